This is an optimization exercise on Yosys and OpenROAD, whose aim is small area, a short achievable clock period and few clock cycles, not a production implementation. Only simulation tests tie the RTL to the original design; equivalence was not proved. Runs are listed by start time; runs that overlapped did not see each other's results, and the first one shown may already differ from the original design. The series may have gaps, and a smaller design here may also do less where the tests do not look.

$ cat flow/constraint.sdc
create_clock -name core_clock -period 5.0 [get_ports {clk_i}]
set_input_delay 1.0000 -clock core_clock [delete_from_list [all_inputs] [get_ports {clk_i}]]
set_output_delay 1.0000 -clock core_clock [all_outputs]
set_load 0.01 [all_outputs]
$ cat flow/design.v
module fibonacci (
    input  logic        clk_i,
    input  logic        rst_ni,
    input  logic        start_i,
    input  logic [31:0] n_i,
    output logic [31:0] result_o,
    output logic        busy_o
);
    logic [31:0] counter, counter_next;
    logic [31:0] a, a_next;
    logic [31:0] result_next;
    typedef enum logic {
        IDLE,
        CALC
    } state_t;
    state_t state, next_state;
    always_ff @(posedge clk_i or negedge rst_ni) begin
        if (!rst_ni) begin
            state     <= IDLE;
            counter   <= 32'd0;
            a         <= 32'd0;
            result_o  <= 32'd0;
        end else begin
            state     <= next_state;
            counter   <= counter_next;
            a         <= a_next;
            result_o  <= result_next;
        end
    end
    always_comb begin
        next_state   = state;
        counter_next = counter;
        a_next       = a;
        result_next  = result_o;
        case (state)
            IDLE: begin
                if (start_i) begin
                    counter_next = 32'd2;
                    a_next       = 32'd0;
                    result_next  = 32'd1;
                    next_state   = CALC;
                    if (n_i < 32'd2) begin
                        result_next = n_i;
                    end
                end
            end
            CALC: begin
                result_next  = a + result_o;
                a_next       = result_o;
                counter_next = counter + 1;
                if (counter >= n_i) begin
                    next_state = IDLE;
                end
            end
            default: begin
                next_state = IDLE;
            end
        endcase
    end
    assign busy_o = (state == CALC);
endmodule
$ cat flow/run.sh
#!/bin/bash
# synth_recipe.tcl (not shown) runs the flow's synth.tcl, then flattens the netlist and writes it again
# the make line also repeats each setting of config.mk as NAME=value (left out here)
make -C /OpenROAD-flow-scripts/flow DESIGN_CONFIG=/design/flow/config.mk WORK_HOME=/design/flow/orfs CLKGATE_MAP_FILE= SYNTH_SCRIPT=/design/flow/synth_recipe.tcl finish
$ cat flow/config.mk
export PLATFORM = sky130hd
export DESIGN_NAME = fibonacci
export DESIGN_NICKNAME = fibonacci
export VERILOG_FILES = /design/flow/design.v
export SDC_FILE = /design/flow/constraint.sdc
export NUM_CORES = 4
export LEC_CHECK = 0
export CAP_MARGIN = 20
export CORE_MARGIN = 2
export CORE_UTILIZATION = 40
export SLEW_MARGIN = 20
==> impl_metrics.yaml, run 1 <==
synthesis:
  synth_top_family_by_area: "compound AO/OA/AOI/OAI gates"
  synthMuxAreaShare_pct: 1.409
  ys_seq_area_share_pct: 37.44
  syn_area_per_cell_um2: 9.105
  synthTopCellsByArea: "dfrtp_1 37%, ha_1 12%, a22o_1 4.6%, nand2_1 4.6%, o21ai_0 3.2%"
  synthArstFlopShare_pct: 100.0
  ys.warnings.count: 1
  syn_nets: 812
  yosysMostFrequentCell: "dfrtp_1"
  synth-seq-cells: 97
  synth_cells: 712
  synth-compound-area-share_pct: 22.89
  synth_fa_ha_area_share_pct: 12.66
  yosys-top-cells-count: "97 x dfrtp_1, 79 x nand2_1, 64 x ha_1"
  synth_flop_cell: "dfrtp_1"
  yosysTopAreaCell: "dfrtp_1"
  synth_xor_area_share_pct: 3.648
  synthSimpleGateAreaFrac_pct: 17.26
  synth-edff-count: 0
  yosysTopAreaCellShare_pct: 37.44
  synth.distinct_cells: 62
  syn_area_um2: 6482
cts:
  cts_max_level: 3
  cts-buffers-inserted: 9
  clk_pin_slew_ns: 0.06
  clockBufferDepth: 2
  clk_latency_ns: 0.36
  clockRootBuffer: "clkbuf_16"
  cts_tree: "done"
  cts_hold_buf: 0
  cts_setup_buffers: 0
  cts_sinks: 97
  cts_resized: 0
setup_path:
  critical_path_arrival_ns: 3.35
  cp-end-kind: "flip-flop"
  start_kind: "flip-flop"
  reg2reg_depth: 10
  timing.rr.start: "result_o[0]"
  crit_slowest_cell: "dfrtp_1"
  worst-path-buf-inv: 0
  critPathMaxStageDelay_ns: 0.43
  cp.required_ns: 5.23
  rrSetupSlack_ns: 1.87
  cp_max_fo: 4
  criticalPathCategory: "reg2reg"
  crit_chain: "ha_1 > fa_1 > a21oi_1 > o211ai_1 > a211oi_2 > o2111ai_1 > a311oi_2 > o21a_1 > nor4_1 > nand3b_1"
  timing.rr.end: "result_o[30]"
  critical-path-top-delay-family: "compound AO/OA/AOI/OAI gates"
floorplanning:
  io_pins: 68
  die-area_um2: 17240
  core_area_um2: 15890
  rows: 46
  fp.dieW_um: 131.3
  initial_core_util_pct: 40.81
  fp.dieH_um: 131.3
grt:
  grt_pass1_wl_mm: 27.25
  grt_pass1_vias: 5449
  grt_max_degree: 67
  grt_antenna_before_repair: 0
  overflow: 0
  grt_usage_pct: 19.02
route:
  drc_errors: 0
  drt-total-wl_mm: 16.14
  antenna_left: 0
  vias_per_cell: 5.620
  first_pass_iters: 5
  routedWlPerCell_um: 16.42
  drt-initial-drc-count: 375
  num_vias: 5524
final_layout:
  diodes: 0
  finalInstanceArea_um2: 7602
  syn_to_final_growth_pct: 17.27
  finish.net_count: 862
  utilization_pct: 47.86
  layout-drive-gt1-share_pct: 5.476
  fillers: 1527
sta:
  fmax_ghz: 0.3197
  grt_setup_unrepaired: "false"
  maxSlewViolCount: 0
  setup_tns_ns: 0
  hold_viol: 0
  finClkSkew_ns: 0.01008
  worst_pin_slew_ns: 0.8040
  period_needed_ns: 3.128
  slew_headroom_pct: 46.40
  timing.hold.ws_ns: 0.5031
  period_share_pct: 62.55
  setup_viol_count_final: 0
job:
  drv_cap: 0
hold_path:
  worstHoldEndpoint: "a[27]"
  min_from: "a[27]"
  min_path_cells: 1
  hold_path.class: "reg2reg"
placement:
  hpwl_mm: 11.48
  place.gp.congestion: 0.8523
  placed_area_um2: 7327
  numPortBuffers: 67
outcome:
  status: "no timing/DRC/antenna violations"
## state kept, by name (all words and copies together), names as in the netlist
name	count
counter	32
a	32
result_o	32
state	1
## worst max path at each step
| stage | cells after the start | startpoint | endpoint |
|---|---|---|---|
| 2_1_floorplan | 10 | n_i[9] | state |
| 3_3_place_gp | 11 | n_i[9] | state |
| 3_5_place_dp | 11 | n_i[9] | state |
| 4_1_cts | 10 | result_o[0] | result_o[30] |
| 5_1_grt | 10 | result_o[0] | result_o[30] |
| 6_report | 10 | result_o[0] | result_o[30] |
## per-layer routing
metal | global-route usage, % | vias to the layer above | share of wire (%)
li1 | - | 2740 | -
met1 | 25.48 | 2645 | 47
met2 | 32.05 | 122 | 47
met3 | 2.546 | 17 | 3.9
met4 | 5.918 | 0 | 1.4
met5 | 0 | - | 0
## final cells by class
cell class	instances	area [um2]	area share, %
multi-input combinational	538	3754	49.37
sequential	97	2429	31.95
timing repair buffer	73	713.2	9.381
tap	216	270.3	3.555
clock buffer	13	260.3	3.423
inverter	43	161.4	2.123
clock inverter	3	15.01	0.1975
## cells by family after synthesis
family / count (synthesis)
muxes: 9
and+or+nand+nor: 224
DFF: 97
adders and majority gates: 65
buffers and inverters: 77
xor gates and xnor gates: 27
AOI/OAI and AO/OA: 213
## through the flow
| stage | std cells | setup slack [ns] |
|---|---|---|
| 6_report | 983 | 1.872 |
| 5_1_grt | 983 | 1.677 |
| 4_1_cts | 983 | 1.868 |
| 3_5_place_dp | 967 | 1.554 |
| 3_3_place_gp | 967 | 1.551 |
| 2_1_floorplan | 712 | 2.258 |
## cells in the final DEF, fill, tap and decap left out, types with 6 or more instances in the layout
| master | Yosys | routed |
|---|---|---|
| nor4_1 | 9 | 9 |
| a21oi_1 | 32 | 32 |
| o22ai_1 | 16 | 16 |
| nor3_1 | 6 | 6 |
| o21ai_0 | 41 | 41 |
| o31ai_1 | 6 | 6 |
| nand2_1 | 79 | 79 |
| o211ai_1 | 10 | 10 |
| nand4_1 | 20 | 20 |
| a21o_1 | 22 | 22 |
| ha_1 | 64 | 64 |
| xnor2_1 | 13 | 13 |
| clkdlybuf4s50_1 | 0 | 66 |
| xor2_1 | 14 | 14 |
| and3_1 | 12 | 12 |
| inv_1 | 43 | 42 |
| nand3_1 | 33 | 33 |
| dfrtp_1 | 97 | 96 |
| a31oi_1 | 9 | 9 |
| buf_4 | 0 | 7 |
| and2_1 | 7 | 7 |
| mux2i_1 | 8 | 8 |
| nor2b_1 | 9 | 9 |
| nor2_1 | 28 | 27 |
| a22o_1 | 34 | 34 |
| clkbuf_16 | 0 | 9 |
Testbench counts, summed over its fixed seeds: cycles 261,695.
Power of run 1 is not shown: the default activity estimate is doubtful for this run.
==> inputs of run 2 (changes only) <==
==> flow/design.v (replaced) <==
module fibonacci (
    input  logic        clk_i,
    input  logic        rst_ni,
    input  logic        start_i,
    input  logic [31:0] n_i,
    output logic [31:0] result_o,
    output logic        busy_o
);
    localparam int T = 5;
    localparam int W = T + 1;
    logic        busy_q;
    logic [1:0]  ph_q;
    logic [4:0]  cnt_q;
    logic [31:0] x_q, r1_q, r2_q, c0_q, c1_q;
    logic [31:0] above, lead;
    always_comb begin
        above[31] = 1'b0;
        for (int i = 30; i >= 0; i--) above[i] = above[i+1] | n_i[i+1];
    end
    assign lead = n_i & ~above;
    logic         big;
    logic [T-1:0] wnd;
    logic [4:0]   cnt0;
    assign big = above[T];
    always_comb begin
        wnd  = '0;
        cnt0 = '0;
        for (int i = T + 1; i < 32; i++) begin
            wnd  = wnd  | ({T{lead[i]}} & n_i[i-1 -: T]);
            cnt0 = cnt0 | ({5{lead[i]}} & 5'(i - T - 1));
        end
    end
    logic [31:0] tab_small;
    always_comb begin
        case (n_i[W-1:0])
            6'd0: tab_small = 32'd0;
            6'd1: tab_small = 32'd1;
            6'd2: tab_small = 32'd1;
            6'd3: tab_small = 32'd2;
            6'd4: tab_small = 32'd3;
            6'd5: tab_small = 32'd5;
            6'd6: tab_small = 32'd8;
            6'd7: tab_small = 32'd13;
            6'd8: tab_small = 32'd21;
            6'd9: tab_small = 32'd34;
            6'd10: tab_small = 32'd55;
            6'd11: tab_small = 32'd89;
            6'd12: tab_small = 32'd144;
            6'd13: tab_small = 32'd233;
            6'd14: tab_small = 32'd377;
            6'd15: tab_small = 32'd610;
            6'd16: tab_small = 32'd987;
            6'd17: tab_small = 32'd1597;
            6'd18: tab_small = 32'd2584;
            6'd19: tab_small = 32'd4181;
            6'd20: tab_small = 32'd6765;
            6'd21: tab_small = 32'd10946;
            6'd22: tab_small = 32'd17711;
            6'd23: tab_small = 32'd28657;
            6'd24: tab_small = 32'd46368;
            6'd25: tab_small = 32'd75025;
            6'd26: tab_small = 32'd121393;
            6'd27: tab_small = 32'd196418;
            6'd28: tab_small = 32'd317811;
            6'd29: tab_small = 32'd514229;
            6'd30: tab_small = 32'd832040;
            6'd31: tab_small = 32'd1346269;
            6'd32: tab_small = 32'd2178309;
            6'd33: tab_small = 32'd3524578;
            6'd34: tab_small = 32'd5702887;
            6'd35: tab_small = 32'd9227465;
            6'd36: tab_small = 32'd14930352;
            6'd37: tab_small = 32'd24157817;
            6'd38: tab_small = 32'd39088169;
            6'd39: tab_small = 32'd63245986;
            6'd40: tab_small = 32'd102334155;
            6'd41: tab_small = 32'd165580141;
            6'd42: tab_small = 32'd267914296;
            6'd43: tab_small = 32'd433494437;
            6'd44: tab_small = 32'd701408733;
            6'd45: tab_small = 32'd1134903170;
            6'd46: tab_small = 32'd1836311903;
            6'd47: tab_small = 32'd2971215073;
            6'd48: tab_small = 32'd512559680;
            6'd49: tab_small = 32'd3483774753;
            6'd50: tab_small = 32'd3996334433;
            6'd51: tab_small = 32'd3185141890;
            6'd52: tab_small = 32'd2886509027;
            6'd53: tab_small = 32'd1776683621;
            6'd54: tab_small = 32'd368225352;
            6'd55: tab_small = 32'd2144908973;
            6'd56: tab_small = 32'd2513134325;
            6'd57: tab_small = 32'd363076002;
            6'd58: tab_small = 32'd2876210327;
            6'd59: tab_small = 32'd3239286329;
            6'd60: tab_small = 32'd1820529360;
            6'd61: tab_small = 32'd764848393;
            6'd62: tab_small = 32'd2585377753;
            6'd63: tab_small = 32'd3350226146;
            default: tab_small = 32'd0;
        endcase
    end
    logic [95:0] tab_big;
    always_comb begin
        case (wnd)
            5'd0: tab_big = {32'd1604658052, 32'd3386204697, 32'd4258988745};
            5'd1: tab_big = {32'd1427769457, 32'd1604658052, 32'd3386204697};
            5'd2: tab_big = {32'd2678650321, 32'd1427769457, 32'd1604658052};
            5'd3: tab_big = {32'd2313214208, 32'd2678650321, 32'd1427769457};
            5'd4: tab_big = {32'd4260992305, 32'd2313214208, 32'd2678650321};
            5'd5: tab_big = {32'd1879828113, 32'd4260992305, 32'd2313214208};
            5'd6: tab_big = {32'd1378492036, 32'd1879828113, 32'd4260992305};
            5'd7: tab_big = {32'd2255647993, 32'd1378492036, 32'd1879828113};
            5'd8: tab_big = {32'd1093484649, 32'd2255647993, 32'd1378492036};
            5'd9: tab_big = {32'd1024805952, 32'd1093484649, 32'd2255647993};
            5'd10: tab_big = {32'd1980933209, 32'd1024805952, 32'd1093484649};
            5'd11: tab_big = {32'd623026377, 32'd1980933209, 32'd1024805952};
            5'd12: tab_big = {32'd4183113220, 32'd623026377, 32'd1980933209};
            5'd13: tab_big = {32'd3336378689, 32'd4183113220, 32'd623026377};
            5'd14: tab_big = {32'd1531055553, 32'd3336378689, 32'd4183113220};
            5'd15: tab_big = {32'd1256787968, 32'd1531055553, 32'd3336378689};
            5'd16: tab_big = {32'd2239308353, 32'd1256787968, 32'd1531055553};
            5'd17: tab_big = {32'd1166169793, 32'd2239308353, 32'd1256787968};
            5'd18: tab_big = {32'd1259201028, 32'd1166169793, 32'd2239308353};
            5'd19: tab_big = {32'd2611433289, 32'd1259201028, 32'd1166169793};
            5'd20: tab_big = {32'd2280131545, 32'd2611433289, 32'd1259201028};
            5'd21: tab_big = {32'd4228961344, 32'd2280131545, 32'd2611433289};
            5'd22: tab_big = {32'd1816817897, 32'd4228961344, 32'd2280131545};
            5'd23: tab_big = {32'd1221492345, 32'd1816817897, 32'd4228961344};
            5'd24: tab_big = {32'd1847659140, 32'd1221492345, 32'd1816817897};
            5'd25: tab_big = {32'd26517777, 32'd1847659140, 32'd1221492345};
            5'd26: tab_big = {32'd2526861489, 32'd26517777, 32'd1847659140};
            5'd27: tab_big = {32'd3259099392, 32'd2526861489, 32'd26517777};
            5'd28: tab_big = {32'd2955469393, 32'd3259099392, 32'd2526861489};
            5'd29: tab_big = {32'd1312341489, 32'd2955469393, 32'd3259099392};
            5'd30: tab_big = {32'd981555076, 32'd1312341489, 32'd2955469393};
            5'd31: tab_big = {32'd1632323737, 32'd981555076, 32'd1312341489};
            default: tab_big = 96'd0;
        endcase
    end
    logic [31:0] sq0, sq1;
    logic ts1;
    logic tc2;
    logic ts3;
    logic tc4;
    logic ts5;
    logic tc6;
    logic ts7;
    logic tc8;
    logic ts9;
    logic tc10;
    logic ts11;
    logic tc12;
    logic ts13;
    logic tc14;
    logic ts15;
    logic tc16;
    logic ts17;
    logic tc18;
    logic ts19;
    logic tc20;
    logic ts21;
    logic tc22;
    logic ts23;
    logic tc24;
    logic ts25;
    logic tc26;
    logic ts27;
    logic tc28;
    logic ts29;
    logic tc30;
    logic ts31;
    logic tc32;
    logic ts33;
    logic tc34;
    logic ts35;
    logic tc36;
    logic ts37;
    logic tc38;
    logic ts39;
    logic tc40;
    logic ts41;
    logic tc42;
    logic ts43;
    logic tc44;
    logic ts45;
    logic tc46;
    logic ts47;
    logic tc48;
    logic ts49;
    logic tc50;
    logic ts51;
    logic tc52;
    logic ts53;
    logic tc54;
    logic ts55;
    logic tc56;
    logic ts57;
    logic tc58;
    logic ts59;
    logic tc60;
    logic ts61;
    logic tc62;
    logic ts63;
    logic tc64;
    logic ts65;
    logic tc66;
    logic ts67;
    logic tc68;
    logic ts69;
    logic tc70;
    logic ts71;
    logic tc72;
    logic ts73;
    logic tc74;
    logic ts75;
    logic tc76;
    logic ts77;
    logic tc78;
    logic ts79;
    logic tc80;
    logic ts81;
    logic tc82;
    logic ts83;
    logic tc84;
    logic ts85;
    logic tc86;
    logic ts87;
    logic tc88;
    logic ts89;
    logic tc90;
    logic ts91;
    logic tc92;
    logic ts93;
    logic tc94;
    logic ts95;
    logic tc96;
    logic ts97;
    logic tc98;
    logic ts99;
    logic tc100;
    logic ts101;
    logic tc102;
    logic ts103;
    logic tc104;
    logic ts105;
    logic tc106;
    logic ts107;
    logic tc108;
    logic ts109;
    logic tc110;
    logic ts111;
    logic tc112;
    logic ts113;
    logic tc114;
    logic ts115;
    logic tc116;
    logic ts117;
    logic tc118;
    logic ts119;
    logic tc120;
    logic ts121;
    logic tc122;
    logic ts123;
    logic tc124;
    logic ts125;
    logic tc126;
    logic ts127;
    logic tc128;
    logic ts129;
    logic tc130;
    logic ts131;
    logic tc132;
    logic ts133;
    logic tc134;
    logic ts135;
    logic tc136;
    logic ts137;
    logic tc138;
    logic ts139;
    logic tc140;
    logic ts141;
    logic tc142;
    logic ts143;
    logic tc144;
    logic ts145;
    logic tc146;
    logic ts147;
    logic tc148;
    logic ts149;
    logic tc150;
    logic ts151;
    logic tc152;
    logic ts153;
    logic tc154;
    logic ts155;
    logic tc156;
    logic ts157;
    logic tc158;
    logic ts159;
    logic tc160;
    logic ts161;
    logic tc162;
    logic ts163;
    logic tc164;
    logic ts165;
    logic tc166;
    logic ts167;
    logic tc168;
    logic ts169;
    logic tc170;
    logic ts171;
    logic tc172;
    logic ts173;
    logic tc174;
    logic ts175;
    logic tc176;
    logic ts177;
    logic tc178;
    logic ts179;
    logic tc180;
    logic ts181;
    logic tc182;
    logic ts183;
    logic tc184;
    logic ts185;
    logic tc186;
    logic ts187;
    logic tc188;
    logic ts189;
    logic tc190;
    logic ts191;
    logic tc192;
    logic ts193;
    logic tc194;
    logic ts195;
    logic tc196;
    logic ts197;
    logic tc198;
    logic ts199;
    logic tc200;
    logic ts201;
    logic tc202;
    logic ts203;
    logic tc204;
    logic ts205;
    logic tc206;
    logic ts207;
    logic tc208;
    logic ts209;
    logic tc210;
    logic ts211;
    logic tc212;
    logic ts213;
    logic tc214;
    logic ts215;
    logic tc216;
    logic ts217;
    logic tc218;
    logic ts219;
    logic tc220;
    logic ts221;
    logic tc222;
    logic ts223;
    logic tc224;
    logic ts225;
    logic tc226;
    logic ts227;
    logic tc228;
    logic ts229;
    logic tc230;
    logic ts231;
    logic tc232;
    logic ts233;
    logic tc234;
    logic ts235;
    logic tc236;
    logic ts237;
    logic tc238;
    logic ts239;
    logic tc240;
    logic ts241;
    logic tc242;
    logic ts243;
    logic tc244;
    logic ts245;
    logic tc246;
    logic ts247;
    logic tc248;
    logic ts249;
    logic tc250;
    logic ts251;
    logic tc252;
    logic ts253;
    logic tc254;
    logic ts255;
    logic tc256;
    logic ts257;
    logic tc258;
    logic ts259;
    logic tc260;
    logic ts261;
    logic tc262;
    logic ts263;
    logic tc264;
    logic ts265;
    logic tc266;
    logic ts267;
    logic tc268;
    logic ts269;
    logic tc270;
    logic ts271;
    logic tc272;
    logic ts273;
    logic tc274;
    logic ts275;
    logic tc276;
    logic ts277;
    logic tc278;
    logic ts279;
    logic tc280;
    logic ts281;
    logic tc282;
    logic ts283;
    logic tc284;
    logic ts285;
    logic tc286;
    logic ts287;
    logic tc288;
    logic ts289;
    logic tc290;
    logic ts291;
    logic tc292;
    logic ts293;
    logic tc294;
    logic ts295;
    logic tc296;
    logic ts297;
    logic tc298;
    logic ts299;
    logic tc300;
    logic ts301;
    logic tc302;
    logic ts303;
    logic tc304;
    logic ts305;
    logic tc306;
    logic ts307;
    logic tc308;
    logic ts309;
    logic tc310;
    logic ts311;
    logic tc312;
    logic ts313;
    logic tc314;
    logic ts315;
    logic tc316;
    logic ts317;
    logic tc318;
    logic ts319;
    logic tc320;
    logic ts321;
    logic tc322;
    logic ts323;
    logic tc324;
    logic ts325;
    logic tc326;
    logic ts327;
    logic tc328;
    logic ts329;
    logic tc330;
    logic ts331;
    logic tc332;
    logic ts333;
    logic tc334;
    logic ts335;
    logic tc336;
    logic ts337;
    logic tc338;
    logic ts339;
    logic tc340;
    logic ts341;
    logic tc342;
    logic ts343;
    logic tc344;
    logic ts345;
    logic tc346;
    logic ts347;
    logic tc348;
    logic ts349;
    logic tc350;
    logic ts351;
    logic tc352;
    logic ts353;
    logic tc354;
    logic ts355;
    logic tc356;
    logic ts357;
    logic tc358;
    logic ts359;
    logic tc360;
    logic ts361;
    logic tc362;
    logic ts363;
    logic tc364;
    logic ts365;
    logic tc366;
    logic ts367;
    logic tc368;
    logic ts369;
    logic tc370;
    logic ts371;
    logic tc372;
    logic ts373;
    logic tc374;
    logic ts375;
    logic tc376;
    logic ts377;
    logic tc378;
    logic ts379;
    logic tc380;
    logic ts381;
    logic tc382;
    logic ts383;
    logic tc384;
    logic ts385;
    logic tc386;
    logic ts387;
    logic tc388;
    logic ts389;
    logic tc390;
    logic ts391;
    logic tc392;
    logic ts393;
    logic tc394;
    logic ts395;
    logic tc396;
    logic ts397;
    logic tc398;
    logic ts399;
    logic tc400;
    logic ts401;
    logic tc402;
    logic ts403;
    logic tc404;
    logic ts405;
    logic tc406;
    logic ts407;
    logic tc408;
    logic ts409;
    logic tc410;
    logic ts411;
    logic tc412;
    logic ts413;
    logic tc414;
    logic ts415;
    logic tc416;
    logic ts417;
    logic tc418;
    logic ts419;
    logic tc420;
    assign ts1 = result_o[13] ^ (result_o[0] & result_o[25]);
    assign tc2 = result_o[13] & (result_o[0] & result_o[25]);
    assign ts3 = (result_o[0] & result_o[26]) ^ (result_o[1] & result_o[25]);
    assign tc4 = (result_o[0] & result_o[26]) & (result_o[1] & result_o[25]);
    assign ts5 = result_o[14] ^ (result_o[0] & result_o[27]) ^ (result_o[1] & result_o[26]);
    assign tc6 = (result_o[14] & (result_o[0] & result_o[27])) | (result_o[14] & (result_o[1] & result_o[26])) | ((result_o[0] & result_o[27]) & (result_o[1] & result_o[26]));
    assign ts7 = (result_o[2] & result_o[25]) ^ (result_o[3] & result_o[24]);
    assign tc8 = (result_o[2] & result_o[25]) & (result_o[3] & result_o[24]);
    assign ts9 = (result_o[0] & result_o[28]) ^ (result_o[1] & result_o[27]) ^ (result_o[2] & result_o[26]);
    assign tc10 = ((result_o[0] & result_o[28]) & (result_o[1] & result_o[27])) | ((result_o[0] & result_o[28]) & (result_o[2] & result_o[26])) | ((result_o[1] & result_o[27]) & (result_o[2] & result_o[26]));
    assign ts11 = (result_o[3] & result_o[25]) ^ (result_o[4] & result_o[24]);
    assign tc12 = (result_o[3] & result_o[25]) & (result_o[4] & result_o[24]);
    assign ts13 = result_o[15] ^ (result_o[0] & result_o[29]) ^ (result_o[1] & result_o[28]);
    assign tc14 = (result_o[15] & (result_o[0] & result_o[29])) | (result_o[15] & (result_o[1] & result_o[28])) | ((result_o[0] & result_o[29]) & (result_o[1] & result_o[28]));
    assign ts15 = (result_o[2] & result_o[27]) ^ (result_o[3] & result_o[26]) ^ (result_o[4] & result_o[25]);
    assign tc16 = ((result_o[2] & result_o[27]) & (result_o[3] & result_o[26])) | ((result_o[2] & result_o[27]) & (result_o[4] & result_o[25])) | ((result_o[3] & result_o[26]) & (result_o[4] & result_o[25]));
    assign ts17 = (result_o[5] & result_o[24]) ^ (result_o[6] & result_o[23]);
    assign tc18 = (result_o[5] & result_o[24]) & (result_o[6] & result_o[23]);
    assign ts19 = (result_o[0] & result_o[30]) ^ (result_o[1] & result_o[29]) ^ (result_o[2] & result_o[28]);
    assign tc20 = ((result_o[0] & result_o[30]) & (result_o[1] & result_o[29])) | ((result_o[0] & result_o[30]) & (result_o[2] & result_o[28])) | ((result_o[1] & result_o[29]) & (result_o[2] & result_o[28]));
    assign ts21 = (result_o[3] & result_o[27]) ^ (result_o[4] & result_o[26]) ^ (result_o[5] & result_o[25]);
    assign tc22 = ((result_o[3] & result_o[27]) & (result_o[4] & result_o[26])) | ((result_o[3] & result_o[27]) & (result_o[5] & result_o[25])) | ((result_o[4] & result_o[26]) & (result_o[5] & result_o[25]));
    assign ts23 = (result_o[6] & result_o[24]) ^ (result_o[7] & result_o[23]);
    assign tc24 = (result_o[6] & result_o[24]) & (result_o[7] & result_o[23]);
    assign ts25 = result_o[9] ^ (result_o[0] & result_o[17]);
    assign tc26 = result_o[9] & (result_o[0] & result_o[17]);
    assign ts27 = (result_o[0] & result_o[18]) ^ (result_o[1] & result_o[17]);
    assign tc28 = (result_o[0] & result_o[18]) & (result_o[1] & result_o[17]);
    assign ts29 = result_o[10] ^ (result_o[0] & result_o[19]) ^ (result_o[1] & result_o[18]);
    assign tc30 = (result_o[10] & (result_o[0] & result_o[19])) | (result_o[10] & (result_o[1] & result_o[18])) | ((result_o[0] & result_o[19]) & (result_o[1] & result_o[18]));
    assign ts31 = (result_o[2] & result_o[17]) ^ (result_o[3] & result_o[16]);
    assign tc32 = (result_o[2] & result_o[17]) & (result_o[3] & result_o[16]);
    assign ts33 = (result_o[0] & result_o[20]) ^ (result_o[1] & result_o[19]) ^ (result_o[2] & result_o[18]);
    assign tc34 = ((result_o[0] & result_o[20]) & (result_o[1] & result_o[19])) | ((result_o[0] & result_o[20]) & (result_o[2] & result_o[18])) | ((result_o[1] & result_o[19]) & (result_o[2] & result_o[18]));
    assign ts35 = (result_o[3] & result_o[17]) ^ (result_o[4] & result_o[16]);
    assign tc36 = (result_o[3] & result_o[17]) & (result_o[4] & result_o[16]);
    assign ts37 = result_o[11] ^ (result_o[0] & result_o[21]) ^ (result_o[1] & result_o[20]);
    assign tc38 = (result_o[11] & (result_o[0] & result_o[21])) | (result_o[11] & (result_o[1] & result_o[20])) | ((result_o[0] & result_o[21]) & (result_o[1] & result_o[20]));
    assign ts39 = (result_o[2] & result_o[19]) ^ (result_o[3] & result_o[18]) ^ (result_o[4] & result_o[17]);
    assign tc40 = ((result_o[2] & result_o[19]) & (result_o[3] & result_o[18])) | ((result_o[2] & result_o[19]) & (result_o[4] & result_o[17])) | ((result_o[3] & result_o[18]) & (result_o[4] & result_o[17]));
    assign ts41 = (result_o[5] & result_o[16]) ^ (result_o[6] & result_o[15]);
    assign tc42 = (result_o[5] & result_o[16]) & (result_o[6] & result_o[15]);
    assign ts43 = (result_o[0] & result_o[22]) ^ (result_o[1] & result_o[21]) ^ (result_o[2] & result_o[20]);
    assign tc44 = ((result_o[0] & result_o[22]) & (result_o[1] & result_o[21])) | ((result_o[0] & result_o[22]) & (result_o[2] & result_o[20])) | ((result_o[1] & result_o[21]) & (result_o[2] & result_o[20]));
    assign ts45 = (result_o[3] & result_o[19]) ^ (result_o[4] & result_o[18]) ^ (result_o[5] & result_o[17]);
    assign tc46 = ((result_o[3] & result_o[19]) & (result_o[4] & result_o[18])) | ((result_o[3] & result_o[19]) & (result_o[5] & result_o[17])) | ((result_o[4] & result_o[18]) & (result_o[5] & result_o[17]));
    assign ts47 = (result_o[6] & result_o[16]) ^ (result_o[7] & result_o[15]);
    assign tc48 = (result_o[6] & result_o[16]) & (result_o[7] & result_o[15]);
    assign ts49 = result_o[12] ^ (result_o[0] & result_o[23]) ^ (result_o[1] & result_o[22]);
    assign tc50 = (result_o[12] & (result_o[0] & result_o[23])) | (result_o[12] & (result_o[1] & result_o[22])) | ((result_o[0] & result_o[23]) & (result_o[1] & result_o[22]));
    assign ts51 = (result_o[2] & result_o[21]) ^ (result_o[3] & result_o[20]) ^ (result_o[4] & result_o[19]);
    assign tc52 = ((result_o[2] & result_o[21]) & (result_o[3] & result_o[20])) | ((result_o[2] & result_o[21]) & (result_o[4] & result_o[19])) | ((result_o[3] & result_o[20]) & (result_o[4] & result_o[19]));
    assign ts53 = (result_o[5] & result_o[18]) ^ (result_o[6] & result_o[17]) ^ (result_o[7] & result_o[16]);
    assign tc54 = ((result_o[5] & result_o[18]) & (result_o[6] & result_o[17])) | ((result_o[5] & result_o[18]) & (result_o[7] & result_o[16])) | ((result_o[6] & result_o[17]) & (result_o[7] & result_o[16]));
    assign ts55 = (result_o[8] & result_o[15]) ^ (result_o[9] & result_o[14]);
    assign tc56 = (result_o[8] & result_o[15]) & (result_o[9] & result_o[14]);
    assign ts57 = (result_o[0] & result_o[24]) ^ (result_o[1] & result_o[23]) ^ (result_o[2] & result_o[22]);
    assign tc58 = ((result_o[0] & result_o[24]) & (result_o[1] & result_o[23])) | ((result_o[0] & result_o[24]) & (result_o[2] & result_o[22])) | ((result_o[1] & result_o[23]) & (result_o[2] & result_o[22]));
    assign ts59 = (result_o[3] & result_o[21]) ^ (result_o[4] & result_o[20]) ^ (result_o[5] & result_o[19]);
    assign tc60 = ((result_o[3] & result_o[21]) & (result_o[4] & result_o[20])) | ((result_o[3] & result_o[21]) & (result_o[5] & result_o[19])) | ((result_o[4] & result_o[20]) & (result_o[5] & result_o[19]));
    assign ts61 = (result_o[6] & result_o[18]) ^ (result_o[7] & result_o[17]) ^ (result_o[8] & result_o[16]);
    assign tc62 = ((result_o[6] & result_o[18]) & (result_o[7] & result_o[17])) | ((result_o[6] & result_o[18]) & (result_o[8] & result_o[16])) | ((result_o[7] & result_o[17]) & (result_o[8] & result_o[16]));
    assign ts63 = (result_o[9] & result_o[15]) ^ (result_o[10] & result_o[14]);
    assign tc64 = (result_o[9] & result_o[15]) & (result_o[10] & result_o[14]);
    assign ts65 = ts1 ^ (result_o[1] & result_o[24]) ^ (result_o[2] & result_o[23]);
    assign tc66 = (ts1 & (result_o[1] & result_o[24])) | (ts1 & (result_o[2] & result_o[23])) | ((result_o[1] & result_o[24]) & (result_o[2] & result_o[23]));
    assign ts67 = (result_o[3] & result_o[22]) ^ (result_o[4] & result_o[21]) ^ (result_o[5] & result_o[20]);
    assign tc68 = ((result_o[3] & result_o[22]) & (result_o[4] & result_o[21])) | ((result_o[3] & result_o[22]) & (result_o[5] & result_o[20])) | ((result_o[4] & result_o[21]) & (result_o[5] & result_o[20]));
    assign ts69 = (result_o[6] & result_o[19]) ^ (result_o[7] & result_o[18]) ^ (result_o[8] & result_o[17]);
    assign tc70 = ((result_o[6] & result_o[19]) & (result_o[7] & result_o[18])) | ((result_o[6] & result_o[19]) & (result_o[8] & result_o[17])) | ((result_o[7] & result_o[18]) & (result_o[8] & result_o[17]));
    assign ts71 = (result_o[9] & result_o[16]) ^ (result_o[10] & result_o[15]) ^ (result_o[11] & result_o[14]);
    assign tc72 = ((result_o[9] & result_o[16]) & (result_o[10] & result_o[15])) | ((result_o[9] & result_o[16]) & (result_o[11] & result_o[14])) | ((result_o[10] & result_o[15]) & (result_o[11] & result_o[14]));
    assign ts73 = tc2 ^ ts3 ^ (result_o[2] & result_o[24]);
    assign tc74 = (tc2 & ts3) | (tc2 & (result_o[2] & result_o[24])) | (ts3 & (result_o[2] & result_o[24]));
    assign ts75 = (result_o[3] & result_o[23]) ^ (result_o[4] & result_o[22]) ^ (result_o[5] & result_o[21]);
    assign tc76 = ((result_o[3] & result_o[23]) & (result_o[4] & result_o[22])) | ((result_o[3] & result_o[23]) & (result_o[5] & result_o[21])) | ((result_o[4] & result_o[22]) & (result_o[5] & result_o[21]));
    assign ts77 = (result_o[6] & result_o[20]) ^ (result_o[7] & result_o[19]) ^ (result_o[8] & result_o[18]);
    assign tc78 = ((result_o[6] & result_o[20]) & (result_o[7] & result_o[19])) | ((result_o[6] & result_o[20]) & (result_o[8] & result_o[18])) | ((result_o[7] & result_o[19]) & (result_o[8] & result_o[18]));
    assign ts79 = (result_o[9] & result_o[17]) ^ (result_o[10] & result_o[16]) ^ (result_o[11] & result_o[15]);
    assign tc80 = ((result_o[9] & result_o[17]) & (result_o[10] & result_o[16])) | ((result_o[9] & result_o[17]) & (result_o[11] & result_o[15])) | ((result_o[10] & result_o[16]) & (result_o[11] & result_o[15]));
    assign ts81 = tc4 ^ ts5 ^ ts7;
    assign tc82 = (tc4 & ts5) | (tc4 & ts7) | (ts5 & ts7);
    assign ts83 = (result_o[4] & result_o[23]) ^ (result_o[5] & result_o[22]) ^ (result_o[6] & result_o[21]);
    assign tc84 = ((result_o[4] & result_o[23]) & (result_o[5] & result_o[22])) | ((result_o[4] & result_o[23]) & (result_o[6] & result_o[21])) | ((result_o[5] & result_o[22]) & (result_o[6] & result_o[21]));
    assign ts85 = (result_o[7] & result_o[20]) ^ (result_o[8] & result_o[19]) ^ (result_o[9] & result_o[18]);
    assign tc86 = ((result_o[7] & result_o[20]) & (result_o[8] & result_o[19])) | ((result_o[7] & result_o[20]) & (result_o[9] & result_o[18])) | ((result_o[8] & result_o[19]) & (result_o[9] & result_o[18]));
    assign ts87 = (result_o[10] & result_o[17]) ^ (result_o[11] & result_o[16]) ^ (result_o[12] & result_o[15]);
    assign tc88 = ((result_o[10] & result_o[17]) & (result_o[11] & result_o[16])) | ((result_o[10] & result_o[17]) & (result_o[12] & result_o[15])) | ((result_o[11] & result_o[16]) & (result_o[12] & result_o[15]));
    assign ts89 = tc6 ^ tc8 ^ ts9;
    assign tc90 = (tc6 & tc8) | (tc6 & ts9) | (tc8 & ts9);
    assign ts91 = ts11 ^ (result_o[5] & result_o[23]) ^ (result_o[6] & result_o[22]);
    assign tc92 = (ts11 & (result_o[5] & result_o[23])) | (ts11 & (result_o[6] & result_o[22])) | ((result_o[5] & result_o[23]) & (result_o[6] & result_o[22]));
    assign ts93 = (result_o[7] & result_o[21]) ^ (result_o[8] & result_o[20]) ^ (result_o[9] & result_o[19]);
    assign tc94 = ((result_o[7] & result_o[21]) & (result_o[8] & result_o[20])) | ((result_o[7] & result_o[21]) & (result_o[9] & result_o[19])) | ((result_o[8] & result_o[20]) & (result_o[9] & result_o[19]));
    assign ts95 = (result_o[10] & result_o[18]) ^ (result_o[11] & result_o[17]) ^ (result_o[12] & result_o[16]);
    assign tc96 = ((result_o[10] & result_o[18]) & (result_o[11] & result_o[17])) | ((result_o[10] & result_o[18]) & (result_o[12] & result_o[16])) | ((result_o[11] & result_o[17]) & (result_o[12] & result_o[16]));
    assign ts97 = tc10 ^ tc12 ^ ts13;
    assign tc98 = (tc10 & tc12) | (tc10 & ts13) | (tc12 & ts13);
    assign ts99 = ts15 ^ ts17 ^ (result_o[7] & result_o[22]);
    assign tc100 = (ts15 & ts17) | (ts15 & (result_o[7] & result_o[22])) | (ts17 & (result_o[7] & result_o[22]));
    assign ts101 = (result_o[8] & result_o[21]) ^ (result_o[9] & result_o[20]) ^ (result_o[10] & result_o[19]);
    assign tc102 = ((result_o[8] & result_o[21]) & (result_o[9] & result_o[20])) | ((result_o[8] & result_o[21]) & (result_o[10] & result_o[19])) | ((result_o[9] & result_o[20]) & (result_o[10] & result_o[19]));
    assign ts103 = (result_o[11] & result_o[18]) ^ (result_o[12] & result_o[17]) ^ (result_o[13] & result_o[16]);
    assign tc104 = ((result_o[11] & result_o[18]) & (result_o[12] & result_o[17])) | ((result_o[11] & result_o[18]) & (result_o[13] & result_o[16])) | ((result_o[12] & result_o[17]) & (result_o[13] & result_o[16]));
    assign ts105 = tc14 ^ tc16 ^ tc18;
    assign tc106 = (tc14 & tc16) | (tc14 & tc18) | (tc16 & tc18);
    assign ts107 = ts19 ^ ts21 ^ ts23;
    assign tc108 = (ts19 & ts21) | (ts19 & ts23) | (ts21 & ts23);
    assign ts109 = (result_o[8] & result_o[22]) ^ (result_o[9] & result_o[21]) ^ (result_o[10] & result_o[20]);
    assign tc110 = ((result_o[8] & result_o[22]) & (result_o[9] & result_o[21])) | ((result_o[8] & result_o[22]) & (result_o[10] & result_o[20])) | ((result_o[9] & result_o[21]) & (result_o[10] & result_o[20]));
    assign ts111 = (result_o[11] & result_o[19]) ^ (result_o[12] & result_o[18]) ^ (result_o[13] & result_o[17]);
    assign tc112 = ((result_o[11] & result_o[19]) & (result_o[12] & result_o[18])) | ((result_o[11] & result_o[19]) & (result_o[13] & result_o[17])) | ((result_o[12] & result_o[18]) & (result_o[13] & result_o[17]));
    assign ts113 = result_o[6] ^ (result_o[0] & result_o[11]);
    assign tc114 = result_o[6] & (result_o[0] & result_o[11]);
    assign ts115 = (result_o[0] & result_o[12]) ^ (result_o[1] & result_o[11]);
    assign tc116 = (result_o[0] & result_o[12]) & (result_o[1] & result_o[11]);
    assign ts117 = result_o[7] ^ (result_o[0] & result_o[13]) ^ (result_o[1] & result_o[12]);
    assign tc118 = (result_o[7] & (result_o[0] & result_o[13])) | (result_o[7] & (result_o[1] & result_o[12])) | ((result_o[0] & result_o[13]) & (result_o[1] & result_o[12]));
    assign ts119 = (result_o[2] & result_o[11]) ^ (result_o[3] & result_o[10]);
    assign tc120 = (result_o[2] & result_o[11]) & (result_o[3] & result_o[10]);
    assign ts121 = (result_o[0] & result_o[14]) ^ (result_o[1] & result_o[13]) ^ (result_o[2] & result_o[12]);
    assign tc122 = ((result_o[0] & result_o[14]) & (result_o[1] & result_o[13])) | ((result_o[0] & result_o[14]) & (result_o[2] & result_o[12])) | ((result_o[1] & result_o[13]) & (result_o[2] & result_o[12]));
    assign ts123 = (result_o[3] & result_o[11]) ^ (result_o[4] & result_o[10]);
    assign tc124 = (result_o[3] & result_o[11]) & (result_o[4] & result_o[10]);
    assign ts125 = result_o[8] ^ (result_o[0] & result_o[15]) ^ (result_o[1] & result_o[14]);
    assign tc126 = (result_o[8] & (result_o[0] & result_o[15])) | (result_o[8] & (result_o[1] & result_o[14])) | ((result_o[0] & result_o[15]) & (result_o[1] & result_o[14]));
    assign ts127 = (result_o[2] & result_o[13]) ^ (result_o[3] & result_o[12]) ^ (result_o[4] & result_o[11]);
    assign tc128 = ((result_o[2] & result_o[13]) & (result_o[3] & result_o[12])) | ((result_o[2] & result_o[13]) & (result_o[4] & result_o[11])) | ((result_o[3] & result_o[12]) & (result_o[4] & result_o[11]));
    assign ts129 = (result_o[5] & result_o[10]) ^ (result_o[6] & result_o[9]);
    assign tc130 = (result_o[5] & result_o[10]) & (result_o[6] & result_o[9]);
    assign ts131 = (result_o[0] & result_o[16]) ^ (result_o[1] & result_o[15]) ^ (result_o[2] & result_o[14]);
    assign tc132 = ((result_o[0] & result_o[16]) & (result_o[1] & result_o[15])) | ((result_o[0] & result_o[16]) & (result_o[2] & result_o[14])) | ((result_o[1] & result_o[15]) & (result_o[2] & result_o[14]));
    assign ts133 = (result_o[3] & result_o[13]) ^ (result_o[4] & result_o[12]) ^ (result_o[5] & result_o[11]);
    assign tc134 = ((result_o[3] & result_o[13]) & (result_o[4] & result_o[12])) | ((result_o[3] & result_o[13]) & (result_o[5] & result_o[11])) | ((result_o[4] & result_o[12]) & (result_o[5] & result_o[11]));
    assign ts135 = (result_o[6] & result_o[10]) ^ (result_o[7] & result_o[9]);
    assign tc136 = (result_o[6] & result_o[10]) & (result_o[7] & result_o[9]);
    assign ts137 = ts25 ^ (result_o[1] & result_o[16]) ^ (result_o[2] & result_o[15]);
    assign tc138 = (ts25 & (result_o[1] & result_o[16])) | (ts25 & (result_o[2] & result_o[15])) | ((result_o[1] & result_o[16]) & (result_o[2] & result_o[15]));
    assign ts139 = (result_o[3] & result_o[14]) ^ (result_o[4] & result_o[13]) ^ (result_o[5] & result_o[12]);
    assign tc140 = ((result_o[3] & result_o[14]) & (result_o[4] & result_o[13])) | ((result_o[3] & result_o[14]) & (result_o[5] & result_o[12])) | ((result_o[4] & result_o[13]) & (result_o[5] & result_o[12]));
    assign ts141 = (result_o[6] & result_o[11]) ^ (result_o[7] & result_o[10]) ^ (result_o[8] & result_o[9]);
    assign tc142 = ((result_o[6] & result_o[11]) & (result_o[7] & result_o[10])) | ((result_o[6] & result_o[11]) & (result_o[8] & result_o[9])) | ((result_o[7] & result_o[10]) & (result_o[8] & result_o[9]));
    assign ts143 = tc26 ^ ts27 ^ (result_o[2] & result_o[16]);
    assign tc144 = (tc26 & ts27) | (tc26 & (result_o[2] & result_o[16])) | (ts27 & (result_o[2] & result_o[16]));
    assign ts145 = (result_o[3] & result_o[15]) ^ (result_o[4] & result_o[14]) ^ (result_o[5] & result_o[13]);
    assign tc146 = ((result_o[3] & result_o[15]) & (result_o[4] & result_o[14])) | ((result_o[3] & result_o[15]) & (result_o[5] & result_o[13])) | ((result_o[4] & result_o[14]) & (result_o[5] & result_o[13]));
    assign ts147 = (result_o[6] & result_o[12]) ^ (result_o[7] & result_o[11]) ^ (result_o[8] & result_o[10]);
    assign tc148 = ((result_o[6] & result_o[12]) & (result_o[7] & result_o[11])) | ((result_o[6] & result_o[12]) & (result_o[8] & result_o[10])) | ((result_o[7] & result_o[11]) & (result_o[8] & result_o[10]));
    assign ts149 = tc28 ^ ts29 ^ ts31;
    assign tc150 = (tc28 & ts29) | (tc28 & ts31) | (ts29 & ts31);
    assign ts151 = (result_o[4] & result_o[15]) ^ (result_o[5] & result_o[14]) ^ (result_o[6] & result_o[13]);
    assign tc152 = ((result_o[4] & result_o[15]) & (result_o[5] & result_o[14])) | ((result_o[4] & result_o[15]) & (result_o[6] & result_o[13])) | ((result_o[5] & result_o[14]) & (result_o[6] & result_o[13]));
    assign ts153 = (result_o[7] & result_o[12]) ^ (result_o[8] & result_o[11]) ^ (result_o[9] & result_o[10]);
    assign tc154 = ((result_o[7] & result_o[12]) & (result_o[8] & result_o[11])) | ((result_o[7] & result_o[12]) & (result_o[9] & result_o[10])) | ((result_o[8] & result_o[11]) & (result_o[9] & result_o[10]));
    assign ts155 = tc30 ^ tc32 ^ ts33;
    assign tc156 = (tc30 & tc32) | (tc30 & ts33) | (tc32 & ts33);
    assign ts157 = ts35 ^ (result_o[5] & result_o[15]) ^ (result_o[6] & result_o[14]);
    assign tc158 = (ts35 & (result_o[5] & result_o[15])) | (ts35 & (result_o[6] & result_o[14])) | ((result_o[5] & result_o[15]) & (result_o[6] & result_o[14]));
    assign ts159 = (result_o[7] & result_o[13]) ^ (result_o[8] & result_o[12]) ^ (result_o[9] & result_o[11]);
    assign tc160 = ((result_o[7] & result_o[13]) & (result_o[8] & result_o[12])) | ((result_o[7] & result_o[13]) & (result_o[9] & result_o[11])) | ((result_o[8] & result_o[12]) & (result_o[9] & result_o[11]));
    assign ts161 = tc34 ^ tc36 ^ ts37;
    assign tc162 = (tc34 & tc36) | (tc34 & ts37) | (tc36 & ts37);
    assign ts163 = ts39 ^ ts41 ^ (result_o[7] & result_o[14]);
    assign tc164 = (ts39 & ts41) | (ts39 & (result_o[7] & result_o[14])) | (ts41 & (result_o[7] & result_o[14]));
    assign ts165 = (result_o[8] & result_o[13]) ^ (result_o[9] & result_o[12]) ^ (result_o[10] & result_o[11]);
    assign tc166 = ((result_o[8] & result_o[13]) & (result_o[9] & result_o[12])) | ((result_o[8] & result_o[13]) & (result_o[10] & result_o[11])) | ((result_o[9] & result_o[12]) & (result_o[10] & result_o[11]));
    assign ts167 = tc38 ^ tc40 ^ tc42;
    assign tc168 = (tc38 & tc40) | (tc38 & tc42) | (tc40 & tc42);
    assign ts169 = ts43 ^ ts45 ^ ts47;
    assign tc170 = (ts43 & ts45) | (ts43 & ts47) | (ts45 & ts47);
    assign ts171 = (result_o[8] & result_o[14]) ^ (result_o[9] & result_o[13]) ^ (result_o[10] & result_o[12]);
    assign tc172 = ((result_o[8] & result_o[14]) & (result_o[9] & result_o[13])) | ((result_o[8] & result_o[14]) & (result_o[10] & result_o[12])) | ((result_o[9] & result_o[13]) & (result_o[10] & result_o[12]));
    assign ts173 = tc44 ^ tc46 ^ tc48;
    assign tc174 = (tc44 & tc46) | (tc44 & tc48) | (tc46 & tc48);
    assign ts175 = ts49 ^ ts51 ^ ts53;
    assign tc176 = (ts49 & ts51) | (ts49 & ts53) | (ts51 & ts53);
    assign ts177 = ts55 ^ (result_o[10] & result_o[13]) ^ (result_o[11] & result_o[12]);
    assign tc178 = (ts55 & (result_o[10] & result_o[13])) | (ts55 & (result_o[11] & result_o[12])) | ((result_o[10] & result_o[13]) & (result_o[11] & result_o[12]));
    assign ts179 = tc50 ^ tc52 ^ tc54;
    assign tc180 = (tc50 & tc52) | (tc50 & tc54) | (tc52 & tc54);
    assign ts181 = tc56 ^ ts57 ^ ts59;
    assign tc182 = (tc56 & ts57) | (tc56 & ts59) | (ts57 & ts59);
    assign ts183 = ts61 ^ ts63 ^ (result_o[11] & result_o[13]);
    assign tc184 = (ts61 & ts63) | (ts61 & (result_o[11] & result_o[13])) | (ts63 & (result_o[11] & result_o[13]));
    assign ts185 = tc58 ^ tc60 ^ tc62;
    assign tc186 = (tc58 & tc60) | (tc58 & tc62) | (tc60 & tc62);
    assign ts187 = tc64 ^ ts65 ^ ts67;
    assign tc188 = (tc64 & ts65) | (tc64 & ts67) | (ts65 & ts67);
    assign ts189 = ts69 ^ ts71 ^ (result_o[12] & result_o[13]);
    assign tc190 = (ts69 & ts71) | (ts69 & (result_o[12] & result_o[13])) | (ts71 & (result_o[12] & result_o[13]));
    assign ts191 = tc66 ^ tc68 ^ tc70;
    assign tc192 = (tc66 & tc68) | (tc66 & tc70) | (tc68 & tc70);
    assign ts193 = tc72 ^ ts73 ^ ts75;
    assign tc194 = (tc72 & ts73) | (tc72 & ts75) | (ts73 & ts75);
    assign ts195 = ts77 ^ ts79 ^ (result_o[12] & result_o[14]);
    assign tc196 = (ts77 & ts79) | (ts77 & (result_o[12] & result_o[14])) | (ts79 & (result_o[12] & result_o[14]));
    assign ts197 = tc74 ^ tc76 ^ tc78;
    assign tc198 = (tc74 & tc76) | (tc74 & tc78) | (tc76 & tc78);
    assign ts199 = tc80 ^ ts81 ^ ts83;
    assign tc200 = (tc80 & ts81) | (tc80 & ts83) | (ts81 & ts83);
    assign ts201 = ts85 ^ ts87 ^ (result_o[13] & result_o[14]);
    assign tc202 = (ts85 & ts87) | (ts85 & (result_o[13] & result_o[14])) | (ts87 & (result_o[13] & result_o[14]));
    assign ts203 = tc82 ^ tc84 ^ tc86;
    assign tc204 = (tc82 & tc84) | (tc82 & tc86) | (tc84 & tc86);
    assign ts205 = tc88 ^ ts89 ^ ts91;
    assign tc206 = (tc88 & ts89) | (tc88 & ts91) | (ts89 & ts91);
    assign ts207 = ts93 ^ ts95 ^ (result_o[13] & result_o[15]);
    assign tc208 = (ts93 & ts95) | (ts93 & (result_o[13] & result_o[15])) | (ts95 & (result_o[13] & result_o[15]));
    assign ts209 = tc90 ^ tc92 ^ tc94;
    assign tc210 = (tc90 & tc92) | (tc90 & tc94) | (tc92 & tc94);
    assign ts211 = tc96 ^ ts97 ^ ts99;
    assign tc212 = (tc96 & ts97) | (tc96 & ts99) | (ts97 & ts99);
    assign ts213 = ts101 ^ ts103 ^ (result_o[14] & result_o[15]);
    assign tc214 = (ts101 & ts103) | (ts101 & (result_o[14] & result_o[15])) | (ts103 & (result_o[14] & result_o[15]));
    assign ts215 = tc98 ^ tc100 ^ tc102;
    assign tc216 = (tc98 & tc100) | (tc98 & tc102) | (tc100 & tc102);
    assign ts217 = tc104 ^ ts105 ^ ts107;
    assign tc218 = (tc104 & ts105) | (tc104 & ts107) | (ts105 & ts107);
    assign ts219 = ts109 ^ ts111 ^ (result_o[14] & result_o[16]);
    assign tc220 = (ts109 & ts111) | (ts109 & (result_o[14] & result_o[16])) | (ts111 & (result_o[14] & result_o[16]));
    assign ts221 = result_o[4] ^ (result_o[0] & result_o[7]);
    assign tc222 = result_o[4] & (result_o[0] & result_o[7]);
    assign ts223 = (result_o[0] & result_o[8]) ^ (result_o[1] & result_o[7]);
    assign tc224 = (result_o[0] & result_o[8]) & (result_o[1] & result_o[7]);
    assign ts225 = result_o[5] ^ (result_o[0] & result_o[9]) ^ (result_o[1] & result_o[8]);
    assign tc226 = (result_o[5] & (result_o[0] & result_o[9])) | (result_o[5] & (result_o[1] & result_o[8])) | ((result_o[0] & result_o[9]) & (result_o[1] & result_o[8]));
    assign ts227 = (result_o[2] & result_o[7]) ^ (result_o[3] & result_o[6]);
    assign tc228 = (result_o[2] & result_o[7]) & (result_o[3] & result_o[6]);
    assign ts229 = (result_o[0] & result_o[10]) ^ (result_o[1] & result_o[9]) ^ (result_o[2] & result_o[8]);
    assign tc230 = ((result_o[0] & result_o[10]) & (result_o[1] & result_o[9])) | ((result_o[0] & result_o[10]) & (result_o[2] & result_o[8])) | ((result_o[1] & result_o[9]) & (result_o[2] & result_o[8]));
    assign ts231 = (result_o[3] & result_o[7]) ^ (result_o[4] & result_o[6]);
    assign tc232 = (result_o[3] & result_o[7]) & (result_o[4] & result_o[6]);
    assign ts233 = ts113 ^ (result_o[1] & result_o[10]) ^ (result_o[2] & result_o[9]);
    assign tc234 = (ts113 & (result_o[1] & result_o[10])) | (ts113 & (result_o[2] & result_o[9])) | ((result_o[1] & result_o[10]) & (result_o[2] & result_o[9]));
    assign ts235 = (result_o[3] & result_o[8]) ^ (result_o[4] & result_o[7]) ^ (result_o[5] & result_o[6]);
    assign tc236 = ((result_o[3] & result_o[8]) & (result_o[4] & result_o[7])) | ((result_o[3] & result_o[8]) & (result_o[5] & result_o[6])) | ((result_o[4] & result_o[7]) & (result_o[5] & result_o[6]));
    assign ts237 = tc114 ^ ts115 ^ (result_o[2] & result_o[10]);
    assign tc238 = (tc114 & ts115) | (tc114 & (result_o[2] & result_o[10])) | (ts115 & (result_o[2] & result_o[10]));
    assign ts239 = (result_o[3] & result_o[9]) ^ (result_o[4] & result_o[8]) ^ (result_o[5] & result_o[7]);
    assign tc240 = ((result_o[3] & result_o[9]) & (result_o[4] & result_o[8])) | ((result_o[3] & result_o[9]) & (result_o[5] & result_o[7])) | ((result_o[4] & result_o[8]) & (result_o[5] & result_o[7]));
    assign ts241 = tc116 ^ ts117 ^ ts119;
    assign tc242 = (tc116 & ts117) | (tc116 & ts119) | (ts117 & ts119);
    assign ts243 = (result_o[4] & result_o[9]) ^ (result_o[5] & result_o[8]) ^ (result_o[6] & result_o[7]);
    assign tc244 = ((result_o[4] & result_o[9]) & (result_o[5] & result_o[8])) | ((result_o[4] & result_o[9]) & (result_o[6] & result_o[7])) | ((result_o[5] & result_o[8]) & (result_o[6] & result_o[7]));
    assign ts245 = tc118 ^ tc120 ^ ts121;
    assign tc246 = (tc118 & tc120) | (tc118 & ts121) | (tc120 & ts121);
    assign ts247 = ts123 ^ (result_o[5] & result_o[9]) ^ (result_o[6] & result_o[8]);
    assign tc248 = (ts123 & (result_o[5] & result_o[9])) | (ts123 & (result_o[6] & result_o[8])) | ((result_o[5] & result_o[9]) & (result_o[6] & result_o[8]));
    assign ts249 = tc122 ^ tc124 ^ ts125;
    assign tc250 = (tc122 & tc124) | (tc122 & ts125) | (tc124 & ts125);
    assign ts251 = ts127 ^ ts129 ^ (result_o[7] & result_o[8]);
    assign tc252 = (ts127 & ts129) | (ts127 & (result_o[7] & result_o[8])) | (ts129 & (result_o[7] & result_o[8]));
    assign ts253 = tc126 ^ tc128 ^ tc130;
    assign tc254 = (tc126 & tc128) | (tc126 & tc130) | (tc128 & tc130);
    assign ts255 = ts131 ^ ts133 ^ ts135;
    assign tc256 = (ts131 & ts133) | (ts131 & ts135) | (ts133 & ts135);
    assign ts257 = tc132 ^ tc134 ^ tc136;
    assign tc258 = (tc132 & tc134) | (tc132 & tc136) | (tc134 & tc136);
    assign ts259 = ts137 ^ ts139 ^ ts141;
    assign tc260 = (ts137 & ts139) | (ts137 & ts141) | (ts139 & ts141);
    assign ts261 = tc138 ^ tc140 ^ tc142;
    assign tc262 = (tc138 & tc140) | (tc138 & tc142) | (tc140 & tc142);
    assign ts263 = ts143 ^ ts145 ^ ts147;
    assign tc264 = (ts143 & ts145) | (ts143 & ts147) | (ts145 & ts147);
    assign ts265 = tc144 ^ tc146 ^ tc148;
    assign tc266 = (tc144 & tc146) | (tc144 & tc148) | (tc146 & tc148);
    assign ts267 = ts149 ^ ts151 ^ ts153;
    assign tc268 = (ts149 & ts151) | (ts149 & ts153) | (ts151 & ts153);
    assign ts269 = tc150 ^ tc152 ^ tc154;
    assign tc270 = (tc150 & tc152) | (tc150 & tc154) | (tc152 & tc154);
    assign ts271 = ts155 ^ ts157 ^ ts159;
    assign tc272 = (ts155 & ts157) | (ts155 & ts159) | (ts157 & ts159);
    assign ts273 = tc156 ^ tc158 ^ tc160;
    assign tc274 = (tc156 & tc158) | (tc156 & tc160) | (tc158 & tc160);
    assign ts275 = ts161 ^ ts163 ^ ts165;
    assign tc276 = (ts161 & ts163) | (ts161 & ts165) | (ts163 & ts165);
    assign ts277 = tc162 ^ tc164 ^ tc166;
    assign tc278 = (tc162 & tc164) | (tc162 & tc166) | (tc164 & tc166);
    assign ts279 = ts167 ^ ts169 ^ ts171;
    assign tc280 = (ts167 & ts169) | (ts167 & ts171) | (ts169 & ts171);
    assign ts281 = tc168 ^ tc170 ^ tc172;
    assign tc282 = (tc168 & tc170) | (tc168 & tc172) | (tc170 & tc172);
    assign ts283 = ts173 ^ ts175 ^ ts177;
    assign tc284 = (ts173 & ts175) | (ts173 & ts177) | (ts175 & ts177);
    assign ts285 = tc174 ^ tc176 ^ tc178;
    assign tc286 = (tc174 & tc176) | (tc174 & tc178) | (tc176 & tc178);
    assign ts287 = ts179 ^ ts181 ^ ts183;
    assign tc288 = (ts179 & ts181) | (ts179 & ts183) | (ts181 & ts183);
    assign ts289 = tc180 ^ tc182 ^ tc184;
    assign tc290 = (tc180 & tc182) | (tc180 & tc184) | (tc182 & tc184);
    assign ts291 = ts185 ^ ts187 ^ ts189;
    assign tc292 = (ts185 & ts187) | (ts185 & ts189) | (ts187 & ts189);
    assign ts293 = tc186 ^ tc188 ^ tc190;
    assign tc294 = (tc186 & tc188) | (tc186 & tc190) | (tc188 & tc190);
    assign ts295 = ts191 ^ ts193 ^ ts195;
    assign tc296 = (ts191 & ts193) | (ts191 & ts195) | (ts193 & ts195);
    assign ts297 = tc192 ^ tc194 ^ tc196;
    assign tc298 = (tc192 & tc194) | (tc192 & tc196) | (tc194 & tc196);
    assign ts299 = ts197 ^ ts199 ^ ts201;
    assign tc300 = (ts197 & ts199) | (ts197 & ts201) | (ts199 & ts201);
    assign ts301 = tc198 ^ tc200 ^ tc202;
    assign tc302 = (tc198 & tc200) | (tc198 & tc202) | (tc200 & tc202);
    assign ts303 = ts203 ^ ts205 ^ ts207;
    assign tc304 = (ts203 & ts205) | (ts203 & ts207) | (ts205 & ts207);
    assign ts305 = tc204 ^ tc206 ^ tc208;
    assign tc306 = (tc204 & tc206) | (tc204 & tc208) | (tc206 & tc208);
    assign ts307 = ts209 ^ ts211 ^ ts213;
    assign tc308 = (ts209 & ts211) | (ts209 & ts213) | (ts211 & ts213);
    assign ts309 = tc210 ^ tc212 ^ tc214;
    assign tc310 = (tc210 & tc212) | (tc210 & tc214) | (tc212 & tc214);
    assign ts311 = ts215 ^ ts217 ^ ts219;
    assign tc312 = (ts215 & ts217) | (ts215 & ts219) | (ts217 & ts219);
    assign ts313 = result_o[3] ^ (result_o[0] & result_o[5]);
    assign tc314 = result_o[3] & (result_o[0] & result_o[5]);
    assign ts315 = (result_o[0] & result_o[6]) ^ (result_o[1] & result_o[5]);
    assign tc316 = (result_o[0] & result_o[6]) & (result_o[1] & result_o[5]);
    assign ts317 = ts221 ^ (result_o[1] & result_o[6]) ^ (result_o[2] & result_o[5]);
    assign tc318 = (ts221 & (result_o[1] & result_o[6])) | (ts221 & (result_o[2] & result_o[5])) | ((result_o[1] & result_o[6]) & (result_o[2] & result_o[5]));
    assign ts319 = tc222 ^ ts223 ^ (result_o[2] & result_o[6]);
    assign tc320 = (tc222 & ts223) | (tc222 & (result_o[2] & result_o[6])) | (ts223 & (result_o[2] & result_o[6]));
    assign ts321 = tc224 ^ ts225 ^ ts227;
    assign tc322 = (tc224 & ts225) | (tc224 & ts227) | (ts225 & ts227);
    assign ts323 = tc226 ^ tc228 ^ ts229;
    assign tc324 = (tc226 & tc228) | (tc226 & ts229) | (tc228 & ts229);
    assign ts325 = tc230 ^ tc232 ^ ts233;
    assign tc326 = (tc230 & tc232) | (tc230 & ts233) | (tc232 & ts233);
    assign ts327 = tc234 ^ tc236 ^ ts237;
    assign tc328 = (tc234 & tc236) | (tc234 & ts237) | (tc236 & ts237);
    assign ts329 = tc238 ^ tc240 ^ ts241;
    assign tc330 = (tc238 & tc240) | (tc238 & ts241) | (tc240 & ts241);
    assign ts331 = tc242 ^ tc244 ^ ts245;
    assign tc332 = (tc242 & tc244) | (tc242 & ts245) | (tc244 & ts245);
    assign ts333 = tc246 ^ tc248 ^ ts249;
    assign tc334 = (tc246 & tc248) | (tc246 & ts249) | (tc248 & ts249);
    assign ts335 = tc250 ^ tc252 ^ ts253;
    assign tc336 = (tc250 & tc252) | (tc250 & ts253) | (tc252 & ts253);
    assign ts337 = tc254 ^ tc256 ^ ts257;
    assign tc338 = (tc254 & tc256) | (tc254 & ts257) | (tc256 & ts257);
    assign ts339 = tc258 ^ tc260 ^ ts261;
    assign tc340 = (tc258 & tc260) | (tc258 & ts261) | (tc260 & ts261);
    assign ts341 = tc262 ^ tc264 ^ ts265;
    assign tc342 = (tc262 & tc264) | (tc262 & ts265) | (tc264 & ts265);
    assign ts343 = tc266 ^ tc268 ^ ts269;
    assign tc344 = (tc266 & tc268) | (tc266 & ts269) | (tc268 & ts269);
    assign ts345 = tc270 ^ tc272 ^ ts273;
    assign tc346 = (tc270 & tc272) | (tc270 & ts273) | (tc272 & ts273);
    assign ts347 = tc274 ^ tc276 ^ ts277;
    assign tc348 = (tc274 & tc276) | (tc274 & ts277) | (tc276 & ts277);
    assign ts349 = tc278 ^ tc280 ^ ts281;
    assign tc350 = (tc278 & tc280) | (tc278 & ts281) | (tc280 & ts281);
    assign ts351 = tc282 ^ tc284 ^ ts285;
    assign tc352 = (tc282 & tc284) | (tc282 & ts285) | (tc284 & ts285);
    assign ts353 = tc286 ^ tc288 ^ ts289;
    assign tc354 = (tc286 & tc288) | (tc286 & ts289) | (tc288 & ts289);
    assign ts355 = tc290 ^ tc292 ^ ts293;
    assign tc356 = (tc290 & tc292) | (tc290 & ts293) | (tc292 & ts293);
    assign ts357 = tc294 ^ tc296 ^ ts297;
    assign tc358 = (tc294 & tc296) | (tc294 & ts297) | (tc296 & ts297);
    assign ts359 = tc298 ^ tc300 ^ ts301;
    assign tc360 = (tc298 & tc300) | (tc298 & ts301) | (tc300 & ts301);
    assign ts361 = tc302 ^ tc304 ^ ts305;
    assign tc362 = (tc302 & tc304) | (tc302 & ts305) | (tc304 & ts305);
    assign ts363 = tc306 ^ tc308 ^ ts309;
    assign tc364 = (tc306 & tc308) | (tc306 & ts309) | (tc308 & ts309);
    assign ts365 = result_o[2] ^ (result_o[0] & result_o[3]);
    assign tc366 = result_o[2] & (result_o[0] & result_o[3]);
    assign ts367 = (result_o[0] & result_o[4]) ^ (result_o[1] & result_o[3]);
    assign tc368 = (result_o[0] & result_o[4]) & (result_o[1] & result_o[3]);
    assign ts369 = ts313 ^ (result_o[1] & result_o[4]) ^ (result_o[2] & result_o[3]);
    assign tc370 = (ts313 & (result_o[1] & result_o[4])) | (ts313 & (result_o[2] & result_o[3])) | ((result_o[1] & result_o[4]) & (result_o[2] & result_o[3]));
    assign ts371 = tc314 ^ ts315 ^ (result_o[2] & result_o[4]);
    assign tc372 = (tc314 & ts315) | (tc314 & (result_o[2] & result_o[4])) | (ts315 & (result_o[2] & result_o[4]));
    assign ts373 = tc316 ^ ts317 ^ (result_o[3] & result_o[4]);
    assign tc374 = (tc316 & ts317) | (tc316 & (result_o[3] & result_o[4])) | (ts317 & (result_o[3] & result_o[4]));
    assign ts375 = tc318 ^ ts319 ^ (result_o[3] & result_o[5]);
    assign tc376 = (tc318 & ts319) | (tc318 & (result_o[3] & result_o[5])) | (ts319 & (result_o[3] & result_o[5]));
    assign ts377 = tc320 ^ ts321 ^ (result_o[4] & result_o[5]);
    assign tc378 = (tc320 & ts321) | (tc320 & (result_o[4] & result_o[5])) | (ts321 & (result_o[4] & result_o[5]));
    assign ts379 = tc322 ^ ts323 ^ ts231;
    assign tc380 = (tc322 & ts323) | (tc322 & ts231) | (ts323 & ts231);
    assign ts381 = tc324 ^ ts325 ^ ts235;
    assign tc382 = (tc324 & ts325) | (tc324 & ts235) | (ts325 & ts235);
    assign ts383 = tc326 ^ ts327 ^ ts239;
    assign tc384 = (tc326 & ts327) | (tc326 & ts239) | (ts327 & ts239);
    assign ts385 = tc328 ^ ts329 ^ ts243;
    assign tc386 = (tc328 & ts329) | (tc328 & ts243) | (ts329 & ts243);
    assign ts387 = tc330 ^ ts331 ^ ts247;
    assign tc388 = (tc330 & ts331) | (tc330 & ts247) | (ts331 & ts247);
    assign ts389 = tc332 ^ ts333 ^ ts251;
    assign tc390 = (tc332 & ts333) | (tc332 & ts251) | (ts333 & ts251);
    assign ts391 = tc334 ^ ts335 ^ ts255;
    assign tc392 = (tc334 & ts335) | (tc334 & ts255) | (ts335 & ts255);
    assign ts393 = tc336 ^ ts337 ^ ts259;
    assign tc394 = (tc336 & ts337) | (tc336 & ts259) | (ts337 & ts259);
    assign ts395 = tc338 ^ ts339 ^ ts263;
    assign tc396 = (tc338 & ts339) | (tc338 & ts263) | (ts339 & ts263);
    assign ts397 = tc340 ^ ts341 ^ ts267;
    assign tc398 = (tc340 & ts341) | (tc340 & ts267) | (ts341 & ts267);
    assign ts399 = tc342 ^ ts343 ^ ts271;
    assign tc400 = (tc342 & ts343) | (tc342 & ts271) | (ts343 & ts271);
    assign ts401 = tc344 ^ ts345 ^ ts275;
    assign tc402 = (tc344 & ts345) | (tc344 & ts275) | (ts345 & ts275);
    assign ts403 = tc346 ^ ts347 ^ ts279;
    assign tc404 = (tc346 & ts347) | (tc346 & ts279) | (ts347 & ts279);
    assign ts405 = tc348 ^ ts349 ^ ts283;
    assign tc406 = (tc348 & ts349) | (tc348 & ts283) | (ts349 & ts283);
    assign ts407 = tc350 ^ ts351 ^ ts287;
    assign tc408 = (tc350 & ts351) | (tc350 & ts287) | (ts351 & ts287);
    assign ts409 = tc352 ^ ts353 ^ ts291;
    assign tc410 = (tc352 & ts353) | (tc352 & ts291) | (ts353 & ts291);
    assign ts411 = tc354 ^ ts355 ^ ts295;
    assign tc412 = (tc354 & ts355) | (tc354 & ts295) | (ts355 & ts295);
    assign ts413 = tc356 ^ ts357 ^ ts299;
    assign tc414 = (tc356 & ts357) | (tc356 & ts299) | (ts357 & ts299);
    assign ts415 = tc358 ^ ts359 ^ ts303;
    assign tc416 = (tc358 & ts359) | (tc358 & ts303) | (ts359 & ts303);
    assign ts417 = tc360 ^ ts361 ^ ts307;
    assign tc418 = (tc360 & ts361) | (tc360 & ts307) | (ts361 & ts307);
    assign ts419 = tc362 ^ ts363 ^ ts311;
    assign tc420 = (tc362 & ts363) | (tc362 & ts311) | (ts363 & ts311);
    assign sq0 = {tc418, tc416, tc414, tc412, tc410, tc408, tc406, tc404, tc402, tc400, tc398, tc396, tc394, tc392, tc390, tc388, tc386, tc384, tc382, tc380, tc378, tc376, tc374, tc372, tc370, tc368, tc366, ts365, (result_o[0] & result_o[2]), result_o[1], 1'b0, result_o[0]};
    assign sq1 = {ts419, ts417, ts415, ts413, ts411, ts409, ts407, ts405, ts403, ts401, ts399, ts397, ts395, ts393, ts391, ts389, ts387, ts385, ts383, ts381, ts379, ts377, ts375, ts373, ts371, ts369, ts367, (result_o[1] & result_o[2]), 1'b0, (result_o[0] & result_o[1]), 1'b0, 1'b0};
    logic        b;
    logic [31:0] ga, gs, gc, es, ec, g, e, h, sum_xy;
    assign b  = n_i[cnt_q];
    assign ga = (ph_q == 2'd3) ? r1_q : 32'd0;
    assign gs = c0_q ^ c1_q ^ ga;
    assign gc = (c0_q & c1_q) | (c0_q & ga) | (c1_q & ga);
    assign es = c0_q ^ c1_q ^ ~r2_q;
    assign ec = (c0_q & c1_q) | (c0_q & ~r2_q) | (c1_q & ~r2_q);
    assign g  = gs + {gc[30:0], 1'b0};           
    assign e  = es + {ec[30:0], 1'b1};           
    assign h  = r1_q + r2_q;                     
    assign sum_xy = result_o + x_q;
    logic accept;
    assign accept = start_i && !busy_q;
    always_ff @(posedge clk_i or negedge rst_ni) begin
        if (!rst_ni) begin
            busy_q   <= 1'b0;
            result_o <= 32'd0;
        end else if (accept) begin
            busy_q   <= big;
            if (!big) result_o <= tab_small;
        end else if (busy_q) begin
            case (ph_q)
                2'd0:    result_o <= x_q;
                2'd1:    result_o <= sum_xy;
                2'd2:    ;
                default: begin
                    result_o <= b ? g : e;
                    busy_q   <= (cnt_q != 5'd0);
                end
            endcase
        end
    end
    always_ff @(posedge clk_i) begin
        if (accept) begin
            c0_q <= tab_big[95:64];
            c1_q <= 32'd0;
        end else begin
            c0_q <= sq0;
            c1_q <= sq1;
        end
    end
    always_ff @(posedge clk_i) begin
        if (accept) begin
            ph_q  <= 2'd3;
            cnt_q <= cnt0;
            r1_q  <= tab_big[63:32];
            r2_q  <= tab_big[31:0];
        end else if (busy_q) begin
            ph_q <= ph_q + 2'd1;
            case (ph_q)
                2'd0: x_q  <= result_o;
                2'd1: r1_q <= g;
                2'd2: r2_q <= g;
                default: begin
                    cnt_q <= cnt_q - 5'd1;
                    x_q   <= b ? e : h;
                end
            endcase
        end
    end
    assign busy_o = busy_q;
endmodule
==> impl_metrics.yaml, run 2 <==
hold_path:
  min_path_cells: 1
  min_from: "ph_q[0]"
  hold_path.class: "reg2reg"
  worstHoldEndpoint: "ph_q[0]"
synthesis:
  synthTopCellsByArea: "fa_1 15%, edfxtp_1 10%, ha_1 8.5%, and2_1 5.2%, nand2_1 4.8%"
  synth_cells: 3730
  synth-seq-cells: 196
  syn_area_um2: 29600
  synth_flop_cell: "edfxtp_1"
  yosysTopAreaCellShare_pct: 15.42
  ys.warnings.count: 1
  synth.distinct_cells: 99
  ys_seq_area_share_pct: 17.23
  yosys-top-cells-count: "376 x nand2_1, 359 x inv_1, 276 x a21oi_1"
  syn_area_per_cell_um2: 7.935
  syn_nets: 4194
  synth-edff-count: 101
  synthArstFlopShare_pct: 16.84
  yosysMostFrequentCell: "nand2_1"
  yosysTopAreaCell: "fa_1"
floorplanning:
  core_area_um2: 73080
  die-area_um2: 76180
  rows: 99
  fp.dieH_um: 276.0
  initial_core_util_pct: 40.50
  fp.dieW_um: 276.0
  io_pins: 68
sta:
  period_share_pct: 96.52
  worst_pin_slew_ns: 1.059
  setup_tns_ns: 0
  layout_setup_ws_ns: 0.1738
  hold_viol: 0
  period_needed_ns: 4.826
  fmax_ghz: 0.2072
  finClkSkew_ns: 0.02190
  grt_setup_unrepaired: "false"
  maxSlewViolCount: 0
  slew_headroom_pct: 29.14
  timing.hold.ws_ns: 0.5716
  setup_viol_count_final: 0
route:
  drc_errors: 0
  drt-total-wl_mm: 130.6
  antenna_left: 0
  vias_per_cell: 6.131
  routedWlPerCell_um: 26.29
  num_vias: 30460
  first_pass_iters: 19
  drt-initial-drc-count: 3693
grt:
  grt_max_degree: 95
  grt_pass1_vias: 29150
  grt_antenna_before_repair: 2
  grt_pass1_wl_mm: 192.2
  overflow: 0
  grt_usage_pct: 33.50
job:
  drv_cap: 0
setup_path:
  cp-end-kind: "flip-flop"
  critPathMaxStageDelay_ns: 0.58
  critical-path-top-delay-family: "simple AND/OR/NAND/NOR gates"
  timing.rr.end: "r2_q[31]"
  crit_chain: "clkdlybuf4s50_1 > buf_4 > nor4_2 > nand4_2 > or4_4 > nor3_2 > nand2_1 > and2_1 > buf_4 > ha_1 > buf_12 > nand2_1 > buf_4 > nor2_1 > a2111oi_0 > buf_4 > nor3_1"
  cp_max_fo: 8
  start_kind: "input port"
  worst-path-buf-inv: 6
  rrSetupSlack_ns: 0.20
  criticalPathCategory: "in2reg"
  timing.rr.start: "ph_q[0]"
  reg2reg_depth: 15
  critical_path_arrival_ns: 5.09
  crit_slowest_cell: "a2111oi_0"
  cp_common_cell: "buf_4"
  cp.required_ns: 5.26
final_layout:
  mostFrequentLayoutCell: "buf_4"
  layout-drive-gt1-share_pct: 13.52
  finish.net_count: 4460
  syn_to_final_growth_pct: 16.66
  layout_common_cells: "412 x buf_4, 375 x nand2_1, 359 x inv_1"
placement:
  pre_cts_slack_ns: -0.3113
  numPortBuffers: 67
  place.gp.congestion: 1.025
  hpwl_mm: 104.6
cts:
  cts-buffers-inserted: 17
  clk_latency_ns: 0.52
  clockRootBuffer: "clkbuf_16"
  clk_pin_slew_ns: 0.08
  cts_tree: "done"
  clockBufferDepth: 2
  cts_sinks: 196
  cts_max_level: 4
  cts_setup_buffers: 0
outcome:
  status: "no timing/DRC/antenna violations"
run 2: changes by cell type after synthesis, moves of 78 or more:
cell / previous run / this run
inv_1: 43 / 359
clkbuf_1: 25 / 180
edfxtp_1: 0 / 101
nand2_1: 79 / 376
a21oi_1: 32 / 276
ha_1: 64 / 201
and2_1: 7 / 246
xnor2_1: 13 / 91
o21ai_0: 41 / 213
nor2_1: 28 / 239
fa_1: 1 / 228
run 2: per-stage QoR:
| step | cell area, um2 | utilization [%] | instances |
|---|---|---|---|
| 2_1_floorplan | 29600 | - | 3730 |
| 3_3_place_gp | 33950 | 46.46 | 4936 |
| 3_5_place_dp | 33950 | 46.46 | 4936 |
| 4_1_cts | 34520 | 47.24 | 4968 |
| 5_1_grt | 34520 | 47.24 | 4968 |
| 6_report | 34530 | 47.24 | 4969 |
run 2: final cells by class:
type / instances / area (um2)
Tap cell: 959 / 1200
Inverter: 365 / 1370
Multi-Input combinational cell: 2919 / 22190
Sequential cell: 196 / 5100
Fill cell: 7365 / 38560
Clock buffer: 19 / 432.9
Antenna cell: 1 / 2.502
Timing Repair Buffer: 497 / 4099
Clock inverter: 13 / 136.4
run 2: what timing repair did:
item,in CTS,in global routing
hold buffers,0,0
setup endpoints to repair,0,1
resized for setup,0,1
run 2: how the worst max path moves through the flow:
stage                 start       end  slack (ns)  cells past startpoint
floorplan           n_i[25]  r1_q[30]        0.05                     19
global placement    n_i[31]   r2_q[7]       -0.26                     17
detailed placement  n_i[31]   r2_q[7]       -0.31                     17
CTS                 n_i[31]   r2_q[7]        0.23                     17
global route        ph_q[0]  r1_q[30]        0.04                     16
finish              n_i[31]   r2_q[7]        0.17                     17
run 2: routing by layer:
metal | wire [um] | global-route usage [%]
met1 | 53480 | 44.11
met2 | 59010 | 53.08
met3 | 12210 | 7.445
met4 | 5929 | 13.94
met5 | 13 | 0
run 2: cell families after synthesis:
| kind of cell | count (synthesis) | share of synthesized area (%) |
|---|---|---|
| buffers and inverters | 615 | 8.054 |
| AOI/OAI and AO/OA | 1106 | 24.27 |
| xor gates and xnor gates | 139 | 4.113 |
| adders and majority gates | 430 | 23.95 |
| and+or+nand+nor | 1185 | 19.87 |
| muxes | 59 | 2.507 |
| DFF | 196 | 17.23 |
run 2: worst reg2reg max path, stage by stage, from the launching register on:
cell and delay (ns):
dfxtp_1 0.37, ha_1 0.25, buf_12 0.16, and2_1 0.20
fa_1 0.38, ha_1 0.36, a211oi_1 0.42, o211ai_1 0.26
a2111oi_0 0.49, nor2_1 0.28, a21oi_1 0.38, o21ai_0 0.19
nor2_1 0.14, xnor2_1 0.25, or2_2 0.25, o31ai_1 0.12
Testbench counts for the RTL of run 2, summed over its fixed seeds: cycles 5,312.
Power of run 2 is left out: the tool's default activity adds up to more than one toggle a clock period on the data nets, which glitch-free logic cannot reach.
==> inputs of run 3 (changes only) <==
--- a/flow/design.v
+++ b/flow/design.v
@@ -8,3 +8,3 @@
 );
-    localparam int T = 5;
+    localparam int T = 6;
     localparam int W = T + 1;
@@ -35,66 +35,130 @@
         case (n_i[W-1:0])
-            6'd0: tab_small = 32'd0;
-            6'd1: tab_small = 32'd1;
-            6'd2: tab_small = 32'd1;
-            6'd3: tab_small = 32'd2;
-            6'd4: tab_small = 32'd3;
-            6'd5: tab_small = 32'd5;
-            6'd6: tab_small = 32'd8;
-            6'd7: tab_small = 32'd13;
-            6'd8: tab_small = 32'd21;
-            6'd9: tab_small = 32'd34;
-            6'd10: tab_small = 32'd55;
-            6'd11: tab_small = 32'd89;
-            6'd12: tab_small = 32'd144;
-            6'd13: tab_small = 32'd233;
-            6'd14: tab_small = 32'd377;
-            6'd15: tab_small = 32'd610;
-            6'd16: tab_small = 32'd987;
-            6'd17: tab_small = 32'd1597;
-            6'd18: tab_small = 32'd2584;
-            6'd19: tab_small = 32'd4181;
-            6'd20: tab_small = 32'd6765;
-            6'd21: tab_small = 32'd10946;
-            6'd22: tab_small = 32'd17711;
-            6'd23: tab_small = 32'd28657;
-            6'd24: tab_small = 32'd46368;
-            6'd25: tab_small = 32'd75025;
-            6'd26: tab_small = 32'd121393;
-            6'd27: tab_small = 32'd196418;
-            6'd28: tab_small = 32'd317811;
-            6'd29: tab_small = 32'd514229;
-            6'd30: tab_small = 32'd832040;
-            6'd31: tab_small = 32'd1346269;
-            6'd32: tab_small = 32'd2178309;
-            6'd33: tab_small = 32'd3524578;
-            6'd34: tab_small = 32'd5702887;
-            6'd35: tab_small = 32'd9227465;
-            6'd36: tab_small = 32'd14930352;
-            6'd37: tab_small = 32'd24157817;
-            6'd38: tab_small = 32'd39088169;
-            6'd39: tab_small = 32'd63245986;
-            6'd40: tab_small = 32'd102334155;
-            6'd41: tab_small = 32'd165580141;
-            6'd42: tab_small = 32'd267914296;
-            6'd43: tab_small = 32'd433494437;
-            6'd44: tab_small = 32'd701408733;
-            6'd45: tab_small = 32'd1134903170;
-            6'd46: tab_small = 32'd1836311903;
-            6'd47: tab_small = 32'd2971215073;
-            6'd48: tab_small = 32'd512559680;
-            6'd49: tab_small = 32'd3483774753;
-            6'd50: tab_small = 32'd3996334433;
-            6'd51: tab_small = 32'd3185141890;
-            6'd52: tab_small = 32'd2886509027;
-            6'd53: tab_small = 32'd1776683621;
-            6'd54: tab_small = 32'd368225352;
-            6'd55: tab_small = 32'd2144908973;
-            6'd56: tab_small = 32'd2513134325;
-            6'd57: tab_small = 32'd363076002;
-            6'd58: tab_small = 32'd2876210327;
-            6'd59: tab_small = 32'd3239286329;
-            6'd60: tab_small = 32'd1820529360;
-            6'd61: tab_small = 32'd764848393;
-            6'd62: tab_small = 32'd2585377753;
-            6'd63: tab_small = 32'd3350226146;
+            7'd0: tab_small = 32'd0;
+            7'd1: tab_small = 32'd1;
+            7'd2: tab_small = 32'd1;
+            7'd3: tab_small = 32'd2;
+            7'd4: tab_small = 32'd3;
+            7'd5: tab_small = 32'd5;
+            7'd6: tab_small = 32'd8;
+            7'd7: tab_small = 32'd13;
+            7'd8: tab_small = 32'd21;
+            7'd9: tab_small = 32'd34;
+            7'd10: tab_small = 32'd55;
+            7'd11: tab_small = 32'd89;
+            7'd12: tab_small = 32'd144;
+            7'd13: tab_small = 32'd233;
+            7'd14: tab_small = 32'd377;
+            7'd15: tab_small = 32'd610;
+            7'd16: tab_small = 32'd987;
+            7'd17: tab_small = 32'd1597;
+            7'd18: tab_small = 32'd2584;
+            7'd19: tab_small = 32'd4181;
+            7'd20: tab_small = 32'd6765;
+            7'd21: tab_small = 32'd10946;
+            7'd22: tab_small = 32'd17711;
+            7'd23: tab_small = 32'd28657;
+            7'd24: tab_small = 32'd46368;
+            7'd25: tab_small = 32'd75025;
+            7'd26: tab_small = 32'd121393;
+            7'd27: tab_small = 32'd196418;
+            7'd28: tab_small = 32'd317811;
+            7'd29: tab_small = 32'd514229;
+            7'd30: tab_small = 32'd832040;
+            7'd31: tab_small = 32'd1346269;
+            7'd32: tab_small = 32'd2178309;
+            7'd33: tab_small = 32'd3524578;
+            7'd34: tab_small = 32'd5702887;
+            7'd35: tab_small = 32'd9227465;
+            7'd36: tab_small = 32'd14930352;
+            7'd37: tab_small = 32'd24157817;
+            7'd38: tab_small = 32'd39088169;
+            7'd39: tab_small = 32'd63245986;
+            7'd40: tab_small = 32'd102334155;
+            7'd41: tab_small = 32'd165580141;
+            7'd42: tab_small = 32'd267914296;
+            7'd43: tab_small = 32'd433494437;
+            7'd44: tab_small = 32'd701408733;
+            7'd45: tab_small = 32'd1134903170;
+            7'd46: tab_small = 32'd1836311903;
+            7'd47: tab_small = 32'd2971215073;
+            7'd48: tab_small = 32'd512559680;
+            7'd49: tab_small = 32'd3483774753;
+            7'd50: tab_small = 32'd3996334433;
+            7'd51: tab_small = 32'd3185141890;
+            7'd52: tab_small = 32'd2886509027;
+            7'd53: tab_small = 32'd1776683621;
+            7'd54: tab_small = 32'd368225352;
+            7'd55: tab_small = 32'd2144908973;
+            7'd56: tab_small = 32'd2513134325;
+            7'd57: tab_small = 32'd363076002;
+            7'd58: tab_small = 32'd2876210327;
+            7'd59: tab_small = 32'd3239286329;
+            7'd60: tab_small = 32'd1820529360;
+            7'd61: tab_small = 32'd764848393;
+            7'd62: tab_small = 32'd2585377753;
+            7'd63: tab_small = 32'd3350226146;
+            7'd64: tab_small = 32'd1640636603;
+            7'd65: tab_small = 32'd695895453;
+            7'd66: tab_small = 32'd2336532056;
+            7'd67: tab_small = 32'd3032427509;
+            7'd68: tab_small = 32'd1073992269;
+            7'd69: tab_small = 32'd4106419778;
+            7'd70: tab_small = 32'd885444751;
+            7'd71: tab_small = 32'd696897233;
+            7'd72: tab_small = 32'd1582341984;
+            7'd73: tab_small = 32'd2279239217;
+            7'd74: tab_small = 32'd3861581201;
+            7'd75: tab_small = 32'd1845853122;
+            7'd76: tab_small = 32'd1412467027;
+            7'd77: tab_small = 32'd3258320149;
+            7'd78: tab_small = 32'd375819880;
+            7'd79: tab_small = 32'd3634140029;
+            7'd80: tab_small = 32'd4009959909;
+            7'd81: tab_small = 32'd3349132642;
+            7'd82: tab_small = 32'd3064125255;
+            7'd83: tab_small = 32'd2118290601;
+            7'd84: tab_small = 32'd887448560;
+            7'd85: tab_small = 32'd3005739161;
+            7'd86: tab_small = 32'd3893187721;
+            7'd87: tab_small = 32'd2603959586;
+            7'd88: tab_small = 32'd2202180011;
+            7'd89: tab_small = 32'd511172301;
+            7'd90: tab_small = 32'd2713352312;
+            7'd91: tab_small = 32'd3224524613;
+            7'd92: tab_small = 32'd1642909629;
+            7'd93: tab_small = 32'd572466946;
+            7'd94: tab_small = 32'd2215376575;
+            7'd95: tab_small = 32'd2787843521;
+            7'd96: tab_small = 32'd708252800;
+            7'd97: tab_small = 32'd3496096321;
+            7'd98: tab_small = 32'd4204349121;
+            7'd99: tab_small = 32'd3405478146;
+            7'd100: tab_small = 32'd3314859971;
+            7'd101: tab_small = 32'd2425370821;
+            7'd102: tab_small = 32'd1445263496;
+            7'd103: tab_small = 32'd3870634317;
+            7'd104: tab_small = 32'd1020930517;
+            7'd105: tab_small = 32'd596597538;
+            7'd106: tab_small = 32'd1617528055;
+            7'd107: tab_small = 32'd2214125593;
+            7'd108: tab_small = 32'd3831653648;
+            7'd109: tab_small = 32'd1750811945;
+            7'd110: tab_small = 32'd1287498297;
+            7'd111: tab_small = 32'd3038310242;
+            7'd112: tab_small = 32'd30841243;
+            7'd113: tab_small = 32'd3069151485;
+            7'd114: tab_small = 32'd3099992728;
+            7'd115: tab_small = 32'd1874176917;
+            7'd116: tab_small = 32'd679202349;
+            7'd117: tab_small = 32'd2553379266;
+            7'd118: tab_small = 32'd3232581615;
+            7'd119: tab_small = 32'd1490993585;
+            7'd120: tab_small = 32'd428607904;
+            7'd121: tab_small = 32'd1919601489;
+            7'd122: tab_small = 32'd2348209393;
+            7'd123: tab_small = 32'd4267810882;
+            7'd124: tab_small = 32'd2321052979;
+            7'd125: tab_small = 32'd2293896565;
+            7'd126: tab_small = 32'd319982248;
+            7'd127: tab_small = 32'd2613878813;
             default: tab_small = 32'd0;
@@ -105,34 +169,66 @@
         case (wnd)
-            5'd0: tab_big = {32'd1604658052, 32'd3386204697, 32'd4258988745};
-            5'd1: tab_big = {32'd1427769457, 32'd1604658052, 32'd3386204697};
-            5'd2: tab_big = {32'd2678650321, 32'd1427769457, 32'd1604658052};
-            5'd3: tab_big = {32'd2313214208, 32'd2678650321, 32'd1427769457};
-            5'd4: tab_big = {32'd4260992305, 32'd2313214208, 32'd2678650321};
-            5'd5: tab_big = {32'd1879828113, 32'd4260992305, 32'd2313214208};
-            5'd6: tab_big = {32'd1378492036, 32'd1879828113, 32'd4260992305};
-            5'd7: tab_big = {32'd2255647993, 32'd1378492036, 32'd1879828113};
-            5'd8: tab_big = {32'd1093484649, 32'd2255647993, 32'd1378492036};
-            5'd9: tab_big = {32'd1024805952, 32'd1093484649, 32'd2255647993};
-            5'd10: tab_big = {32'd1980933209, 32'd1024805952, 32'd1093484649};
-            5'd11: tab_big = {32'd623026377, 32'd1980933209, 32'd1024805952};
-            5'd12: tab_big = {32'd4183113220, 32'd623026377, 32'd1980933209};
-            5'd13: tab_big = {32'd3336378689, 32'd4183113220, 32'd623026377};
-            5'd14: tab_big = {32'd1531055553, 32'd3336378689, 32'd4183113220};
-            5'd15: tab_big = {32'd1256787968, 32'd1531055553, 32'd3336378689};
-            5'd16: tab_big = {32'd2239308353, 32'd1256787968, 32'd1531055553};
-            5'd17: tab_big = {32'd1166169793, 32'd2239308353, 32'd1256787968};
-            5'd18: tab_big = {32'd1259201028, 32'd1166169793, 32'd2239308353};
-            5'd19: tab_big = {32'd2611433289, 32'd1259201028, 32'd1166169793};
-            5'd20: tab_big = {32'd2280131545, 32'd2611433289, 32'd1259201028};
-            5'd21: tab_big = {32'd4228961344, 32'd2280131545, 32'd2611433289};
-            5'd22: tab_big = {32'd1816817897, 32'd4228961344, 32'd2280131545};
-            5'd23: tab_big = {32'd1221492345, 32'd1816817897, 32'd4228961344};
-            5'd24: tab_big = {32'd1847659140, 32'd1221492345, 32'd1816817897};
-            5'd25: tab_big = {32'd26517777, 32'd1847659140, 32'd1221492345};
-            5'd26: tab_big = {32'd2526861489, 32'd26517777, 32'd1847659140};
-            5'd27: tab_big = {32'd3259099392, 32'd2526861489, 32'd26517777};
-            5'd28: tab_big = {32'd2955469393, 32'd3259099392, 32'd2526861489};
-            5'd29: tab_big = {32'd1312341489, 32'd2955469393, 32'd3259099392};
-            5'd30: tab_big = {32'd981555076, 32'd1312341489, 32'd2955469393};
-            5'd31: tab_big = {32'd1632323737, 32'd981555076, 32'd1312341489};
+            6'd0: tab_big = {32'd3915416137, 32'd1632323737, 32'd981555076};
+            6'd1: tab_big = {32'd1523990080, 32'd3915416137, 32'd1632323737};
+            6'd2: tab_big = {32'd656554105, 32'd1523990080, 32'd3915416137};
+            6'd3: tab_big = {32'd445672233, 32'd656554105, 32'd1523990080};
+            6'd4: tab_big = {32'd680462596, 32'd445672233, 32'd656554105};
+            6'd5: tab_big = {32'd1595715553, 32'd680462596, 32'd445672233};
+            6'd6: tab_big = {32'd4106684065, 32'd1595715553, 32'd680462596};
+            6'd7: tab_big = {32'd2134402048, 32'd4106684065, 32'd1595715553};
+            6'd8: tab_big = {32'd2296522081, 32'd2134402048, 32'd4106684065};
+            6'd9: tab_big = {32'd460196897, 32'd2296522081, 32'd2134402048};
+            6'd10: tab_big = {32'd3379035908, 32'd460196897, 32'd2296522081};
+            6'd11: tab_big = {32'd1086976233, 32'd3379035908, 32'd460196897};
+            6'd12: tab_big = {32'd4176860089, 32'd1086976233, 32'd3379035908};
+            6'd13: tab_big = {32'd2853669440, 32'd4176860089, 32'd1086976233};
+            6'd14: tab_big = {32'd89180937, 32'd2853669440, 32'd4176860089};
+            6'd15: tab_big = {32'd1708840665, 32'd89180937, 32'd2853669440};
+            6'd16: tab_big = {32'd742373764, 32'd1708840665, 32'd89180937};
+            6'd17: tab_big = {32'd518280625, 32'd742373764, 32'd1708840665};
+            6'd18: tab_big = {32'd812468113, 32'd518280625, 32'd742373764};
+            6'd19: tab_big = {32'd1919123712, 32'd812468113, 32'd518280625};
+            6'd20: tab_big = {32'd649935729, 32'd1919123712, 32'd812468113};
+            6'd21: tab_big = {32'd30683473, 32'd649935729, 32'd1919123712};
+            6'd22: tab_big = {32'd3737081988, 32'd30683473, 32'd649935729};
+            6'd23: tab_big = {32'd2590627897, 32'd3737081988, 32'd30683473};
+            6'd24: tab_big = {32'd4034801705, 32'd2590627897, 32'd3737081988};
+            6'd25: tab_big = {32'd923842624, 32'd4034801705, 32'd2590627897};
+            6'd26: tab_big = {32'd3031693465, 32'd923842624, 32'd4034801705};
+            6'd27: tab_big = {32'd3876270473, 32'd3031693465, 32'd923842624};
+            6'd28: tab_big = {32'd7183364, 32'd3876270473, 32'd3031693465};
+            6'd29: tab_big = {32'd440246913, 32'd7183364, 32'd3876270473};
+            6'd30: tab_big = {32'd1313557377, 32'd440246913, 32'd7183364};
+            6'd31: tab_big = {32'd3500425216, 32'd1313557377, 32'd440246913};
+            6'd32: tab_big = {32'd597783681, 32'd3500425216, 32'd1313557377};
+            6'd33: tab_big = {32'd2587893121, 32'd597783681, 32'd3500425216};
+            6'd34: tab_big = {32'd2870928388, 32'd2587893121, 32'd597783681};
+            6'd35: tab_big = {32'd1729924745, 32'd2870928388, 32'd2587893121};
+            6'd36: tab_big = {32'd2318845849, 32'd1729924745, 32'd2870928388};
+            6'd37: tab_big = {32'd931645504, 32'd2318845849, 32'd1729924745};
+            6'd38: tab_big = {32'd476090665, 32'd931645504, 32'd2318845849};
+            6'd39: tab_big = {32'd496626489, 32'd476090665, 32'd931645504};
+            6'd40: tab_big = {32'd1013788804, 32'd496626489, 32'd476090665};
+            6'd41: tab_big = {32'd2544739921, 32'd1013788804, 32'd496626489};
+            6'd42: tab_big = {32'd2325463665, 32'd2544739921, 32'd1013788804};
+            6'd43: tab_big = {32'd136683776, 32'd2325463665, 32'd2544739921};
+            6'd44: tab_big = {32'd2379554961, 32'd136683776, 32'd2325463665};
+            6'd45: tab_big = {32'd2707013809, 32'd2379554961, 32'd136683776};
+            6'd46: tab_big = {32'd1446519172, 32'd2707013809, 32'd2379554961};
+            6'd47: tab_big = {32'd1632543705, 32'd1446519172, 32'd2707013809};
+            6'd48: tab_big = {32'd3451111945, 32'd1632543705, 32'd1446519172};
+            6'd49: tab_big = {32'd130857536, 32'd3451111945, 32'd1632543705};
+            6'd50: tab_big = {32'd1236427961, 32'd130857536, 32'd3451111945};
+            6'd51: tab_big = {32'd3578426345, 32'd1236427961, 32'd130857536};
+            6'd52: tab_big = {32'd908916484, 32'd3578426345, 32'd1236427961};
+            6'd53: tab_big = {32'd3443290401, 32'd908916484, 32'd3578426345};
+            6'd54: tab_big = {32'd831020129, 32'd3443290401, 32'd908916484};
+            6'd55: tab_big = {32'd3344737280, 32'd831020129, 32'd3443290401};
+            6'd56: tab_big = {32'd613257121, 32'd3344737280, 32'd831020129};
+            6'd57: tab_big = {32'd2790001377, 32'd613257121, 32'd3344737280};
+            6'd58: tab_big = {32'd3461779716, 32'd2790001377, 32'd613257121};
+            6'd59: tab_big = {32'd3300370473, 32'd3461779716, 32'd2790001377};
+            6'd60: tab_big = {32'd2144364409, 32'd3300370473, 32'd3461779716};
+            6'd61: tab_big = {32'd3132722752, 32'd2144364409, 32'd3300370473};
+            6'd62: tab_big = {32'd2958836553, 32'd3132722752, 32'd2144364409};
+            6'd63: tab_big = {32'd1448819609, 32'd2958836553, 32'd3132722752};
             default: tab_big = 96'd0;
--- a/flow/config.mk
+++ b/flow/config.mk
@@ -11 +11,2 @@
 export SLEW_MARGIN = 20
+export SYNTH_MEMORY_MAX_BITS = 65536
==> impl_metrics.yaml, run 3 <==
outcome:
  status: "finished with violations"
  so_faults: "negative setup slack"
synthesis:
  ys_seq_area_share_pct: 14.35
  yosysTopAreaCell: "fa_1"
  synthArstFlopShare_pct: 16.84
  synth-seq-cells: 196
  syn_nets: 5205
  synth-edff-count: 101
  synth.distinct_cells: 98
  synth_cells: 4753
  syn_area_um2: 35530
  ys.warnings.count: 1
  yosysMostFrequentCell: "nand2_1"
  yosys-top-cells-count: "470 x nand2_1, 380 x o21ai_0, 363 x inv_1"
  synthTopCellsByArea: "fa_1 13%, edfxtp_1 8.5%, ha_1 6.7%, o21ai_0 5.4%, nand2_1 5.0%"
  synth_flop_cell: "edfxtp_1"
  syn_area_per_cell_um2: 7.475
  yosysTopAreaCellShare_pct: 12.85
floorplanning:
  fp.dieH_um: 302.0
  die-area_um2: 91230
  io_pins: 68
  initial_core_util_pct: 40.27
  core_area_um2: 88240
  fp.dieW_um: 302.0
  rows: 109
hold_path:
  worstHoldEndpoint: "ph_q[0]"
  hold_path.class: "reg2reg"
  min_path_cells: 1
  min_from: "ph_q[0]"
setup_path:
  timing.rr.end: "r2_q[18]"
  start_kind: "input port"
  reg2reg_depth: 18
  cp.required_ns: 5.41
  crit_chain: "clkdlybuf4s50_1 > or4_1 > buf_4 > nor4_2 > buf_4 > a32oi_1 > o211ai_1 > buf_4 > or3_4 > buf_12 > inv_4 > buf_12 > nand2_2 > nor2_1 > nor2_1 > o311ai_1 > buf_4 > o31ai_1"
  cp-end-kind: "flip-flop"
  criticalPathCategory: "in2reg"
  timing.rr.start: "ph_q[0]"
  rrSetupSlack_ns: 0.23
  cp_max_fo: 22
  crit_slowest_cell: "o311ai_1"
  critical_path_arrival_ns: 5.46
  cp_common_cell: "buf_4"
  critPathMaxStageDelay_ns: 0.54
sta:
  hold_viol: 0
  layout_setup_ws_ns: -0.04160
  maxSlewViolCount: 0
  worst_pin_slew_ns: 1.105
  grt_setup_unrepaired: "false"
  period_share_pct: 100.8
  fmax_ghz: 0.1984
  period_needed_ns: 5.042
  setup_viol_count_final: 1
  finClkSkew_ns: 0.03180
  slew_headroom_pct: 26.19
placement:
  dp.cells: 6657
  numPortBuffers: 67
  place.gp.congestion: 1.143
  hpwl_mm: 188.4
final_layout:
  regArea_um2: 5100
  layout-drive-gt1-share_pct: 22.17
  layout_common_cells: "996 x buf_4, 468 x nand2_1, 378 x o21ai_0"
  mostFrequentLayoutCell: "buf_4"
  finish.net_count: 5964
  multi_input_area_um2: 27510
  fillers: 8318
  stdcell_count: 6699
  syn_to_final_growth_pct: 28.68
grt:
  grt_pass1_wl_mm: 327.0
  grt_max_degree: 175
  overflow: 0
  grt_pass1_vias: 44040
  grt_usage_pct: 50.47
  grt_antenna_before_repair: 17
cts:
  cts_sinks: 196
  cts_tree: "done"
  clockRootBuffer: "clkbuf_16"
  clk_pin_slew_ns: 0.09
  clk_latency_ns: 0.55
  cts-buffers-inserted: 17
  cts_max_level: 4
  clockBufferDepth: 2
route:
  antenna_left: 0
  first_pass_iters: 9
  routedWlPerCell_um: 35.13
  vias_per_cell: 6.873
  drt-initial-drc-count: 8282
  drt-total-wl_mm: 235.3
  drc_errors: 0
  num_vias: 46040
job:
  drv_cap: 0
-- run 3: repair_timing --
| action | 4_1_cts | 5_1_grt |
|---|---|---|
| setup endpoints to repair | 3 | 69 |
| hold buffers | 0 | 0 |
| cloned | 0 | 0 |
| setup buffers | 0 | 1 |
| pin swaps | 0 | 2 |
| resized for setup | 3 | 15 |
-- run 3: kinds of logic after synthesis --
| family | share of synthesized area [%] |
|---|---|
| mux | 2.715 |
| buf+inv | 8.645 |
| xor+xnor | 3.550 |
| compound gates | 29.68 |
| fa+ha+maj | 19.50 |
| flops | 14.35 |
| simple gates | 21.55 |
-- run 3: worst max-delay path by stage --
stage          endpoint     from  depth (start not counted)
3_3_place_gp   r1_q[15]  n_i[22]                         17
3_5_place_dp   r1_q[15]  n_i[22]                         17
6_report       c0_q[30]  n_i[21]                         18
2_1_floorplan   r1_q[3]  n_i[23]                         20
5_1_grt         c0_q[0]  n_i[14]                         17
4_1_cts        r1_q[15]  n_i[22]                         17
-- run 3: per-stage QoR --
stage	setup slack, ns	TNS (ns)	hold WS [ns]	util, %	area [um2]
5_1_grt	0.01013	0	0.6015	51.79	45700
3_5_place_dp	-0.8011	-35.67	0.5552	50.96	44960
6_report	-0.04160	-0.04160	0.5923	51.81	45720
3_3_place_gp	-0.8370	-36.87	0.5199	50.95	44960
4_1_cts	0.001671	0	0.5755	51.71	45630
2_1_floorplan	-0.001354	-0.001354	0.4985	-	35540
-- run 3: metal layers --
| metal | part of all wire, % | track usage, % | vias to the layer above |
|---|---|---|---|
| li1 | - | - | 18760 |
| met1 | 38 | 64.51 | 22130 |
| met2 | 39 | 70.03 | 4127 |
| met3 | 16 | 21.37 | 1010 |
| met4 | 7.9 | 30.67 | 16 |
| met5 | 0.043 | 0 | - |
-- run 3: area by class of cell --
type	count	area share, %
multi-input combinational	3790	60.18
timing repair buffer	1135	20.94
sequential	196	11.15
tap	1165	3.188
inverter	372	3.071
clock buffer	17	0.9305
clock inverter	15	0.4953
antenna	9	0.04926
-- run 3: worst max-delay path: cells and delay by family --
| family | cells | cell delay [ns] |
|---|---|---|
| AND/OR/NAND/NOR | 6 | 1.29 |
| AO/OA/AOI/OAI | 4 | 1.21 |
| buffers and inverters | 8 | 1.89 |
Testbench counts for the RTL of run 3, summed over its fixed seeds: cycles 3,473.
Power of run 3 is not shown: the default activity estimate is doubtful for this run.
==> inputs of run 4 (changes only) <==
--- a/flow/design.v
+++ b/flow/design.v
@@ -8,4 +8,3 @@
 );
-    localparam int T = 6;
-    localparam int W = T + 1;
+    localparam int K = 8;
     logic        busy_q;
@@ -20,6 +19,7 @@
     assign lead = n_i & ~above;
-    logic         big;
-    logic [T-1:0] wnd;
+    logic         win, more;
+    logic [K-2:0] wnd;
     logic [4:0]   cnt0;
-    assign big = above[T];
+    assign win  = above[K-2];
+    assign more = above[K-1];
     always_comb begin
@@ -27,209 +27,404 @@
         cnt0 = '0;
-        for (int i = T + 1; i < 32; i++) begin
-            wnd  = wnd  | ({T{lead[i]}} & n_i[i-1 -: T]);
-            cnt0 = cnt0 | ({5{lead[i]}} & 5'(i - T - 1));
+        for (int i = K - 1; i < 32; i++) begin
+            wnd  = wnd  | ({(K-1){lead[i]}} & n_i[i-1 -: K-1]);
+        end
+        for (int i = K; i < 32; i++) begin
+            cnt0 = cnt0 | ({5{lead[i]}} & 5'(i - K));
         end
     end
-    logic [31:0] tab_small;
+    logic [K-1:0] idx;
+    assign idx = win ? {1'b1, wnd} : n_i[K-1:0];
+    logic [31:0] tab_y, tab_x;
     always_comb begin
-        case (n_i[W-1:0])
-            7'd0: tab_small = 32'd0;
-            7'd1: tab_small = 32'd1;
-            7'd2: tab_small = 32'd1;
-            7'd3: tab_small = 32'd2;
-            7'd4: tab_small = 32'd3;
-            7'd5: tab_small = 32'd5;
-            7'd6: tab_small = 32'd8;
-            7'd7: tab_small = 32'd13;
-            7'd8: tab_small = 32'd21;
-            7'd9: tab_small = 32'd34;
-            7'd10: tab_small = 32'd55;
-            7'd11: tab_small = 32'd89;
-            7'd12: tab_small = 32'd144;
-            7'd13: tab_small = 32'd233;
-            7'd14: tab_small = 32'd377;
-            7'd15: tab_small = 32'd610;
-            7'd16: tab_small = 32'd987;
-            7'd17: tab_small = 32'd1597;
-            7'd18: tab_small = 32'd2584;
-            7'd19: tab_small = 32'd4181;
-            7'd20: tab_small = 32'd6765;
-            7'd21: tab_small = 32'd10946;
-            7'd22: tab_small = 32'd17711;
-            7'd23: tab_small = 32'd28657;
-            7'd24: tab_small = 32'd46368;
-            7'd25: tab_small = 32'd75025;
-            7'd26: tab_small = 32'd121393;
-            7'd27: tab_small = 32'd196418;
-            7'd28: tab_small = 32'd317811;
-            7'd29: tab_small = 32'd514229;
-            7'd30: tab_small = 32'd832040;
-            7'd31: tab_small = 32'd1346269;
-            7'd32: tab_small = 32'd2178309;
-            7'd33: tab_small = 32'd3524578;
-            7'd34: tab_small = 32'd5702887;
-            7'd35: tab_small = 32'd9227465;
-            7'd36: tab_small = 32'd14930352;
-            7'd37: tab_small = 32'd24157817;
-            7'd38: tab_small = 32'd39088169;
-            7'd39: tab_small = 32'd63245986;
-            7'd40: tab_small = 32'd102334155;
-            7'd41: tab_small = 32'd165580141;
-            7'd42: tab_small = 32'd267914296;
-            7'd43: tab_small = 32'd433494437;
-            7'd44: tab_small = 32'd701408733;
-            7'd45: tab_small = 32'd1134903170;
-            7'd46: tab_small = 32'd1836311903;
-            7'd47: tab_small = 32'd2971215073;
-            7'd48: tab_small = 32'd512559680;
-            7'd49: tab_small = 32'd3483774753;
-            7'd50: tab_small = 32'd3996334433;
-            7'd51: tab_small = 32'd3185141890;
-            7'd52: tab_small = 32'd2886509027;
-            7'd53: tab_small = 32'd1776683621;
-            7'd54: tab_small = 32'd368225352;
-            7'd55: tab_small = 32'd2144908973;
-            7'd56: tab_small = 32'd2513134325;
-            7'd57: tab_small = 32'd363076002;
-            7'd58: tab_small = 32'd2876210327;
-            7'd59: tab_small = 32'd3239286329;
-            7'd60: tab_small = 32'd1820529360;
-            7'd61: tab_small = 32'd764848393;
-            7'd62: tab_small = 32'd2585377753;
-            7'd63: tab_small = 32'd3350226146;
-            7'd64: tab_small = 32'd1640636603;
-            7'd65: tab_small = 32'd695895453;
-            7'd66: tab_small = 32'd2336532056;
-            7'd67: tab_small = 32'd3032427509;
-            7'd68: tab_small = 32'd1073992269;
-            7'd69: tab_small = 32'd4106419778;
-            7'd70: tab_small = 32'd885444751;
-            7'd71: tab_small = 32'd696897233;
-            7'd72: tab_small = 32'd1582341984;
-            7'd73: tab_small = 32'd2279239217;
-            7'd74: tab_small = 32'd3861581201;
-            7'd75: tab_small = 32'd1845853122;
-            7'd76: tab_small = 32'd1412467027;
-            7'd77: tab_small = 32'd3258320149;
-            7'd78: tab_small = 32'd375819880;
-            7'd79: tab_small = 32'd3634140029;
-            7'd80: tab_small = 32'd4009959909;
-            7'd81: tab_small = 32'd3349132642;
-            7'd82: tab_small = 32'd3064125255;
-            7'd83: tab_small = 32'd2118290601;
-            7'd84: tab_small = 32'd887448560;
-            7'd85: tab_small = 32'd3005739161;
-            7'd86: tab_small = 32'd3893187721;
-            7'd87: tab_small = 32'd2603959586;
-            7'd88: tab_small = 32'd2202180011;
-            7'd89: tab_small = 32'd511172301;
-            7'd90: tab_small = 32'd2713352312;
-            7'd91: tab_small = 32'd3224524613;
-            7'd92: tab_small = 32'd1642909629;
-            7'd93: tab_small = 32'd572466946;
-            7'd94: tab_small = 32'd2215376575;
-            7'd95: tab_small = 32'd2787843521;
-            7'd96: tab_small = 32'd708252800;
-            7'd97: tab_small = 32'd3496096321;
-            7'd98: tab_small = 32'd4204349121;
-            7'd99: tab_small = 32'd3405478146;
-            7'd100: tab_small = 32'd3314859971;
-            7'd101: tab_small = 32'd2425370821;
-            7'd102: tab_small = 32'd1445263496;
-            7'd103: tab_small = 32'd3870634317;
-            7'd104: tab_small = 32'd1020930517;
-            7'd105: tab_small = 32'd596597538;
-            7'd106: tab_small = 32'd1617528055;
-            7'd107: tab_small = 32'd2214125593;
-            7'd108: tab_small = 32'd3831653648;
-            7'd109: tab_small = 32'd1750811945;
-            7'd110: tab_small = 32'd1287498297;
-            7'd111: tab_small = 32'd3038310242;
-            7'd112: tab_small = 32'd30841243;
-            7'd113: tab_small = 32'd3069151485;
-            7'd114: tab_small = 32'd3099992728;
-            7'd115: tab_small = 32'd1874176917;
-            7'd116: tab_small = 32'd679202349;
-            7'd117: tab_small = 32'd2553379266;
-            7'd118: tab_small = 32'd3232581615;
-            7'd119: tab_small = 32'd1490993585;
-            7'd120: tab_small = 32'd428607904;
-            7'd121: tab_small = 32'd1919601489;
-            7'd122: tab_small = 32'd2348209393;
-            7'd123: tab_small = 32'd4267810882;
-            7'd124: tab_small = 32'd2321052979;
-            7'd125: tab_small = 32'd2293896565;
-            7'd126: tab_small = 32'd319982248;
-            7'd127: tab_small = 32'd2613878813;
-            default: tab_small = 32'd0;
+        case (idx)
+            8'd0: tab_y = 32'd0;
+            8'd1: tab_y = 32'd1;
+            8'd2: tab_y = 32'd1;
+            8'd3: tab_y = 32'd2;
+            8'd4: tab_y = 32'd3;
+            8'd5: tab_y = 32'd5;
+            8'd6: tab_y = 32'd8;
+            8'd7: tab_y = 32'd13;
+            8'd8: tab_y = 32'd21;
+            8'd9: tab_y = 32'd34;
+            8'd10: tab_y = 32'd55;
+            8'd11: tab_y = 32'd89;
+            8'd12: tab_y = 32'd144;
+            8'd13: tab_y = 32'd233;
+            8'd14: tab_y = 32'd377;
+            8'd15: tab_y = 32'd610;
+            8'd16: tab_y = 32'd987;
+            8'd17: tab_y = 32'd1597;
+            8'd18: tab_y = 32'd2584;
+            8'd19: tab_y = 32'd4181;
+            8'd20: tab_y = 32'd6765;
+            8'd21: tab_y = 32'd10946;
+            8'd22: tab_y = 32'd17711;
+            8'd23: tab_y = 32'd28657;
+            8'd24: tab_y = 32'd46368;
+            8'd25: tab_y = 32'd75025;
+            8'd26: tab_y = 32'd121393;
+            8'd27: tab_y = 32'd196418;
+            8'd28: tab_y = 32'd317811;
+            8'd29: tab_y = 32'd514229;
+            8'd30: tab_y = 32'd832040;
+            8'd31: tab_y = 32'd1346269;
+            8'd32: tab_y = 32'd2178309;
+            8'd33: tab_y = 32'd3524578;
+            8'd34: tab_y = 32'd5702887;
+            8'd35: tab_y = 32'd9227465;
+            8'd36: tab_y = 32'd14930352;
+            8'd37: tab_y = 32'd24157817;
+            8'd38: tab_y = 32'd39088169;
+            8'd39: tab_y = 32'd63245986;
+            8'd40: tab_y = 32'd102334155;
+            8'd41: tab_y = 32'd165580141;
+            8'd42: tab_y = 32'd267914296;
+            8'd43: tab_y = 32'd433494437;
+            8'd44: tab_y = 32'd701408733;
+            8'd45: tab_y = 32'd1134903170;
+            8'd46: tab_y = 32'd1836311903;
+            8'd47: tab_y = 32'd2971215073;
+            8'd48: tab_y = 32'd512559680;
+            8'd49: tab_y = 32'd3483774753;
+            8'd50: tab_y = 32'd3996334433;
+            8'd51: tab_y = 32'd3185141890;
+            8'd52: tab_y = 32'd2886509027;
+            8'd53: tab_y = 32'd1776683621;
+            8'd54: tab_y = 32'd368225352;
+            8'd55: tab_y = 32'd2144908973;
+            8'd56: tab_y = 32'd2513134325;
+            8'd57: tab_y = 32'd363076002;
+            8'd58: tab_y = 32'd2876210327;
+            8'd59: tab_y = 32'd3239286329;
+            8'd60: tab_y = 32'd1820529360;
+            8'd61: tab_y = 32'd764848393;
+            8'd62: tab_y = 32'd2585377753;
+            8'd63: tab_y = 32'd3350226146;
+            8'd64: tab_y = 32'd1640636603;
+            8'd65: tab_y = 32'd695895453;
+            8'd66: tab_y = 32'd2336532056;
+            8'd67: tab_y = 32'd3032427509;
+            8'd68: tab_y = 32'd1073992269;
+            8'd69: tab_y = 32'd4106419778;
+            8'd70: tab_y = 32'd885444751;
+            8'd71: tab_y = 32'd696897233;
+            8'd72: tab_y = 32'd1582341984;
+            8'd73: tab_y = 32'd2279239217;
+            8'd74: tab_y = 32'd3861581201;
+            8'd75: tab_y = 32'd1845853122;
+            8'd76: tab_y = 32'd1412467027;
+            8'd77: tab_y = 32'd3258320149;
+            8'd78: tab_y = 32'd375819880;
+            8'd79: tab_y = 32'd3634140029;
+            8'd80: tab_y = 32'd4009959909;
+            8'd81: tab_y = 32'd3349132642;
+            8'd82: tab_y = 32'd3064125255;
+            8'd83: tab_y = 32'd2118290601;
+            8'd84: tab_y = 32'd887448560;
+            8'd85: tab_y = 32'd3005739161;
+            8'd86: tab_y = 32'd3893187721;
+            8'd87: tab_y = 32'd2603959586;
+            8'd88: tab_y = 32'd2202180011;
+            8'd89: tab_y = 32'd511172301;
+            8'd90: tab_y = 32'd2713352312;
+            8'd91: tab_y = 32'd3224524613;
+            8'd92: tab_y = 32'd1642909629;
+            8'd93: tab_y = 32'd572466946;
+            8'd94: tab_y = 32'd2215376575;
+            8'd95: tab_y = 32'd2787843521;
+            8'd96: tab_y = 32'd708252800;
+            8'd97: tab_y = 32'd3496096321;
+            8'd98: tab_y = 32'd4204349121;
+            8'd99: tab_y = 32'd3405478146;
+            8'd100: tab_y = 32'd3314859971;
+            8'd101: tab_y = 32'd2425370821;
+            8'd102: tab_y = 32'd1445263496;
+            8'd103: tab_y = 32'd3870634317;
+            8'd104: tab_y = 32'd1020930517;
+            8'd105: tab_y = 32'd596597538;
+            8'd106: tab_y = 32'd1617528055;
+            8'd107: tab_y = 32'd2214125593;
+            8'd108: tab_y = 32'd3831653648;
+            8'd109: tab_y = 32'd1750811945;
+            8'd110: tab_y = 32'd1287498297;
+            8'd111: tab_y = 32'd3038310242;
+            8'd112: tab_y = 32'd30841243;
+            8'd113: tab_y = 32'd3069151485;
+            8'd114: tab_y = 32'd3099992728;
+            8'd115: tab_y = 32'd1874176917;
+            8'd116: tab_y = 32'd679202349;
+            8'd117: tab_y = 32'd2553379266;
+            8'd118: tab_y = 32'd3232581615;
+            8'd119: tab_y = 32'd1490993585;
+            8'd120: tab_y = 32'd428607904;
+            8'd121: tab_y = 32'd1919601489;
+            8'd122: tab_y = 32'd2348209393;
+            8'd123: tab_y = 32'd4267810882;
+            8'd124: tab_y = 32'd2321052979;
+            8'd125: tab_y = 32'd2293896565;
+            8'd126: tab_y = 32'd319982248;
+            8'd127: tab_y = 32'd2613878813;
+            8'd128: tab_y = 32'd2933861061;
+            8'd129: tab_y = 32'd1252772578;
+            8'd130: tab_y = 32'd4186633639;
+            8'd131: tab_y = 32'd1144438921;
+            8'd132: tab_y = 32'd1036105264;
+            8'd133: tab_y = 32'd2180544185;
+            8'd134: tab_y = 32'd3216649449;
+            8'd135: tab_y = 32'd1102226338;
+            8'd136: tab_y = 32'd23908491;
+            8'd137: tab_y = 32'd1126134829;
+            8'd138: tab_y = 32'd1150043320;
+            8'd139: tab_y = 32'd2276178149;
+            8'd140: tab_y = 32'd3426221469;
+            8'd141: tab_y = 32'd1407432322;
+            8'd142: tab_y = 32'd538686495;
+            8'd143: tab_y = 32'd1946118817;
+            8'd144: tab_y = 32'd2484805312;
+            8'd145: tab_y = 32'd135956833;
+            8'd146: tab_y = 32'd2620762145;
+            8'd147: tab_y = 32'd2756718978;
+            8'd148: tab_y = 32'd1082513827;
+            8'd149: tab_y = 32'd3839232805;
+            8'd150: tab_y = 32'd626779336;
+            8'd151: tab_y = 32'd171044845;
+            8'd152: tab_y = 32'd797824181;
+            8'd153: tab_y = 32'd968869026;
+            8'd154: tab_y = 32'd1766693207;
+            8'd155: tab_y = 32'd2735562233;
+            8'd156: tab_y = 32'd207288144;
+            8'd157: tab_y = 32'd2942850377;
+            8'd158: tab_y = 32'd3150138521;
+            8'd159: tab_y = 32'd1798021602;
+            8'd160: tab_y = 32'd653192827;
+            8'd161: tab_y = 32'd2451214429;
+            8'd162: tab_y = 32'd3104407256;
+            8'd163: tab_y = 32'd1260654389;
+            8'd164: tab_y = 32'd70094349;
+            8'd165: tab_y = 32'd1330748738;
+            8'd166: tab_y = 32'd1400843087;
+            8'd167: tab_y = 32'd2731591825;
+            8'd168: tab_y = 32'd4132434912;
+            8'd169: tab_y = 32'd2569059441;
+            8'd170: tab_y = 32'd2406527057;
+            8'd171: tab_y = 32'd680619202;
+            8'd172: tab_y = 32'd3087146259;
+            8'd173: tab_y = 32'd3767765461;
+            8'd174: tab_y = 32'd2559944424;
+            8'd175: tab_y = 32'd2032742589;
+            8'd176: tab_y = 32'd297719717;
+            8'd177: tab_y = 32'd2330462306;
+            8'd178: tab_y = 32'd2628182023;
+            8'd179: tab_y = 32'd663677033;
+            8'd180: tab_y = 32'd3291859056;
+            8'd181: tab_y = 32'd3955536089;
+            8'd182: tab_y = 32'd2952427849;
+            8'd183: tab_y = 32'd2612996642;
+            8'd184: tab_y = 32'd1270457195;
+            8'd185: tab_y = 32'd3883453837;
+            8'd186: tab_y = 32'd858943736;
+            8'd187: tab_y = 32'd447430277;
+            8'd188: tab_y = 32'd1306374013;
+            8'd189: tab_y = 32'd1753804290;
+            8'd190: tab_y = 32'd3060178303;
+            8'd191: tab_y = 32'd519015297;
+            8'd192: tab_y = 32'd3579193600;
+            8'd193: tab_y = 32'd4098208897;
+            8'd194: tab_y = 32'd3382435201;
+            8'd195: tab_y = 32'd3185676802;
+            8'd196: tab_y = 32'd2273144707;
+            8'd197: tab_y = 32'd1163854213;
+            8'd198: tab_y = 32'd3436998920;
+            8'd199: tab_y = 32'd305885837;
+            8'd200: tab_y = 32'd3742884757;
+            8'd201: tab_y = 32'd4048770594;
+            8'd202: tab_y = 32'd3496688055;
+            8'd203: tab_y = 32'd3250491353;
+            8'd204: tab_y = 32'd2452212112;
+            8'd205: tab_y = 32'd1407736169;
+            8'd206: tab_y = 32'd3859948281;
+            8'd207: tab_y = 32'd972717154;
+            8'd208: tab_y = 32'd537698139;
+            8'd209: tab_y = 32'd1510415293;
+            8'd210: tab_y = 32'd2048113432;
+            8'd211: tab_y = 32'd3558528725;
+            8'd212: tab_y = 32'd1311674861;
+            8'd213: tab_y = 32'd575236290;
+            8'd214: tab_y = 32'd1886911151;
+            8'd215: tab_y = 32'd2462147441;
+            8'd216: tab_y = 32'd54091296;
+            8'd217: tab_y = 32'd2516238737;
+            8'd218: tab_y = 32'd2570330033;
+            8'd219: tab_y = 32'd791601474;
+            8'd220: tab_y = 32'd3361931507;
+            8'd221: tab_y = 32'd4153532981;
+            8'd222: tab_y = 32'd3220497192;
+            8'd223: tab_y = 32'd3079062877;
+            8'd224: tab_y = 32'd2004592773;
+            8'd225: tab_y = 32'd788688354;
+            8'd226: tab_y = 32'd2793281127;
+            8'd227: tab_y = 32'd3581969481;
+            8'd228: tab_y = 32'd2080283312;
+            8'd229: tab_y = 32'd1367285497;
+            8'd230: tab_y = 32'd3447568809;
+            8'd231: tab_y = 32'd519887010;
+            8'd232: tab_y = 32'd3967455819;
+            8'd233: tab_y = 32'd192375533;
+            8'd234: tab_y = 32'd4159831352;
+            8'd235: tab_y = 32'd57239589;
+            8'd236: tab_y = 32'd4217070941;
+            8'd237: tab_y = 32'd4274310530;
+            8'd238: tab_y = 32'd4196414175;
+            8'd239: tab_y = 32'd4175757409;
+            8'd240: tab_y = 32'd4077204288;
+            8'd241: tab_y = 32'd3957994401;
+            8'd242: tab_y = 32'd3740231393;
+            8'd243: tab_y = 32'd3403258498;
+            8'd244: tab_y = 32'd2848522595;
+            8'd245: tab_y = 32'd1956813797;
+            8'd246: tab_y = 32'd510369096;
+            8'd247: tab_y = 32'd2467182893;
+            8'd248: tab_y = 32'd2977551989;
+            8'd249: tab_y = 32'd1149767586;
+            8'd250: tab_y = 32'd4127319575;
+            8'd251: tab_y = 32'd982119865;
+            8'd252: tab_y = 32'd814472144;
+            8'd253: tab_y = 32'd1796592009;
+            8'd254: tab_y = 32'd2611064153;
+            8'd255: tab_y = 32'd112688866;
+            default: tab_y = 32'd0;
         endcase
     end
-    logic [95:0] tab_big;
     always_comb begin
         case (wnd)
-            6'd0: tab_big = {32'd3915416137, 32'd1632323737, 32'd981555076};
-            6'd1: tab_big = {32'd1523990080, 32'd3915416137, 32'd1632323737};
-            6'd2: tab_big = {32'd656554105, 32'd1523990080, 32'd3915416137};
-            6'd3: tab_big = {32'd445672233, 32'd656554105, 32'd1523990080};
-            6'd4: tab_big = {32'd680462596, 32'd445672233, 32'd656554105};
-            6'd5: tab_big = {32'd1595715553, 32'd680462596, 32'd445672233};
-            6'd6: tab_big = {32'd4106684065, 32'd1595715553, 32'd680462596};
-            6'd7: tab_big = {32'd2134402048, 32'd4106684065, 32'd1595715553};
-            6'd8: tab_big = {32'd2296522081, 32'd2134402048, 32'd4106684065};
-            6'd9: tab_big = {32'd460196897, 32'd2296522081, 32'd2134402048};
-            6'd10: tab_big = {32'd3379035908, 32'd460196897, 32'd2296522081};
-            6'd11: tab_big = {32'd1086976233, 32'd3379035908, 32'd460196897};
-            6'd12: tab_big = {32'd4176860089, 32'd1086976233, 32'd3379035908};
-            6'd13: tab_big = {32'd2853669440, 32'd4176860089, 32'd1086976233};
-            6'd14: tab_big = {32'd89180937, 32'd2853669440, 32'd4176860089};
-            6'd15: tab_big = {32'd1708840665, 32'd89180937, 32'd2853669440};
-            6'd16: tab_big = {32'd742373764, 32'd1708840665, 32'd89180937};
-            6'd17: tab_big = {32'd518280625, 32'd742373764, 32'd1708840665};
-            6'd18: tab_big = {32'd812468113, 32'd518280625, 32'd742373764};
-            6'd19: tab_big = {32'd1919123712, 32'd812468113, 32'd518280625};
-            6'd20: tab_big = {32'd649935729, 32'd1919123712, 32'd812468113};
-            6'd21: tab_big = {32'd30683473, 32'd649935729, 32'd1919123712};
-            6'd22: tab_big = {32'd3737081988, 32'd30683473, 32'd649935729};
-            6'd23: tab_big = {32'd2590627897, 32'd3737081988, 32'd30683473};
-            6'd24: tab_big = {32'd4034801705, 32'd2590627897, 32'd3737081988};
-            6'd25: tab_big = {32'd923842624, 32'd4034801705, 32'd2590627897};
-            6'd26: tab_big = {32'd3031693465, 32'd923842624, 32'd4034801705};
-            6'd27: tab_big = {32'd3876270473, 32'd3031693465, 32'd923842624};
-            6'd28: tab_big = {32'd7183364, 32'd3876270473, 32'd3031693465};
-            6'd29: tab_big = {32'd440246913, 32'd7183364, 32'd3876270473};
-            6'd30: tab_big = {32'd1313557377, 32'd440246913, 32'd7183364};
-            6'd31: tab_big = {32'd3500425216, 32'd1313557377, 32'd440246913};
-            6'd32: tab_big = {32'd597783681, 32'd3500425216, 32'd1313557377};
-            6'd33: tab_big = {32'd2587893121, 32'd597783681, 32'd3500425216};
-            6'd34: tab_big = {32'd2870928388, 32'd2587893121, 32'd597783681};
-            6'd35: tab_big = {32'd1729924745, 32'd2870928388, 32'd2587893121};
-            6'd36: tab_big = {32'd2318845849, 32'd1729924745, 32'd2870928388};
-            6'd37: tab_big = {32'd931645504, 32'd2318845849, 32'd1729924745};
-            6'd38: tab_big = {32'd476090665, 32'd931645504, 32'd2318845849};
-            6'd39: tab_big = {32'd496626489, 32'd476090665, 32'd931645504};
-            6'd40: tab_big = {32'd1013788804, 32'd496626489, 32'd476090665};
-            6'd41: tab_big = {32'd2544739921, 32'd1013788804, 32'd496626489};
-            6'd42: tab_big = {32'd2325463665, 32'd2544739921, 32'd1013788804};
-            6'd43: tab_big = {32'd136683776, 32'd2325463665, 32'd2544739921};
-            6'd44: tab_big = {32'd2379554961, 32'd136683776, 32'd2325463665};
-            6'd45: tab_big = {32'd2707013809, 32'd2379554961, 32'd136683776};
-            6'd46: tab_big = {32'd1446519172, 32'd2707013809, 32'd2379554961};
-            6'd47: tab_big = {32'd1632543705, 32'd1446519172, 32'd2707013809};
-            6'd48: tab_big = {32'd3451111945, 32'd1632543705, 32'd1446519172};
-            6'd49: tab_big = {32'd130857536, 32'd3451111945, 32'd1632543705};
-            6'd50: tab_big = {32'd1236427961, 32'd130857536, 32'd3451111945};
-            6'd51: tab_big = {32'd3578426345, 32'd1236427961, 32'd130857536};
-            6'd52: tab_big = {32'd908916484, 32'd3578426345, 32'd1236427961};
-            6'd53: tab_big = {32'd3443290401, 32'd908916484, 32'd3578426345};
-            6'd54: tab_big = {32'd831020129, 32'd3443290401, 32'd908916484};
-            6'd55: tab_big = {32'd3344737280, 32'd831020129, 32'd3443290401};
-            6'd56: tab_big = {32'd613257121, 32'd3344737280, 32'd831020129};
-            6'd57: tab_big = {32'd2790001377, 32'd613257121, 32'd3344737280};
-            6'd58: tab_big = {32'd3461779716, 32'd2790001377, 32'd613257121};
-            6'd59: tab_big = {32'd3300370473, 32'd3461779716, 32'd2790001377};
-            6'd60: tab_big = {32'd2144364409, 32'd3300370473, 32'd3461779716};
-            6'd61: tab_big = {32'd3132722752, 32'd2144364409, 32'd3300370473};
-            6'd62: tab_big = {32'd2958836553, 32'd3132722752, 32'd2144364409};
-            6'd63: tab_big = {32'd1448819609, 32'd2958836553, 32'd3132722752};
-            default: tab_big = 96'd0;
+            7'd0: tab_x = 32'd2613878813;
+            7'd1: tab_x = 32'd2933861061;
+            7'd2: tab_x = 32'd1252772578;
+            7'd3: tab_x = 32'd4186633639;
+            7'd4: tab_x = 32'd1144438921;
+            7'd5: tab_x = 32'd1036105264;
+            7'd6: tab_x = 32'd2180544185;
+            7'd7: tab_x = 32'd3216649449;
+            7'd8: tab_x = 32'd1102226338;
+            7'd9: tab_x = 32'd23908491;
+            7'd10: tab_x = 32'd1126134829;
+            7'd11: tab_x = 32'd1150043320;
+            7'd12: tab_x = 32'd2276178149;
+            7'd13: tab_x = 32'd3426221469;
+            7'd14: tab_x = 32'd1407432322;
+            7'd15: tab_x = 32'd538686495;
+            7'd16: tab_x = 32'd1946118817;
+            7'd17: tab_x = 32'd2484805312;
+            7'd18: tab_x = 32'd135956833;
+            7'd19: tab_x = 32'd2620762145;
+            7'd20: tab_x = 32'd2756718978;
+            7'd21: tab_x = 32'd1082513827;
+            7'd22: tab_x = 32'd3839232805;
+            7'd23: tab_x = 32'd626779336;
+            7'd24: tab_x = 32'd171044845;
+            7'd25: tab_x = 32'd797824181;
+            7'd26: tab_x = 32'd968869026;
+            7'd27: tab_x = 32'd1766693207;
+            7'd28: tab_x = 32'd2735562233;
+            7'd29: tab_x = 32'd207288144;
+            7'd30: tab_x = 32'd2942850377;
+            7'd31: tab_x = 32'd3150138521;
+            7'd32: tab_x = 32'd1798021602;
+            7'd33: tab_x = 32'd653192827;
+            7'd34: tab_x = 32'd2451214429;
+            7'd35: tab_x = 32'd3104407256;
+            7'd36: tab_x = 32'd1260654389;
+            7'd37: tab_x = 32'd70094349;
+            7'd38: tab_x = 32'd1330748738;
+            7'd39: tab_x = 32'd1400843087;
+            7'd40: tab_x = 32'd2731591825;
+            7'd41: tab_x = 32'd4132434912;
+            7'd42: tab_x = 32'd2569059441;
+            7'd43: tab_x = 32'd2406527057;
+            7'd44: tab_x = 32'd680619202;
+            7'd45: tab_x = 32'd3087146259;
+            7'd46: tab_x = 32'd3767765461;
+            7'd47: tab_x = 32'd2559944424;
+            7'd48: tab_x = 32'd2032742589;
+            7'd49: tab_x = 32'd297719717;
+            7'd50: tab_x = 32'd2330462306;
+            7'd51: tab_x = 32'd2628182023;
+            7'd52: tab_x = 32'd663677033;
+            7'd53: tab_x = 32'd3291859056;
+            7'd54: tab_x = 32'd3955536089;
+            7'd55: tab_x = 32'd2952427849;
+            7'd56: tab_x = 32'd2612996642;
+            7'd57: tab_x = 32'd1270457195;
+            7'd58: tab_x = 32'd3883453837;
+            7'd59: tab_x = 32'd858943736;
+            7'd60: tab_x = 32'd447430277;
+            7'd61: tab_x = 32'd1306374013;
+            7'd62: tab_x = 32'd1753804290;
+            7'd63: tab_x = 32'd3060178303;
+            7'd64: tab_x = 32'd519015297;
+            7'd65: tab_x = 32'd3579193600;
+            7'd66: tab_x = 32'd4098208897;
+            7'd67: tab_x = 32'd3382435201;
+            7'd68: tab_x = 32'd3185676802;
+            7'd69: tab_x = 32'd2273144707;
+            7'd70: tab_x = 32'd1163854213;
+            7'd71: tab_x = 32'd3436998920;
+            7'd72: tab_x = 32'd305885837;
+            7'd73: tab_x = 32'd3742884757;
+            7'd74: tab_x = 32'd4048770594;
+            7'd75: tab_x = 32'd3496688055;
+            7'd76: tab_x = 32'd3250491353;
+            7'd77: tab_x = 32'd2452212112;
+            7'd78: tab_x = 32'd1407736169;
+            7'd79: tab_x = 32'd3859948281;
+            7'd80: tab_x = 32'd972717154;
+            7'd81: tab_x = 32'd537698139;
+            7'd82: tab_x = 32'd1510415293;
+            7'd83: tab_x = 32'd2048113432;
+            7'd84: tab_x = 32'd3558528725;
+            7'd85: tab_x = 32'd1311674861;
+            7'd86: tab_x = 32'd575236290;
+            7'd87: tab_x = 32'd1886911151;
+            7'd88: tab_x = 32'd2462147441;
+            7'd89: tab_x = 32'd54091296;
+            7'd90: tab_x = 32'd2516238737;
+            7'd91: tab_x = 32'd2570330033;
+            7'd92: tab_x = 32'd791601474;
+            7'd93: tab_x = 32'd3361931507;
+            7'd94: tab_x = 32'd4153532981;
+            7'd95: tab_x = 32'd3220497192;
+            7'd96: tab_x = 32'd3079062877;
+            7'd97: tab_x = 32'd2004592773;
+            7'd98: tab_x = 32'd788688354;
+            7'd99: tab_x = 32'd2793281127;
+            7'd100: tab_x = 32'd3581969481;
+            7'd101: tab_x = 32'd2080283312;
+            7'd102: tab_x = 32'd1367285497;
+            7'd103: tab_x = 32'd3447568809;
+            7'd104: tab_x = 32'd519887010;
+            7'd105: tab_x = 32'd3967455819;
+            7'd106: tab_x = 32'd192375533;
+            7'd107: tab_x = 32'd4159831352;
+            7'd108: tab_x = 32'd57239589;
+            7'd109: tab_x = 32'd4217070941;
+            7'd110: tab_x = 32'd4274310530;
+            7'd111: tab_x = 32'd4196414175;
+            7'd112: tab_x = 32'd4175757409;
+            7'd113: tab_x = 32'd4077204288;
+            7'd114: tab_x = 32'd3957994401;
+            7'd115: tab_x = 32'd3740231393;
+            7'd116: tab_x = 32'd3403258498;
+            7'd117: tab_x = 32'd2848522595;
+            7'd118: tab_x = 32'd1956813797;
+            7'd119: tab_x = 32'd510369096;
+            7'd120: tab_x = 32'd2467182893;
+            7'd121: tab_x = 32'd2977551989;
+            7'd122: tab_x = 32'd1149767586;
+            7'd123: tab_x = 32'd4127319575;
+            7'd124: tab_x = 32'd982119865;
+            7'd125: tab_x = 32'd814472144;
+            7'd126: tab_x = 32'd1796592009;
+            7'd127: tab_x = 32'd2611064153;
+            default: tab_x = 32'd0;
         endcase
@@ -1079,16 +1274,19 @@
     assign sq1 = {ts419, ts417, ts415, ts413, ts411, ts409, ts407, ts405, ts403, ts401, ts399, ts397, ts395, ts393, ts391, ts389, ts387, ts385, ts383, ts381, ts379, ts377, ts375, ts373, ts371, ts369, ts367, (result_o[1] & result_o[2]), 1'b0, (result_o[0] & result_o[1]), 1'b0, 1'b0};
-    logic        b;
-    logic [31:0] ga, gs, gc, es, ec, g, e, h, sum_xy;
-    assign b  = n_i[cnt_q];
-    assign ga = (ph_q == 2'd3) ? r1_q : 32'd0;
-    assign gs = c0_q ^ c1_q ^ ga;
-    assign gc = (c0_q & c1_q) | (c0_q & ga) | (c1_q & ga);
-    assign es = c0_q ^ c1_q ^ ~r2_q;
-    assign ec = (c0_q & c1_q) | (c0_q & ~r2_q) | (c1_q & ~r2_q);
-    assign g  = gs + {gc[30:0], 1'b0};           
-    assign e  = es + {ec[30:0], 1'b1};           
-    assign h  = r1_q + r2_q;                     
+    logic        b, ph2, ph3;
+    logic [31:0] ga, ea, gs, gc, es, ec, sum_g, sum_e, sum_xy;
+    assign b   = n_i[cnt_q];
+    assign ph2 = (ph_q == 2'd2);
+    assign ph3 = (ph_q == 2'd3);
+    assign ga  = ph2 ? r2_q : (ph3 ? r1_q : 32'd0);
+    assign ea  = ph3 ? ~r2_q : 32'd0;
+    assign gs  = c0_q ^ c1_q ^ ga;
+    assign gc  = (c0_q & c1_q) | (c0_q & ga) | (c1_q & ga);
+    assign es  = c0_q ^ c1_q ^ ea;
+    assign ec  = (c0_q & c1_q) | (c0_q & ea) | (c1_q & ea);
+    assign sum_g  = gs + {gc[30:0], 1'b0};
+    assign sum_e  = es + {ec[30:0], ph3};
     assign sum_xy = result_o + x_q;
-    logic accept;
+    logic accept, last;
     assign accept = start_i && !busy_q;
+    assign last   = (cnt_q == 5'd0);
     always_ff @(posedge clk_i or negedge rst_ni) begin
@@ -1098,12 +1296,12 @@
         end else if (accept) begin
-            busy_q   <= big;
-            if (!big) result_o <= tab_small;
+            busy_q   <= more;
+            result_o <= more ? tab_x : tab_y;
         end else if (busy_q) begin
             case (ph_q)
-                2'd0:    result_o <= x_q;
-                2'd1:    result_o <= sum_xy;
-                2'd2:    ;
+                2'd0: result_o <= x_q;
+                2'd1: result_o <= sum_xy;
+                2'd2: if (!b) result_o <= sum_g;
                 default: begin
-                    result_o <= b ? g : e;
-                    busy_q   <= (cnt_q != 5'd0);
+                    result_o <= (b && last) ? sum_g : sum_e;
+                    busy_q   <= !last;
                 end
@@ -1113,9 +1311,4 @@
     always_ff @(posedge clk_i) begin
-        if (accept) begin
-            c0_q <= tab_big[95:64];
-            c1_q <= 32'd0;
-        end else begin
-            c0_q <= sq0;
-            c1_q <= sq1;
-        end
+        c0_q <= sq0;
+        c1_q <= sq1;
     end
@@ -1123,15 +1316,24 @@
         if (accept) begin
-            ph_q  <= 2'd3;
+            ph_q  <= 2'd0;
             cnt_q <= cnt0;
-            r1_q  <= tab_big[63:32];
-            r2_q  <= tab_big[31:0];
+            x_q   <= tab_y;
         end else if (busy_q) begin
-            ph_q <= ph_q + 2'd1;
             case (ph_q)
-                2'd0: x_q  <= result_o;
-                2'd1: r1_q <= g;
-                2'd2: r2_q <= g;
+                2'd0: begin
+                    ph_q <= 2'd1;
+                    x_q  <= result_o;
+                end
+                2'd1: begin
+                    ph_q <= 2'd2;
+                    r2_q <= sum_g;
+                end
+                2'd2: begin
+                    ph_q <= 2'd3;
+                    r1_q <= sum_e;
+                    x_q  <= sum_g;
+                end
                 default: begin
+                    ph_q  <= b ? 2'd0 : 2'd1;
                     cnt_q <= cnt_q - 5'd1;
-                    x_q   <= b ? e : h;
+                    if (b) x_q <= sum_g;
                 end
==> impl_metrics.yaml, run 4 <==
grt:
  grt_usage_pct: 56.49
  grt_antenna_before_repair: 23
  overflow: 0
  grt_max_degree: 57
  grt_pass1_wl_mm: 367.8
  grt_pass1_vias: 49170
setup_path:
  critical_path_arrival_ns: 5.53
  worst-path-buf-inv: 10
  criticalPathCategory: "in2reg"
  rrSetupSlack_ns: 0.09
  cp-end-kind: "flip-flop"
  timing.rr.start: "ph_q[1]"
  critPathMaxStageDelay_ns: 0.59
  crit_chain: "dlygate4sd2_1 > buf_6 > buf_4 > a21oi_1 > o21ai_0 > o2111ai_4 > o211ai_1 > buf_4 > buf_4 > buf_4 > or3_4 > buf_6 > o31ai_4 > buf_4 > a21oi_1 > buf_4 > o311ai_0 > buf_4 > o311ai_2 > o21a_2 > o21ai_0"
  cp_max_fo: 8
  crit_start: "n_i[15]"
  cp.required_ns: 5.34
  cp_common_cell: "buf_4"
  critical-path-top-delay-family: "compound AO/OA/AOI/OAI gates"
  start_kind: "input port"
  crit_slowest_cell: "o31ai_4"
route:
  drt-total-wl_mm: 267.7
  antenna_left: 0
  num_vias: 52380
  first_pass_iters: 12
  vias_per_cell: 7.125
  drc_errors: 0
  routedWlPerCell_um: 36.41
  drt-initial-drc-count: 9468
outcome:
  so_faults: "negative setup slack"
  status: "finished with violations"
sta:
  hold_viol: 0
  maxSlewViolCount: 0
  period_share_pct: 103.7
  finClkSkew_ns: 0.04817
  worst_pin_slew_ns: 1.058
  period_needed_ns: 5.183
  slew_headroom_pct: 29.48
  setup_viol_count_final: 5
  fmax_ghz: 0.1929
  layout_setup_ws_ns: -0.1833
floorplanning:
  fp.dieH_um: 303.1
  io_pins: 68
  fp.dieW_um: 303.1
  die-area_um2: 91880
  initial_core_util_pct: 40.43
  core_area_um2: 88510
  rows: 109
hold_path:
  hold_path.class: "in2async"
final_layout:
  mostFrequentLayoutCell: "buf_4"
  layout_common_cells: "1524 x buf_4, 505 x nand2_1, 357 x a21oi_1"
  layout-drive-gt1-share_pct: 34.96
  stdcell_count: 7352
  finish.net_count: 6582
  syn_to_final_growth_pct: 49.09
synthesis:
  yosys-top-cells-count: "530 x nand2_1, 388 x a21oi_1, 359 x o21ai_0"
  synth.distinct_cells: 103
  syn_area_per_cell_um2: 7.414
  ys_seq_area_share_pct: 14.25
  synthTopCellsByArea: "fa_1 13%, edfxtp_1 8.5%, ha_1 5.6%, nand2_1 5.6%, a21oi_1 5.4%"
  synth-seq-cells: 196
  ys.warnings.count: 1
  yosysTopAreaCell: "fa_1"
  synth_flop_cell: "edfxtp_1"
  synth-edff-count: 101
  yosysMostFrequentCell: "nand2_1"
  synthArstFlopShare_pct: 16.84
  yosysTopAreaCellShare_pct: 12.70
  syn_nets: 5249
  synth_cells: 4827
  syn_area_um2: 35790
cts:
  cts_sinks: 196
  clk_latency_ns: 0.54
  cts_tree: "done"
  clk_pin_slew_ns: 0.12
  cts_max_level: 4
  clockRootBuffer: "clkbuf_16"
  clockBufferDepth: 2
  cts-buffers-inserted: 17
placement:
  numPortBuffers: 67
  hpwl_mm: 208.8
  dp.cells: 7226
  place.gp.congestion: 1.217
job:
  drv_cap: 0
[run 4: cell families after synthesis]
kind of cell               after synthesis  share of synthesized area, %
AOI/OAI and AO/OA                     1735                         32.41
and+or+nand+nor                       1616                         21.95
buffers and inverters                  712                         8.083
adders and majority gates              387                         18.29
DFF                                    196                         14.25
xor gates and xnor gates               121                         2.961
muxes                                   60                         2.059
[run 4: area by class of cell]
type,count,area (um2)
Inverter,266,1039
Clock buffer,17,425.4
Timing Repair Buffer,1760,14800
Sequential cell,196,5102
Antenna cell,14,35.03
Multi-Input combinational cell,3919,30320
Fill cell,7775,35160
Clock inverter,15,177.7
Tap cell,1165,1458
[run 4: final timing paths]
| check | end | cells past startpoint |
|---|---|---|
| worst min-delay path | result_o[9] | 2 |
| worst min register to register | result_o[15] | 2 |
| worst max register to register | result_o[28] | 23 |
| worst max-delay path | x_q[10] | 21 |
| max in group asynchronous | result_o[30] | 2 |
| min in group core_clock | result_o[15] | 2 |
[run 4: per-stage QoR]
step | cell area (um2) | TNS, ns | hold WS (ns) | setup WS (ns) | utilization, %
floorplan | 36090 | -0.07101 | 0.4643 | -0.06193 | -
global placement | 49420 | -57.70 | 0.5219 | -1.282 | 55.84
detailed placement | 49430 | -56.09 | 0.5266 | -1.177 | 55.85
CTS | 51420 | -0.1740 | 0.5263 | -0.02997 | 58.10
global route | 53330 | -0.8945 | 0.5667 | -0.1018 | 60.25
finish | 53360 | -0.3979 | 0.5238 | -0.1833 | 60.28
[run 4: timing repair]
item / in CTS / in global routing
pin swaps: 49 / 108
setup buffers: 23 / 59
endpoints found under the setup margin: 62 / 65
hold buffers: 0 / 0
gates resized for setup: 296 / 336
gates cloned: 1 / 2
[run 4: layer usage]
metal | GRT usage [%] | wire [um] | vias up | share of wire, %
li1 | - | - | 20580 | -
met2 | 77.93 | 103400 | 5240 | 39
met1 | 67.08 | 93950 | 24890 | 35
met4 | 38.51 | 25730 | 22 | 9.6
met5 | 0.1035 | 178 | - | 0.066
met3 | 30.09 | 44490 | 1651 | 17
Testbench counts for the RTL of run 4, summed over its fixed seeds: cycles 2,901.
Power of run 4 is not shown: the default activity estimate is doubtful for this run.
==> inputs of run 5 (changes only) <==
--- a/flow/design.v
+++ b/flow/design.v
@@ -8,7 +8,9 @@
 );
-    localparam int K = 8;
     logic        busy_q;
-    logic [1:0]  ph_q;
+    logic        ld_q, p0_q, p1_q, p2_q, p3_q;    
+    logic        b_q, last_q;                     
+    logic        qg_q, qe_q, xg_q;                
     logic [4:0]  cnt_q;
-    logic [31:0] x_q, r1_q, r2_q, c0_q, c1_q;
+    logic [6:0]  wnd_q;
+    logic [31:0] x_q, ra_q, rb_q, c0_q, c1_q;
     logic [31:0] above, lead;
@@ -19,7 +21,6 @@
     assign lead = n_i & ~above;
-    logic         win, more;
-    logic [K-2:0] wnd;
-    logic [4:0]   cnt0;
-    assign win  = above[K-2];
-    assign more = above[K-1];
+    logic       big;
+    logic [6:0] wnd;
+    logic [4:0] cnt0;
+    assign big = above[7];
     always_comb begin
@@ -27,271 +28,142 @@
         cnt0 = '0;
-        for (int i = K - 1; i < 32; i++) begin
-            wnd  = wnd  | ({(K-1){lead[i]}} & n_i[i-1 -: K-1]);
-        end
-        for (int i = K; i < 32; i++) begin
-            cnt0 = cnt0 | ({5{lead[i]}} & 5'(i - K));
+        for (int i = 8; i < 32; i++) begin
+            wnd  = wnd  | ({7{lead[i]}} & n_i[i-1 -: 7]);
+            cnt0 = cnt0 | ({5{lead[i]}} & 5'(i - 8));
         end
     end
-    logic [K-1:0] idx;
-    assign idx = win ? {1'b1, wnd} : n_i[K-1:0];
-    logic [31:0] tab_y, tab_x;
+    logic [7:0]  ti, ti_od;
+    logic [31:0] tab_ev, tab_od, tab_f, tab_fm1;
+    assign ti    = ld_q ? {1'b1, wnd_q} : n_i[7:0];
+    assign ti_od = 8'(ti[7:1]) + 8'(ti[0]);
     always_comb begin
-        case (idx)
-            8'd0: tab_y = 32'd0;
-            8'd1: tab_y = 32'd1;
-            8'd2: tab_y = 32'd1;
-            8'd3: tab_y = 32'd2;
-            8'd4: tab_y = 32'd3;
-            8'd5: tab_y = 32'd5;
-            8'd6: tab_y = 32'd8;
-            8'd7: tab_y = 32'd13;
-            8'd8: tab_y = 32'd21;
-            8'd9: tab_y = 32'd34;
-            8'd10: tab_y = 32'd55;
-            8'd11: tab_y = 32'd89;
-            8'd12: tab_y = 32'd144;
-            8'd13: tab_y = 32'd233;
-            8'd14: tab_y = 32'd377;
-            8'd15: tab_y = 32'd610;
-            8'd16: tab_y = 32'd987;
-            8'd17: tab_y = 32'd1597;
-            8'd18: tab_y = 32'd2584;
-            8'd19: tab_y = 32'd4181;
-            8'd20: tab_y = 32'd6765;
-            8'd21: tab_y = 32'd10946;
-            8'd22: tab_y = 32'd17711;
-            8'd23: tab_y = 32'd28657;
-            8'd24: tab_y = 32'd46368;
-            8'd25: tab_y = 32'd75025;
-            8'd26: tab_y = 32'd121393;
-            8'd27: tab_y = 32'd196418;
-            8'd28: tab_y = 32'd317811;
-            8'd29: tab_y = 32'd514229;
-            8'd30: tab_y = 32'd832040;
-            8'd31: tab_y = 32'd1346269;
-            8'd32: tab_y = 32'd2178309;
-            8'd33: tab_y = 32'd3524578;
-            8'd34: tab_y = 32'd5702887;
-            8'd35: tab_y = 32'd9227465;
-            8'd36: tab_y = 32'd14930352;
-            8'd37: tab_y = 32'd24157817;
-            8'd38: tab_y = 32'd39088169;
-            8'd39: tab_y = 32'd63245986;
-            8'd40: tab_y = 32'd102334155;
-            8'd41: tab_y = 32'd165580141;
-            8'd42: tab_y = 32'd267914296;
-            8'd43: tab_y = 32'd433494437;
-            8'd44: tab_y = 32'd701408733;
-            8'd45: tab_y = 32'd1134903170;
-            8'd46: tab_y = 32'd1836311903;
-            8'd47: tab_y = 32'd2971215073;
-            8'd48: tab_y = 32'd512559680;
-            8'd49: tab_y = 32'd3483774753;
-            8'd50: tab_y = 32'd3996334433;
-            8'd51: tab_y = 32'd3185141890;
-            8'd52: tab_y = 32'd2886509027;
-            8'd53: tab_y = 32'd1776683621;
-            8'd54: tab_y = 32'd368225352;
-            8'd55: tab_y = 32'd2144908973;
-            8'd56: tab_y = 32'd2513134325;
-            8'd57: tab_y = 32'd363076002;
-            8'd58: tab_y = 32'd2876210327;
-            8'd59: tab_y = 32'd3239286329;
-            8'd60: tab_y = 32'd1820529360;
-            8'd61: tab_y = 32'd764848393;
-            8'd62: tab_y = 32'd2585377753;
-            8'd63: tab_y = 32'd3350226146;
-            8'd64: tab_y = 32'd1640636603;
-            8'd65: tab_y = 32'd695895453;
-            8'd66: tab_y = 32'd2336532056;
-            8'd67: tab_y = 32'd3032427509;
-            8'd68: tab_y = 32'd1073992269;
-            8'd69: tab_y = 32'd4106419778;
-            8'd70: tab_y = 32'd885444751;
-            8'd71: tab_y = 32'd696897233;
-            8'd72: tab_y = 32'd1582341984;
-            8'd73: tab_y = 32'd2279239217;
-            8'd74: tab_y = 32'd3861581201;
-            8'd75: tab_y = 32'd1845853122;
-            8'd76: tab_y = 32'd1412467027;
-            8'd77: tab_y = 32'd3258320149;
-            8'd78: tab_y = 32'd375819880;
-            8'd79: tab_y = 32'd3634140029;
-            8'd80: tab_y = 32'd4009959909;
-            8'd81: tab_y = 32'd3349132642;
-            8'd82: tab_y = 32'd3064125255;
-            8'd83: tab_y = 32'd2118290601;
-            8'd84: tab_y = 32'd887448560;
-            8'd85: tab_y = 32'd3005739161;
-            8'd86: tab_y = 32'd3893187721;
-            8'd87: tab_y = 32'd2603959586;
-            8'd88: tab_y = 32'd2202180011;
-            8'd89: tab_y = 32'd511172301;
-            8'd90: tab_y = 32'd2713352312;
-            8'd91: tab_y = 32'd3224524613;
-            8'd92: tab_y = 32'd1642909629;
-            8'd93: tab_y = 32'd572466946;
-            8'd94: tab_y = 32'd2215376575;
-            8'd95: tab_y = 32'd2787843521;
-            8'd96: tab_y = 32'd708252800;
-            8'd97: tab_y = 32'd3496096321;
-            8'd98: tab_y = 32'd4204349121;
-            8'd99: tab_y = 32'd3405478146;
-            8'd100: tab_y = 32'd3314859971;
-            8'd101: tab_y = 32'd2425370821;
-            8'd102: tab_y = 32'd1445263496;
-            8'd103: tab_y = 32'd3870634317;
-            8'd104: tab_y = 32'd1020930517;
-            8'd105: tab_y = 32'd596597538;
-            8'd106: tab_y = 32'd1617528055;
-            8'd107: tab_y = 32'd2214125593;
-            8'd108: tab_y = 32'd3831653648;
-            8'd109: tab_y = 32'd1750811945;
-            8'd110: tab_y = 32'd1287498297;
-            8'd111: tab_y = 32'd3038310242;
-            8'd112: tab_y = 32'd30841243;
-            8'd113: tab_y = 32'd3069151485;
-            8'd114: tab_y = 32'd3099992728;
-            8'd115: tab_y = 32'd1874176917;
-            8'd116: tab_y = 32'd679202349;
-            8'd117: tab_y = 32'd2553379266;
-            8'd118: tab_y = 32'd3232581615;
-            8'd119: tab_y = 32'd1490993585;
-            8'd120: tab_y = 32'd428607904;
-            8'd121: tab_y = 32'd1919601489;
-            8'd122: tab_y = 32'd2348209393;
-            8'd123: tab_y = 32'd4267810882;
-            8'd124: tab_y = 32'd2321052979;
-            8'd125: tab_y = 32'd2293896565;
-            8'd126: tab_y = 32'd319982248;
-            8'd127: tab_y = 32'd2613878813;
-            8'd128: tab_y = 32'd2933861061;
-            8'd129: tab_y = 32'd1252772578;
-            8'd130: tab_y = 32'd4186633639;
-            8'd131: tab_y = 32'd1144438921;
-            8'd132: tab_y = 32'd1036105264;
-            8'd133: tab_y = 32'd2180544185;
-            8'd134: tab_y = 32'd3216649449;
-            8'd135: tab_y = 32'd1102226338;
-            8'd136: tab_y = 32'd23908491;
-            8'd137: tab_y = 32'd1126134829;
-            8'd138: tab_y = 32'd1150043320;
-            8'd139: tab_y = 32'd2276178149;
-            8'd140: tab_y = 32'd3426221469;
-            8'd141: tab_y = 32'd1407432322;
-            8'd142: tab_y = 32'd538686495;
-            8'd143: tab_y = 32'd1946118817;
-            8'd144: tab_y = 32'd2484805312;
-            8'd145: tab_y = 32'd135956833;
-            8'd146: tab_y = 32'd2620762145;
-            8'd147: tab_y = 32'd2756718978;
-            8'd148: tab_y = 32'd1082513827;
-            8'd149: tab_y = 32'd3839232805;
-            8'd150: tab_y = 32'd626779336;
-            8'd151: tab_y = 32'd171044845;
-            8'd152: tab_y = 32'd797824181;
-            8'd153: tab_y = 32'd968869026;
-            8'd154: tab_y = 32'd1766693207;
-            8'd155: tab_y = 32'd2735562233;
-            8'd156: tab_y = 32'd207288144;
-            8'd157: tab_y = 32'd2942850377;
-            8'd158: tab_y = 32'd3150138521;
-            8'd159: tab_y = 32'd1798021602;
-            8'd160: tab_y = 32'd653192827;
-            8'd161: tab_y = 32'd2451214429;
-            8'd162: tab_y = 32'd3104407256;
-            8'd163: tab_y = 32'd1260654389;
-            8'd164: tab_y = 32'd70094349;
-            8'd165: tab_y = 32'd1330748738;
-            8'd166: tab_y = 32'd1400843087;
-            8'd167: tab_y = 32'd2731591825;
-            8'd168: tab_y = 32'd4132434912;
-            8'd169: tab_y = 32'd2569059441;
-            8'd170: tab_y = 32'd2406527057;
-            8'd171: tab_y = 32'd680619202;
-            8'd172: tab_y = 32'd3087146259;
-            8'd173: tab_y = 32'd3767765461;
-            8'd174: tab_y = 32'd2559944424;
-            8'd175: tab_y = 32'd2032742589;
-            8'd176: tab_y = 32'd297719717;
-            8'd177: tab_y = 32'd2330462306;
-            8'd178: tab_y = 32'd2628182023;
-            8'd179: tab_y = 32'd663677033;
-            8'd180: tab_y = 32'd3291859056;
-            8'd181: tab_y = 32'd3955536089;
-            8'd182: tab_y = 32'd2952427849;
-            8'd183: tab_y = 32'd2612996642;
-            8'd184: tab_y = 32'd1270457195;
-            8'd185: tab_y = 32'd3883453837;
-            8'd186: tab_y = 32'd858943736;
-            8'd187: tab_y = 32'd447430277;
-            8'd188: tab_y = 32'd1306374013;
-            8'd189: tab_y = 32'd1753804290;
-            8'd190: tab_y = 32'd3060178303;
-            8'd191: tab_y = 32'd519015297;
-            8'd192: tab_y = 32'd3579193600;
-            8'd193: tab_y = 32'd4098208897;
-            8'd194: tab_y = 32'd3382435201;
-            8'd195: tab_y = 32'd3185676802;
-            8'd196: tab_y = 32'd2273144707;
-            8'd197: tab_y = 32'd1163854213;
-            8'd198: tab_y = 32'd3436998920;
-            8'd199: tab_y = 32'd305885837;
-            8'd200: tab_y = 32'd3742884757;
-            8'd201: tab_y = 32'd4048770594;
-            8'd202: tab_y = 32'd3496688055;
-            8'd203: tab_y = 32'd3250491353;
-            8'd204: tab_y = 32'd2452212112;
-            8'd205: tab_y = 32'd1407736169;
-            8'd206: tab_y = 32'd3859948281;
-            8'd207: tab_y = 32'd972717154;
-            8'd208: tab_y = 32'd537698139;
-            8'd209: tab_y = 32'd1510415293;
-            8'd210: tab_y = 32'd2048113432;
-            8'd211: tab_y = 32'd3558528725;
-            8'd212: tab_y = 32'd1311674861;
-            8'd213: tab_y = 32'd575236290;
-            8'd214: tab_y = 32'd1886911151;
-            8'd215: tab_y = 32'd2462147441;
-            8'd216: tab_y = 32'd54091296;
-            8'd217: tab_y = 32'd2516238737;
-            8'd218: tab_y = 32'd2570330033;
-            8'd219: tab_y = 32'd791601474;
-            8'd220: tab_y = 32'd3361931507;
-            8'd221: tab_y = 32'd4153532981;
-            8'd222: tab_y = 32'd3220497192;
-            8'd223: tab_y = 32'd3079062877;
-            8'd224: tab_y = 32'd2004592773;
-            8'd225: tab_y = 32'd788688354;
-            8'd226: tab_y = 32'd2793281127;
-            8'd227: tab_y = 32'd3581969481;
-            8'd228: tab_y = 32'd2080283312;
-            8'd229: tab_y = 32'd1367285497;
-            8'd230: tab_y = 32'd3447568809;
-            8'd231: tab_y = 32'd519887010;
-            8'd232: tab_y = 32'd3967455819;
-            8'd233: tab_y = 32'd192375533;
-            8'd234: tab_y = 32'd4159831352;
-            8'd235: tab_y = 32'd57239589;
-            8'd236: tab_y = 32'd4217070941;
-            8'd237: tab_y = 32'd4274310530;
-            8'd238: tab_y = 32'd4196414175;
-            8'd239: tab_y = 32'd4175757409;
-            8'd240: tab_y = 32'd4077204288;
-            8'd241: tab_y = 32'd3957994401;
-            8'd242: tab_y = 32'd3740231393;
-            8'd243: tab_y = 32'd3403258498;
-            8'd244: tab_y = 32'd2848522595;
-            8'd245: tab_y = 32'd1956813797;
-            8'd246: tab_y = 32'd510369096;
-            8'd247: tab_y = 32'd2467182893;
-            8'd248: tab_y = 32'd2977551989;
-            8'd249: tab_y = 32'd1149767586;
-            8'd250: tab_y = 32'd4127319575;
-            8'd251: tab_y = 32'd982119865;
-            8'd252: tab_y = 32'd814472144;
-            8'd253: tab_y = 32'd1796592009;
-            8'd254: tab_y = 32'd2611064153;
-            8'd255: tab_y = 32'd112688866;
-            default: tab_y = 32'd0;
+        case (ti[7:1])
+            7'd0: tab_ev = 32'd0;
+            7'd1: tab_ev = 32'd1;
+            7'd2: tab_ev = 32'd3;
+            7'd3: tab_ev = 32'd8;
+            7'd4: tab_ev = 32'd21;
+            7'd5: tab_ev = 32'd55;
+            7'd6: tab_ev = 32'd144;
+            7'd7: tab_ev = 32'd377;
+            7'd8: tab_ev = 32'd987;
+            7'd9: tab_ev = 32'd2584;
+            7'd10: tab_ev = 32'd6765;
+            7'd11: tab_ev = 32'd17711;
+            7'd12: tab_ev = 32'd46368;
+            7'd13: tab_ev = 32'd121393;
+            7'd14: tab_ev = 32'd317811;
+            7'd15: tab_ev = 32'd832040;
+            7'd16: tab_ev = 32'd2178309;
+            7'd17: tab_ev = 32'd5702887;
+            7'd18: tab_ev = 32'd14930352;
+            7'd19: tab_ev = 32'd39088169;
+            7'd20: tab_ev = 32'd102334155;
+            7'd21: tab_ev = 32'd267914296;
+            7'd22: tab_ev = 32'd701408733;
+            7'd23: tab_ev = 32'd1836311903;
+            7'd24: tab_ev = 32'd512559680;
+            7'd25: tab_ev = 32'd3996334433;
+            7'd26: tab_ev = 32'd2886509027;
+            7'd27: tab_ev = 32'd368225352;
+            7'd28: tab_ev = 32'd2513134325;
+            7'd29: tab_ev = 32'd2876210327;
+            7'd30: tab_ev = 32'd1820529360;
+            7'd31: tab_ev = 32'd2585377753;
+            7'd32: tab_ev = 32'd1640636603;
+            7'd33: tab_ev = 32'd2336532056;
+            7'd34: tab_ev = 32'd1073992269;
+            7'd35: tab_ev = 32'd885444751;
+            7'd36: tab_ev = 32'd1582341984;
+            7'd37: tab_ev = 32'd3861581201;
+            7'd38: tab_ev = 32'd1412467027;
+            7'd39: tab_ev = 32'd375819880;
+            7'd40: tab_ev = 32'd4009959909;
+            7'd41: tab_ev = 32'd3064125255;
+            7'd42: tab_ev = 32'd887448560;
+            7'd43: tab_ev = 32'd3893187721;
+            7'd44: tab_ev = 32'd2202180011;
+            7'd45: tab_ev = 32'd2713352312;
+            7'd46: tab_ev = 32'd1642909629;
+            7'd47: tab_ev = 32'd2215376575;
+            7'd48: tab_ev = 32'd708252800;
+            7'd49: tab_ev = 32'd4204349121;
+            7'd50: tab_ev = 32'd3314859971;
+            7'd51: tab_ev = 32'd1445263496;
+            7'd52: tab_ev = 32'd1020930517;
+            7'd53: tab_ev = 32'd1617528055;
+            7'd54: tab_ev = 32'd3831653648;
+            7'd55: tab_ev = 32'd1287498297;
+            7'd56: tab_ev = 32'd30841243;
+            7'd57: tab_ev = 32'd3099992728;
+            7'd58: tab_ev = 32'd679202349;
+            7'd59: tab_ev = 32'd3232581615;
+            7'd60: tab_ev = 32'd428607904;
+            7'd61: tab_ev = 32'd2348209393;
+            7'd62: tab_ev = 32'd2321052979;
+            7'd63: tab_ev = 32'd319982248;
+            7'd64: tab_ev = 32'd2933861061;
+            7'd65: tab_ev = 32'd4186633639;
+            7'd66: tab_ev = 32'd1036105264;
+            7'd67: tab_ev = 32'd3216649449;
+            7'd68: tab_ev = 32'd23908491;
+            7'd69: tab_ev = 32'd1150043320;
+            7'd70: tab_ev = 32'd3426221469;
+            7'd71: tab_ev = 32'd538686495;
+            7'd72: tab_ev = 32'd2484805312;
+            7'd73: tab_ev = 32'd2620762145;
+            7'd74: tab_ev = 32'd1082513827;
+            7'd75: tab_ev = 32'd626779336;
+            7'd76: tab_ev = 32'd797824181;
+            7'd77: tab_ev = 32'd1766693207;
+            7'd78: tab_ev = 32'd207288144;
+            7'd79: tab_ev = 32'd3150138521;
+            7'd80: tab_ev = 32'd653192827;
+            7'd81: tab_ev = 32'd3104407256;
+            7'd82: tab_ev = 32'd70094349;
+            7'd83: tab_ev = 32'd1400843087;
+            7'd84: tab_ev = 32'd4132434912;
+            7'd85: tab_ev = 32'd2406527057;
+            7'd86: tab_ev = 32'd3087146259;
+            7'd87: tab_ev = 32'd2559944424;
+            7'd88: tab_ev = 32'd297719717;
+            7'd89: tab_ev = 32'd2628182023;
+            7'd90: tab_ev = 32'd3291859056;
+            7'd91: tab_ev = 32'd2952427849;
+            7'd92: tab_ev = 32'd1270457195;
+            7'd93: tab_ev = 32'd858943736;
+            7'd94: tab_ev = 32'd1306374013;
+            7'd95: tab_ev = 32'd3060178303;
+            7'd96: tab_ev = 32'd3579193600;
+            7'd97: tab_ev = 32'd3382435201;
+            7'd98: tab_ev = 32'd2273144707;
+            7'd99: tab_ev = 32'd3436998920;
+            7'd100: tab_ev = 32'd3742884757;
+            7'd101: tab_ev = 32'd3496688055;
+            7'd102: tab_ev = 32'd2452212112;
+            7'd103: tab_ev = 32'd3859948281;
+            7'd104: tab_ev = 32'd537698139;
+            7'd105: tab_ev = 32'd2048113432;
+            7'd106: tab_ev = 32'd1311674861;
+            7'd107: tab_ev = 32'd1886911151;
+            7'd108: tab_ev = 32'd54091296;
+            7'd109: tab_ev = 32'd2570330033;
+            7'd110: tab_ev = 32'd3361931507;
+            7'd111: tab_ev = 32'd3220497192;
+            7'd112: tab_ev = 32'd2004592773;
+            7'd113: tab_ev = 32'd2793281127;
+            7'd114: tab_ev = 32'd2080283312;
+            7'd115: tab_ev = 32'd3447568809;
+            7'd116: tab_ev = 32'd3967455819;
+            7'd117: tab_ev = 32'd4159831352;
+            7'd118: tab_ev = 32'd4217070941;
+            7'd119: tab_ev = 32'd4196414175;
+            7'd120: tab_ev = 32'd4077204288;
+            7'd121: tab_ev = 32'd3740231393;
+            7'd122: tab_ev = 32'd2848522595;
+            7'd123: tab_ev = 32'd510369096;
+            7'd124: tab_ev = 32'd2977551989;
+            7'd125: tab_ev = 32'd4127319575;
+            7'd126: tab_ev = 32'd814472144;
+            7'd127: tab_ev = 32'd2611064153;
+            default: tab_ev = 32'd0;
         endcase
@@ -299,134 +171,137 @@
     always_comb begin
-        case (wnd)
-            7'd0: tab_x = 32'd2613878813;
-            7'd1: tab_x = 32'd2933861061;
-            7'd2: tab_x = 32'd1252772578;
-            7'd3: tab_x = 32'd4186633639;
-            7'd4: tab_x = 32'd1144438921;
-            7'd5: tab_x = 32'd1036105264;
-            7'd6: tab_x = 32'd2180544185;
-            7'd7: tab_x = 32'd3216649449;
-            7'd8: tab_x = 32'd1102226338;
-            7'd9: tab_x = 32'd23908491;
-            7'd10: tab_x = 32'd1126134829;
-            7'd11: tab_x = 32'd1150043320;
-            7'd12: tab_x = 32'd2276178149;
-            7'd13: tab_x = 32'd3426221469;
-            7'd14: tab_x = 32'd1407432322;
-            7'd15: tab_x = 32'd538686495;
-            7'd16: tab_x = 32'd1946118817;
-            7'd17: tab_x = 32'd2484805312;
-            7'd18: tab_x = 32'd135956833;
-            7'd19: tab_x = 32'd2620762145;
-            7'd20: tab_x = 32'd2756718978;
-            7'd21: tab_x = 32'd1082513827;
-            7'd22: tab_x = 32'd3839232805;
-            7'd23: tab_x = 32'd626779336;
-            7'd24: tab_x = 32'd171044845;
-            7'd25: tab_x = 32'd797824181;
-            7'd26: tab_x = 32'd968869026;
-            7'd27: tab_x = 32'd1766693207;
-            7'd28: tab_x = 32'd2735562233;
-            7'd29: tab_x = 32'd207288144;
-            7'd30: tab_x = 32'd2942850377;
-            7'd31: tab_x = 32'd3150138521;
-            7'd32: tab_x = 32'd1798021602;
-            7'd33: tab_x = 32'd653192827;
-            7'd34: tab_x = 32'd2451214429;
-            7'd35: tab_x = 32'd3104407256;
-            7'd36: tab_x = 32'd1260654389;
-            7'd37: tab_x = 32'd70094349;
-            7'd38: tab_x = 32'd1330748738;
-            7'd39: tab_x = 32'd1400843087;
-            7'd40: tab_x = 32'd2731591825;
-            7'd41: tab_x = 32'd4132434912;
-            7'd42: tab_x = 32'd2569059441;
-            7'd43: tab_x = 32'd2406527057;
-            7'd44: tab_x = 32'd680619202;
-            7'd45: tab_x = 32'd3087146259;
-            7'd46: tab_x = 32'd3767765461;
-            7'd47: tab_x = 32'd2559944424;
-            7'd48: tab_x = 32'd2032742589;
-            7'd49: tab_x = 32'd297719717;
-            7'd50: tab_x = 32'd2330462306;
-            7'd51: tab_x = 32'd2628182023;
-            7'd52: tab_x = 32'd663677033;
-            7'd53: tab_x = 32'd3291859056;
-            7'd54: tab_x = 32'd3955536089;
-            7'd55: tab_x = 32'd2952427849;
-            7'd56: tab_x = 32'd2612996642;
-            7'd57: tab_x = 32'd1270457195;
-            7'd58: tab_x = 32'd3883453837;
-            7'd59: tab_x = 32'd858943736;
-            7'd60: tab_x = 32'd447430277;
-            7'd61: tab_x = 32'd1306374013;
-            7'd62: tab_x = 32'd1753804290;
-            7'd63: tab_x = 32'd3060178303;
-            7'd64: tab_x = 32'd519015297;
-            7'd65: tab_x = 32'd3579193600;
-            7'd66: tab_x = 32'd4098208897;
-            7'd67: tab_x = 32'd3382435201;
-            7'd68: tab_x = 32'd3185676802;
-            7'd69: tab_x = 32'd2273144707;
-            7'd70: tab_x = 32'd1163854213;
-            7'd71: tab_x = 32'd3436998920;
-            7'd72: tab_x = 32'd305885837;
-            7'd73: tab_x = 32'd3742884757;
-            7'd74: tab_x = 32'd4048770594;
-            7'd75: tab_x = 32'd3496688055;
-            7'd76: tab_x = 32'd3250491353;
-            7'd77: tab_x = 32'd2452212112;
-            7'd78: tab_x = 32'd1407736169;
-            7'd79: tab_x = 32'd3859948281;
-            7'd80: tab_x = 32'd972717154;
-            7'd81: tab_x = 32'd537698139;
-            7'd82: tab_x = 32'd1510415293;
-            7'd83: tab_x = 32'd2048113432;
-            7'd84: tab_x = 32'd3558528725;
-            7'd85: tab_x = 32'd1311674861;
-            7'd86: tab_x = 32'd575236290;
-            7'd87: tab_x = 32'd1886911151;
-            7'd88: tab_x = 32'd2462147441;
-            7'd89: tab_x = 32'd54091296;
-            7'd90: tab_x = 32'd2516238737;
-            7'd91: tab_x = 32'd2570330033;
-            7'd92: tab_x = 32'd791601474;
-            7'd93: tab_x = 32'd3361931507;
-            7'd94: tab_x = 32'd4153532981;
-            7'd95: tab_x = 32'd3220497192;
-            7'd96: tab_x = 32'd3079062877;
-            7'd97: tab_x = 32'd2004592773;
-            7'd98: tab_x = 32'd788688354;
-            7'd99: tab_x = 32'd2793281127;
-            7'd100: tab_x = 32'd3581969481;
-            7'd101: tab_x = 32'd2080283312;
-            7'd102: tab_x = 32'd1367285497;
-            7'd103: tab_x = 32'd3447568809;
-            7'd104: tab_x = 32'd519887010;
-            7'd105: tab_x = 32'd3967455819;
-            7'd106: tab_x = 32'd192375533;
-            7'd107: tab_x = 32'd4159831352;
-            7'd108: tab_x = 32'd57239589;
-            7'd109: tab_x = 32'd4217070941;
-            7'd110: tab_x = 32'd4274310530;
-            7'd111: tab_x = 32'd4196414175;
-            7'd112: tab_x = 32'd4175757409;
-            7'd113: tab_x = 32'd4077204288;
-            7'd114: tab_x = 32'd3957994401;
-            7'd115: tab_x = 32'd3740231393;
-            7'd116: tab_x = 32'd3403258498;
-            7'd117: tab_x = 32'd2848522595;
-            7'd118: tab_x = 32'd1956813797;
-            7'd119: tab_x = 32'd510369096;
-            7'd120: tab_x = 32'd2467182893;
-            7'd121: tab_x = 32'd2977551989;
-            7'd122: tab_x = 32'd1149767586;
-            7'd123: tab_x = 32'd4127319575;
-            7'd124: tab_x = 32'd982119865;
-            7'd125: tab_x = 32'd814472144;
-            7'd126: tab_x = 32'd1796592009;
-            7'd127: tab_x = 32'd2611064153;
-            default: tab_x = 32'd0;
+        case (ti_od)
+            8'd0: tab_od = 32'd1;
+            8'd1: tab_od = 32'd1;
+            8'd2: tab_od = 32'd2;
+            8'd3: tab_od = 32'd5;
+            8'd4: tab_od = 32'd13;
+            8'd5: tab_od = 32'd34;
+            8'd6: tab_od = 32'd89;
+            8'd7: tab_od = 32'd233;
+            8'd8: tab_od = 32'd610;
+            8'd9: tab_od = 32'd1597;
+            8'd10: tab_od = 32'd4181;
+            8'd11: tab_od = 32'd10946;
+            8'd12: tab_od = 32'd28657;
+            8'd13: tab_od = 32'd75025;
+            8'd14: tab_od = 32'd196418;
+            8'd15: tab_od = 32'd514229;
+            8'd16: tab_od = 32'd1346269;
+            8'd17: tab_od = 32'd3524578;
+            8'd18: tab_od = 32'd9227465;
+            8'd19: tab_od = 32'd24157817;
+            8'd20: tab_od = 32'd63245986;
+            8'd21: tab_od = 32'd165580141;
+            8'd22: tab_od = 32'd433494437;
+            8'd23: tab_od = 32'd1134903170;
+            8'd24: tab_od = 32'd2971215073;
+            8'd25: tab_od = 32'd3483774753;
+            8'd26: tab_od = 32'd3185141890;
+            8'd27: tab_od = 32'd1776683621;
+            8'd28: tab_od = 32'd2144908973;
+            8'd29: tab_od = 32'd363076002;
+            8'd30: tab_od = 32'd3239286329;
+            8'd31: tab_od = 32'd764848393;
+            8'd32: tab_od = 32'd3350226146;
+            8'd33: tab_od = 32'd695895453;
+            8'd34: tab_od = 32'd3032427509;
+            8'd35: tab_od = 32'd4106419778;
+            8'd36: tab_od = 32'd696897233;
+            8'd37: tab_od = 32'd2279239217;
+            8'd38: tab_od = 32'd1845853122;
+            8'd39: tab_od = 32'd3258320149;
+            8'd40: tab_od = 32'd3634140029;
+            8'd41: tab_od = 32'd3349132642;
+            8'd42: tab_od = 32'd2118290601;
+            8'd43: tab_od = 32'd3005739161;
+            8'd44: tab_od = 32'd2603959586;
+            8'd45: tab_od = 32'd511172301;
+            8'd46: tab_od = 32'd3224524613;
+            8'd47: tab_od = 32'd572466946;
+            8'd48: tab_od = 32'd2787843521;
+            8'd49: tab_od = 32'd3496096321;
+            8'd50: tab_od = 32'd3405478146;
+            8'd51: tab_od = 32'd2425370821;
+            8'd52: tab_od = 32'd3870634317;
+            8'd53: tab_od = 32'd596597538;
+            8'd54: tab_od = 32'd2214125593;
+            8'd55: tab_od = 32'd1750811945;
+            8'd56: tab_od = 32'd3038310242;
+            8'd57: tab_od = 32'd3069151485;
+            8'd58: tab_od = 32'd1874176917;
+            8'd59: tab_od = 32'd2553379266;
+            8'd60: tab_od = 32'd1490993585;
+            8'd61: tab_od = 32'd1919601489;
+            8'd62: tab_od = 32'd4267810882;
+            8'd63: tab_od = 32'd2293896565;
+            8'd64: tab_od = 32'd2613878813;
+            8'd65: tab_od = 32'd1252772578;
+            8'd66: tab_od = 32'd1144438921;
+            8'd67: tab_od = 32'd2180544185;
+            8'd68: tab_od = 32'd1102226338;
+            8'd69: tab_od = 32'd1126134829;
+            8'd70: tab_od = 32'd2276178149;
+            8'd71: tab_od = 32'd1407432322;
+            8'd72: tab_od = 32'd1946118817;
+            8'd73: tab_od = 32'd135956833;
+            8'd74: tab_od = 32'd2756718978;
+            8'd75: tab_od = 32'd3839232805;
+            8'd76: tab_od = 32'd171044845;
+            8'd77: tab_od = 32'd968869026;
+            8'd78: tab_od = 32'd2735562233;
+            8'd79: tab_od = 32'd2942850377;
+            8'd80: tab_od = 32'd1798021602;
+            8'd81: tab_od = 32'd2451214429;
+            8'd82: tab_od = 32'd1260654389;
+            8'd83: tab_od = 32'd1330748738;
+            8'd84: tab_od = 32'd2731591825;
+            8'd85: tab_od = 32'd2569059441;
+            8'd86: tab_od = 32'd680619202;
+            8'd87: tab_od = 32'd3767765461;
+            8'd88: tab_od = 32'd2032742589;
+            8'd89: tab_od = 32'd2330462306;
+            8'd90: tab_od = 32'd663677033;
+            8'd91: tab_od = 32'd3955536089;
+            8'd92: tab_od = 32'd2612996642;
+            8'd93: tab_od = 32'd3883453837;
+            8'd94: tab_od = 32'd447430277;
+            8'd95: tab_od = 32'd1753804290;
+            8'd96: tab_od = 32'd519015297;
+            8'd97: tab_od = 32'd4098208897;
+            8'd98: tab_od = 32'd3185676802;
+            8'd99: tab_od = 32'd1163854213;
+            8'd100: tab_od = 32'd305885837;
+            8'd101: tab_od = 32'd4048770594;
+            8'd102: tab_od = 32'd3250491353;
+            8'd103: tab_od = 32'd1407736169;
+            8'd104: tab_od = 32'd972717154;
+            8'd105: tab_od = 32'd1510415293;
+            8'd106: tab_od = 32'd3558528725;
+            8'd107: tab_od = 32'd575236290;
+            8'd108: tab_od = 32'd2462147441;
+            8'd109: tab_od = 32'd2516238737;
+            8'd110: tab_od = 32'd791601474;
+            8'd111: tab_od = 32'd4153532981;
+            8'd112: tab_od = 32'd3079062877;
+            8'd113: tab_od = 32'd788688354;
+            8'd114: tab_od = 32'd3581969481;
+            8'd115: tab_od = 32'd1367285497;
+            8'd116: tab_od = 32'd519887010;
+            8'd117: tab_od = 32'd192375533;
+            8'd118: tab_od = 32'd57239589;
+            8'd119: tab_od = 32'd4274310530;
+            8'd120: tab_od = 32'd4175757409;
+            8'd121: tab_od = 32'd3957994401;
+            8'd122: tab_od = 32'd3403258498;
+            8'd123: tab_od = 32'd1956813797;
+            8'd124: tab_od = 32'd2467182893;
+            8'd125: tab_od = 32'd1149767586;
+            8'd126: tab_od = 32'd982119865;
+            8'd127: tab_od = 32'd1796592009;
+            8'd128: tab_od = 32'd112688866;
+            default: tab_od = 32'd0;
         endcase
     end
+    assign tab_f   = ti[0] ? tab_od : tab_ev;
+    assign tab_fm1 = ti[0] ? tab_ev : tab_od;
     logic [31:0] sq0, sq1;
@@ -1274,9 +1149,5 @@
     assign sq1 = {ts419, ts417, ts415, ts413, ts411, ts409, ts407, ts405, ts403, ts401, ts399, ts397, ts395, ts393, ts391, ts389, ts387, ts385, ts383, ts381, ts379, ts377, ts375, ts373, ts371, ts369, ts367, (result_o[1] & result_o[2]), 1'b0, (result_o[0] & result_o[1]), 1'b0, 1'b0};
-    logic        b, ph2, ph3;
     logic [31:0] ga, ea, gs, gc, es, ec, sum_g, sum_e, sum_xy;
-    assign b   = n_i[cnt_q];
-    assign ph2 = (ph_q == 2'd2);
-    assign ph3 = (ph_q == 2'd3);
-    assign ga  = ph2 ? r2_q : (ph3 ? r1_q : 32'd0);
-    assign ea  = ph3 ? ~r2_q : 32'd0;
+    assign ga  = ra_q & {32{p2_q | p3_q}};
+    assign ea  = ~rb_q & {32{p3_q}};
     assign gs  = c0_q ^ c1_q ^ ga;
@@ -1286,7 +1157,6 @@
     assign sum_g  = gs + {gc[30:0], 1'b0};
-    assign sum_e  = es + {ec[30:0], ph3};
+    assign sum_e  = es + {ec[30:0], p3_q};
     assign sum_xy = result_o + x_q;
-    logic accept, last;
+    logic accept;
     assign accept = start_i && !busy_q;
-    assign last   = (cnt_q == 5'd0);
     always_ff @(posedge clk_i or negedge rst_ni) begin
@@ -1295,15 +1165,14 @@
             result_o <= 32'd0;
-        end else if (accept) begin
-            busy_q   <= more;
-            result_o <= more ? tab_x : tab_y;
-        end else if (busy_q) begin
-            case (ph_q)
-                2'd0: result_o <= x_q;
-                2'd1: result_o <= sum_xy;
-                2'd2: if (!b) result_o <= sum_g;
-                default: begin
-                    result_o <= (b && last) ? sum_g : sum_e;
-                    busy_q   <= !last;
-                end
-            endcase
+        end else begin
+            if (accept) begin
+                busy_q <= big;
+                if (!big) result_o <= tab_f;
+            end else if (p3_q && last_q) begin
+                busy_q <= 1'b0;
+            end
+            if (ld_q)      result_o <= tab_fm1;
+            else if (p0_q) result_o <= x_q;
+            else if (p1_q) result_o <= sum_xy;
+            else if (qg_q) result_o <= sum_g;
+            else if (qe_q) result_o <= sum_e;
         end
@@ -1314,28 +1183,44 @@
     end
+    always_ff @(posedge clk_i or negedge rst_ni) begin
+        if (!rst_ni) begin
+            ld_q <= 1'b0;
+            p0_q <= 1'b0;
+            p1_q <= 1'b0;
+            p2_q <= 1'b0;
+            p3_q <= 1'b0;
+            qg_q <= 1'b0;
+            qe_q <= 1'b0;
+            xg_q <= 1'b0;
+        end else begin
+            ld_q <= accept && big;
+            p0_q <= ld_q || (p3_q && !last_q && b_q);
+            p1_q <= p0_q || (p3_q && !last_q && !b_q);
+            p2_q <= p1_q;
+            p3_q <= p2_q;
+            qg_q <= (p1_q && !b_q) || (p2_q && b_q && last_q);
+            qe_q <= p2_q && !(b_q && last_q);
+            xg_q <= p1_q || (p2_q && b_q);
+        end
+    end
     always_ff @(posedge clk_i) begin
         if (accept) begin
-            ph_q  <= 2'd0;
+            wnd_q <= wnd;
             cnt_q <= cnt0;
-            x_q   <= tab_y;
-        end else if (busy_q) begin
-            case (ph_q)
-                2'd0: begin
-                    ph_q <= 2'd1;
-                    x_q  <= result_o;
-                end
-                2'd1: begin
-                    ph_q <= 2'd2;
-                    r2_q <= sum_g;
-                end
-                2'd2: begin
-                    ph_q <= 2'd3;
-                    r1_q <= sum_e;
-                    x_q  <= sum_g;
-                end
-                default: begin
-                    ph_q  <= b ? 2'd0 : 2'd1;
-                    cnt_q <= cnt_q - 5'd1;
-                    if (b) x_q <= sum_g;
-                end
-            endcase
+        end
+        if (ld_q) begin
+            b_q    <= n_i[cnt_q];
+            last_q <= (cnt_q == 5'd0);
+        end else if (p3_q) begin
+            b_q    <= n_i[cnt_q - 5'd1];
+            last_q <= (cnt_q == 5'd1);
+            cnt_q  <= cnt_q - 5'd1;
+        end
+        if (ld_q)      x_q <= tab_f;
+        else if (p0_q) x_q <= result_o;
+        else if (xg_q) x_q <= sum_g;
+        if (p1_q) begin
+            ra_q <= sum_e;
+            rb_q <= sum_e;
+        end else if (p2_q) begin
+            ra_q <= sum_e;
         end
--- a/flow/config.mk
+++ b/flow/config.mk
@@ -7,2 +7,3 @@
 export LEC_CHECK = 0
+export ABC_AREA = 1
 export CAP_MARGIN = 20
==> impl_metrics.yaml, run 5 <==
floorplanning:
  fp.dieH_um: 295.2
  initial_core_util_pct: 40.47
  die-area_um2: 87160
  io_pins: 68
  fp.dieW_um: 295.2
  rows: 106
  core_area_um2: 83820
placement:
  dp.cells: 6965
  numPortBuffers: 67
  hpwl_mm: 147.7
  place.gp.congestion: 1.106
  pre_cts_slack_ns: -0.3479
sta:
  setup_viol_count_final: 0
  fmax_ghz: 0.2068
  maxSlewViolCount: 0
  period_needed_ns: 4.835
  layout_setup_ws_ns: 0.1652
  grt_setup_unrepaired: "false"
  slew_headroom_pct: 24.48
  hold_viol: 0
  period_share_pct: 96.70
  worst_pin_slew_ns: 1.132
  finClkSkew_ns: 0.01832
setup_path:
  critical-path-top-delay-family: "simple AND/OR/NAND/NOR gates"
  start_kind: "flip-flop"
  crit_chain: "clkinv_1 > buf_12 > nor2_1 > fa_1 > ha_1 > a21oi_1 > o21ai_0 > buf_4 > and2_1 > o21ai_0 > nand3_1 > nand2_1 > nand3_1 > nand3_1 > nand2_1 > nand3_1 > nand2_1 > nand2_1 > nand2_1"
  critPathMaxStageDelay_ns: 0.69
  critical_path_arrival_ns: 5.26
  cp-end-kind: "flip-flop"
  crit_slowest_cell: "dfrtp_1"
  cp_max_fo: 34
  criticalPathCategory: "reg2reg"
  cp_common_cell: "nand2_1"
  worst-path-buf-inv: 3
  cp.required_ns: 5.43
route:
  routedWlPerCell_um: 26.29
  drt-total-wl_mm: 184.3
  drc_errors: 0
  num_vias: 41170
  antenna_left: 0
  drt-initial-drc-count: 5808
  vias_per_cell: 5.874
  first_pass_iters: 6
final_layout:
  finish.net_count: 6296
  layout-drive-gt1-share_pct: 12.24
  utilization_pct: 48.47
  syn_to_final_growth_pct: 19.75
  fillers: 8986
  mostFrequentLayoutCell: "nand2_1"
  layout_common_cells: "1631 x nand2_1, 754 x inv_1, 657 x nand3_1"
  stdcell_count: 7008
cts:
  clk_latency_ns: 0.55
  cts_sinks: 211
  cts_hold_buf: 0
  clk_pin_slew_ns: 0.07
  cts_tree: "done"
  cts-buffers-inserted: 23
  clockRootBuffer: "clkbuf_16"
  cts_max_level: 1
  clockBufferDepth: 3
grt:
  grt_pass1_wl_mm: 264.7
  grt_usage_pct: 41.43
  grt_max_degree: 61
  grt_antenna_before_repair: 2
  grt_pass1_vias: 38220
  overflow: 0
synthesis:
  synth-edff-count: 105
  synth_cells: 5441
  synthTopCellsByArea: "nand2_1 18%, fa_1 13%, nand3_1 9.7%, edfxtp_1 9.3%, inv_1 8.4%"
  yosysTopAreaCell: "nand2_1"
  ys_seq_area_share_pct: 16.15
  syn_nets: 5881
  yosys-top-cells-count: "1638 x nand2_1, 756 x inv_1, 657 x nand3_1"
  synth.distinct_cells: 59
  synthArstFlopShare_pct: 19.43
  yosysMostFrequentCell: "nand2_1"
  yosysTopAreaCellShare_pct: 18.12
  syn_area_um2: 33930
  syn_area_per_cell_um2: 6.235
  synth-seq-cells: 211
  synth_flop_cell: "edfxtp_1"
  ys.warnings.count: 1
hold_path:
  hold_path.class: "reg2reg"
job:
  drv_cap: 0
outcome:
  status: "no timing/DRC/antenna violations"
run 5: worst register-to-register path, delay by kind of cell (launching register included):
kind                     cells  cell delay, ns
adder cells (fa/ha/maj)      2            0.81
buffers and inverters        3            0.69
AO/OA/AOI/OAI                3            1.09
flip-flops                   1            0.69
AND/OR/NAND/NOR             11            1.44
run 5: metal layers:
metal / part of all wire, % / routed length, um / global-route usage [%] / up-vias
met5: 0 / 0 / 0 / -
met2: 40 / 73770 / 58.50 / 2693
li1: - / - / - / 18420
met1: 43 / 79170 / 60.39 / 19620
met4: 4.7 / 8673 / 16.05 / 0
met3: 12 / 22660 / 9.780 / 429
run 5: logic make-up (layout without fill, tap and decap cells):
kind of cell | Yosys count | after routing | synth area share, %
and+or+nand+nor | 2918 | 2918 | 36.45
buffers and inverters | 1050 | 1481 | 12.07
AOI/OAI and AO/OA | 773 | 773 | 13.20
adders and majority gates | 405 | 405 | 19.96
DFF | 211 | 211 | 16.15
xor gates and xnor gates | 84 | 84 | 2.169
other | 0 | 2 | 0
run 5: layout make-up:
type | count | area [um2] | area share, %
timing repair buffer | 669 | 5573 | 13.72
clock buffer | 32 | 723.2 | 1.780
sequential | 211 | 5487 | 13.51
tap | 1134 | 1419 | 3.493
antenna | 2 | 5.005 | 0.01232
multi-input combinational | 4180 | 24440 | 60.17
clock inverter | 9 | 81.33 | 0.2002
inverter | 771 | 2894 | 7.124
run 5: worst paths after layout:
path,startpoint,endpoint,slack (ns),cells after the start
min in group asynchronous,rst_ni,result_o[28],0.63,2
worst min-delay path,cnt_q[0],cnt_q[0],0.54,1
worst min register to register,cnt_q[0],cnt_q[0],0.54,1
worst max-delay path,p3_q,result_o[25],0.17,19
worst max register to register,p3_q,result_o[25],0.17,19
max in group asynchronous,rst_ni,result_o[0],3.83,2
run 5: metrics by stage:
step           cell area, um2  hold slack, ns  setup TNS (ns)
2_1_floorplan           33930          0.4237               0
3_3_place_gp            39810          0.5034          -3.965
3_5_place_dp            39810          0.5093          -5.849
4_1_cts                 40610          0.5142               0
5_1_grt                 40620          0.5484               0
6_report                40620          0.5357               0
run 5: timing repair:
action / CTS / global route
resized for setup: 0 / 3
buffers inserted: 0 / 0
endpoints found under the setup margin: 0 / 9
Testbench counts for the RTL of run 5, summed over its fixed seeds: cycles 3,280.
Power of run 5 is not shown: the default activity estimate is doubtful for this run.
==> inputs of run 6 (changes only) <==
--- a/flow/design.v
+++ b/flow/design.v
@@ -14,3 +14,3 @@
     logic [6:0]  wnd_q;
-    logic [31:0] x_q, ra_q, rb_q, c0_q, c1_q;
+    logic [31:0] x_q, ra_q, rb_q, c0_q, c1_q, c2_q;
     logic [31:0] above, lead;
@@ -33,8 +33,11 @@
     end
-    logic [7:0]  ti, ti_od;
+    logic [6:0]  ev_i, od_i, ld_od;
     logic [31:0] tab_ev, tab_od, tab_f, tab_fm1;
-    assign ti    = ld_q ? {1'b1, wnd_q} : n_i[7:0];
-    assign ti_od = 8'(ti[7:1]) + 8'(ti[0]);
+    logic        odd;
+    assign ld_od = {1'b1, wnd_q[6:1]} - 7'(!wnd_q[0]);
+    assign ev_i  = ld_q ? {1'b1, wnd_q[6:1]} : n_i[7:1];
+    assign od_i  = ld_q ? ld_od : n_i[7:1];
+    assign odd   = ld_q ? wnd_q[0] : n_i[0];
     always_comb begin
-        case (ti[7:1])
+        case (ev_i)
             7'd0: tab_ev = 32'd0;
@@ -171,132 +174,131 @@
     always_comb begin
-        case (ti_od)
-            8'd0: tab_od = 32'd1;
-            8'd1: tab_od = 32'd1;
-            8'd2: tab_od = 32'd2;
-            8'd3: tab_od = 32'd5;
-            8'd4: tab_od = 32'd13;
-            8'd5: tab_od = 32'd34;
-            8'd6: tab_od = 32'd89;
-            8'd7: tab_od = 32'd233;
-            8'd8: tab_od = 32'd610;
-            8'd9: tab_od = 32'd1597;
-            8'd10: tab_od = 32'd4181;
-            8'd11: tab_od = 32'd10946;
-            8'd12: tab_od = 32'd28657;
-            8'd13: tab_od = 32'd75025;
-            8'd14: tab_od = 32'd196418;
-            8'd15: tab_od = 32'd514229;
-            8'd16: tab_od = 32'd1346269;
-            8'd17: tab_od = 32'd3524578;
-            8'd18: tab_od = 32'd9227465;
-            8'd19: tab_od = 32'd24157817;
-            8'd20: tab_od = 32'd63245986;
-            8'd21: tab_od = 32'd165580141;
-            8'd22: tab_od = 32'd433494437;
-            8'd23: tab_od = 32'd1134903170;
-            8'd24: tab_od = 32'd2971215073;
-            8'd25: tab_od = 32'd3483774753;
-            8'd26: tab_od = 32'd3185141890;
-            8'd27: tab_od = 32'd1776683621;
-            8'd28: tab_od = 32'd2144908973;
-            8'd29: tab_od = 32'd363076002;
-            8'd30: tab_od = 32'd3239286329;
-            8'd31: tab_od = 32'd764848393;
-            8'd32: tab_od = 32'd3350226146;
-            8'd33: tab_od = 32'd695895453;
-            8'd34: tab_od = 32'd3032427509;
-            8'd35: tab_od = 32'd4106419778;
-            8'd36: tab_od = 32'd696897233;
-            8'd37: tab_od = 32'd2279239217;
-            8'd38: tab_od = 32'd1845853122;
-            8'd39: tab_od = 32'd3258320149;
-            8'd40: tab_od = 32'd3634140029;
-            8'd41: tab_od = 32'd3349132642;
-            8'd42: tab_od = 32'd2118290601;
-            8'd43: tab_od = 32'd3005739161;
-            8'd44: tab_od = 32'd2603959586;
-            8'd45: tab_od = 32'd511172301;
-            8'd46: tab_od = 32'd3224524613;
-            8'd47: tab_od = 32'd572466946;
-            8'd48: tab_od = 32'd2787843521;
-            8'd49: tab_od = 32'd3496096321;
-            8'd50: tab_od = 32'd3405478146;
-            8'd51: tab_od = 32'd2425370821;
-            8'd52: tab_od = 32'd3870634317;
-            8'd53: tab_od = 32'd596597538;
-            8'd54: tab_od = 32'd2214125593;
-            8'd55: tab_od = 32'd1750811945;
-            8'd56: tab_od = 32'd3038310242;
-            8'd57: tab_od = 32'd3069151485;
-            8'd58: tab_od = 32'd1874176917;
-            8'd59: tab_od = 32'd2553379266;
-            8'd60: tab_od = 32'd1490993585;
-            8'd61: tab_od = 32'd1919601489;
-            8'd62: tab_od = 32'd4267810882;
-            8'd63: tab_od = 32'd2293896565;
-            8'd64: tab_od = 32'd2613878813;
-            8'd65: tab_od = 32'd1252772578;
-            8'd66: tab_od = 32'd1144438921;
-            8'd67: tab_od = 32'd2180544185;
-            8'd68: tab_od = 32'd1102226338;
-            8'd69: tab_od = 32'd1126134829;
-            8'd70: tab_od = 32'd2276178149;
-            8'd71: tab_od = 32'd1407432322;
-            8'd72: tab_od = 32'd1946118817;
-            8'd73: tab_od = 32'd135956833;
-            8'd74: tab_od = 32'd2756718978;
-            8'd75: tab_od = 32'd3839232805;
-            8'd76: tab_od = 32'd171044845;
-            8'd77: tab_od = 32'd968869026;
-            8'd78: tab_od = 32'd2735562233;
-            8'd79: tab_od = 32'd2942850377;
-            8'd80: tab_od = 32'd1798021602;
-            8'd81: tab_od = 32'd2451214429;
-            8'd82: tab_od = 32'd1260654389;
-            8'd83: tab_od = 32'd1330748738;
-            8'd84: tab_od = 32'd2731591825;
-            8'd85: tab_od = 32'd2569059441;
-            8'd86: tab_od = 32'd680619202;
-            8'd87: tab_od = 32'd3767765461;
-            8'd88: tab_od = 32'd2032742589;
-            8'd89: tab_od = 32'd2330462306;
-            8'd90: tab_od = 32'd663677033;
-            8'd91: tab_od = 32'd3955536089;
-            8'd92: tab_od = 32'd2612996642;
-            8'd93: tab_od = 32'd3883453837;
-            8'd94: tab_od = 32'd447430277;
-            8'd95: tab_od = 32'd1753804290;
-            8'd96: tab_od = 32'd519015297;
-            8'd97: tab_od = 32'd4098208897;
-            8'd98: tab_od = 32'd3185676802;
-            8'd99: tab_od = 32'd1163854213;
-            8'd100: tab_od = 32'd305885837;
-            8'd101: tab_od = 32'd4048770594;
-            8'd102: tab_od = 32'd3250491353;
-            8'd103: tab_od = 32'd1407736169;
-            8'd104: tab_od = 32'd972717154;
-            8'd105: tab_od = 32'd1510415293;
-            8'd106: tab_od = 32'd3558528725;
-            8'd107: tab_od = 32'd575236290;
-            8'd108: tab_od = 32'd2462147441;
-            8'd109: tab_od = 32'd2516238737;
-            8'd110: tab_od = 32'd791601474;
-            8'd111: tab_od = 32'd4153532981;
-            8'd112: tab_od = 32'd3079062877;
-            8'd113: tab_od = 32'd788688354;
-            8'd114: tab_od = 32'd3581969481;
-            8'd115: tab_od = 32'd1367285497;
-            8'd116: tab_od = 32'd519887010;
-            8'd117: tab_od = 32'd192375533;
-            8'd118: tab_od = 32'd57239589;
-            8'd119: tab_od = 32'd4274310530;
-            8'd120: tab_od = 32'd4175757409;
-            8'd121: tab_od = 32'd3957994401;
-            8'd122: tab_od = 32'd3403258498;
-            8'd123: tab_od = 32'd1956813797;
-            8'd124: tab_od = 32'd2467182893;
-            8'd125: tab_od = 32'd1149767586;
-            8'd126: tab_od = 32'd982119865;
-            8'd127: tab_od = 32'd1796592009;
-            8'd128: tab_od = 32'd112688866;
+        case (od_i)
+            7'd0: tab_od = 32'd1;
+            7'd1: tab_od = 32'd2;
+            7'd2: tab_od = 32'd5;
+            7'd3: tab_od = 32'd13;
+            7'd4: tab_od = 32'd34;
+            7'd5: tab_od = 32'd89;
+            7'd6: tab_od = 32'd233;
+            7'd7: tab_od = 32'd610;
+            7'd8: tab_od = 32'd1597;
+            7'd9: tab_od = 32'd4181;
+            7'd10: tab_od = 32'd10946;
+            7'd11: tab_od = 32'd28657;
+            7'd12: tab_od = 32'd75025;
+            7'd13: tab_od = 32'd196418;
+            7'd14: tab_od = 32'd514229;
+            7'd15: tab_od = 32'd1346269;
+            7'd16: tab_od = 32'd3524578;
+            7'd17: tab_od = 32'd9227465;
+            7'd18: tab_od = 32'd24157817;
+            7'd19: tab_od = 32'd63245986;
+            7'd20: tab_od = 32'd165580141;
+            7'd21: tab_od = 32'd433494437;
+            7'd22: tab_od = 32'd1134903170;
+            7'd23: tab_od = 32'd2971215073;
+            7'd24: tab_od = 32'd3483774753;
+            7'd25: tab_od = 32'd3185141890;
+            7'd26: tab_od = 32'd1776683621;
+            7'd27: tab_od = 32'd2144908973;
+            7'd28: tab_od = 32'd363076002;
+            7'd29: tab_od = 32'd3239286329;
+            7'd30: tab_od = 32'd764848393;
+            7'd31: tab_od = 32'd3350226146;
+            7'd32: tab_od = 32'd695895453;
+            7'd33: tab_od = 32'd3032427509;
+            7'd34: tab_od = 32'd4106419778;
+            7'd35: tab_od = 32'd696897233;
+            7'd36: tab_od = 32'd2279239217;
+            7'd37: tab_od = 32'd1845853122;
+            7'd38: tab_od = 32'd3258320149;
+            7'd39: tab_od = 32'd3634140029;
+            7'd40: tab_od = 32'd3349132642;
+            7'd41: tab_od = 32'd2118290601;
+            7'd42: tab_od = 32'd3005739161;
+            7'd43: tab_od = 32'd2603959586;
+            7'd44: tab_od = 32'd511172301;
+            7'd45: tab_od = 32'd3224524613;
+            7'd46: tab_od = 32'd572466946;
+            7'd47: tab_od = 32'd2787843521;
+            7'd48: tab_od = 32'd3496096321;
+            7'd49: tab_od = 32'd3405478146;
+            7'd50: tab_od = 32'd2425370821;
+            7'd51: tab_od = 32'd3870634317;
+            7'd52: tab_od = 32'd596597538;
+            7'd53: tab_od = 32'd2214125593;
+            7'd54: tab_od = 32'd1750811945;
+            7'd55: tab_od = 32'd3038310242;
+            7'd56: tab_od = 32'd3069151485;
+            7'd57: tab_od = 32'd1874176917;
+            7'd58: tab_od = 32'd2553379266;
+            7'd59: tab_od = 32'd1490993585;
+            7'd60: tab_od = 32'd1919601489;
+            7'd61: tab_od = 32'd4267810882;
+            7'd62: tab_od = 32'd2293896565;
+            7'd63: tab_od = 32'd2613878813;
+            7'd64: tab_od = 32'd1252772578;
+            7'd65: tab_od = 32'd1144438921;
+            7'd66: tab_od = 32'd2180544185;
+            7'd67: tab_od = 32'd1102226338;
+            7'd68: tab_od = 32'd1126134829;
+            7'd69: tab_od = 32'd2276178149;
+            7'd70: tab_od = 32'd1407432322;
+            7'd71: tab_od = 32'd1946118817;
+            7'd72: tab_od = 32'd135956833;
+            7'd73: tab_od = 32'd2756718978;
+            7'd74: tab_od = 32'd3839232805;
+            7'd75: tab_od = 32'd171044845;
+            7'd76: tab_od = 32'd968869026;
+            7'd77: tab_od = 32'd2735562233;
+            7'd78: tab_od = 32'd2942850377;
+            7'd79: tab_od = 32'd1798021602;
+            7'd80: tab_od = 32'd2451214429;
+            7'd81: tab_od = 32'd1260654389;
+            7'd82: tab_od = 32'd1330748738;
+            7'd83: tab_od = 32'd2731591825;
+            7'd84: tab_od = 32'd2569059441;
+            7'd85: tab_od = 32'd680619202;
+            7'd86: tab_od = 32'd3767765461;
+            7'd87: tab_od = 32'd2032742589;
+            7'd88: tab_od = 32'd2330462306;
+            7'd89: tab_od = 32'd663677033;
+            7'd90: tab_od = 32'd3955536089;
+            7'd91: tab_od = 32'd2612996642;
+            7'd92: tab_od = 32'd3883453837;
+            7'd93: tab_od = 32'd447430277;
+            7'd94: tab_od = 32'd1753804290;
+            7'd95: tab_od = 32'd519015297;
+            7'd96: tab_od = 32'd4098208897;
+            7'd97: tab_od = 32'd3185676802;
+            7'd98: tab_od = 32'd1163854213;
+            7'd99: tab_od = 32'd305885837;
+            7'd100: tab_od = 32'd4048770594;
+            7'd101: tab_od = 32'd3250491353;
+            7'd102: tab_od = 32'd1407736169;
+            7'd103: tab_od = 32'd972717154;
+            7'd104: tab_od = 32'd1510415293;
+            7'd105: tab_od = 32'd3558528725;
+            7'd106: tab_od = 32'd575236290;
+            7'd107: tab_od = 32'd2462147441;
+            7'd108: tab_od = 32'd2516238737;
+            7'd109: tab_od = 32'd791601474;
+            7'd110: tab_od = 32'd4153532981;
+            7'd111: tab_od = 32'd3079062877;
+            7'd112: tab_od = 32'd788688354;
+            7'd113: tab_od = 32'd3581969481;
+            7'd114: tab_od = 32'd1367285497;
+            7'd115: tab_od = 32'd519887010;
+            7'd116: tab_od = 32'd192375533;
+            7'd117: tab_od = 32'd57239589;
+            7'd118: tab_od = 32'd4274310530;
+            7'd119: tab_od = 32'd4175757409;
+            7'd120: tab_od = 32'd3957994401;
+            7'd121: tab_od = 32'd3403258498;
+            7'd122: tab_od = 32'd1956813797;
+            7'd123: tab_od = 32'd2467182893;
+            7'd124: tab_od = 32'd1149767586;
+            7'd125: tab_od = 32'd982119865;
+            7'd126: tab_od = 32'd1796592009;
+            7'd127: tab_od = 32'd112688866;
             default: tab_od = 32'd0;
@@ -304,5 +306,5 @@
     end
-    assign tab_f   = ti[0] ? tab_od : tab_ev;
-    assign tab_fm1 = ti[0] ? tab_ev : tab_od;
-    logic [31:0] sq0, sq1;
+    assign tab_f   = odd ? tab_od : tab_ev;
+    assign tab_fm1 = odd ? tab_ev : tab_od;
+    logic [31:0] sq0, sq1, sq2;
     logic ts1;
@@ -671,58 +673,2 @@
     logic tc364;
-    logic ts365;
-    logic tc366;
-    logic ts367;
-    logic tc368;
-    logic ts369;
-    logic tc370;
-    logic ts371;
-    logic tc372;
-    logic ts373;
-    logic tc374;
-    logic ts375;
-    logic tc376;
-    logic ts377;
-    logic tc378;
-    logic ts379;
-    logic tc380;
-    logic ts381;
-    logic tc382;
-    logic ts383;
-    logic tc384;
-    logic ts385;
-    logic tc386;
-    logic ts387;
-    logic tc388;
-    logic ts389;
-    logic tc390;
-    logic ts391;
-    logic tc392;
-    logic ts393;
-    logic tc394;
-    logic ts395;
-    logic tc396;
-    logic ts397;
-    logic tc398;
-    logic ts399;
-    logic tc400;
-    logic ts401;
-    logic tc402;
-    logic ts403;
-    logic tc404;
-    logic ts405;
-    logic tc406;
-    logic ts407;
-    logic tc408;
-    logic ts409;
-    logic tc410;
-    logic ts411;
-    logic tc412;
-    logic ts413;
-    logic tc414;
-    logic ts415;
-    logic tc416;
-    logic ts417;
-    logic tc418;
-    logic ts419;
-    logic tc420;
     assign ts1 = result_o[13] ^ (result_o[0] & result_o[25]);
@@ -1091,67 +1037,15 @@
     assign tc364 = (tc306 & tc308) | (tc306 & ts309) | (tc308 & ts309);
-    assign ts365 = result_o[2] ^ (result_o[0] & result_o[3]);
-    assign tc366 = result_o[2] & (result_o[0] & result_o[3]);
-    assign ts367 = (result_o[0] & result_o[4]) ^ (result_o[1] & result_o[3]);
-    assign tc368 = (result_o[0] & result_o[4]) & (result_o[1] & result_o[3]);
-    assign ts369 = ts313 ^ (result_o[1] & result_o[4]) ^ (result_o[2] & result_o[3]);
-    assign tc370 = (ts313 & (result_o[1] & result_o[4])) | (ts313 & (result_o[2] & result_o[3])) | ((result_o[1] & result_o[4]) & (result_o[2] & result_o[3]));
-    assign ts371 = tc314 ^ ts315 ^ (result_o[2] & result_o[4]);
-    assign tc372 = (tc314 & ts315) | (tc314 & (result_o[2] & result_o[4])) | (ts315 & (result_o[2] & result_o[4]));
-    assign ts373 = tc316 ^ ts317 ^ (result_o[3] & result_o[4]);
-    assign tc374 = (tc316 & ts317) | (tc316 & (result_o[3] & result_o[4])) | (ts317 & (result_o[3] & result_o[4]));
-    assign ts375 = tc318 ^ ts319 ^ (result_o[3] & result_o[5]);
-    assign tc376 = (tc318 & ts319) | (tc318 & (result_o[3] & result_o[5])) | (ts319 & (result_o[3] & result_o[5]));
-    assign ts377 = tc320 ^ ts321 ^ (result_o[4] & result_o[5]);
-    assign tc378 = (tc320 & ts321) | (tc320 & (result_o[4] & result_o[5])) | (ts321 & (result_o[4] & result_o[5]));
-    assign ts379 = tc322 ^ ts323 ^ ts231;
-    assign tc380 = (tc322 & ts323) | (tc322 & ts231) | (ts323 & ts231);
-    assign ts381 = tc324 ^ ts325 ^ ts235;
-    assign tc382 = (tc324 & ts325) | (tc324 & ts235) | (ts325 & ts235);
-    assign ts383 = tc326 ^ ts327 ^ ts239;
-    assign tc384 = (tc326 & ts327) | (tc326 & ts239) | (ts327 & ts239);
-    assign ts385 = tc328 ^ ts329 ^ ts243;
-    assign tc386 = (tc328 & ts329) | (tc328 & ts243) | (ts329 & ts243);
-    assign ts387 = tc330 ^ ts331 ^ ts247;
-    assign tc388 = (tc330 & ts331) | (tc330 & ts247) | (ts331 & ts247);
-    assign ts389 = tc332 ^ ts333 ^ ts251;
-    assign tc390 = (tc332 & ts333) | (tc332 & ts251) | (ts333 & ts251);
-    assign ts391 = tc334 ^ ts335 ^ ts255;
-    assign tc392 = (tc334 & ts335) | (tc334 & ts255) | (ts335 & ts255);
-    assign ts393 = tc336 ^ ts337 ^ ts259;
-    assign tc394 = (tc336 & ts337) | (tc336 & ts259) | (ts337 & ts259);
-    assign ts395 = tc338 ^ ts339 ^ ts263;
-    assign tc396 = (tc338 & ts339) | (tc338 & ts263) | (ts339 & ts263);
-    assign ts397 = tc340 ^ ts341 ^ ts267;
-    assign tc398 = (tc340 & ts341) | (tc340 & ts267) | (ts341 & ts267);
-    assign ts399 = tc342 ^ ts343 ^ ts271;
-    assign tc400 = (tc342 & ts343) | (tc342 & ts271) | (ts343 & ts271);
-    assign ts401 = tc344 ^ ts345 ^ ts275;
-    assign tc402 = (tc344 & ts345) | (tc344 & ts275) | (ts345 & ts275);
-    assign ts403 = tc346 ^ ts347 ^ ts279;
-    assign tc404 = (tc346 & ts347) | (tc346 & ts279) | (ts347 & ts279);
-    assign ts405 = tc348 ^ ts349 ^ ts283;
-    assign tc406 = (tc348 & ts349) | (tc348 & ts283) | (ts349 & ts283);
-    assign ts407 = tc350 ^ ts351 ^ ts287;
-    assign tc408 = (tc350 & ts351) | (tc350 & ts287) | (ts351 & ts287);
-    assign ts409 = tc352 ^ ts353 ^ ts291;
-    assign tc410 = (tc352 & ts353) | (tc352 & ts291) | (ts353 & ts291);
-    assign ts411 = tc354 ^ ts355 ^ ts295;
-    assign tc412 = (tc354 & ts355) | (tc354 & ts295) | (ts355 & ts295);
-    assign ts413 = tc356 ^ ts357 ^ ts299;
-    assign tc414 = (tc356 & ts357) | (tc356 & ts299) | (ts357 & ts299);
-    assign ts415 = tc358 ^ ts359 ^ ts303;
-    assign tc416 = (tc358 & ts359) | (tc358 & ts303) | (ts359 & ts303);
-    assign ts417 = tc360 ^ ts361 ^ ts307;
-    assign tc418 = (tc360 & ts361) | (tc360 & ts307) | (ts361 & ts307);
-    assign ts419 = tc362 ^ ts363 ^ ts311;
-    assign tc420 = (tc362 & ts363) | (tc362 & ts311) | (ts363 & ts311);
-    assign sq0 = {tc418, tc416, tc414, tc412, tc410, tc408, tc406, tc404, tc402, tc400, tc398, tc396, tc394, tc392, tc390, tc388, tc386, tc384, tc382, tc380, tc378, tc376, tc374, tc372, tc370, tc368, tc366, ts365, (result_o[0] & result_o[2]), result_o[1], 1'b0, result_o[0]};
-    assign sq1 = {ts419, ts417, ts415, ts413, ts411, ts409, ts407, ts405, ts403, ts401, ts399, ts397, ts395, ts393, ts391, ts389, ts387, ts385, ts383, ts381, ts379, ts377, ts375, ts373, ts371, ts369, ts367, (result_o[1] & result_o[2]), 1'b0, (result_o[0] & result_o[1]), 1'b0, 1'b0};
-    logic [31:0] ga, ea, gs, gc, es, ec, sum_g, sum_e, sum_xy;
+    assign sq0 = {tc362, tc360, tc358, tc356, tc354, tc352, tc350, tc348, tc346, tc344, tc342, tc340, tc338, tc336, tc334, tc332, tc330, tc328, tc326, tc324, tc322, tc320, tc318, tc316, tc314, ts313, (result_o[0] & result_o[4]), result_o[2], (result_o[0] & result_o[2]), result_o[1], 1'b0, result_o[0]};
+    assign sq1 = {ts363, ts361, ts359, ts357, ts355, ts353, ts351, ts349, ts347, ts345, ts343, ts341, ts339, ts337, ts335, ts333, ts331, ts329, ts327, ts325, ts323, ts321, ts319, ts317, ts315, (result_o[1] & result_o[4]), (result_o[1] & result_o[3]), (result_o[0] & result_o[3]), 1'b0, (result_o[0] & result_o[1]), 1'b0, 1'b0};
+    assign sq2 = {ts311, ts307, ts303, ts299, ts295, ts291, ts287, ts283, ts279, ts275, ts271, ts267, ts263, ts259, ts255, ts251, ts247, ts243, ts239, ts235, ts231, (result_o[4] & result_o[5]), (result_o[3] & result_o[5]), (result_o[3] & result_o[4]), (result_o[2] & result_o[4]), (result_o[2] & result_o[3]), 1'b0, (result_o[1] & result_o[2]), 1'b0, 1'b0, 1'b0, 1'b0};
+    logic [31:0] ga, ea, ts, tc, t1, gs, gc, es, ec, sum_g, sum_e, sum_xy;
+    assign ts  = c0_q ^ c1_q ^ c2_q;
+    assign tc  = (c0_q & c1_q) | (c0_q & c2_q) | (c1_q & c2_q);
+    assign t1  = {tc[30:0], 1'b0};
     assign ga  = ra_q & {32{p2_q | p3_q}};
     assign ea  = ~rb_q & {32{p3_q}};
-    assign gs  = c0_q ^ c1_q ^ ga;
-    assign gc  = (c0_q & c1_q) | (c0_q & ga) | (c1_q & ga);
-    assign es  = c0_q ^ c1_q ^ ea;
-    assign ec  = (c0_q & c1_q) | (c0_q & ea) | (c1_q & ea);
+    assign gs  = ts ^ t1 ^ ga;
+    assign gc  = (ts & t1) | (ts & ga) | (t1 & ga);
+    assign es  = ts ^ t1 ^ ea;
+    assign ec  = (ts & t1) | (ts & ea) | (t1 & ea);
     assign sum_g  = gs + {gc[30:0], 1'b0};
@@ -1182,2 +1076,3 @@
         c1_q <= sq1;
+        c2_q <= sq2;
     end
--- a/flow/config.mk
+++ b/flow/config.mk
@@ -11,2 +11,3 @@
 export CORE_UTILIZATION = 40
+export GPL_TIMING_DRIVEN = 0
 export SLEW_MARGIN = 20
==> impl_metrics.yaml, run 6 <==
outcome:
  status: "finished with violations"
  so_faults: "negative setup slack"
synthesis:
  ys_seq_area_share_pct: 18.09
  synth_cells: 5225
  yosys-top-cells-count: "1496 x nand2_1, 671 x inv_1, 572 x nand3_1"
  synth.distinct_cells: 56
  yosysTopAreaCell: "nand2_1"
  synth_flop_cell: "edfxtp_1"
  synthTopCellsByArea: "nand2_1 17%, fa_1 14%, edfxtp_1 9.5%, nand3_1 8.6%, inv_1 7.6%"
  ys.warnings.count: 1
  syn_nets: 5651
  synthArstFlopShare_pct: 17.23
  syn_area_um2: 33280
  yosysTopAreaCellShare_pct: 16.87
  synth-seq-cells: 238
  syn_area_per_cell_um2: 6.370
  synth-edff-count: 105
  yosysMostFrequentCell: "nand2_1"
setup_path:
  crit_start: "wnd_q[0]"
  cp-end-kind: "flip-flop"
  criticalPathCategory: "reg2reg"
  start_kind: "flip-flop"
  reg2reg_depth: 20
  cp_max_fo: 9
  critical_path_arrival_ns: 5.70
  rrSetupSlack_ns: -0.19
  cp.required_ns: 5.50
  timing.rr.start: "wnd_q[0]"
  timing.rr.end: "result_o[25]"
floorplanning:
  io_pins: 68
  fp.dieW_um: 292.4
  core_area_um2: 82240
  fp.dieH_um: 292.4
  rows: 105
  initial_core_util_pct: 40.47
  die-area_um2: 85520
sta:
  hold_viol: 0
  finClkSkew_ns: 0.06011
  period_needed_ns: 5.195
  layout_setup_ws_ns: -0.1947
  period_share_pct: 103.9
  grt_setup_unrepaired: "true"
  worst_pin_slew_ns: 1.295
  setup_viol_count_final: 20
  maxSlewViolCount: 0
  slew_headroom_pct: 13.67
  fmax_ghz: 0.1925
cts:
  cts_max_level: 1
  cts_sinks: 238
  cts_hold_buf: 0
  clockRootBuffer: "clkbuf_16"
  clockBufferDepth: 3
  cts-buffers-inserted: 27
  cts_tree: "done"
  clk_latency_ns: 0.62
  clk_pin_slew_ns: 0.07
final_layout:
  layout-drive-gt1-share_pct: 3.951
  mostFrequentLayoutCell: "nand2_1"
  syn_to_final_growth_pct: 9.523
  fillers: 8929
  layout_common_cells: "1486 x nand2_1, 671 x inv_1, 568 x nand3_1"
  finish.net_count: 5746
  utilization_pct: 44.32
grt:
  overflow: 0
  grt_usage_pct: 44.94
  grt_pass1_vias: 38000
  grt_max_degree: 33
  grt_antenna_before_repair: 12
  grt_pass1_wl_mm: 276.1
placement:
  place.gp.congestion: 1.125
  numPortBuffers: 55
  hpwl_mm: 155.0
route:
  drt-total-wl_mm: 198.1
  num_vias: 40560
  drc_errors: 0
  routedWlPerCell_um: 30.87
  antenna_left: 0
  first_pass_iters: 13
  vias_per_cell: 6.320
  drt-initial-drc-count: 7034
hold_path:
  hold_path.class: "in2async"
job:
  drv_cap: 0
==> run 6: kinds of logic (layout without fill, tap and decap cells) <==
| family | count (synthesis) | in the layout | synth area share (%) |
|---|---|---|---|
| flops | 238 | 238 | 18.09 |
| simple gates | 2780 | 2780 | 35.55 |
| fa+ha+maj | 391 | 391 | 19.80 |
| xor+xnor | 82 | 82 | 2.158 |
| compound gates | 788 | 788 | 13.53 |
| other cells | 0 | 6 | 0 |
| buf+inv | 946 | 1062 | 10.87 |
==> run 6: worst max path at each step <==
stage / cells after the start / endpoint
2_1_floorplan: 25 / result_o[29]
3_3_place_gp: 21 / result_o[7]
3_5_place_dp: 19 / result_o[12]
4_1_cts: 19 / result_o[18]
5_1_grt: 18 / x_q[11]
6_report: 20 / result_o[25]
==> run 6: layer usage <==
layer / track usage (%) / part of all wire, % / wire length [um]
met1: 59.84 / 39 / 76850
met2: 61.89 / 39 / 76470
met4: 25.45 / 7.5 / 14810
met5: 0 / 0.042 / 83
met3: 16.92 / 15 / 29880
==> run 6: worst max-delay path: stages, from the launching register on <==
cell,delay [ns]
edfxtp_1,0.40
inv_1,0.26
ha_1,0.27
ha_1,0.28
a21oi_4,0.33
buf_6,0.25
ha_1,0.28
inv_1,0.06
nor2_1,0.61
nand2_1,0.62
nand3_1,0.34
nand2_1,0.08
nand3_1,0.19
nand3_1,0.11
nand2_1,0.39
nand2_1,0.16
nand4_1,0.16
o21ai_0,0.10
nand2_1,0.07
nand2_1,0.06
nand2_1,0.08
==> run 6: layout make-up <==
class                   count  area [um2]  area share (%)
repair buffers             67       706.9           1.939
plain buffers             258        1089           2.986
inverters                 687        2597           7.126
clock inverters            16       135.1          0.3707
well taps                1070        1339           3.673
multi-input cells        4041       23780           65.24
clock buffers              34       764.5           2.097
diodes                      6       15.01         0.04119
flip-flops and latches    238        6023           16.52
==> run 6: stage by stage <==
stage | hold WS [ns] | TNS (ns) | cells | setup slack (ns) | area, um2
floorplan | 0.3956 | 0 | 5225 | 1.044 | 33280
global placement | 0.5157 | -155.87 | 6350 | -2.724 | 35170
detailed placement | 0.5059 | -46.87 | 6356 | -1.250 | 35320
CTS | 0.4296 | 0 | 6409 | 0.02348 | 36300
global route | 0.4622 | -0.5830 | 6411 | -0.1666 | 36430
finish | 0.4187 | -1.792 | 6417 | -0.1947 | 36450
==> run 6: repair_timing <==
| action | 4_1_cts | 5_1_grt |
|---|---|---|
| resized for setup | 26 | 80 |
| buffers inserted | 4 | 2 |
| pin swaps | 2 | 0 |
| endpoints found under the setup margin | 72 | 54 |
Testbench counts for the RTL of run 6, summed over its fixed seeds: cycles 3,280.
Power of run 6 is not shown: the default activity estimate is doubtful for this run.
==> inputs of run 7 (changes only) <==
--- a/flow/design.v
+++ b/flow/design.v
@@ -8,8 +8,10 @@
 );
-    logic        busy_q;
+    logic        busy_q, big_q;
     logic        ld_q, p0_q, p1_q, p2_q, p3_q;    
+    logic        gen_q, een_q;                    
     logic        b_q, last_q;                     
     logic        qg_q, qe_q, xg_q;                
+    logic        rsel_q, xsel_q;                  
     logic [4:0]  cnt_q;
-    logic [6:0]  wnd_q;
+    logic [6:0]  eva_q, oda_q;                    
     logic [31:0] x_q, ra_q, rb_q, c0_q, c1_q, c2_q;
@@ -33,277 +35,79 @@
     end
-    logic [6:0]  ev_i, od_i, ld_od;
-    logic [31:0] tab_ev, tab_od, tab_f, tab_fm1;
-    logic        odd;
-    assign ld_od = {1'b1, wnd_q[6:1]} - 7'(!wnd_q[0]);
-    assign ev_i  = ld_q ? {1'b1, wnd_q[6:1]} : n_i[7:1];
-    assign od_i  = ld_q ? ld_od : n_i[7:1];
-    assign odd   = ld_q ? wnd_q[0] : n_i[0];
+    logic [7:0]  ti;
+    logic [6:0]  eva, oda;
+    assign ti  = big ? {1'b1, wnd} : n_i[7:0];
+    assign eva = ti[7:1];
+    assign oda = ti[7:1] - 7'(big && !ti[0]);
+    logic [127:0] dec_ev, dec_od;
+    logic [31:0]  tab_ev, tab_od;
     always_comb begin
-        case (ev_i)
-            7'd0: tab_ev = 32'd0;
-            7'd1: tab_ev = 32'd1;
-            7'd2: tab_ev = 32'd3;
-            7'd3: tab_ev = 32'd8;
-            7'd4: tab_ev = 32'd21;
-            7'd5: tab_ev = 32'd55;
-            7'd6: tab_ev = 32'd144;
-            7'd7: tab_ev = 32'd377;
-            7'd8: tab_ev = 32'd987;
-            7'd9: tab_ev = 32'd2584;
-            7'd10: tab_ev = 32'd6765;
-            7'd11: tab_ev = 32'd17711;
-            7'd12: tab_ev = 32'd46368;
-            7'd13: tab_ev = 32'd121393;
-            7'd14: tab_ev = 32'd317811;
-            7'd15: tab_ev = 32'd832040;
-            7'd16: tab_ev = 32'd2178309;
-            7'd17: tab_ev = 32'd5702887;
-            7'd18: tab_ev = 32'd14930352;
-            7'd19: tab_ev = 32'd39088169;
-            7'd20: tab_ev = 32'd102334155;
-            7'd21: tab_ev = 32'd267914296;
-            7'd22: tab_ev = 32'd701408733;
-            7'd23: tab_ev = 32'd1836311903;
-            7'd24: tab_ev = 32'd512559680;
-            7'd25: tab_ev = 32'd3996334433;
-            7'd26: tab_ev = 32'd2886509027;
-            7'd27: tab_ev = 32'd368225352;
-            7'd28: tab_ev = 32'd2513134325;
-            7'd29: tab_ev = 32'd2876210327;
-            7'd30: tab_ev = 32'd1820529360;
-            7'd31: tab_ev = 32'd2585377753;
-            7'd32: tab_ev = 32'd1640636603;
-            7'd33: tab_ev = 32'd2336532056;
-            7'd34: tab_ev = 32'd1073992269;
-            7'd35: tab_ev = 32'd885444751;
-            7'd36: tab_ev = 32'd1582341984;
-            7'd37: tab_ev = 32'd3861581201;
-            7'd38: tab_ev = 32'd1412467027;
-            7'd39: tab_ev = 32'd375819880;
-            7'd40: tab_ev = 32'd4009959909;
-            7'd41: tab_ev = 32'd3064125255;
-            7'd42: tab_ev = 32'd887448560;
-            7'd43: tab_ev = 32'd3893187721;
-            7'd44: tab_ev = 32'd2202180011;
-            7'd45: tab_ev = 32'd2713352312;
-            7'd46: tab_ev = 32'd1642909629;
-            7'd47: tab_ev = 32'd2215376575;
-            7'd48: tab_ev = 32'd708252800;
-            7'd49: tab_ev = 32'd4204349121;
-            7'd50: tab_ev = 32'd3314859971;
-            7'd51: tab_ev = 32'd1445263496;
-            7'd52: tab_ev = 32'd1020930517;
-            7'd53: tab_ev = 32'd1617528055;
-            7'd54: tab_ev = 32'd3831653648;
-            7'd55: tab_ev = 32'd1287498297;
-            7'd56: tab_ev = 32'd30841243;
-            7'd57: tab_ev = 32'd3099992728;
-            7'd58: tab_ev = 32'd679202349;
-            7'd59: tab_ev = 32'd3232581615;
-            7'd60: tab_ev = 32'd428607904;
-            7'd61: tab_ev = 32'd2348209393;
-            7'd62: tab_ev = 32'd2321052979;
-            7'd63: tab_ev = 32'd319982248;
-            7'd64: tab_ev = 32'd2933861061;
-            7'd65: tab_ev = 32'd4186633639;
-            7'd66: tab_ev = 32'd1036105264;
-            7'd67: tab_ev = 32'd3216649449;
-            7'd68: tab_ev = 32'd23908491;
-            7'd69: tab_ev = 32'd1150043320;
-            7'd70: tab_ev = 32'd3426221469;
-            7'd71: tab_ev = 32'd538686495;
-            7'd72: tab_ev = 32'd2484805312;
-            7'd73: tab_ev = 32'd2620762145;
-            7'd74: tab_ev = 32'd1082513827;
-            7'd75: tab_ev = 32'd626779336;
-            7'd76: tab_ev = 32'd797824181;
-            7'd77: tab_ev = 32'd1766693207;
-            7'd78: tab_ev = 32'd207288144;
-            7'd79: tab_ev = 32'd3150138521;
-            7'd80: tab_ev = 32'd653192827;
-            7'd81: tab_ev = 32'd3104407256;
-            7'd82: tab_ev = 32'd70094349;
-            7'd83: tab_ev = 32'd1400843087;
-            7'd84: tab_ev = 32'd4132434912;
-            7'd85: tab_ev = 32'd2406527057;
-            7'd86: tab_ev = 32'd3087146259;
-            7'd87: tab_ev = 32'd2559944424;
-            7'd88: tab_ev = 32'd297719717;
-            7'd89: tab_ev = 32'd2628182023;
-            7'd90: tab_ev = 32'd3291859056;
-            7'd91: tab_ev = 32'd2952427849;
-            7'd92: tab_ev = 32'd1270457195;
-            7'd93: tab_ev = 32'd858943736;
-            7'd94: tab_ev = 32'd1306374013;
-            7'd95: tab_ev = 32'd3060178303;
-            7'd96: tab_ev = 32'd3579193600;
-            7'd97: tab_ev = 32'd3382435201;
-            7'd98: tab_ev = 32'd2273144707;
-            7'd99: tab_ev = 32'd3436998920;
-            7'd100: tab_ev = 32'd3742884757;
-            7'd101: tab_ev = 32'd3496688055;
-            7'd102: tab_ev = 32'd2452212112;
-            7'd103: tab_ev = 32'd3859948281;
-            7'd104: tab_ev = 32'd537698139;
-            7'd105: tab_ev = 32'd2048113432;
-            7'd106: tab_ev = 32'd1311674861;
-            7'd107: tab_ev = 32'd1886911151;
-            7'd108: tab_ev = 32'd54091296;
-            7'd109: tab_ev = 32'd2570330033;
-            7'd110: tab_ev = 32'd3361931507;
-            7'd111: tab_ev = 32'd3220497192;
-            7'd112: tab_ev = 32'd2004592773;
-            7'd113: tab_ev = 32'd2793281127;
-            7'd114: tab_ev = 32'd2080283312;
-            7'd115: tab_ev = 32'd3447568809;
-            7'd116: tab_ev = 32'd3967455819;
-            7'd117: tab_ev = 32'd4159831352;
-            7'd118: tab_ev = 32'd4217070941;
-            7'd119: tab_ev = 32'd4196414175;
-            7'd120: tab_ev = 32'd4077204288;
-            7'd121: tab_ev = 32'd3740231393;
-            7'd122: tab_ev = 32'd2848522595;
-            7'd123: tab_ev = 32'd510369096;
-            7'd124: tab_ev = 32'd2977551989;
-            7'd125: tab_ev = 32'd4127319575;
-            7'd126: tab_ev = 32'd814472144;
-            7'd127: tab_ev = 32'd2611064153;
-            default: tab_ev = 32'd0;
-        endcase
-    end
-    always_comb begin
-        case (od_i)
-            7'd0: tab_od = 32'd1;
-            7'd1: tab_od = 32'd2;
-            7'd2: tab_od = 32'd5;
-            7'd3: tab_od = 32'd13;
-            7'd4: tab_od = 32'd34;
-            7'd5: tab_od = 32'd89;
-            7'd6: tab_od = 32'd233;
-            7'd7: tab_od = 32'd610;
-            7'd8: tab_od = 32'd1597;
-            7'd9: tab_od = 32'd4181;
-            7'd10: tab_od = 32'd10946;
-            7'd11: tab_od = 32'd28657;
-            7'd12: tab_od = 32'd75025;
-            7'd13: tab_od = 32'd196418;
-            7'd14: tab_od = 32'd514229;
-            7'd15: tab_od = 32'd1346269;
-            7'd16: tab_od = 32'd3524578;
-            7'd17: tab_od = 32'd9227465;
-            7'd18: tab_od = 32'd24157817;
-            7'd19: tab_od = 32'd63245986;
-            7'd20: tab_od = 32'd165580141;
-            7'd21: tab_od = 32'd433494437;
-            7'd22: tab_od = 32'd1134903170;
-            7'd23: tab_od = 32'd2971215073;
-            7'd24: tab_od = 32'd3483774753;
-            7'd25: tab_od = 32'd3185141890;
-            7'd26: tab_od = 32'd1776683621;
-            7'd27: tab_od = 32'd2144908973;
-            7'd28: tab_od = 32'd363076002;
-            7'd29: tab_od = 32'd3239286329;
-            7'd30: tab_od = 32'd764848393;
-            7'd31: tab_od = 32'd3350226146;
-            7'd32: tab_od = 32'd695895453;
-            7'd33: tab_od = 32'd3032427509;
-            7'd34: tab_od = 32'd4106419778;
-            7'd35: tab_od = 32'd696897233;
-            7'd36: tab_od = 32'd2279239217;
-            7'd37: tab_od = 32'd1845853122;
-            7'd38: tab_od = 32'd3258320149;
-            7'd39: tab_od = 32'd3634140029;
-            7'd40: tab_od = 32'd3349132642;
-            7'd41: tab_od = 32'd2118290601;
-            7'd42: tab_od = 32'd3005739161;
-            7'd43: tab_od = 32'd2603959586;
-            7'd44: tab_od = 32'd511172301;
-            7'd45: tab_od = 32'd3224524613;
-            7'd46: tab_od = 32'd572466946;
-            7'd47: tab_od = 32'd2787843521;
-            7'd48: tab_od = 32'd3496096321;
-            7'd49: tab_od = 32'd3405478146;
-            7'd50: tab_od = 32'd2425370821;
-            7'd51: tab_od = 32'd3870634317;
-            7'd52: tab_od = 32'd596597538;
-            7'd53: tab_od = 32'd2214125593;
-            7'd54: tab_od = 32'd1750811945;
-            7'd55: tab_od = 32'd3038310242;
-            7'd56: tab_od = 32'd3069151485;
-            7'd57: tab_od = 32'd1874176917;
-            7'd58: tab_od = 32'd2553379266;
-            7'd59: tab_od = 32'd1490993585;
-            7'd60: tab_od = 32'd1919601489;
-            7'd61: tab_od = 32'd4267810882;
-            7'd62: tab_od = 32'd2293896565;
-            7'd63: tab_od = 32'd2613878813;
-            7'd64: tab_od = 32'd1252772578;
-            7'd65: tab_od = 32'd1144438921;
-            7'd66: tab_od = 32'd2180544185;
-            7'd67: tab_od = 32'd1102226338;
-            7'd68: tab_od = 32'd1126134829;
-            7'd69: tab_od = 32'd2276178149;
-            7'd70: tab_od = 32'd1407432322;
-            7'd71: tab_od = 32'd1946118817;
-            7'd72: tab_od = 32'd135956833;
-            7'd73: tab_od = 32'd2756718978;
-            7'd74: tab_od = 32'd3839232805;
-            7'd75: tab_od = 32'd171044845;
-            7'd76: tab_od = 32'd968869026;
-            7'd77: tab_od = 32'd2735562233;
-            7'd78: tab_od = 32'd2942850377;
-            7'd79: tab_od = 32'd1798021602;
-            7'd80: tab_od = 32'd2451214429;
-            7'd81: tab_od = 32'd1260654389;
-            7'd82: tab_od = 32'd1330748738;
-            7'd83: tab_od = 32'd2731591825;
-            7'd84: tab_od = 32'd2569059441;
-            7'd85: tab_od = 32'd680619202;
-            7'd86: tab_od = 32'd3767765461;
-            7'd87: tab_od = 32'd2032742589;
-            7'd88: tab_od = 32'd2330462306;
-            7'd89: tab_od = 32'd663677033;
-            7'd90: tab_od = 32'd3955536089;
-            7'd91: tab_od = 32'd2612996642;
-            7'd92: tab_od = 32'd3883453837;
-            7'd93: tab_od = 32'd447430277;
-            7'd94: tab_od = 32'd1753804290;
-            7'd95: tab_od = 32'd519015297;
-            7'd96: tab_od = 32'd4098208897;
-            7'd97: tab_od = 32'd3185676802;
-            7'd98: tab_od = 32'd1163854213;
-            7'd99: tab_od = 32'd305885837;
-            7'd100: tab_od = 32'd4048770594;
-            7'd101: tab_od = 32'd3250491353;
-            7'd102: tab_od = 32'd1407736169;
-            7'd103: tab_od = 32'd972717154;
-            7'd104: tab_od = 32'd1510415293;
-            7'd105: tab_od = 32'd3558528725;
-            7'd106: tab_od = 32'd575236290;
-            7'd107: tab_od = 32'd2462147441;
-            7'd108: tab_od = 32'd2516238737;
-            7'd109: tab_od = 32'd791601474;
-            7'd110: tab_od = 32'd4153532981;
-            7'd111: tab_od = 32'd3079062877;
-            7'd112: tab_od = 32'd788688354;
-            7'd113: tab_od = 32'd3581969481;
-            7'd114: tab_od = 32'd1367285497;
-            7'd115: tab_od = 32'd519887010;
-            7'd116: tab_od = 32'd192375533;
-            7'd117: tab_od = 32'd57239589;
-            7'd118: tab_od = 32'd4274310530;
-            7'd119: tab_od = 32'd4175757409;
-            7'd120: tab_od = 32'd3957994401;
-            7'd121: tab_od = 32'd3403258498;
-            7'd122: tab_od = 32'd1956813797;
-            7'd123: tab_od = 32'd2467182893;
-            7'd124: tab_od = 32'd1149767586;
-            7'd125: tab_od = 32'd982119865;
-            7'd126: tab_od = 32'd1796592009;
-            7'd127: tab_od = 32'd112688866;
-            default: tab_od = 32'd0;
-        endcase
+        for (int j = 0; j < 128; j++) begin
+            dec_ev[j] = (eva_q == 7'(j));
+            dec_od[j] = (oda_q == 7'(j));
+        end
     end
-    assign tab_f   = odd ? tab_od : tab_ev;
-    assign tab_fm1 = odd ? tab_ev : tab_od;
+    assign tab_ev[0] = |(dec_ev & 128'hb6db6db6db6db6db6db6db6db6db6db6);
+    assign tab_ev[1] = |(dec_ev & 128'h24924924924924924924924924924924);
+    assign tab_ev[2] = |(dec_ev & 128'h30c30c30c30c30c30c30c30c30c30c30);
+    assign tab_ev[3] = |(dec_ev & 128'h88f88f88f88f88f88f88f88f88f88f88);
+    assign tab_ev[4] = |(dec_ev & 128'hf0e463f0e463f0e463f0e463f0e463f0);
+    assign tab_ev[5] = |(dec_ev & 128'h162efca0f591162efca0f591162efca0);
+    assign tab_ev[6] = |(dec_ev & 128'hdfd24580fcbb6909283627d6dfd24580);
+    assign tab_ev[7] = |(dec_ev & 128'h428d6cf621929d7bbb3fdd29f4560140);
+    assign tab_ev[8] = |(dec_ev & 128'hcd68a77fd95864425954577086c55980);
+    assign tab_ev[9] = |(dec_ev & 128'h7396bb94519f41058e86c696d110a700);
+    assign tab_ev[10] = |(dec_ev & 128'hba623106c1c7d9ee6c67cab228f31800);
+    assign tab_ev[11] = |(dec_ev & 128'hc82d3b67cc4fa749959c70f0ab316600);
+    assign tab_ev[12] = |(dec_ev & 128'h59be3f2aa97275d6610dba1ce21df400);
+    assign tab_ev[13] = |(dec_ev & 128'ha3e98abd7abb4acf42dca503bed99000);
+    assign tab_ev[14] = |(dec_ev & 128'h7260985e2f13dc726c4aee0c309c6800);
+    assign tab_ev[15] = |(dec_ev & 128'hf83d8f52d7b57ed6a5acd2de8cc4f000);
+    assign tab_ev[16] = |(dec_ev & 128'hff695a76549ebfc50ca38d24f3972000);
+    assign tab_ev[17] = |(dec_ev & 128'h4a574eb3ab59c9cba751b3ad7ac60000);
+    assign tab_ev[18] = |(dec_ev & 128'h030ead1dc79d36713b8d4c8a254ac000);
+    assign tab_ev[19] = |(dec_ev & 128'h5e5f156e591f79bb5cb2e821b5708000);
+    assign tab_ev[20] = |(dec_ev & 128'h107fba9f7da84bc9e59720508aba0000);
+    assign tab_ev[21] = |(dec_ev & 128'h9abffc64bf2d02582ce966e02aa50000);
+    assign tab_ev[22] = |(dec_ev & 128'h1e7fc82dc839e8156770549b38ee0000);
+    assign tab_ev[23] = |(dec_ev & 128'hc624800a5b81942f3b96660959640000);
+    assign tab_ev[24] = |(dec_ev & 128'h956db017792ab81eb104710338e00000);
+    assign tab_ev[25] = |(dec_ev & 128'habe796d4b8399009e00b13b2a3380000);
+    assign tab_ev[26] = |(dec_ev & 128'h2a3b849dce355b6d00dc87f85fb00000);
+    assign tab_ev[27] = |(dec_ev & 128'h8edce61a5ae2f24f76930912e7e00000);
+    assign tab_ev[28] = |(dec_ev & 128'hfbe5aa71a3da830e921a06d899000000);
+    assign tab_ev[29] = |(dec_ev & 128'h75f78b80a853b88f06736f2966c00000);
+    assign tab_ev[30] = |(dec_ev & 128'h23fd4ebb5418246208ee497542800000);
+    assign tab_ev[31] = |(dec_ev & 128'hb7fae0ff8ef2834b6a46bb22b6000000);
+    assign tab_od[0] = |(dec_od & 128'h6db6db6db6db6db6db6db6db6db6db6d);
+    assign tab_od[1] = |(dec_od & 128'h92492492492492492492492492492492);
+    assign tab_od[2] = |(dec_od & 128'h0c30c30c30c30c30c30c30c30c30c30c);
+    assign tab_od[3] = |(dec_od & 128'h68168168168168168168168168168168);
+    assign tab_od[4] = |(dec_od & 128'h2004db2004db2004db2004db2004db20);
+    assign tab_od[5] = |(dec_od & 128'hbdbd49d00b92bdbd49d00b92bdbd49d0);
+    assign tab_od[6] = |(dec_od & 128'h8497aee00775e921758db1ae8497aee0);
+    assign tab_od[7] = |(dec_od & 128'hf75d172db4e8baef0f04962b9aebcc40);
+    assign tab_od[8] = |(dec_od & 128'h7d41b9649046ef085edae9e351713800);
+    assign tab_od[9] = |(dec_od & 128'h97144b3ae8020ccd129170be2d4dad80);
+    assign tab_od[10] = |(dec_od & 128'hb04782b17036785440c0fb5da9df3900);
+    assign tab_od[11] = |(dec_od & 128'h9e7d05e0fb7e2da11796923e577eec00);
+    assign tab_od[12] = |(dec_od & 128'hef0c03db24956274441fb5a438646200);
+    assign tab_od[13] = |(dec_od & 128'ha9316c896eb08afca6af4536cbc03c00);
+    assign tab_od[14] = |(dec_od & 128'he079fed8522878971cf23c3c82036800);
+    assign tab_od[15] = |(dec_od & 128'h664af223d65d996bbba0178d6837e000);
+    assign tab_od[16] = |(dec_od & 128'he2b44d1fa8e4b8f1275add2a22c95000);
+    assign tab_od[17] = |(dec_od & 128'h8d15b3bcaa4195fb5953f75765306000);
+    assign tab_od[18] = |(dec_od & 128'hc8dca1258e0234928b185de2557bc000);
+    assign tab_od[19] = |(dec_od & 128'h3b2c36ecfb81f1b5d9f2c19b0a920000);
+    assign tab_od[20] = |(dec_od & 128'hc21c52bc186d1f9e4eee79d3eab58000);
+    assign tab_od[21] = |(dec_od & 128'h85bc30eab992d8ef772bbc4395450000);
+    assign tab_od[22] = |(dec_od & 128'h03fc1cd7950c46c4b96312150e3c0000);
+    assign tab_od[23] = |(dec_od & 128'hb7cad8e2ef6814edcb3e019edf7a0000);
+    assign tab_od[24] = |(dec_od & 128'h4937f0f61e96f0fc82b00d19fffc0000);
+    assign tab_od[25] = |(dec_od & 128'heb79ed48bf0fe8f1b33adf7089480000);
+    assign tab_od[26] = |(dec_od & 128'h944bf2079204462223889336db000000);
+    assign tab_od[27] = |(dec_od & 128'h63d92182edb6d901ee421aa94f300000);
+    assign tab_od[28] = |(dec_od & 128'h2ccedbdba89110c0bd851e861aa00000);
+    assign tab_od[29] = |(dec_od & 128'h65c1e49356e8f68033d8c62f4e800000);
+    assign tab_od[30] = |(dec_od & 128'h57c6437554c684db3a4b23e4ad400000);
+    assign tab_od[31] = |(dec_od & 128'h0bc2da331d596624e5afadd6a3800000);
     logic [31:0] sq0, sq1, sq2;
@@ -1044,4 +848,4 @@
     assign t1  = {tc[30:0], 1'b0};
-    assign ga  = ra_q & {32{p2_q | p3_q}};
-    assign ea  = ~rb_q & {32{p3_q}};
+    assign ga  = ra_q & {32{gen_q}};
+    assign ea  = ~rb_q & {32{een_q}};
     assign gs  = ts ^ t1 ^ ga;
@@ -1051,3 +855,3 @@
     assign sum_g  = gs + {gc[30:0], 1'b0};
-    assign sum_e  = es + {ec[30:0], p3_q};
+    assign sum_e  = es + {ec[30:0], een_q};
     assign sum_xy = result_o + x_q;
@@ -1060,9 +864,6 @@
         end else begin
-            if (accept) begin
-                busy_q <= big;
-                if (!big) result_o <= tab_f;
-            end else if (p3_q && last_q) begin
-                busy_q <= 1'b0;
-            end
-            if (ld_q)      result_o <= tab_fm1;
+            if (accept)                    busy_q <= 1'b1;
+            else if (ld_q && !big_q)       busy_q <= 1'b0;
+            else if (p3_q && last_q)       busy_q <= 1'b0;
+            if (ld_q)      result_o <= rsel_q ? tab_od : tab_ev;
             else if (p0_q) result_o <= x_q;
@@ -1085,2 +886,4 @@
             p3_q <= 1'b0;
+            gen_q <= 1'b0;
+            een_q <= 1'b0;
             qg_q <= 1'b0;
@@ -1089,10 +892,12 @@
         end else begin
-            ld_q <= accept && big;
-            p0_q <= ld_q || (p3_q && !last_q && b_q);
-            p1_q <= p0_q || (p3_q && !last_q && !b_q);
-            p2_q <= p1_q;
-            p3_q <= p2_q;
-            qg_q <= (p1_q && !b_q) || (p2_q && b_q && last_q);
-            qe_q <= p2_q && !(b_q && last_q);
-            xg_q <= p1_q || (p2_q && b_q);
+            ld_q  <= accept;
+            p0_q  <= (ld_q && big_q) || (p3_q && !last_q && b_q);
+            p1_q  <= p0_q || (p3_q && !last_q && !b_q);
+            p2_q  <= p1_q;
+            p3_q  <= p2_q;
+            gen_q <= p1_q || p2_q;
+            een_q <= p2_q;
+            qg_q  <= (p1_q && !b_q) || (p2_q && b_q && last_q);
+            qe_q  <= p2_q && !(b_q && last_q);
+            xg_q  <= p1_q || (p2_q && b_q);
         end
@@ -1101,4 +906,8 @@
         if (accept) begin
-            wnd_q <= wnd;
-            cnt_q <= cnt0;
+            big_q  <= big;
+            cnt_q  <= cnt0;
+            eva_q  <= eva;
+            oda_q  <= oda;
+            rsel_q <= ti[0] ^ big;
+            xsel_q <= ti[0];
         end
@@ -1112,3 +921,3 @@
         end
-        if (ld_q)      x_q <= tab_f;
+        if (ld_q)      x_q <= xsel_q ? tab_od : tab_ev;
         else if (p0_q) x_q <= result_o;
--- a/flow/config.mk
+++ b/flow/config.mk
@@ -11,4 +11,2 @@
 export CORE_UTILIZATION = 40
-export GPL_TIMING_DRIVEN = 0
 export SLEW_MARGIN = 20
-export SYNTH_MEMORY_MAX_BITS = 65536
==> impl_metrics.yaml, run 7 <==
outcome:
  status: "no timing/DRC/antenna violations"
hold_path:
  hold_path.class: "reg2reg"
  min_from: "p2_q"
cts:
  cts_resized: 0
  clk_pin_slew_ns: 0.07
  cts_sinks: 249
  cts_hold_buf: 0
  cts-buffers-inserted: 29
  clockBufferDepth: 3
  clockRootBuffer: "clkbuf_16"
  cts_setup_buffers: 0
  clk_latency_ns: 0.60
  cts_tree: "done"
  cts_max_level: 1
sta:
  period_needed_ns: 4.863
  fmax_ghz: 0.2056
  setup_viol_count_final: 0
  maxSlewViolCount: 0
  period_share_pct: 97.26
  timing.hold.ws_ns: 0.4477
  setup_tns_ns: 0
  layout_setup_ws_ns: 0.1368
  worst_pin_slew_ns: 1.344
  hold_viol: 0
  grt_setup_unrepaired: "false"
  slew_headroom_pct: 10.04
  finClkSkew_ns: 0.02455
grt:
  grt_pass1_vias: 40970
  grt_usage_pct: 49.49
  overflow: 0
  grt_pass1_wl_mm: 294.8
  grt_antenna_before_repair: 18
  grt_max_degree: 59
placement:
  pre_cts_slack_ns: 0.1588
  numPortBuffers: 67
  place.gp.congestion: 1.184
  hpwl_mm: 165.4
floorplanning:
  initial_core_util_pct: 40.48
  io_pins: 68
  die-area_um2: 83940
  core_area_um2: 80680
  fp.dieW_um: 289.7
  fp.dieH_um: 289.7
  rows: 104
synthesis:
  synthTopCellsByArea: "fa_1 14%, nor2_1 11%, edfxtp_1 11%, nand2_1 10%, inv_1 9.5%"
  synth-edff-count: 115
  syn_nets: 5405
  yosys-top-cells-count: "972 x nor2_1, 886 x nand2_1, 827 x inv_1"
  ys_seq_area_share_pct: 19.43
  syn_area_um2: 32660
  synth_flop_cell: "edfxtp_1"
  synth_cells: 5014
  ys.warnings.count: 1
  synth-seq-cells: 249
  synth.distinct_cells: 57
  yosysMostFrequentCell: "nor2_1"
  yosysTopAreaCellShare_pct: 13.85
  yosysTopAreaCell: "fa_1"
  syn_area_per_cell_um2: 6.513
  synthArstFlopShare_pct: 16.87
route:
  first_pass_iters: 14
  drc_errors: 0
  antenna_left: 0
  drt-initial-drc-count: 7640
  vias_per_cell: 6.610
  routedWlPerCell_um: 33.29
  num_vias: 42210
  drt-total-wl_mm: 212.6
setup_path:
  critical_path_arrival_ns: 5.19
  cp-end-kind: "flip-flop"
  criticalPathCategory: "reg2reg"
  timing.rr.start: "eva_q[0]"
  start_kind: "flip-flop"
  crit_start: "eva_q[0]"
  cp_max_fo: 8
  cp.required_ns: 5.33
job:
  drv_cap: 0
final_layout:
  mostFrequentLayoutCell: "nor2_1"
  layout_common_cells: "969 x nor2_1, 886 x nand2_1, 825 x inv_1"
  finish.net_count: 5687
  layout-drive-gt1-share_pct: 8.272
  fillers: 8070
  syn_to_final_growth_pct: 15.48
run 7: changes by cell type in the layout (fill, tap and decap cells not counted), moves of 38 or more:
| cell | previous run | this run |
|---|---|---|
| nor3_1 | 36 | 192 |
| nor4_1 | 8 | 193 |
| buf_1 | 38 | 0 |
| a21oi_1 | 248 | 198 |
| nand3_1 | 568 | 230 |
| nand4_1 | 117 | 236 |
| nor2_1 | 471 | 969 |
| clkbuf_1 | 157 | 6 |
| o21ai_0 | 301 | 121 |
| nand2_1 | 1486 | 886 |
| inv_1 | 671 | 825 |
| buf_4 | 13 | 350 |
run 7: final timing paths:
check                                    end  slack, ns  depth (start not counted)
worst min-delay path                    p3_q       0.45                          0
worst max register to register       x_q[17]       0.14                         15
min in group asynchronous       result_o[24]       0.56                          2
worst max-delay path                 x_q[17]       0.14                         15
max in group asynchronous               ld_q       3.88                          2
worst min register to register          p3_q       0.45                          0
run 7: per-layer routing:
layer  vias up  share of wire, %  GRT usage [%]
li1      17120                 -              -
met1     19620                35          57.93
met2      4152                40          71.40
met3      1300                16          22.39
met4        26               9.6          34.88
met5         -              0.25          3.864
run 7: logic make-up after synthesis:
logic type,after synthesis,synth area share (%)
AND/OR/NAND/NOR,2761,37.65
flip-flops,249,19.43
buffers and inverters,1027,11.91
adder cells (fa/ha/maj),356,18.84
AO/OA/AOI/OAI,519,9.437
XOR/XNOR,102,2.736
run 7: area by class of cell:
cell class	count	area (um2)	area share [%]
repair buffers	419	3328	8.826
multi-input cells	3738	22440	59.51
clock inverters	16	227.7	0.6039
inverters	859	3224	8.550
flip-flops and latches	249	6355	16.85
clock buffers	38	789.5	2.094
well taps	1060	1326	3.517
diodes	7	17.52	0.04645
run 7: per-stage QoR:
stage	util [%]	instance area (um2)	std cells
detailed placement	45.44	36660	6324
global route	46.72	37690	6380
floorplan	-	32660	5014
finish	46.74	37710	6386
global placement	45.44	36660	6324
CTS	46.70	37670	6378
run 7: worst max-delay path: stages (launching register included):
cell      delay (ns)
edfxtp_1        0.52
inv_1           0.15
nor2_1          0.05
inv_1           0.25
nor2_1          0.07
inv_1           0.38
nor2_1          0.35
inv_1           0.17
nand2_1         0.13
nor4_1          0.98
nand4_1         0.43
nor4_1          0.56
buf_4           0.23
a21oi_1         0.06
o21ai_0         0.13
o211ai_1        0.11
Testbench counts for the RTL of run 7, summed over its fixed seeds: cycles 3,413.
Power of run 7 is not shown: the default activity estimate is doubtful for this run.
==> inputs of run 8 (changes only) <==
--- a/flow/config.mk
+++ b/flow/config.mk
@@ -11,2 +11,3 @@
 export CORE_UTILIZATION = 40
+export GPL_TIMING_DRIVEN = 0
 export SLEW_MARGIN = 20
==> impl_metrics.yaml, run 8 <==
setup_path:
  timing.rr.start: "eva_q[0]"
  critical_path_arrival_ns: 5.75
  critPathMaxStageDelay_ns: 0.88
  reg2reg_depth: 14
  cp-end-kind: "flip-flop"
  crit_chain: "nor2_1 > inv_1 > nor2_1 > inv_1 > clkbuf_1 > nor2_1 > inv_1 > nand4_1 > nor4_1 > nand4_1 > nor3_1 > a21oi_1 > o21ai_0 > o211ai_1"
  timing.rr.end: "x_q[24]"
  criticalPathCategory: "reg2reg"
  crit_slowest_cell: "nor4_1"
  rrSetupSlack_ns: -0.38
  cp.required_ns: 5.37
  cp_max_fo: 10
  start_kind: "flip-flop"
final_layout:
  layout-drive-gt1-share_pct: 3.721
  syn_to_final_growth_pct: 10.16
  mostFrequentLayoutCell: "nor2_1"
  finish.net_count: 5500
  layout_common_cells: "935 x nor2_1, 885 x nand2_1, 827 x inv_1"
synthesis:
  syn_area_um2: 32660
  synth_fa_ha_area_share_pct: 18.84
  synth-seq-cells: 249
  yosysTopAreaCell: "fa_1"
  synth_cells: 5014
  synthArstFlopShare_pct: 16.87
  synth-compound-area-share_pct: 9.437
  synth.distinct_cells: 57
  syn_nets: 5405
  synthTopCellsByArea: "fa_1 14%, nor2_1 11%, edfxtp_1 11%, nand2_1 10%, inv_1 9.5%"
  synth_xor_area_share_pct: 2.736
  yosysTopAreaCellShare_pct: 13.85
  synth_top_family_by_area: "simple AND/OR/NAND/NOR gates"
  ys_seq_area_share_pct: 19.43
  synth-edff-count: 115
  yosys-top-cells-count: "972 x nor2_1, 886 x nand2_1, 827 x inv_1"
  syn_area_per_cell_um2: 6.513
  ys.warnings.count: 1
  synthSimpleGateAreaFrac_pct: 37.65
  yosysMostFrequentCell: "nor2_1"
  synth_flop_cell: "edfxtp_1"
  synthMuxAreaShare_pct: 0
grt:
  grt_pass1_wl_mm: 298.3
  grt_antenna_before_repair: 13
  grt_max_degree: 33
  grt_usage_pct: 50.69
  overflow: 0
  grt_pass1_vias: 40150
sta:
  slew_headroom_pct: 6.250
  finClkSkew_ns: 0.03866
  layout_setup_ws_ns: -0.3836
  worst_pin_slew_ns: 1.393
  hold_viol: 0
  fmax_ghz: 0.1858
  period_needed_ns: 5.384
  setup_tns_ns: -2.350
  maxSlewViolCount: 0
  setup_viol_count_final: 22
  period_share_pct: 107.7
floorplanning:
  core_area_um2: 80680
  fp.dieH_um: 289.7
  die-area_um2: 83940
  io_pins: 68
  rows: 104
  initial_core_util_pct: 40.48
  fp.dieW_um: 289.7
cts:
  cts_hold_buf: 0
  clk_pin_slew_ns: 0.07
  cts_max_level: 1
  clk_latency_ns: 0.64
  cts_sinks: 249
  cts-buffers-inserted: 30
  cts_tree: "done"
  clockRootBuffer: "clkbuf_16"
  clockBufferDepth: 3
hold_path:
  hold_path.class: "in2async"
outcome:
  status: "finished with violations"
  so_faults: "negative setup slack"
route:
  drt-initial-drc-count: 7861
  routedWlPerCell_um: 35.12
  vias_per_cell: 6.744
  first_pass_iters: 13
  antenna_left: 0
  drc_errors: 0
  num_vias: 41800
  drt-total-wl_mm: 217.7
placement:
  place.gp.congestion: 1.246
  hpwl_mm: 172.8
  numPortBuffers: 52
job:
  drv_cap: 0
run 8: cell counts after synthesis:
No cell type changed its count.
run 8: critical path: cells and delay by family, from the launching register on:
| kind | cells | cell delay [ns] |
|---|---|---|
| simple gates | 7 | 2.85 |
| compound gates | 3 | 0.44 |
| flops | 1 | 0.50 |
| buf+inv | 4 | 1.34 |
run 8: what timing repair did:
| action | 4_1_cts | 5_1_grt |
|---|---|---|
| gates resized for setup | 16 | 33 |
| hold endpoints to repair | 0 | 0 |
| setup buffers | 0 | 3 |
| setup endpoints to repair | 47 | 42 |
| pin swaps | 0 | 1 |
run 8: cell families after synthesis:
family / after synthesis
adder cells (fa/ha/maj): 356
XOR/XNOR: 102
buffers and inverters: 1027
AND/OR/NAND/NOR: 2761
AO/OA/AOI/OAI: 519
flip-flops: 249
run 8: area by class of cell:
type | count | area (um2)
antenna | 5 | 12.51
buffer | 166 | 674.4
clock buffer | 37 | 787.0
clock inverter | 19 | 152.6
fill | 8277 | 44710
inverter | 859 | 3229
multi-input combinational | 3738 | 22760
sequential | 249 | 6347
tap | 1060 | 1326
timing repair buffer | 65 | 685.7
run 8: worst max path at each step:
stage                              end  depth (start not counted)  startpoint  slack [ns]
after floorplan               oda_q[6]                         23     n_i[29]        0.99
after global placement          x_q[1]                         12    oda_q[6]       -0.91
after detailed placement  result_o[27]                         21        p3_q       -0.65
after CTS                      x_q[25]                         14    eva_q[6]      0.0007
after global routing           x_q[21]                         16    eva_q[0]      -0.007
final                          x_q[24]                         14    eva_q[0]       -0.38
run 8: layer usage:
| metal | track usage, % | vias up | part of all wire [%] |
|---|---|---|---|
| li1 | - | 16740 | - |
| met1 | 60.92 | 19530 | 35 |
| met2 | 69.93 | 4247 | 39 |
| met3 | 23.59 | 1262 | 16 |
| met4 | 37.96 | 18 | 9.9 |
| met5 | 1.364 | - | 0.11 |
run 8: per-stage QoR:
step | instances | utilization (%) | setup WS, ns | instance area (um2) | hold slack (ns)
CTS | 6191 | 44.34 | 0.0007483 | 35780 | 0.3498
detailed placement | 6135 | 43.11 | -0.6533 | 34780 | 0.3883
floorplan | 5014 | - | 0.9927 | 32660 | 0.3746
global route | 6194 | 44.58 | -0.007157 | 35960 | 0.3733
finish | 6198 | 44.59 | -0.3836 | 35970 | 0.3504
global placement | 6126 | 42.77 | -0.9124 | 34500 | 0.3802
Power of run 8 is not shown: the default activity estimate is doubtful for this run.
==> inputs of run 9 (changes only) <==
--- a/flow/design.v
+++ b/flow/design.v
@@ -16,3 +16,3 @@
     logic [6:0]  eva_q, oda_q;                    
-    logic [31:0] x_q, ra_q, rb_q, c0_q, c1_q, c2_q;
+    logic [31:0] x_q, ra_q, rb_q, c0_q, c1_q;
     logic [31:0] above, lead;
@@ -112,3 +112,3 @@
     assign tab_od[31] = |(dec_od & 128'h0bc2da331d596624e5afadd6a3800000);
-    logic [31:0] sq0, sq1, sq2;
+    logic [31:0] sq0, sq1;
     logic ts1;
@@ -477,2 +477,58 @@
     logic tc364;
+    logic ts365;
+    logic tc366;
+    logic ts367;
+    logic tc368;
+    logic ts369;
+    logic tc370;
+    logic ts371;
+    logic tc372;
+    logic ts373;
+    logic tc374;
+    logic ts375;
+    logic tc376;
+    logic ts377;
+    logic tc378;
+    logic ts379;
+    logic tc380;
+    logic ts381;
+    logic tc382;
+    logic ts383;
+    logic tc384;
+    logic ts385;
+    logic tc386;
+    logic ts387;
+    logic tc388;
+    logic ts389;
+    logic tc390;
+    logic ts391;
+    logic tc392;
+    logic ts393;
+    logic tc394;
+    logic ts395;
+    logic tc396;
+    logic ts397;
+    logic tc398;
+    logic ts399;
+    logic tc400;
+    logic ts401;
+    logic tc402;
+    logic ts403;
+    logic tc404;
+    logic ts405;
+    logic tc406;
+    logic ts407;
+    logic tc408;
+    logic ts409;
+    logic tc410;
+    logic ts411;
+    logic tc412;
+    logic ts413;
+    logic tc414;
+    logic ts415;
+    logic tc416;
+    logic ts417;
+    logic tc418;
+    logic ts419;
+    logic tc420;
     assign ts1 = result_o[13] ^ (result_o[0] & result_o[25]);
@@ -841,9 +897,63 @@
     assign tc364 = (tc306 & tc308) | (tc306 & ts309) | (tc308 & ts309);
-    assign sq0 = {tc362, tc360, tc358, tc356, tc354, tc352, tc350, tc348, tc346, tc344, tc342, tc340, tc338, tc336, tc334, tc332, tc330, tc328, tc326, tc324, tc322, tc320, tc318, tc316, tc314, ts313, (result_o[0] & result_o[4]), result_o[2], (result_o[0] & result_o[2]), result_o[1], 1'b0, result_o[0]};
-    assign sq1 = {ts363, ts361, ts359, ts357, ts355, ts353, ts351, ts349, ts347, ts345, ts343, ts341, ts339, ts337, ts335, ts333, ts331, ts329, ts327, ts325, ts323, ts321, ts319, ts317, ts315, (result_o[1] & result_o[4]), (result_o[1] & result_o[3]), (result_o[0] & result_o[3]), 1'b0, (result_o[0] & result_o[1]), 1'b0, 1'b0};
-    assign sq2 = {ts311, ts307, ts303, ts299, ts295, ts291, ts287, ts283, ts279, ts275, ts271, ts267, ts263, ts259, ts255, ts251, ts247, ts243, ts239, ts235, ts231, (result_o[4] & result_o[5]), (result_o[3] & result_o[5]), (result_o[3] & result_o[4]), (result_o[2] & result_o[4]), (result_o[2] & result_o[3]), 1'b0, (result_o[1] & result_o[2]), 1'b0, 1'b0, 1'b0, 1'b0};
-    logic [31:0] ga, ea, ts, tc, t1, gs, gc, es, ec, sum_g, sum_e, sum_xy;
-    assign ts  = c0_q ^ c1_q ^ c2_q;
-    assign tc  = (c0_q & c1_q) | (c0_q & c2_q) | (c1_q & c2_q);
-    assign t1  = {tc[30:0], 1'b0};
+    assign ts365 = result_o[2] ^ (result_o[0] & result_o[3]);
+    assign tc366 = result_o[2] & (result_o[0] & result_o[3]);
+    assign ts367 = (result_o[0] & result_o[4]) ^ (result_o[1] & result_o[3]);
+    assign tc368 = (result_o[0] & result_o[4]) & (result_o[1] & result_o[3]);
+    assign ts369 = ts313 ^ (result_o[1] & result_o[4]) ^ (result_o[2] & result_o[3]);
+    assign tc370 = (ts313 & (result_o[1] & result_o[4])) | (ts313 & (result_o[2] & result_o[3])) | ((result_o[1] & result_o[4]) & (result_o[2] & result_o[3]));
+    assign ts371 = tc314 ^ ts315 ^ (result_o[2] & result_o[4]);
+    assign tc372 = (tc314 & ts315) | (tc314 & (result_o[2] & result_o[4])) | (ts315 & (result_o[2] & result_o[4]));
+    assign ts373 = tc316 ^ ts317 ^ (result_o[3] & result_o[4]);
+    assign tc374 = (tc316 & ts317) | (tc316 & (result_o[3] & result_o[4])) | (ts317 & (result_o[3] & result_o[4]));
+    assign ts375 = tc318 ^ ts319 ^ (result_o[3] & result_o[5]);
+    assign tc376 = (tc318 & ts319) | (tc318 & (result_o[3] & result_o[5])) | (ts319 & (result_o[3] & result_o[5]));
+    assign ts377 = tc320 ^ ts321 ^ (result_o[4] & result_o[5]);
+    assign tc378 = (tc320 & ts321) | (tc320 & (result_o[4] & result_o[5])) | (ts321 & (result_o[4] & result_o[5]));
+    assign ts379 = tc322 ^ ts323 ^ ts231;
+    assign tc380 = (tc322 & ts323) | (tc322 & ts231) | (ts323 & ts231);
+    assign ts381 = tc324 ^ ts325 ^ ts235;
+    assign tc382 = (tc324 & ts325) | (tc324 & ts235) | (ts325 & ts235);
+    assign ts383 = tc326 ^ ts327 ^ ts239;
+    assign tc384 = (tc326 & ts327) | (tc326 & ts239) | (ts327 & ts239);
+    assign ts385 = tc328 ^ ts329 ^ ts243;
+    assign tc386 = (tc328 & ts329) | (tc328 & ts243) | (ts329 & ts243);
+    assign ts387 = tc330 ^ ts331 ^ ts247;
+    assign tc388 = (tc330 & ts331) | (tc330 & ts247) | (ts331 & ts247);
+    assign ts389 = tc332 ^ ts333 ^ ts251;
+    assign tc390 = (tc332 & ts333) | (tc332 & ts251) | (ts333 & ts251);
+    assign ts391 = tc334 ^ ts335 ^ ts255;
+    assign tc392 = (tc334 & ts335) | (tc334 & ts255) | (ts335 & ts255);
+    assign ts393 = tc336 ^ ts337 ^ ts259;
+    assign tc394 = (tc336 & ts337) | (tc336 & ts259) | (ts337 & ts259);
+    assign ts395 = tc338 ^ ts339 ^ ts263;
+    assign tc396 = (tc338 & ts339) | (tc338 & ts263) | (ts339 & ts263);
+    assign ts397 = tc340 ^ ts341 ^ ts267;
+    assign tc398 = (tc340 & ts341) | (tc340 & ts267) | (ts341 & ts267);
+    assign ts399 = tc342 ^ ts343 ^ ts271;
+    assign tc400 = (tc342 & ts343) | (tc342 & ts271) | (ts343 & ts271);
+    assign ts401 = tc344 ^ ts345 ^ ts275;
+    assign tc402 = (tc344 & ts345) | (tc344 & ts275) | (ts345 & ts275);
+    assign ts403 = tc346 ^ ts347 ^ ts279;
+    assign tc404 = (tc346 & ts347) | (tc346 & ts279) | (ts347 & ts279);
+    assign ts405 = tc348 ^ ts349 ^ ts283;
+    assign tc406 = (tc348 & ts349) | (tc348 & ts283) | (ts349 & ts283);
+    assign ts407 = tc350 ^ ts351 ^ ts287;
+    assign tc408 = (tc350 & ts351) | (tc350 & ts287) | (ts351 & ts287);
+    assign ts409 = tc352 ^ ts353 ^ ts291;
+    assign tc410 = (tc352 & ts353) | (tc352 & ts291) | (ts353 & ts291);
+    assign ts411 = tc354 ^ ts355 ^ ts295;
+    assign tc412 = (tc354 & ts355) | (tc354 & ts295) | (ts355 & ts295);
+    assign ts413 = tc356 ^ ts357 ^ ts299;
+    assign tc414 = (tc356 & ts357) | (tc356 & ts299) | (ts357 & ts299);
+    assign ts415 = tc358 ^ ts359 ^ ts303;
+    assign tc416 = (tc358 & ts359) | (tc358 & ts303) | (ts359 & ts303);
+    assign ts417 = tc360 ^ ts361 ^ ts307;
+    assign tc418 = (tc360 & ts361) | (tc360 & ts307) | (ts361 & ts307);
+    assign ts419 = tc362 ^ ts363 ^ ts311;
+    assign tc420 = (tc362 & ts363) | (tc362 & ts311) | (ts363 & ts311);
+    assign sq0 = {tc418, tc416, tc414, tc412, tc410, tc408, tc406, tc404, tc402, tc400, tc398, tc396, tc394, tc392, tc390, tc388, tc386, tc384, tc382, tc380, tc378, tc376, tc374, tc372, tc370, tc368, tc366, ts365, (result_o[0] & result_o[2]), result_o[1], 1'b0, result_o[0]};
+    assign sq1 = {ts419, ts417, ts415, ts413, ts411, ts409, ts407, ts405, ts403, ts401, ts399, ts397, ts395, ts393, ts391, ts389, ts387, ts385, ts383, ts381, ts379, ts377, ts375, ts373, ts371, ts369, ts367, (result_o[1] & result_o[2]), 1'b0, (result_o[0] & result_o[1]), 1'b0, 1'b0};
+    logic [31:0] ga, ea, ts, t1, gs, gc, es, ec, sum_g, sum_e, sum_xy;
+    assign ts  = c0_q;
+    assign t1  = c1_q;
     assign ga  = ra_q & {32{gen_q}};
@@ -877,3 +987,2 @@
         c1_q <= sq1;
-        c2_q <= sq2;
     end
--- a/flow/config.mk
+++ b/flow/config.mk
@@ -11,3 +11,2 @@
 export CORE_UTILIZATION = 40
-export GPL_TIMING_DRIVEN = 0
 export SLEW_MARGIN = 20
==> impl_metrics.yaml, run 9 <==
outcome:
  status: "no timing/DRC/antenna violations"
cts:
  cts_sinks: 222
  clk_latency_ns: 0.60
  cts-buffers-inserted: 28
  cts_setup_buffers: 0
  cts_tree: "done"
  clk_pin_slew_ns: 0.07
  clockBufferDepth: 3
  clockRootBuffer: "clkbuf_16"
  cts_max_level: 1
synthesis:
  yosysMostFrequentCell: "nor2_1"
  syn_nets: 5386
  synthSimpleGateAreaFrac_pct: 37.82
  synthArstFlopShare_pct: 18.92
  ys.warnings.count: 1
  syn_area_per_cell_um2: 6.441
  synth-seq-cells: 222
  synth_top_family_by_area: "simple AND/OR/NAND/NOR gates"
  syn_area_um2: 32180
  synth_cells: 4996
  synth.distinct_cells: 57
  ys_seq_area_share_pct: 18.04
  yosys-top-cells-count: "979 x nor2_1, 882 x inv_1, 858 x nand2_1"
  yosysTopAreaCell: "fa_1"
  synth_xor_area_share_pct: 2.912
  synth-compound-area-share_pct: 9.565
  synth-edff-count: 115
  synth_fa_ha_area_share_pct: 19.10
  yosysTopAreaCellShare_pct: 14.12
  synth_flop_cell: "edfxtp_1"
  synthTopCellsByArea: "fa_1 14%, nor2_1 11%, edfxtp_1 11%, inv_1 10%, nand2_1 10%"
  synthMuxAreaShare_pct: 0
hold_path:
  hold_path.class: "in2async"
placement:
  hpwl_mm: 158.0
  dp.cells: 6255
  place.gp.congestion: 1.293
  numPortBuffers: 67
setup_path:
  cp-end-kind: "flip-flop"
  cp.required_ns: 5.48
  worst-path-buf-inv: 5
  critPathMaxStageDelay_ns: 0.77
  reg2reg_depth: 18
  crit_start: "eva_q[0]"
  rrSetupSlack_ns: 0.20
  cp_max_fo: 8
  criticalPathCategory: "reg2reg"
  critical_path_depth: 18
  crit_slowest_cell: "nor4_1"
  crit_chain: "inv_1 > nor2_1 > inv_1 > nor2_1 > inv_1 > nor2_1 > nor2_1 > inv_1 > nor2_1 > and3_1 > nand4_1 > nor4_1 > buf_4 > nand2_1 > o211ai_1 > nand2_1 > a21oi_1 > nor2_1"
  cp_common_cell: "nor2_1"
  critical-path-top-delay-family: "simple AND/OR/NAND/NOR gates"
  start_kind: "flip-flop"
  timing.rr.end: "result_o[30]"
  timing.rr.start: "eva_q[0]"
  critical_path_arrival_ns: 5.28
sta:
  grt_setup_unrepaired: "false"
  timing.hold.ws_ns: 0.3884
  maxSlewViolCount: 0
  finClkSkew_ns: 0.01838
  worst_pin_slew_ns: 1.365
  slew_headroom_pct: 8.172
  period_needed_ns: 4.802
  hold_viol: 0
  fmax_ghz: 0.2083
  setup_tns_ns: 0
  period_share_pct: 96.04
  setup_viol_count_final: 0
final_layout:
  mostFrequentLayoutCell: "nor2_1"
  layout-drive-gt1-share_pct: 7.280
  syn_to_final_growth_pct: 14.21
  finish.net_count: 5615
  layout_common_cells: "975 x nor2_1, 880 x inv_1, 858 x nand2_1"
  stdcell_count: 6321
grt:
  grt_antenna_before_repair: 19
  grt_usage_pct: 48.36
  grt_pass1_wl_mm: 285.0
  overflow: 0
  grt_pass1_vias: 39350
  grt_max_degree: 56
route:
  drt-total-wl_mm: 204.5
  num_vias: 41110
  antenna_left: 0
  drc_errors: 0
  drt-initial-drc-count: 6806
  routedWlPerCell_um: 32.36
  vias_per_cell: 6.503
  first_pass_iters: 14
job:
  drv_cap: 0
floorplanning:
  io_pins: 68
  initial_core_util_pct: 40.21
  core_area_um2: 80030
  fp.dieH_um: 287.6
  die-area_um2: 82730
  fp.dieW_um: 287.6
  rows: 104
## run 9: changes by cell type after synthesis, moves of 10 or more
cell      previous run  this run
nand4_1            236       246
dfxtp_1             92        65
nor3_1             192       174
nand2_1            886       858
inv_1              827       882
o211ai_1            73        49
nand3_1            230       212
## run 9: how the worst max path moves through the flow
| stage | end | slack [ns] |
|---|---|---|
| final | result_o[30] | 0.20 |
| after floorplan | c1_q[31] | 0.58 |
| after CTS | result_o[28] | 0.36 |
| after global routing | result_o[28] | 0.07 |
| after global placement | oda_q[6] | -0.02 |
| after detailed placement | oda_q[6] | -0.04 |
## run 9: cell families (layout without fill, tap and decap cells)
kind of cell,count (synthesis),after routing
DFF,222,222
adders and majority gates,355,355
other,0,14
xor gates and xnor gates,107,107
AOI/OAI and AO/OA,515,515
buffers and inverters,1071,1322
and+or+nand+nor,2726,2726
## run 9: layout make-up
cell class                 count  area (um2)
inverter                     916        3442
clock buffer                  34       753.2
multi-input combinational   3703       22380
timing repair buffer         354        2820
fill                        8394       43280
tap                         1060        1326
antenna                       14       35.03
sequential                   222        5811
clock inverter                18       181.4
## run 9: per-layer routing
metal  up-vias  wire length [um]  track usage, %
met1     19370             69830           54.77
li1      16870                 -               -
met3      1211             32150           24.54
met5         -               320           1.512
met2      3646             81680           69.44
met4        18             20560           35.51
## run 9: repair_timing
action | 4_1_cts | 5_1_grt
hold buffers | 0 | 0
setup endpoints to repair | 0 | 1
resized for setup | 0 | 1
## run 9: stage by stage
step                      cell area (um2)  setup WS [ns]  utilization (%)
after floorplan                     32180         0.5792                -
after global placement              35760       -0.02140            44.68
after detailed placement            35760       -0.04372            44.69
after CTS                           36700         0.3578            45.86
after global routing                36720        0.06719            45.88
final                               36750         0.1982            45.92
Testbench counts for the RTL of run 9, summed over its fixed seeds: cycles 3,413.
Power of run 9 is not shown: the default activity estimate is doubtful for this run.
==> inputs of run 10 (changes only) <==
==> flow/design.v: back to that of run 7 <==
--- a/flow/config.mk
+++ b/flow/config.mk
@@ -11,2 +11,3 @@
 export CORE_UTILIZATION = 40
+export PLACE_DENSITY = 0.7
 export SLEW_MARGIN = 20
==> impl_metrics.yaml, run 10 <==
sta:
  fmax_ghz: 0.1946
  slew_headroom_pct: 13.46
  worst_pin_slew_ns: 1.293
  maxSlewViolCount: 0
  setup_tns_ns: -0.1399
  finClkSkew_ns: 0.03890
  layout_setup_ws_ns: -0.1399
  setup_viol_count_final: 1
  period_share_pct: 102.8
  grt_setup_unrepaired: "false"
  period_needed_ns: 5.140
  hold_viol: 0
synthesis:
  synth_flop_cell: "edfxtp_1"
  ys.warnings.count: 1
  syn_area_um2: 32660
  synth.distinct_cells: 57
  synthArstFlopShare_pct: 16.87
  yosysTopAreaCellShare_pct: 13.85
  synthTopCellsByArea: "fa_1 14%, nor2_1 11%, edfxtp_1 11%, nand2_1 10%, inv_1 9.5%"
  ys_seq_area_share_pct: 19.43
  syn_area_per_cell_um2: 6.513
  yosys-top-cells-count: "972 x nor2_1, 886 x nand2_1, 827 x inv_1"
  synth-edff-count: 115
  yosysMostFrequentCell: "nor2_1"
  yosysTopAreaCell: "fa_1"
  synth-seq-cells: 249
  synth_cells: 5014
  syn_nets: 5405
grt:
  grt_usage_pct: 50.36
  grt_pass1_vias: 41010
  grt_antenna_before_repair: 15
  use_met2_pct: 71.09
  grt_max_degree: 59
  grt_use_met3_pct: 22.89
  met1_usage_pct: 58.81
  grt_busiest_layer: "met2"
  overflow: 0
  grt_pass1_wl_mm: 299.5
setup_path:
  crit_chain: "inv_1 > nor2_1 > inv_1 > nor2_1 > inv_1 > nor2_1 > nor2_1 > nand2_1 > nor3_1 > nand4_1 > nor4_1 > buf_4 > a21oi_1 > a211o_1"
  cp.required_ns: 5.36
  critPathMaxStageDelay_ns: 0.84
  crit_slowest_cell: "nor2_1"
  cp_max_fo: 7
  critical_path_arrival_ns: 5.50
  start_kind: "flip-flop"
  cp_common_cell: "nor2_1"
  cp-end-kind: "flip-flop"
  criticalPathCategory: "reg2reg"
final_layout:
  fillers: 8022
  mostFrequentLayoutCell: "nor2_1"
  stdcell_count: 6340
  syn_to_final_growth_pct: 14.24
  layout_common_cells: "967 x nor2_1, 886 x nand2_1, 825 x inv_1"
  finish.net_count: 5637
  layout-drive-gt1-share_pct: 7.438
cts:
  cts_sinks: 249
  clockBufferDepth: 3
  clk_pin_slew_ns: 0.07
  cts_setup_buffers: 0
  clockRootBuffer: "clkbuf_16"
  cts_tree: "done"
  cts-buffers-inserted: 30
  clk_latency_ns: 0.63
  cts_max_level: 1
floorplanning:
  fp.dieW_um: 289.7
  fp.dieH_um: 289.7
  die-area_um2: 83940
  initial_core_util_pct: 40.48
  rows: 104
  core_area_um2: 80680
  io_pins: 68
route:
  num_vias: 42400
  drt-total-wl_mm: 216.5
  drc_errors: 0
  first_pass_iters: 11
  vias_per_cell: 6.688
  antenna_left: 0
  routedWlPerCell_um: 34.14
  drt-initial-drc-count: 8309
placement:
  pre_cts_slack_ns: 0.07995
  dp.cells: 6273
  numPortBuffers: 67
  hpwl_mm: 168.3
  place.gp.congestion: 1.240
job:
  drv_cap: 0
outcome:
  so_faults: "negative setup slack"
  status: "finished with violations"
hold_path:
  hold_path.class: "in2async"
==> run 10: final timing paths <==
path                          start           end  slack (ns)  cells past startpoint
hold reg to reg                p2_q          p3_q        0.52                      0
max in group asynchronous    rst_ni          p1_q        3.57                      2
min in group core_clock        p2_q          p3_q        0.52                      0
hold / removal               rst_ni  result_o[31]        0.47                      1
setup / recovery           eva_q[0]       x_q[30]       -0.14                     14
setup reg to reg           eva_q[0]       x_q[30]       -0.14                     14
==> run 10: routing by layer <==
layer,wire length [um],part of all wire (%)
met1,74590,34
met4,22980,11
met3,33930,16
met5,209,0.097
met2,84760,39
==> run 10: cell type report <==
cell class	instances	area, um2	share of cell area, %
multi-input cells	3738	22460	60.22
repair buffers	368	2945	7.895
flip-flops and latches	249	6351	17.02
clock buffers	41	853.3	2.287
diodes	10	25.02	0.06708
clock inverters	15	115.1	0.3086
inverters	859	3224	8.643
well taps	1060	1326	3.555
==> run 10: repair_timing <==
item / CTS / global route
setup endpoints to repair: 0 / 1
resized for setup: 0 / 1
hold buffers: 0 / 0
hold endpoints to repair: 0 / 0
==> run 10: logic make-up (layout without fill, tap and decap cells) <==
group           Yosys count  after routing  synth area share [%]
xor+xnor                102            102                 2.736
flops                   249            249                 19.43
fa+ha+maj               356            356                 18.84
buf+inv                1027           1283                 11.91
other cells               0             10                     0
compound gates          519            519                 9.437
simple gates           2761           2761                 37.65
==> run 10: worst max-delay path, delay by kind of cell, from the launching register on <==
family	cells	cell delay (ns)
buffers and inverters	4	0.99
AOI/OAI and AO/OA	2	0.33
and+or+nand+nor	8	2.95
DFF	1	0.61
==> run 10: stage by stage <==
| stage | hold slack (ns) | utilization [%] | cell area (um2) |
|---|---|---|---|
| after floorplan | 0.3746 | - | 32660 |
| after global placement | 0.4697 | 44.96 | 36270 |
| after detailed placement | 0.4704 | 44.96 | 36270 |
| after CTS | 0.4593 | 46.16 | 37240 |
| after global routing | 0.4888 | 46.21 | 37280 |
| final | 0.4703 | 46.24 | 37300 |
Testbench counts for the RTL of run 10, summed over its fixed seeds: cycles 3,413.
Power of run 10 is not shown: the default activity estimate is doubtful for this run.

port drivers added, routing unchanged:
The results above use ideal ports. As a check the final layouts listed here were re-extracted and re-timed, cells and wires unchanged. Step 1, drivers: a clkbuf_16 drives clk_i and a buf_2 each remaining input, both assumed. Step 2 adds t to the input delays and takes it off the output delays; t is the mean of the earliest and latest rising clock arrival at the registers after step 1. Input paths then give back, and output paths get back, about the clock's delay inside the block. Slacks: ideal ports / drivers / drivers and shift; pairs: ideal ports / drivers.
run	t (ns)	slack for setup (ns)	hold slack, ns	worst register clock-pin slew, ns	cell pins on the clock port's net
run 1	0.387	1.872 / 1.872 / 1.516	0.503 / 0.503 / 0.503	0.07 / 0.07	1
run 2	0.571	0.174 / 0.203 / -0.355	0.572 / 0.572 / 0.572	0.09 / 0.09	1
run 3	0.604	-0.042 / 0.002 / -0.602	0.592 / 0.582 / 0.592	0.11 / 0.11	1
run 4	0.583	-0.183 / -0.138 / -0.720	0.524 / 0.512 / 0.549	0.12 / 0.12	1
run 5	0.599	0.165 / 0.165 / -0.311	0.536 / 0.536 / 0.536	0.08 / 0.08	1
run 6	0.655	-0.195 / -0.195 / -0.802	0.419 / 0.404 / 0.513	0.08 / 0.08	1
run 7	0.663	0.137 / 0.137 / 0.133	0.448 / 0.448 / 0.448	0.07 / 0.07	1
run 8	0.696	-0.384 / -0.384 / -0.384	0.350 / 0.294 / 0.410	0.07 / 0.07	1
run 9	0.659	0.198 / 0.198 / -0.103	0.388 / 0.343 / 0.459	0.07 / 0.07	1
run 10	0.675	-0.140 / -0.140 / -0.140	0.470 / 0.439 / 0.518	0.07 / 0.07	1
Met with ideal ports but missed after step 2: setup timing in run 2, run 5 and run 9. The setup slack of run 6, which loses most, moves by 0.000 ns with the drivers and by -0.607 ns with both steps.
